Background: an optimization exercise with open tools, aiming at small area. Do not read the settings as production practice.
RTL that was checked went through simulation tests only; none was proved equivalent to the original.
The runs stand in the order in which they began. Some may have run side by side, so a run need not build on the results above it, and the first need not be the original design.
Some runs may be left out. An edit can pass the tests and still lose a function that they never use.
For runs 2 to 7 and 13 to 25, only the layout was checked, not whether the RTL still works.
The clock cells of runs 9 to 25 come from the design's own scripts or RTL, not from TritonCTS.
The clock port is modelled as an ideal driver, which makes a skipped or thinned clock tree look cheaper than it is; a real chip needs a root buffer or a tree.

==> design/flow/design.v <==
module digital_lock #(
	parameter	width = 4,  
	parameter	tick_cycles = 250  
)(
	input 				clock,
	input 				reset,
	input				[3:0] key,
	output reg		[6:0] HEX0,
	output reg		[6:0] HEX1,
	output reg		[6:0] HEX2,
	output reg		[6:0] HEX3,
	output reg		[6:0] HEX4,
	output reg		[6:0] HEX5,
	output reg 			LOCK_STATE,
	output reg 			UNLOCK_STATE,
	output reg 			ORIGIN_STATE,
	output reg 			SECOND_STATE,
	output reg 			THIRD_STATE
);
reg	[6:0] state;
reg 	 		key0_last;
reg	 		key1_last;
reg	 		key2_last;
reg	 		key3_last;
localparam	UNLOCKED		=	7'b0000000;
localparam	LOCKED		=	7'b0000001;
localparam	ORIGIN		=	7'b0000010;
localparam	SECOND		=	7'b0000100;
localparam	THIRD			= 	7'b0001000;
localparam	LOCKING		=	7'b0010000;
localparam	UNLOCKING	=	7'b0100000;
reg	[2*width-1:0]	password_origin;  
reg	[2*width-1:0]	password_second;  
reg	[2*width-1:0]	password_unlock; 
reg 	[27:0]			counter;                   
wire [1:0] x1 = 2'b00;	 
wire [1:0] x2 = 2'b01;	 
wire [1:0] x3 = 2'b10;	 
wire [1:0] x4 = 2'b11;	 
integer i,s,t;
integer i_e,s_e,t_e; 
reg [3:0] t_h;			 
wire [3:0] timecount = t_h;
always @ (posedge clock) begin 
		if (!reset) begin 
			counter				<= 28'd0;  
			password_origin 	<= 0; 
			password_second	<= 0;
			password_unlock	<=	0;
			t_h			 		<= 4'b0;	
			state					<= 7'b0000000;
			i						 = 0;
			s						 = 0;
			t						 = 0;
			s_e					<= 1'b0;
			t_e					<= 1'b0;
			LOCK_STATE	<= 1'b1;  
			UNLOCK_STATE<= 1'b1;
			ORIGIN_STATE<= 1'b1;
			SECOND_STATE<= 1'b1;
			THIRD_STATE <= 1'b1;
		end
		else begin 
			if (counter < tick_cycles - 1)
				counter			<= counter + 1'b1;
			else begin 
				counter 			<= 28'd0;
				t_h		<= timecount + 4'b0001;  
			end 
			key0_last			<= key[0];
			key1_last			<= key[1];
			key2_last			<= key[2];
			key3_last			<= key[3];
			case (state) 
				UNLOCKED 	: begin 
					LOCK_STATE	<= 1'b0;
					UNLOCK_STATE<= 1'b1;
					ORIGIN_STATE<= 1'b0;
					SECOND_STATE<= 1'b0;
					THIRD_STATE <= 1'b0;
					if (key0_last && ~key[0]) begin  
						HEX5		<= 7'b1111111;
						HEX4		<= 7'b1111111;
						HEX3		<= 7'b1111111;
						HEX2		<= 7'b1111111;
						HEX1		<= 7'b1111111;
						HEX0		<= 7'b1111111;
						s_e		<= 1'b0;
						t_h		<= 4'b0;  
						state		<= ORIGIN;  
					end
					else if (s_e == 1'b1) begin 
						HEX5		<= 7'b0000110;
						HEX4		<= 7'b0101111;
						HEX3		<= 7'b0101111;
						HEX2		<= 7'b0100011;
						HEX1		<= 7'b0101111;
						HEX0		<= 7'b1111111;
					end
					else begin 
						HEX5		<= 7'b1000001;
						HEX4		<= 7'b0101011;
						HEX3		<= 7'b1000111;
						HEX2		<= 7'b0100011;
						HEX1		<= 7'b0100111;
						HEX0		<= 7'b0000101;
						state		<= UNLOCKED;  
					end
				end
				ORIGIN		: begin	 
					LOCK_STATE	<= 1'b0;
					UNLOCK_STATE<= 1'b0;
					ORIGIN_STATE<= 1'b1;
					SECOND_STATE<= 1'b0;
					THIRD_STATE <= 1'b0;							 
					if 		  (i == width && key1_last && ~key[1]) begin  
						HEX5		<= 7'b1111111;
						HEX4		<= 7'b1111111;
						HEX3		<= 7'b1111111;
						HEX2		<= 7'b1111111;
						HEX1		<= 7'b1111111;
						HEX0		<= 7'b1111111;
						t_h		<= 4'b0;	  
						i			 = 0;	  
						state		<= SECOND;	 
					end
					else if 	  (t_h > 4'b0101 ) begin  
						t_h		<= 4'b0;
						state		<= UNLOCKED;  
					end
					else begin 
						if 	  (key0_last && ~key[0]) begin   
							password_origin [2 * i +:2] <= x1;  
							i	= i + 1;  
						end
						else if (key1_last && ~key[1]) begin 
							password_origin [2 * i +:2] <= x2;  
							i	= i + 1;
						end
						else if (key2_last && ~key[2]) begin 
							password_origin [2 * i +:2] <= x3;
							i	= i + 1;
						end
						else if (key3_last && ~key[3]) begin 
							password_origin [2 * i +:2] <= x4;
							i	= i + 1;
						end
						else begin
							if 	  (i	== 1) begin 
								if 	  (password_origin [2 * (i-1) +:2] == x1) begin 
									HEX5		<= 7'b1111001;
								end
								else if (password_origin [2 * (i-1) +:2] == x2) begin 
									HEX5		<= 7'b0100100;
								end
								else if (password_origin [2 * (i-1) +:2] == x3) begin 
									HEX5		<= 7'b0110000;
								end
								else if (password_origin [2 * (i-1) +:2] == x4) begin 
									HEX5		<= 7'b0011001;
								end
								else begin 
									HEX5		<= 7'b1111111;
								end
							end
							else if (i	== 2) begin 
								if 	  (password_origin [2 * (i-1) +:2] == x1) begin 
									HEX4		<= 7'b1111001;
								end
								else if (password_origin [2 * (i-1) +:2] == x2) begin 
									HEX4		<= 7'b0100100;
								end
								else if (password_origin [2 * (i-1) +:2] == x3) begin 
									HEX4		<= 7'b0110000;
								end
								else if (password_origin [2 * (i-1) +:2] == x4) begin 
									HEX4		<= 7'b0011001;
								end
								else begin 
									HEX4		<= 7'b1111111;
								end
							end
							else if (i	== 3) begin 
								if 	  (password_origin [2 * (i-1) +:2] == x1) begin 
									HEX3		<= 7'b1111001;
								end
								else if (password_origin [2 * (i-1) +:2] == x2) begin 
									HEX3		<= 7'b0100100;
								end
								else if (password_origin [2 * (i-1) +:2] == x3) begin 
									HEX3		<= 7'b0110000;
								end
								else if (password_origin [2 * (i-1) +:2] == x4) begin 
									HEX3		<= 7'b0011001;
								end
								else begin 
									HEX3		<= 7'b1111111;
								end
							end
							else if (i	== 4) begin 
								if 	  (password_origin [2 * (i-1) +:2] == x1) begin 
									HEX2		<= 7'b1111001;
								end
								else if (password_origin [2 * (i-1) +:2] == x2) begin 
									HEX2		<= 7'b0100100;
								end
								else if (password_origin [2 * (i-1) +:2] == x3) begin 
									HEX2		<= 7'b0110000;
								end
								else if (password_origin [2 * (i-1) +:2] == x4) begin 
									HEX2		<= 7'b0011001;
								end
								else begin 
									HEX2		<= 7'b1111111;
								end
							end
							else if (i	== 5) begin 
								HEX1		<= 7'b1111111;  
							end
							else if (i	== 6) begin 
								HEX0		<= 7'b1111111;  
							end
							else begin 
								HEX5		<= 7'b1111111;
								HEX4		<= 7'b1111111;
								HEX3		<= 7'b1111111;
								HEX2		<= 7'b1111111;
								HEX1		<= 7'b1111111;
								HEX0		<= 7'b1111111;
							end
						end
					end
				end
				SECOND		: begin   
					LOCK_STATE	<= 1'b0;
					UNLOCK_STATE<= 1'b0;
					ORIGIN_STATE<= 1'b0;
					SECOND_STATE<= 1'b1;
					THIRD_STATE <= 1'b0;						  
					if 		  (s == width && key1_last && ~key[1]) begin  
						HEX5		<= 7'b1111111;
						HEX4		<= 7'b1111111;
						HEX3		<= 7'b1111111;
						HEX2		<= 7'b1111111;
						HEX1		<= 7'b1111111;
						HEX0		<= 7'b1111111;
						t_h		<= 4'b0;
						s			 = 0;  
						state 	<= LOCKING;  
					end
					else if (t_h > 4'b0101 ) begin  
						t_h		<= 4'b0;
						state		<= UNLOCKED;  
					end
					else begin 
						if 	  (key0_last && ~key[0]) begin   
							password_second [2 * s +:2] <= x1;
							s	= s + 1;
						end
						else if (key1_last && ~key[1]) begin 
							password_second [2 * s +:2] <= x2;
							s	= s + 1;
						end
						else if (key2_last && ~key[2]) begin 
							password_second [2 * s +:2] <= x3;
							s	= s + 1;
						end
						else if (key3_last && ~key[3]) begin 
							password_second [2 * s +:2] <= x4;
							s	= s + 1;
						end
						else begin
							if 	  (s	== 1) begin 
								if 	  (password_second [2 * (s-1) +:2] == x1) begin 
									HEX5		<= 7'b1111001;
								end
								else if (password_second [2 * (s-1) +:2] == x2) begin 
									HEX5		<= 7'b0100100;
								end
								else if (password_second [2 * (s-1) +:2] == x3) begin 
									HEX5		<= 7'b0110000;
								end
								else if (password_second [2 * (s-1) +:2] == x4) begin 
									HEX5		<= 7'b0011001;
								end
								else begin 
									HEX5		<= 7'b1111111;
								end
							end
							else if (s	== 2) begin 
								if 	  (password_second [2 * (s-1) +:2] == x1) begin 
									HEX4		<= 7'b1111001;
								end
								else if (password_second [2 * (s-1) +:2] == x2) begin 
									HEX4		<= 7'b0100100;
								end
								else if (password_second [2 * (s-1) +:2] == x3) begin 
									HEX4		<= 7'b0110000;
								end
								else if (password_second [2 * (s-1) +:2] == x4) begin 
									HEX4		<= 7'b0011001;
								end
								else begin 
									HEX4		<= 7'b1111111;
								end
							end
							else if (s	== 3) begin 
								if 	  (password_second [2 * (s-1) +:2] == x1) begin 
									HEX3		<= 7'b1111001;
								end
								else if (password_second [2 * (s-1) +:2] == x2) begin 
									HEX3		<= 7'b0100100;
								end
								else if (password_second [2 * (s-1) +:2] == x3) begin 
									HEX3		<= 7'b0110000;
								end
								else if (password_second [2 * (s-1) +:2] == x4) begin 
									HEX3		<= 7'b0011001;
								end
								else begin 
									HEX3		<= 7'b1111111;
								end
							end
							else if (s	== 4) begin 
								if 	  (password_second [2 * (s-1) +:2] == x1) begin 
									HEX2		<= 7'b1111001;
								end
								else if (password_second [2 * (s-1) +:2] == x2) begin 
									HEX2		<= 7'b0100100;
								end
								else if (password_second [2 * (s-1) +:2] == x3) begin 
									HEX2		<= 7'b0110000;
								end
								else if (password_second [2 * (s-1) +:2] == x4) begin 
									HEX2		<= 7'b0011001;
								end
								else begin 
									HEX2		<= 7'b1111111;
								end
							end
							else if (s	== 5) begin 
								HEX1		<= 7'b1111111;  
							end
							else if (s	== 6) begin 
								HEX0		<= 7'b1111111;  
							end
							else begin 
								HEX5		<= 7'b1111111;
								HEX4		<= 7'b1111111;
								HEX3		<= 7'b1111111;
								HEX2		<= 7'b1111111;
								HEX1		<= 7'b1111111;
								HEX0		<= 7'b1111111;
							end
						end
					end
				end 
				LOCKING		: begin  
					if (password_origin	== password_second) begin 
						state				<= LOCKED; 
					end
					else begin 
						s_e				<= 1'b1;
						state				<= UNLOCKED;  
					end
				end
				LOCKED		: begin 
					LOCK_STATE	<= 1'b1;
					UNLOCK_STATE<= 1'b0;
					ORIGIN_STATE<= 1'b0;
					SECOND_STATE<= 1'b0;
					THIRD_STATE <= 1'b0; 
					if (key3_last && ~key[3]) begin   
						HEX5		<= 7'b1111111;
						HEX4		<= 7'b1111111;
						HEX3		<= 7'b1111111;
						HEX2		<= 7'b1111111;
						HEX1		<= 7'b1111111;
						HEX0		<= 7'b1111111;
						t_h		<= 4'b0; 
						state		<= THIRD; 
					end
					else if (t_e == 1'b1) begin 
						HEX5		<= 7'b0000110;
						HEX4		<= 7'b0101111;
						HEX3		<= 7'b0101111;
						HEX2		<= 7'b0100011;
						HEX1		<= 7'b0101111;
						HEX0		<= 7'b1111111;
					end
					else begin 
						HEX5		<= 7'b1000111;
						HEX4		<= 7'b0100011;
						HEX3		<= 7'b0100111;
						HEX2		<= 7'b0000101;
						HEX1		<= 7'b1111111;
						HEX0		<= 7'b1111111;
						state		<= LOCKED; 
					end
				end
				THIRD			: begin  
					LOCK_STATE	<= 1'b0;
					UNLOCK_STATE<= 1'b0;
					ORIGIN_STATE<= 1'b0;
					SECOND_STATE<= 1'b0;
					THIRD_STATE <= 1'b1;						 
					if (t == width && key1_last && ~key[1]) begin  
						HEX5		<= 7'b1111111;
						HEX4		<= 7'b1111111;
						HEX3		<= 7'b1111111;
						HEX2		<= 7'b1111111;
						HEX1		<= 7'b1111111;
						HEX0		<= 7'b1111111;
						t_h		<= 4'b0;
						t			 = 0; 
						state 	<= UNLOCKING; 
					end
					else if 	  (t_h > 4'b0101 ) begin  
						state		<= LOCKED; 
					end
					else begin
						if 	  (key0_last && ~key[0]) begin  
							password_unlock [2 * t +:2] <= x1;
							t = t + 1;
						end
						else if (key1_last && ~key[1]) begin 
							password_unlock [2 * t +:2] <= x2;
							t = t + 1;
						end
						else if (key2_last && ~key[2]) begin 
							password_unlock [2 * t +:2] <= x3;
							t = t + 1;
						end
						else if (key3_last && ~key[3]) begin 
							password_unlock [2 * t +:2] <= x4;
							t = t + 1;
						end
						else begin
							if 	  (t	== 1) begin 
								if 	  (password_unlock [2 * (t-1) +:2] == x1) begin 
									HEX5		<= 7'b1111001;
								end
								else if (password_unlock [2 * (t-1) +:2] == x2) begin 
									HEX5		<= 7'b0100100;
								end
								else if (password_unlock [2 * (t-1) +:2] == x3) begin 
									HEX5		<= 7'b0110000;
								end
								else if (password_unlock [2 * (t-1) +:2] == x4) begin 
									HEX5		<= 7'b0011001;
								end
								else begin 
									HEX5		<= 7'b1111111;
								end
							end
							else if (t	== 2) begin 
								if 	  (password_unlock [2 * (t-1) +:2] == x1) begin 
									HEX4		<= 7'b1111001;
								end
								else if (password_unlock [2 * (t-1) +:2] == x2) begin 
									HEX4		<= 7'b0100100;
								end
								else if (password_unlock [2 * (t-1) +:2] == x3) begin 
									HEX4		<= 7'b0110000;
								end
								else if (password_unlock [2 * (t-1) +:2] == x4) begin 
									HEX4		<= 7'b0011001;
								end
								else begin 
									HEX4		<= 7'b1111111;
								end
							end
							else if (t	== 3) begin 
								if 	  (password_unlock [2 * (t-1) +:2] == x1) begin 
									HEX3		<= 7'b1111001;
								end
								else if (password_unlock [2 * (t-1) +:2] == x2) begin 
									HEX3		<= 7'b0100100;
								end
								else if (password_unlock [2 * (t-1) +:2] == x3) begin 
									HEX3		<= 7'b0110000;
								end
								else if (password_unlock [2 * (t-1) +:2] == x4) begin 
									HEX3		<= 7'b0011001;
								end
								else begin 
									HEX3		<= 7'b1111111;
								end
							end
							else if (t	== 4) begin 
								if 	  (password_unlock [2 * (t-1) +:2] == x1) begin 
									HEX2		<= 7'b1111001;
								end
								else if (password_unlock [2 * (t-1) +:2] == x2) begin 
									HEX2		<= 7'b0100100;
								end
								else if (password_unlock [2 * (t-1) +:2] == x3) begin 
									HEX2		<= 7'b0110000;
								end
								else if (password_unlock [2 * (t-1) +:2] == x4) begin 
									HEX2		<= 7'b0011001;
								end
								else begin 
									HEX2		<= 7'b1111111;
								end
							end
							else if (t	== 5) begin 
								HEX1		<= 7'b1111111;  
							end
							else if (t	== 6) begin 
								HEX0		<= 7'b1111111;  
							end
							else begin 
								HEX5		<= 7'b1111111;
								HEX4		<= 7'b1111111;
								HEX3		<= 7'b1111111;
								HEX2		<= 7'b1111111;
								HEX1		<= 7'b1111111;
								HEX0		<= 7'b1111111;
							end
						end
					end
				end
				UNLOCKING	: begin  
					if (password_unlock	==	password_origin) begin 
						state 			<= UNLOCKED; 
					end
					else begin 
						t_e				<= 1'b1;
						state				<= LOCKED; 
					end
				end 
				default state			<= UNLOCKED; 
			endcase
		end
end
endmodule
==> design/flow/run.sh <==
#!/bin/bash
# synth_recipe.tcl (not shown) runs the flow's synth.tcl, then flattens the netlist and writes it again
# the make line also repeats each setting of config.mk as NAME=value (left out here)
make -C /OpenROAD-flow-scripts/flow DESIGN_CONFIG=/design/flow/config.mk WORK_HOME=/design/flow/orfs CLKGATE_MAP_FILE= SYNTH_SCRIPT=/design/flow/synth_recipe.tcl finish
==> design/flow/config.mk <==
export PLATFORM = sky130hd
export DESIGN_NAME = digital_lock
export DESIGN_NICKNAME = digital_lock
export VERILOG_FILES = /design/flow/design.v
export SDC_FILE = /design/flow/constraint.sdc
export NUM_CORES = 4
export LEC_CHECK = 0
export CAP_MARGIN = 20
export CORE_MARGIN = 2
export CORE_UTILIZATION = 40
export SLEW_MARGIN = 20
==> design/flow/constraint.sdc <==
create_clock -name core_clock -period 10.0 [get_ports {clock}]
set_input_delay 2.0000 -clock core_clock [delete_from_list [all_inputs] [get_ports {clock}]]
set_output_delay 2.0000 -clock core_clock [all_outputs]
set_load 0.01 [all_outputs]
==> impl_metrics.yaml, run 1 <==
timing:
  relSlewSlack_pct: 23.15
  fin_setup_tns_ps: 0
  hold_ws_ps: 473.6
  final.setup.worst_slack_ps: 4766
  max_freq_mhz: 191.1
  setup_violations: 0
  drv_slew: 0
  fin_crit_sh_pct: 52.34
  rsz0062_at_grt: "no"
  tightest_slew_ps: 1150
  fin_crit_ps: 5234
  hold_viol: 0
  finalClockSkew_ps: 10.72
cts:
  cts_resized: 0
  h-tree-depth: 1
  clock_sinks: 201
  clockBufferDepth: 3
  cts_hold_buf: 0
  cts_setup_buffers: 0
  numCtsBuffers: 24
  root_buffer: "clkbuf_16"
  path_clk_slew_ps: 60
  clk_latency_ps: 540
  cts_tree: "done"
critical_path:
  critPathRequiredTime_ps: 10150
  path_class: "in -> reg"
  crit_fanout: 10
  critPathArrivalTime_ps: 5380
  startpoint_type: "primary input"
  cp-end-kind: "flop"
global_routing:
  track_usage_pct: 23.43
  antenna_found_initial: 0
  grt_max_degree: 49
  grt_pass1_wl_mm: 69.35
  grt_pass1_vias: 12823
  overflow: 0
detailed_routing:
  vias: 13914
  drtIter0Drc: 1299
  post_drt_wl_per_cell_um: 18.95
  antenna_left: 0
  drc: 0
  drt_wl_total_mm: 43.04
  drt-vias-per-instance: 6.127
  drt-pass1-iter-count: 6
cells_and_area:
  nNetsFinal: 1833
  n_fill_cell: 3496
  seqCellArea_mm2: 0.004374
  final_layout_size_suffix_gt1_share_pct: 6.112
  multi_input_comb_area_mm2: 0.008803
  area_growth_pct: 10.54
  antennaDiodeCount: 0
die:
  core_area_mm2: 0.03437
  num_rows: 68
  start_util_pct: 40.46
  ios: 53
  die-area_mm2: 0.03627
  die_w_um: 190.5
  die_y_um: 190.5
place:
  place_ws_ps: 4310
  hpwl_mm: 30.82
  port_buffers: 46
  place.gp.congestion: 0.9121
yosys:
  synth.area.top_cells: "dfxtp_1 24%, edfxtp_1 7.6%, nor2_1 5.3%"
  synth_seq_cells: 201
  synth_edf_count: 35
  postSynthAreaPerCell_um2: 7.541
  synth_sequential_area_ratio_pct: 31.46
  syn_inst: 1844
  syn_area_mm2: 0.01391
  synthDistinctLibCells: 83
  ys.flop_type: "dfxtp_1"
  netlist.area_leader.share_pct: 23.90
  synth_area_leader_cell: "dfxtp_1"
  postSynth.asyncResetShare_pct: 0
  ys_warn_count: 1
job:
  drv_cap: 0
min_path:
  hp-class: "reg -> reg"
run_status:
  status: "timing/DRC/antenna clean"
==> routing by layer <==
metal | wire length [um] | track usage (%) | vias up
met2 | 19840 | 38.34 | 536
met1 | 19000 | 31.47 | 6593
met5 | 0 | 0 | -
met3 | 2928 | 3.220 | 89
li1 | - | - | 6696
met4 | 1272 | 8.497 | 0
==> path summary, 6_finish.rpt <==
path	startpoint	end	slack, ps	cells past startpoint
max reg2reg	s[0]	password_second[7]	5270	10
min reg2reg	SECOND_STATE	SECOND_STATE	470	2
max	key[1]	HEX5[0]	4770	9
min	SECOND_STATE	SECOND_STATE	470	2
==> flip-flops by register name (all words and copies together), names as in the netlist, 2 cells and up <==
register / count
state: 7
password_unlock: 8
HEX2: 7
password_origin: 8
t: 32
HEX1: 2
t_h: 4
counter: 28
HEX3: 7
password_second: 8
i: 32
HEX5: 7
HEX4: 7
s: 32
==> stage by stage <==
stage	std cells	cell area (um2)	utilization [%]
floorplan	1869	14000	-
CTS	2271	15350	44.67
detailed placement	2227	14500	42.18
global placement	2226	14490	42.16
finish	2271	15370	44.72
global route	2271	15370	44.72
==> cell usage after synthesis, drive strengths merged (7+ instances only) <==
master,count
nor2,196
dfxtp,166
nand2,151
a21oi,142
clkbuf,136
o21ai,106
nor3,83
nand3,81
nor4,54
nand4,52
inv,43
or3,37
edfxtp,35
mux2i,34
xnor2,34
and3,31
ha,29
or4,29
buf,27
xor2,27
a211oi,26
a31oi,23
and2,23
nand3b,22
nor2b,19
or2,16
a21o,14
o211ai,13
nand2b,12
a211o,9
a41oi,9
nor3b,9
o21a,9
o22ai,9
o31a,9
nand4b,8
o2111ai,8
and4,7
o31ai,7
o41ai,7
==> layout make-up <==
class	count	share of cell area (%)
Multi-Input combinational cell	1461	57.27
Clock buffer	27	4.184
Inverter	44	1.074
Tap cell	455	3.703
Sequential cell	201	28.46
Timing Repair Buffer	66	3.939
Clock inverter	17	1.376
==> layout by cell type (no fill, tap or decap), types with 12 or more instances in the layout <==
cell	n
or3_1	37
clkbuf_16	25
nand2b_1	12
nor2_1	196
edfxtp_1	35
and3_1	31
ha_1	29
a21o_1	14
mux2i_1	34
inv_1	43
nor4_1	50
a211oi_1	23
a21oi_1	142
nand3_1	81
and2_1	22
buf_4	20
clkdlybuf4s50_1	45
dfxtp_1	166
xor2_1	27
nand4_1	52
o21ai_0	104
or2_2	15
o211ai_1	13
a31oi_1	23
nand2_1	151
nor2b_1	19
nor3_1	82
xnor2_1	34
nand3b_1	22
or4_1	25
conb_1	27
==> logic make-up (layout without fill, tap and decap cells) <==
kind of cell             Yosys count  after routing  share of synthesized area [%]
multiplexers                      39             39                          2.852
AND/OR/NAND/NOR                  847            847                          31.86
buffers and inverters            207            154                          6.037
other                              2             27                        0.05401
AO/OA/AOI/OAI                    458            458                          21.29
flip-flops                       201            201                          31.46
adder cells (fa/ha/maj)           29             29                          2.609
XOR/XNOR                          61             61                          3.842
==> worst max-delay path: stages <==
cell	delay, ps
clkdlybuf4s50_1	440
nor2b_1	580
nand4_1	170
nor4_1	600
nor2_1	250
nor2_1	200
a31o_2	210
o211ai_1	100
a211oi_1	820
Power of run 1 is not shown: the default activity estimate is doubtful for this run.
==> run 2, diff against run 1 <==
==> design/flow/design.v (replaced) <==
module digital_lock #(
	parameter	width = 4,
	parameter	tick_cycles = 250
)(
	input				clock,
	input				reset,
	input		[3:0]	key,
	output	reg	[6:0]	HEX0,
	output	reg	[6:0]	HEX1,
	output	reg	[6:0]	HEX2,
	output	reg	[6:0]	HEX3,
	output	reg	[6:0]	HEX4,
	output	reg	[6:0]	HEX5,
	output	reg			LOCK_STATE,
	output	reg			UNLOCK_STATE,
	output	reg			ORIGIN_STATE,
	output	reg			SECOND_STATE,
	output	reg			THIRD_STATE
);
localparam	UNLOCKED	= 3'd0;
localparam	ORIGIN		= 3'd1;
localparam	SECOND		= 3'd2;
localparam	THIRD		= 3'd3;
localparam	LOCKED		= 3'd4;
localparam	LOCKING		= 3'd6;
localparam	UNLOCKING	= 3'd7;
reg	[2:0]	state;
reg	[3:0]	key_last;
reg	[7:0]	counter;		 
reg	[2:0]	t_h;			 
reg	[2:0]	cnt_o, cnt_s, cnt_u;	 
reg	[7:0]	pw_o, pw_s, pw_u;	 
reg			s_e, t_e;
reg	[3:0]	shown;			 
wire	[3:0]	press = key_last & ~key;
wire			any_press = |press;
wire	[1:0]	digit = press[0] ? 2'd0 : press[1] ? 2'd1 : press[2] ? 2'd2 : 2'd3;
wire			tick = (counter == tick_cycles - 1);
wire			in_o = (state == ORIGIN);
wire			in_s = (state == SECOND);
wire			in_u = (state == THIRD);
wire			in_entry = in_o | in_s | in_u;
wire	[2:0]	cnt = in_o ? cnt_o : in_s ? cnt_s : cnt_u;
wire			confirm = (cnt == 3'd4) & press[1];
wire			timeout = t_h[2] & t_h[1];
wire			enter = ~confirm & ~timeout & any_press;	 
wire			show = ~timeout & ~any_press;				 
wire	[2:0]	cnt_inc = (cnt == 3'd7) ? 3'd7 : cnt + 3'd1;
always @(posedge clock) begin
	key_last	<= key;
	if (!reset) begin
		cnt_o	<= 3'd0;
		cnt_s	<= 3'd0;
		cnt_u	<= 3'd0;
	end
	else if (in_entry) begin
		if (confirm) begin
			if (in_o) cnt_o <= 3'd0;
			if (in_s) cnt_s <= 3'd0;
			if (in_u) cnt_u <= 3'd0;
		end
		else if (enter) begin
			if (in_o) cnt_o <= cnt_inc;
			if (in_s) cnt_s <= cnt_inc;
			if (in_u) cnt_u <= cnt_inc;
		end
	end
	if (in_entry & enter & ~cnt[2]) begin
		if (in_o) pw_o[2*cnt[1:0] +: 2] <= digit;
		if (in_s) pw_s[2*cnt[1:0] +: 2] <= digit;
		if (in_u) pw_u[2*cnt[1:0] +: 2] <= digit;
	end
	if (!in_entry | confirm)
		t_h		<= 3'd0;
	else if (tick)
		t_h		<= t_h + 3'd1;
	if (!reset | tick)
		counter	<= 8'd0;
	else
		counter	<= counter + 8'd1;
	if (!in_entry | confirm)
		shown	<= 4'b0000;
	else if (show) begin
		case (cnt)
			3'd1: shown[0] <= 1'b1;
			3'd2: shown[1] <= 1'b1;
			3'd3: shown[2] <= 1'b1;
			3'd4: shown[3] <= 1'b1;
			3'd7: shown <= 4'b0000;
			default: ;
		endcase
	end
	LOCK_STATE		<= !reset | (state == LOCKED);
	UNLOCK_STATE	<= !reset | (state == UNLOCKED);
	ORIGIN_STATE	<= !reset | in_o;
	SECOND_STATE	<= !reset | in_s | (state == LOCKING);
	THIRD_STATE		<= !reset | in_u | (state == UNLOCKING);
	if (!reset) begin
		state	<= UNLOCKED;
		s_e		<= 1'b0;
		t_e		<= 1'b0;
	end
	else case (state)
		UNLOCKED: if (press[0]) begin
			state	<= ORIGIN;
			s_e		<= 1'b0;
		end
		LOCKED: if (press[3])
			state	<= THIRD;
		ORIGIN: if (confirm)
			state	<= SECOND;
		else if (timeout)
			state	<= UNLOCKED;
		SECOND: if (confirm)
			state	<= LOCKING;
		else if (timeout)
			state	<= UNLOCKED;
		THIRD: if (confirm)
			state	<= UNLOCKING;
		else if (timeout)
			state	<= LOCKED;
		LOCKING: if (pw_o == pw_s)
			state	<= LOCKED;
		else begin
			state	<= UNLOCKED;
			s_e		<= 1'b1;
		end
		UNLOCKING: if (pw_u == pw_o)
			state	<= UNLOCKED;
		else begin
			state	<= LOCKED;
			t_e		<= 1'b1;
		end
		default: state	<= UNLOCKED;
	endcase
end
wire		msg_u = UNLOCK_STATE & (state == UNLOCKED);	 
wire		msg_l = LOCK_STATE & (state == LOCKED);		 
wire	[7:0]	pw_shown = ORIGIN_STATE ? pw_o : SECOND_STATE ? pw_s : pw_u;
function [6:0] seg;
	input [1:0] d;
	case (d)
		2'd0:	seg = 7'b1111001;
		2'd1:	seg = 7'b0100100;
		2'd2:	seg = 7'b0110000;
		default: seg = 7'b0011001;
	endcase
endfunction
always @(*) begin
	if ((msg_u & s_e) | (msg_l & t_e)) begin
		HEX5 = 7'b0000110;
		HEX4 = 7'b0101111;
		HEX3 = 7'b0101111;
		HEX2 = 7'b0100011;
		HEX1 = 7'b0101111;
		HEX0 = 7'b1111111;
	end
	else if (msg_u) begin
		HEX5 = 7'b1000001;
		HEX4 = 7'b0101011;
		HEX3 = 7'b1000111;
		HEX2 = 7'b0100011;
		HEX1 = 7'b0100111;
		HEX0 = 7'b0000101;
	end
	else if (msg_l) begin
		HEX5 = 7'b1000111;
		HEX4 = 7'b0100011;
		HEX3 = 7'b0100111;
		HEX2 = 7'b0000101;
		HEX1 = 7'b1111111;
		HEX0 = 7'b1111111;
	end
	else begin
		HEX5 = shown[0] ? seg(pw_shown[1:0]) : 7'b1111111;
		HEX4 = shown[1] ? seg(pw_shown[3:2]) : 7'b1111111;
		HEX3 = shown[2] ? seg(pw_shown[5:4]) : 7'b1111111;
		HEX2 = shown[3] ? seg(pw_shown[7:6]) : 7'b1111111;
		HEX1 = 7'b1111111;
		HEX0 = 7'b1111111;
	end
end
endmodule
==> impl_metrics.yaml, run 2 <==
run_status:
  status: "timing/DRC/antenna clean"
die:
  ios: 53
  core_area_mm2: 0.009639
  die-area_mm2: 0.01056
  num_rows: 36
  die_y_um: 102.7
  die_w_um: 102.7
  start_util_pct: 40.46
timing:
  fin_crit_sh_pct: 46.93
  drv_slew: 0
  max_freq_mhz: 213.1
  tightest_slew_ps: 1058
  fin_crit_ps: 4693
  rsz0062_at_grt: "no"
  hold_viol: 0
  fin_setup_tns_ps: 0
  setup_violations: 0
  finalClockSkew_ps: 10.73
  relSlewSlack_pct: 28.91
critical_path:
  rrSetupSlack_ps: 6740
  startpoint_type: "flop"
  critical-path-top-delay-family: "flip-flops"
  cp-end-kind: "primary output"
  crit_fanout: 16
  setup.worst_path.start: "state[1]"
  r2r_end: "cnt_u[0]"
  rr_worst_depth: 11
  crit_end: "HEX2[2]"
  crit_buf_inv: 1
  r2r_start: "state[0]"
  path_class: "reg -> out"
  slowest_stage: "dfxtp_1"
  crit_cells: 5
  crit_chain: "nor2_1 > and3_2 > a21oi_1 > o31a_1 > clkdlybuf4s50_1"
  critPathRequiredTime_ps: 8000
  critPathArrivalTime_ps: 2690
  cpPeakStageDelay_ps: 610
global_routing:
  track_usage_pct: 18.16
  grt_max_degree: 22
  grt_pass1_vias: 2984
  grt_pass1_wl_mm: 14.90
  overflow: 0
  antenna_found_initial: 0
detailed_routing:
  post_drt_wl_per_cell_um: 15.11
  vias: 3129
  antenna_left: 0
  drc: 0
  drt-vias-per-instance: 5.189
  drt_wl_total_mm: 9.109
  drtIter0Drc: 177
  drt-pass1-iter-count: 4
cells_and_area:
  nNetsFinal: 497
  n_fill_cell: 969
  final_layout_size_suffix_gt1_share_pct: 7.872
  antennaDiodeCount: 0
  final_common_cell: "nand2_1"
  final_core_util_pct: 47.52
  area_growth_pct: 17.45
  mostFrequentLayoutCells: "47 x nand2_1, 46 x clkdlybuf4s50_1, 38 x dfxtp_1"
yosys:
  netlist.area_leader.share_pct: 19.51
  postSynth.asyncResetShare_pct: 0
  syn_area_mm2: 0.003900
  synthDistinctLibCells: 64
  yosys-top-cells-count: "47 x nand2_1, 38 x dfxtp_1, 33 x inv_1"
  syn_inst: 427
  synth_area_leader_cell: "dfxtp_1"
  synth_most_common_cell: "nand2_1"
  ys.flop_type: "dfxtp_1"
  postSynthAreaPerCell_um2: 9.133
  synth_sequential_area_ratio_pct: 37.99
  synth.area.top_cells: "dfxtp_1 20%, edfxtp_1 18%, ha_1 8.3%"
  synth_seq_cells: 62
  ys_warn_count: 1
  synth_edf_count: 24
job:
  drv_cap: 0
cts:
  path_clk_slew_ps: 70
  root_buffer: "clkbuf_8"
  clockBufferDepth: 2
  numCtsBuffers: 9
  cts_hold_buf: 0
  cts_resized: 0
  cts_setup_buffers: 0
  h-tree-depth: 3
  cts_tree: "done"
  clk_latency_ps: 340
  clock_sinks: 62
place:
  place.gp.congestion: 0.8817
  hpwl_mm: 6.979
  port_buffers: 46
min_path:
  whs_path_depth: 1
  hp-class: "reg -> reg"
-- run 2: changes by cell type in the layout (fill, tap and decap cells not counted), sizes merged, moves of 27 or more --
cell   delta
dfxtp   -128
nor4     -48
o21ai    -81
nor2    -164
nand3    -70
nor3     -75
a21oi   -123
or3      -37
nand2   -104
or4      -29
xnor2    -29
nand4    -46
and3     -27
-- run 2: per-layer routing --
layer	vias to the layer above	part of all wire (%)	global-route usage, %
li1	1546	-	-
met1	1507	50	25.35
met2	61	44	28.05
met3	15	3.5	2.576
met4	0	2.4	8.097
met5	-	0	0
-- run 2: how the worst min path moves through the flow --
| stage | startpoint | to | slack [ps] |
|---|---|---|---|
| after global placement | counter[0] | counter[0] | 450 |
| after detailed placement | counter[0] | counter[0] | 460 |
| final | counter[0] | counter[0] | 470 |
| after global routing | cnt_u[1] | cnt_u[1] | 500 |
| after CTS | counter[0] | counter[0] | 470 |
| after floorplan | counter[0] | counter[0] | 430 |
-- run 2: worst reg2reg max path: stages (launching register included) --
cell and delay, ps:
dfxtp_1 590, and2b_4 290, nand2b_1 240, mux2i_1 240
nor2_1 70, a21oi_1 240, ha_1 380, and3b_1 330
nand4_1 160, o21ai_0 240, nand2_1 150, o32ai_1 240
-- run 2: layout make-up --
class                   instances  area, um2  share of cell area [%]
multi-input cells             312       2162                   47.20
clock inverters                 6      52.55                   1.147
clock buffers                  10      127.6                   2.786
well taps                     133      166.4                   3.633
inverters                      34      130.1                   2.841
flip-flops and latches         62       1481                   32.34
repair buffers                 46      460.4                   10.05
-- run 2: metrics by stage --
| step | instance area, um2 | hold slack [ps] | setup WS (ps) | std cells |
|---|---|---|---|---|
| 6_report | 4581 | 465.6 | 5307 | 603 |
| 5_1_grt | 4581 | 496.6 | 5135 | 603 |
| 4_1_cts | 4571 | 473.6 | 5267 | 603 |
| 3_5_place_dp | 4390 | 459.5 | 5531 | 587 |
| 3_3_place_gp | 4390 | 446.3 | 5627 | 587 |
| 2_1_floorplan | 3919 | 433.4 | 6195 | 432 |
-- run 2: logic make-up (layout without fill, tap and decap cells) --
| family | after synthesis | in the layout | share of synthesized area [%] |
|---|---|---|---|
| AO/OA/AOI/OAI | 97 | 97 | 18.38 |
| multiplexers | 12 | 12 | 3.080 |
| adder cells (fa/ha/maj) | 26 | 26 | 8.341 |
| XOR/XNOR | 24 | 24 | 5.390 |
| buffers and inverters | 58 | 96 | 7.315 |
| other | 1 | 6 | 0.09615 |
| flip-flops | 62 | 62 | 37.99 |
| AND/OR/NAND/NOR | 147 | 147 | 19.41 |
Power of run 2 is not shown: the default activity estimate is doubtful for this run.
==> run 3, diff against run 2 <==
==> design/flow/design.v (replaced) <==
module digital_lock #(
	parameter	width = 4,
	parameter	tick_cycles = 250
)(
	input				clock,
	input				reset,
	input		[3:0]	key,
	output	reg	[6:0]	HEX0,
	output	reg	[6:0]	HEX1,
	output	reg	[6:0]	HEX2,
	output	reg	[6:0]	HEX3,
	output	reg	[6:0]	HEX4,
	output	reg	[6:0]	HEX5,
	output	reg			LOCK_STATE,
	output	reg			UNLOCK_STATE,
	output	reg			ORIGIN_STATE,
	output	reg			SECOND_STATE,
	output	reg			THIRD_STATE
);
localparam	UNLOCKED		= 3'b000;
localparam	UNLOCKED_ERR	= 3'b001;
localparam	LOCKED			= 3'b010;
localparam	LOCKING			= 3'b011;
localparam	ORIGIN			= 3'b100;
localparam	UNLOCKING		= 3'b101;
localparam	SECOND			= 3'b110;
localparam	THIRD			= 3'b111;
localparam	TICK_START	= 8'h08;
localparam	TICK_END	= 8'ha0;
localparam	TH_START	= 3'b001;
localparam	C0 = 3'b110, C1 = 3'b100, C2 = 3'b000, C3 = 3'b001,
			C4 = 3'b010, C5 = 3'b101, C6 = 3'b011, C7 = 3'b111;
reg	[2:0]	state;
reg	[3:0]	key_last;
reg	[7:0]	counter;
reg	[2:0]	t_h;
reg	[2:0]	cnt_o, cnt_b;	 
reg	[7:0]	pw_o, pw_b;		 
reg			t_e;
reg	[3:0]	shown;			 
wire	[3:0]	press = key_last & ~key;
wire			any_press = |press;
wire	[1:0]	digit = {~press[0] & ~press[1], ~press[0] & (press[1] | press[2])};
wire			tick = ({counter[7:6], counter[4:0]} == {TICK_END[7:6], TICK_END[4:0]});
wire			in_o = (state == ORIGIN);
wire			in_b = (state == SECOND) | (state == THIRD);
wire			in_entry = in_o | in_b;
wire	[2:0]	cnt = in_o ? cnt_o : cnt_b;
wire			confirm = (cnt == C4) & press[1];
wire			timeout = ~t_h[1] & ~t_h[0];
wire			enter = ~confirm & ~timeout & any_press;	 
wire			show = ~timeout & ~any_press;				 
wire	[2:0]	cnt_next = {cnt[1:0], cnt[0] ? (cnt[2] | cnt[1]) : ~cnt[2]};
wire	[3:0]	wpos = {cnt == C3, cnt == C2, cnt == C1, cnt == C0};
wire	[3:0]	spos = {cnt == C4, cnt == C3, cnt == C2, cnt == C1};
wire	[7:0]	pw_shown = ORIGIN_STATE ? pw_o : pw_b;
wire			match = (pw_shown == pw_o);
integer k;
always @(posedge clock) begin
	key_last	<= key;
	if (!reset) begin
		cnt_o	<= C0;
		cnt_b	<= C0;
	end
	else if (confirm) begin
		if (in_o) cnt_o <= C0;
		if (in_b) cnt_b <= C0;
	end
	else if (enter) begin
		if (in_o) cnt_o <= cnt_next;
		if (in_b) cnt_b <= cnt_next;
	end
	for (k = 0; k < 4; k = k + 1)
		if (enter & wpos[k]) begin
			if (in_o) pw_o[2*k +: 2] <= digit;
			if (in_b) pw_b[2*k +: 2] <= digit;
		end
	if (!in_entry | confirm)
		t_h		<= TH_START;
	else if (tick)
		t_h		<= {t_h[1:0], t_h[2] ^ t_h[1]};
	if (!reset | tick)
		counter	<= TICK_START;
	else
		counter	<= {counter[6:0], counter[7] ^ counter[5] ^ counter[4] ^ counter[3]};
	if (!in_entry | confirm | (show & (cnt == C7)))
		shown	<= 4'b0000;
	else if (show)
		shown	<= shown | spos;
	LOCK_STATE		<= !reset | (state == LOCKED);
	UNLOCK_STATE	<= !reset | (state == UNLOCKED) | (state == UNLOCKED_ERR);
	ORIGIN_STATE	<= !reset | in_o;
	SECOND_STATE	<= !reset | (state == SECOND) | (state == LOCKING);
	THIRD_STATE		<= !reset | (state == THIRD) | (state == UNLOCKING);
	if (!reset) begin
		state	<= UNLOCKED;
		t_e		<= 1'b0;
	end
	else case (state)
		UNLOCKED, UNLOCKED_ERR: if (press[0])
			state	<= ORIGIN;
		LOCKED: if (press[3])
			state	<= THIRD;
		ORIGIN: if (confirm)
			state	<= SECOND;
		else if (timeout)
			state	<= UNLOCKED;
		SECOND: if (confirm)
			state	<= LOCKING;
		else if (timeout)
			state	<= UNLOCKED;
		THIRD: if (confirm)
			state	<= UNLOCKING;
		else if (timeout)
			state	<= LOCKED;
		LOCKING:
			state	<= match ? LOCKED : UNLOCKED_ERR;
		UNLOCKING: if (match)
			state	<= UNLOCKED;
		else begin
			state	<= LOCKED;
			t_e		<= 1'b1;
		end
	endcase
end
wire		msg_u = UNLOCK_STATE & (state == UNLOCKED);		 
wire		msg_ue = UNLOCK_STATE & (state == UNLOCKED_ERR);	 
wire		msg_l = LOCK_STATE & (state == LOCKED);			 
function [6:0] seg;
	input [1:0] d;
	seg = {~d[1] & ~d[0], ~(d[1] & ~d[0]), ~(~d[1] & d[0]), ~d[0], ~d[1] & d[0], 1'b0, ~d[0]};
endfunction
always @(*) begin
	if (msg_ue | (msg_l & t_e)) begin
		HEX5 = 7'b0000110;
		HEX4 = 7'b0101111;
		HEX3 = 7'b0101111;
		HEX2 = 7'b0100011;
		HEX1 = 7'b0101111;
		HEX0 = 7'b1111111;
	end
	else if (msg_u) begin
		HEX5 = 7'b1000001;
		HEX4 = 7'b0101011;
		HEX3 = 7'b1000111;
		HEX2 = 7'b0100011;
		HEX1 = 7'b0100111;
		HEX0 = 7'b0000101;
	end
	else if (msg_l) begin
		HEX5 = 7'b1000111;
		HEX4 = 7'b0100011;
		HEX3 = 7'b0100111;
		HEX2 = 7'b0000101;
		HEX1 = 7'b1111111;
		HEX0 = 7'b1111111;
	end
	else begin
		HEX5 = shown[0] ? seg(pw_shown[1:0]) : 7'b1111111;
		HEX4 = shown[1] ? seg(pw_shown[3:2]) : 7'b1111111;
		HEX3 = shown[2] ? seg(pw_shown[5:4]) : 7'b1111111;
		HEX2 = shown[3] ? seg(pw_shown[7:6]) : 7'b1111111;
		HEX1 = 7'b1111111;
		HEX0 = 7'b1111111;
	end
end
endmodule
==> impl_metrics.yaml, run 3 <==
run_status:
  status: "timing/DRC/antenna clean"
yosys:
  syn_area_mm2: 0.002743
  synth_xor_area_share_pct: 4.151
  synth_area_leader_cell: "dfxtp_1"
  synth-compound-area-share_pct: 14.01
  postSynthAreaPerCell_um2: 9.173
  syn_inst: 299
  ys.flop_type: "dfxtp_1"
  synth_top_family_by_area: "simple AND/OR/NAND/NOR gates"
  synthMuxAreaShare_pct: 10.17
  netlist.area_leader.share_pct: 24.82
  postSynth.asyncResetShare_pct: 0
  yosys.area_share.simple_pct: 23.45
  synth_edf_count: 16
  ys_warn_count: 1
  synthDistinctLibCells: 47
  synth_seq_cells: 50
  yosys-top-cells-count: "34 x dfxtp_1, 32 x nand2_1, 22 x a21oi_1, 22 x nor2_1, 17 x mux2i_1"
  synth_most_common_cell: "dfxtp_1"
  synth.area.top_cells: "dfxtp_1 25%, edfxtp_1 18%, mux2i_1 6.2%"
  synthAdderAreaFrac_pct: 0
  synth_sequential_area_ratio_pct: 42.34
timing:
  drv_slew: 0
  tightest_slew_ps: 774.1
  fin_crit_ps: 4660
  rsz0062_at_grt: "no"
  finalClockSkew_ps: 10.47
  max_freq_mhz: 214.6
  fin_crit_sh_pct: 46.60
  hold_viol: 0
  relSlewSlack_pct: 48.23
  fin_setup_tns_ps: 0
  hold_ws_ps: 457.8
  setup_violations: 0
die:
  core_area_mm2: 0.006719
  start_util_pct: 40.82
  num_rows: 30
  die-area_mm2: 0.007535
  ios: 53
  die_y_um: 86.81
  die_w_um: 86.81
critical_path:
  crit_fanout: 15
  cpPeakStageDelay_ps: 640
  critPathRequiredTime_ps: 8000
  crit_buf_inv: 1
  startpoint_type: "flop"
  cp-end-kind: "primary output"
  critPathArrivalTime_ps: 2660
  critical-path-top-delay-family: "flip-flops"
  crit_chain: "nor2b_1 > nand2_1 > a21oi_1 > nor2_1 > o21ai_0 > clkdlybuf4s50_1"
  path_class: "reg -> out"
  slowest_stage: "dfxtp_1"
cells_and_area:
  final_layout_size_suffix_gt1_share_pct: 6.866
  final_common_cell: "clkdlybuf4s50_1"
  mostFrequentLayoutCells: "46 x clkdlybuf4s50_1, 34 x dfxtp_1, 32 x nand2_1"
  antennaDiodeCount: 0
  fin_cells: 415
  area_growth_pct: 19.66
  nNetsFinal: 340
detailed_routing:
  post_drt_wl_per_cell_um: 15.15
  drc: 0
  vias: 2250
  antenna_left: 0
  drt-vias-per-instance: 5.422
  drt_wl_total_mm: 6.286
  drtIter0Drc: 186
  drt-pass1-iter-count: 4
cts:
  clockBufferDepth: 2
  clock_sinks: 50
  cts_hold_buf: 0
  path_clk_slew_ps: 90
  cts_resized: 0
  cts_tree: "done"
  h-tree-depth: 2
  cts_setup_buffers: 0
  root_buffer: "clkbuf_8"
  numCtsBuffers: 5
  clk_latency_ps: 300
global_routing:
  grt_pass1_wl_mm: 10.27
  grt_pass1_vias: 2041
  overflow: 0
  grt_max_degree: 26
  track_usage_pct: 17.47
  antenna_found_initial: 0
place:
  dp.cells: 407
  port_buffers: 46
  hpwl_mm: 4.756
  place.gp.congestion: 0.8550
min_path:
  hp-class: "reg -> reg"
job:
  drv_cap: 0
## run 3: layout make-up
cell class              instances  area, um2
clock buffers                   7      76.32
clock inverters                 1      30.03
fillers                       640       3437
inverters                       3      11.26
multi-input cells             228       1443
flip-flops and latches         50       1161
well taps                      80      100.1
repair buffers                 46      460.4
## run 3: per-layer routing
layer / part of all wire [%] / vias to the layer above / global-route usage (%)
met5: 0 / - / 0
met3: 4.8 / 14 / 3.429
li1: - / 1128 / -
met4: 2.2 / 0 / 6.960
met2: 46 / 76 / 28.24
met1: 47 / 1032 / 22.90
## run 3: path summary, 6_finish.rpt
check                                 from  cells after the start  slack, ps    endpoint
worst max-delay path              state[0]                      6       5340     HEX2[5]
worst min-delay path            counter[1]                      1        460  counter[2]
worst min register to register  counter[1]                      1        460  counter[2]
worst max register to register    state[2]                      4       6990     pw_o[6]
## run 3: cell families after synthesis
kind of cell / after synthesis
xor gates and xnor gates: 13
DFF: 50
buffers and inverters: 26
other: 1
muxes: 25
and+or+nand+nor: 123
AOI/OAI and AO/OA: 61
## run 3: worst register-to-register path: cells and delay by family, from the launching register on
family / cells / cell delay [ps]
muxes: 1 / 570
and+or+nand+nor: 3 / 1290
DFF: 1 / 800
## run 3: through the flow
step / util [%] / worst slack (ps) / area, um2
finish: 48.85 / 5340 / 3282
CTS: 48.85 / 5301 / 3282
global route: 48.85 / 5072 / 3282
detailed placement: 47.26 / 5669 / 3176
floorplan: - / 6349 / 2761
global placement: 47.26 / 5658 / 3176
Power of run 3 is not shown: the default activity estimate is doubtful for this run.
==> run 4, diff against run 3 <==
==> design/flow/flow/run.sh (new file) <==
#!/bin/bash
# Standard layout, with the port buffers made of the smallest buffer and a
# clock tree without dummy loads.
cp standard.sh standard_sh_copy.log
export BUFFER_PORTS_ARGS="-buffer_cell sky130_fd_sc_hd__buf_1"
export CTS_ARGS="-sink_clustering_enable -repair_clock_nets -sink_clustering_size 64 -sink_clustering_max_diameter 500 -buf_list sky130_fd_sc_hd__clkbuf_8 -dont_use_dummy_load"
bash standard.sh > standard.log 2>&1
==> design/flow/standard.sh (new file) <==
#!/bin/bash
# synth_recipe.tcl (not shown) runs the flow's synth.tcl, then flattens the netlist and writes it again
# the make line also repeats each setting of config.mk as NAME=value (left out here)
make -C /OpenROAD-flow-scripts/flow DESIGN_CONFIG=/design/flow/config.mk WORK_HOME=/design/flow/orfs CLKGATE_MAP_FILE= SYNTH_SCRIPT=/design/flow/synth_recipe.tcl "${@:-finish}"
removed: design/flow/run.sh
==> impl_metrics.yaml, run 4 <==
run_status:
  status: "timing/DRC/antenna clean"
cts:
  cts_resized: 0
  cts_hold_buf: 0
  h-tree-depth: 2
  clockBufferDepth: 2
  cts_tree: "done"
  clk_latency_ps: 290
  numCtsBuffers: 5
  cts_setup_buffers: 0
  path_clk_slew_ps: 80
  clock_sinks: 50
  root_buffer: "clkbuf_8"
timing:
  rsz0062_at_grt: "no"
  drv_slew: 0
  setup_violations: 0
  fin_crit_ps: 4404
  max_freq_mhz: 227.1
  finalClockSkew_ps: 8.813
  tightest_slew_ps: 1011
  fin_crit_sh_pct: 44.04
  fin_setup_tns_ps: 0
  hold_viol: 0
  relSlewSlack_pct: 32.57
critical_path:
  path_class: "reg -> out"
  rrSetupSlack_ps: 6880
  startpoint_type: "flop"
  r2r_end: "pw_o[5]"
  r2r_start: "state[2]"
  critPathArrivalTime_ps: 2400
  rr_worst_depth: 4
  crit_fanout: 15
  cp-end-kind: "primary output"
  critPathRequiredTime_ps: 8000
detailed_routing:
  drt-vias-per-instance: 5.437
  drtIter0Drc: 196
  drt_wl_total_mm: 6.306
  drt-pass1-iter-count: 5
  drc: 0
  post_drt_wl_per_cell_um: 15.31
  antenna_left: 0
  vias: 2240
yosys:
  ys_warn_count: 1
  yosys-top-cells-count: "34 x dfxtp_1, 32 x nand2_1, 22 x a21oi_1, 22 x nor2_1, 17 x mux2i_1"
  synth_area_leader_cell: "dfxtp_1"
  synthDistinctLibCells: 47
  netlist.area_leader.share_pct: 24.82
  synth_seq_cells: 50
  synthMuxAreaShare_pct: 10.17
  synth-compound-area-share_pct: 14.01
  synth_sequential_area_ratio_pct: 42.34
  ys.flop_type: "dfxtp_1"
  yosys.area_share.simple_pct: 23.45
  synthAdderAreaFrac_pct: 0
  synth_most_common_cell: "dfxtp_1"
  syn_inst: 299
  synth.area.top_cells: "dfxtp_1 25%, edfxtp_1 18%, mux2i_1 6.2%"
  synth_xor_area_share_pct: 4.151
  syn_area_mm2: 0.002743
  synth_top_family_by_area: "simple AND/OR/NAND/NOR gates"
  postSynthAreaPerCell_um2: 9.173
  postSynth.asyncResetShare_pct: 0
  synth_edf_count: 16
die:
  core_area_mm2: 0.006719
  die_y_um: 86.81
  num_rows: 30
  die_w_um: 86.81
  start_util_pct: 40.82
  die-area_mm2: 0.007535
  ios: 53
job:
  drv_cap: 0
global_routing:
  grt_pass1_wl_mm: 10.31
  track_usage_pct: 17.41
  antenna_found_initial: 0
  overflow: 0
  grtUsageMet2_pct: 27.06
  gr-usage-met1_pct: 23.61
  grt_pass1_vias: 2076
  grt_max_degree: 26
  grtUsageMet3_pct: 3.714
  top_usage_layer: "met2"
cells_and_area:
  final_common_cell: "buf_1"
  multi_input_comb_area_mm2: 0.001443
  antennaDiodeCount: 0
  final_layout_size_suffix_gt1_share_pct: 6.627
  area_growth_pct: 7.801
  seqCellArea_mm2: 0.001161
  nNetsFinal: 340
  n_fill_cell: 661
  mostFrequentLayoutCells: "46 x buf_1, 34 x dfxtp_1, 32 x nand2_1"
place:
  place.gp.congestion: 0.8702
  port_buffers: 46
  hpwl_mm: 4.689
min_path:
  whs_path_depth: 1
  hold_end: "counter[3]"
  hold_start: "counter[2]"
  hp-class: "reg -> reg"
[run 4: cell type report]
type                            instances  area share [%]
Inverter                                3          0.3809
Clock buffer                            5           2.328
Sequential cell                        50           39.27
Multi-Input combinational cell        228           48.79
Timing Repair Buffer                   46           5.840
Tap cell                               80           3.386
[run 4: worst max-delay path, cell delays in order, from the launching register on]
cell and delay, ps:
dfxtp_1 690, nor2b_1 380, nand2_1 120, a21oi_1 400
nor2_1 190, o21ai_0 150, buf_1 180
[run 4: metal layers]
metal,part of all wire (%),wire length [um]
met5,0,0
met3,5.3,337
met4,1.8,116
met2,44,2799
met1,48,3051
[run 4: how the worst max path moves through the flow]
stage / slack, ps / to / from
4_1_cts: 5650 / HEX2[2] / state[0]
5_1_grt: 5450 / HEX2[1] / state[0]
3_5_place_dp: 5980 / HEX2[2] / state[0]
3_3_place_gp: 6020 / HEX2[2] / state[0]
6_report: 5600 / HEX2[5] / state[0]
2_1_floorplan: 6350 / HEX3[6] / ORIGIN_STATE
[run 4: through the flow]
| stage | instances | utilization [%] | cell area, um2 | setup slack (ps) | hold slack [ps] |
|---|---|---|---|---|---|
| 2_1_floorplan | 304 | - | 2761 | 6349 | 418.2 |
| 3_3_place_gp | 407 | 42.98 | 2888 | 6022 | 430.3 |
| 3_5_place_dp | 407 | 42.98 | 2888 | 5984 | 444.6 |
| 4_1_cts | 412 | 44.00 | 2957 | 5645 | 459.1 |
| 5_1_grt | 412 | 44.00 | 2957 | 5446 | 495.0 |
| 6_report | 412 | 44.00 | 2957 | 5596 | 463.7 |
[run 4: logic make-up after synthesis]
logic type | Yosys count
compound gates | 61
flops | 50
mux | 25
buf+inv | 26
xor+xnor | 13
other cells | 1
simple gates | 123
Power of run 4 is not shown: the default activity estimate is doubtful for this run.
==> run 5, diff against run 4 <==
==> design/flow/flow/run.sh (replaced) <==
#!/bin/bash
# Standard layout, with the port buffers made of the smallest buffer and a
# clock tree without dummy loads.
cp standard.sh standard_sh_copy.log
export BUFFER_PORTS_ARGS="-buffer_cell sky130_fd_sc_hd__buf_1"
export CTS_ARGS="-sink_clustering_enable -repair_clock_nets -sink_clustering_size 64 -sink_clustering_max_diameter 500 -buf_list sky130_fd_sc_hd__clkbuf_16 -dont_use_dummy_load"
bash standard.sh > standard.log 2>&1
==> impl_metrics.yaml, run 5 <==
run_status:
  status: "timing/DRC/antenna clean"
detailed_routing:
  drtIter0Drc: 228
  drc: 0
  wl_met3_um: 433
  post_drt_wl_per_cell_um: 15.02
  drt-vias-per-instance: 5.505
  route.met2.wl_mm: 2.841
  maxUsedRoutingLayer: "met4"
  drt-pass1-iter-count: 4
  vias: 2268
  antenna_left: 0
  wl_met1_mm: 2.805
  drt_wl_total_mm: 6.189
cts:
  cts_resized: 0
  clk_latency_ps: 280
  root_buffer: "clkbuf_16"
  clock_sinks: 50
  cts_setup_buffers: 0
  path_clk_slew_ps: 60
  cts_tree: "done"
  cts_hold_buf: 0
  h-tree-depth: 2
  clockBufferDepth: 2
  numCtsBuffers: 5
timing:
  tightest_slew_ps: 979.4
  final.setup.worst_slack_ps: 5657
  relSlewSlack_pct: 34.71
  finalClockSkew_ps: 7.071
  fin_setup_tns_ps: 0
  max_freq_mhz: 230.2
  hold_viol: 0
  setup_violations: 0
  rsz0062_at_grt: "no"
  drv_slew: 0
  fin_crit_sh_pct: 43.43
  fin_crit_ps: 4343
cells_and_area:
  final_common_cell: "buf_1"
  multi_input_comb_area_mm2: 0.001443
  area_growth_pct: 9.854
  seqCellArea_mm2: 0.001161
  mostFrequentLayoutCells: "46 x buf_1, 34 x dfxtp_1, 32 x nand2_1"
  nNetsFinal: 340
  final_layout_size_suffix_gt1_share_pct: 6.627
  n_fill_cell: 650
  antennaDiodeCount: 0
yosys:
  postSynthAreaPerCell_um2: 9.173
  synth_edf_count: 16
  postSynth.asyncResetShare_pct: 0
  netlist.area_leader.share_pct: 24.82
  synth_most_common_cell: "dfxtp_1"
  syn_inst: 299
  ys.flop_type: "dfxtp_1"
  syn_area_mm2: 0.002743
  yosys-top-cells-count: "34 x dfxtp_1, 32 x nand2_1, 22 x a21oi_1, 22 x nor2_1, 17 x mux2i_1"
  ys_warn_count: 1
  synth_area_leader_cell: "dfxtp_1"
  synth_sequential_area_ratio_pct: 42.34
  synth_seq_cells: 50
  synthDistinctLibCells: 47
  synth.area.top_cells: "dfxtp_1 25%, edfxtp_1 18%, mux2i_1 6.2%"
die:
  num_rows: 30
  ios: 53
  core_area_mm2: 0.006719
  start_util_pct: 40.82
  die_y_um: 86.81
  die_w_um: 86.81
  die-area_mm2: 0.007535
job:
  drv_cap: 0
critical_path:
  cp-end-kind: "primary output"
  slowest_stage: "dfxtp_1"
  crit_fanout: 15
  critPathArrivalTime_ps: 2340
  critPathRequiredTime_ps: 8000
  cpPeakStageDelay_ps: 650
  crit_buf_inv: 1
  crit_chain: "nor2b_1 > nand2_1 > a21oi_1 > nor2_1 > o21ai_0 > buf_1"
  path_class: "reg -> out"
  startpoint_type: "flop"
  critical-path-top-delay-family: "simple AND/OR/NAND/NOR gates"
global_routing:
  track_usage_pct: 17.33
  grt_max_degree: 26
  grt_pass1_wl_mm: 10.34
  antenna_found_initial: 0
  overflow: 0
  grt_pass1_vias: 2058
min_path:
  hp-class: "reg -> reg"
place:
  hpwl_mm: 4.689
  place_ws_ps: 5984
  place.gp.congestion: 0.8702
  port_buffers: 46
run 5: cell counts after synthesis:
No cell type changed its count.
run 5: cell families after synthesis:
group | share of synthesized area (%)
DFF | 42.34
AOI/OAI and AO/OA | 14.01
other | 0.1367
muxes | 10.17
and+or+nand+nor | 23.45
buffers and inverters | 5.748
xor gates and xnor gates | 4.151
run 5: per-layer routing:
| layer | GRT usage, % | vias up |
|---|---|---|
| li1 | - | 1127 |
| met1 | 24.15 | 1038 |
| met2 | 27.27 | 93 |
| met3 | 2.857 | 10 |
| met4 | 5.824 | 0 |
| met5 | 0 | - |
run 5: worst paths after layout:
check,cells past startpoint,startpoint,end,slack [ps]
worst min register to register,1,counter[0],counter[1],460
worst min-delay path,1,counter[0],counter[1],460
worst max register to register,4,state[2],pw_o[5],6940
worst max-delay path,6,state[0],HEX2[5],5660
run 5: final cells by class:
cell class	count	area share, %
inverters	3	0.3738
well taps	80	3.322
multi-input cells	228	47.88
repair buffers	46	5.731
flip-flops and latches	50	38.54
clock buffers	5	4.153
run 5: through the flow:
step | cell area [um2] | cells | util (%) | hold WS, ps
finish | 3013 | 412 | 44.84 | 457.1
global route | 3013 | 412 | 44.84 | 488.7
CTS | 3013 | 412 | 44.84 | 454.0
detailed placement | 2888 | 407 | 42.98 | 444.6
global placement | 2888 | 407 | 42.98 | 430.3
floorplan | 2761 | 304 | - | 418.2
Power of run 5 is not shown: the default activity estimate is doubtful for this run.
==> run 6, diff against run 5 <==
==> design/flow/flow/run.sh (replaced) <==
#!/bin/bash
# Standard layout, with the port buffers made of the smallest buffer and a
# clock tree without dummy loads.
cp standard.sh standard_sh_copy.log
export BUFFER_PORTS_ARGS="-buffer_cell sky130_fd_sc_hd__buf_1"
export CTS_ARGS="-sink_clustering_enable -repair_clock_nets -sink_clustering_size 64 -sink_clustering_max_diameter 500 -buf_list {sky130_fd_sc_hd__clkbuf_2 sky130_fd_sc_hd__clkbuf_4 sky130_fd_sc_hd__clkbuf_8} -dont_use_dummy_load"
bash standard.sh > standard.log 2>&1
==> impl_metrics.yaml, run 6 <==
yosys:
  postSynth.asyncResetShare_pct: 0
  netlist.area_leader.share_pct: 24.82
  ys_warn_count: 1
  yosys-top-cells-count: "34 x dfxtp_1, 32 x nand2_1, 22 x a21oi_1, 22 x nor2_1, 17 x mux2i_1"
  synth_most_common_cell: "dfxtp_1"
  ys.flop_type: "dfxtp_1"
  synthDistinctLibCells: 47
  synthAdderAreaFrac_pct: 0
  synth-compound-area-share_pct: 14.01
  synth_area_leader_cell: "dfxtp_1"
  syn_area_mm2: 0.002743
  syn_inst: 299
  synth.area.top_cells: "dfxtp_1 25%, edfxtp_1 18%, mux2i_1 6.2%"
  synth_xor_area_share_pct: 4.151
  postSynthAreaPerCell_um2: 9.173
  synthMuxAreaShare_pct: 10.17
  synth_sequential_area_ratio_pct: 42.34
  synth_top_family_by_area: "simple AND/OR/NAND/NOR gates"
  synth_edf_count: 16
  yosys.area_share.simple_pct: 23.45
  synth_seq_cells: 50
cts:
  cts_hold_buf: 0
  clock_sinks: 50
  cts_resized: 0
  h-tree-depth: 2
  numCtsBuffers: 5
  cts_tree: "done"
  cts_setup_buffers: 0
  path_clk_slew_ps: 80
  root_buffer: "clkbuf_8"
  clk_latency_ps: 290
  clockBufferDepth: 2
timing:
  max_freq_mhz: 227.1
  rsz0062_at_grt: "no"
  fin_setup_tns_ps: 0
  finalClockSkew_ps: 8.813
  fin_crit_sh_pct: 44.04
  fin_crit_ps: 4404
  drv_slew: 0
  tightest_slew_ps: 1011
  hold_viol: 0
  setup_violations: 0
  final.setup.worst_slack_ps: 5596
  relSlewSlack_pct: 32.57
global_routing:
  gr-usage-met1_pct: 23.61
  grtUsageMet3_pct: 3.714
  overflow: 0
  top_usage_layer: "met2"
  grt_pass1_vias: 2076
  grt_pass1_wl_mm: 10.31
  antenna_found_initial: 0
  grtUsageMet2_pct: 27.06
  track_usage_pct: 17.41
  grt_max_degree: 26
cells_and_area:
  fin_area_mm2: 0.002957
  fin_cells: 412
  nNetsFinal: 340
  final_layout_size_suffix_gt1_share_pct: 6.627
  mostFrequentLayoutCells: "46 x buf_1, 34 x dfxtp_1, 32 x nand2_1"
  area_growth_pct: 7.801
  antennaDiodeCount: 0
  final_common_cell: "buf_1"
job:
  drv_cap: 0
place:
  hpwl_mm: 4.689
  port_buffers: 46
  dp.cells: 407
  place_ws_ps: 5984
  place.gp.congestion: 0.8702
  dpl-instance-area_mm2: 0.002888
run_status:
  status: "timing/DRC/antenna clean"
critical_path:
  critPathRequiredTime_ps: 8000
  startpoint_type: "flop"
  critPathArrivalTime_ps: 2400
  path_class: "reg -> out"
  cp-end-kind: "primary output"
  crit_fanout: 15
die:
  die-area_mm2: 0.007535
  die_y_um: 86.81
  num_rows: 30
  die_w_um: 86.81
  start_util_pct: 40.82
  core_area_mm2: 0.006719
  ios: 53
detailed_routing:
  drtIter0Drc: 196
  antenna_left: 0
  drt-vias-per-instance: 5.437
  drt_wl_total_mm: 6.306
  drt-pass1-iter-count: 5
  drc: 0
  post_drt_wl_per_cell_um: 15.31
  vias: 2240
min_path:
  hp-class: "reg -> reg"
[run 6: cell families after synthesis]
| family | after synthesis |
|---|---|
| buf+inv | 26 |
| other cells | 1 |
| simple gates | 123 |
| compound gates | 61 |
| xor+xnor | 13 |
| flops | 50 |
| mux | 25 |
[run 6: worst max-delay path, stage by stage, from the launching register on]
cell     delay, ps
dfxtp_1        690
nor2b_1        380
nand2_1        120
a21oi_1        400
nor2_1         190
o21ai_0        150
buf_1          180
[run 6: area by class of cell]
type | instances | area, um2
Tap cell | 80 | 100.1
Clock buffer | 5 | 68.82
Fill cell | 661 | 3762
Multi-Input combinational cell | 228 | 1443
Timing Repair Buffer | 46 | 172.7
Inverter | 3 | 11.26
Sequential cell | 50 | 1161
[run 6: final timing paths]
path                   start          to  slack (ps)  cells after the start
setup / recovery    state[0]     HEX2[5]        5600                      6
hold / removal    counter[2]  counter[3]         460                      1
setup reg to reg    state[2]     pw_o[5]        6880                      4
hold reg to reg   counter[2]  counter[3]         460                      1
[run 6: through the flow]
stage / hold slack [ps] / utilization [%]
after global placement: 430.3 / 42.98
final: 463.7 / 44.00
after floorplan: 418.2 / -
after CTS: 459.1 / 44.00
after detailed placement: 444.6 / 42.98
after global routing: 495.0 / 44.00
[run 6: per-layer routing]
metal,routed length [um],vias up
met5,0,-
met4,116,0
met3,337,9
met2,2799,81
met1,3051,1020
li1,-,1130
Power of run 6 is not shown: the default activity estimate is doubtful for this run.
==> run 7, diff against run 6 <==
--- a/design/flow/design.v
+++ b/design/flow/design.v
@@ -19,12 +19,12 @@
 );
 localparam	UNLOCKED		= 3'b000;
 localparam	UNLOCKED_ERR	= 3'b001;
-localparam	LOCKED			= 3'b010;
+localparam	SECOND			= 3'b010;
 localparam	LOCKING			= 3'b011;
+localparam	THIRD			= 3'b110;
+localparam	UNLOCKING		= 3'b111;
 localparam	ORIGIN			= 3'b100;
-localparam	UNLOCKING		= 3'b101;
-localparam	SECOND			= 3'b110;
-localparam	THIRD			= 3'b111;
+localparam	LOCKED			= 3'b101;
 localparam	TICK_START	= 8'h08;
 localparam	TICK_END	= 8'ha0;
 localparam	TH_START	= 3'b001;
@@ -43,7 +43,7 @@
 wire	[1:0]	digit = {~press[0] & ~press[1], ~press[0] & (press[1] | press[2])};
 wire			tick = ({counter[7:6], counter[4:0]} == {TICK_END[7:6], TICK_END[4:0]});
 wire			in_o = (state == ORIGIN);
-wire			in_b = (state == SECOND) | (state == THIRD);
+wire			in_b = state[1] & ~state[0];
 wire			in_entry = in_o | in_b;
 wire	[2:0]	cnt = in_o ? cnt_o : cnt_b;
 wire			confirm = (cnt == C4) & press[1];
@@ -88,10 +88,10 @@
 	else if (show)
 		shown	<= shown | spos;
 	LOCK_STATE		<= !reset | (state == LOCKED);
-	UNLOCK_STATE	<= !reset | (state == UNLOCKED) | (state == UNLOCKED_ERR);
+	UNLOCK_STATE	<= !reset | (state[2:1] == 2'b00);
 	ORIGIN_STATE	<= !reset | in_o;
-	SECOND_STATE	<= !reset | (state == SECOND) | (state == LOCKING);
-	THIRD_STATE		<= !reset | (state == THIRD) | (state == UNLOCKING);
+	SECOND_STATE	<= !reset | (state[2:1] == 2'b01);
+	THIRD_STATE		<= !reset | (state[2:1] == 2'b11);
 	if (!reset) begin
 		state	<= UNLOCKED;
 		t_e		<= 1'b0;
==> design/flow/flow/run.sh (replaced) <==
#!/bin/bash
# Standard layout, with the port buffers made of the smallest buffer and a
# clock tree without dummy loads.
cp standard.sh standard_sh_copy.log
export BUFFER_PORTS_ARGS="-buffer_cell sky130_fd_sc_hd__buf_1"
export CTS_ARGS="-sink_clustering_enable -repair_clock_nets -sink_clustering_size 64 -sink_clustering_max_diameter 500 -buf_list sky130_fd_sc_hd__clkbuf_8 -dont_use_dummy_load"
bash standard.sh > standard.log 2>&1
==> impl_metrics.yaml, run 7 <==
run_status:
  status: "timing/DRC/antenna clean"
detailed_routing:
  vias: 2110
  drt-pass1-iter-count: 4
  drc: 0
  drt-vias-per-instance: 5.342
  antenna_left: 0
  drtIter0Drc: 151
  drt_wl_total_mm: 5.721
  post_drt_wl_per_cell_um: 14.48
yosys:
  synth_sequential_area_ratio_pct: 42.96
  synth_edf_count: 16
  netlist.area_leader.share_pct: 25.19
  syn_area_mm2: 0.002703
  ys_warn_count: 1
  synth-compound-area-share_pct: 14.86
  syn_inst: 287
  synthAdderAreaFrac_pct: 0
  synth_seq_cells: 50
  synthDistinctLibCells: 59
  yosys-top-cells-count: "34 x dfxtp_1, 30 x nand2_1, 22 x nor2_1"
  synthMuxAreaShare_pct: 7.685
  postSynth.asyncResetShare_pct: 0
  synth_most_common_cell: "dfxtp_1"
  synth_top_family_by_area: "simple AND/OR/NAND/NOR gates"
  synth_xor_area_share_pct: 3.889
  synth_area_leader_cell: "dfxtp_1"
  postSynthAreaPerCell_um2: 9.417
  yosys.area_share.simple_pct: 23.84
  ys.flop_type: "dfxtp_1"
  synth.area.top_cells: "dfxtp_1 25%, edfxtp_1 18%, mux2i_1 4.8%"
timing:
  rsz0062_at_grt: "no"
  fin_crit_sh_pct: 40.88
  drv_slew: 0
  finalClockSkew_ps: 10.62
  max_freq_mhz: 244.6
  tightest_slew_ps: 997.3
  relSlewSlack_pct: 33.52
  hold_viol: 0
  fin_crit_ps: 4088
  fin_setup_tns_ps: 0
  setup_violations: 0
die:
  ios: 53
  die_w_um: 86.20
  num_rows: 29
  die_y_um: 86.20
  die-area_mm2: 0.007430
  start_util_pct: 41.84
  core_area_mm2: 0.006459
critical_path:
  startpoint_type: "flop"
  critPathArrivalTime_ps: 2090
  crit_fanout: 14
  path_class: "reg -> out"
  cp-end-kind: "primary output"
  critPathRequiredTime_ps: 8000
  cpPeakStageDelay_ps: 620
  crit_chain: "nor2b_1 > and3_1 > nor2_2 > nand2_1 > or2_1 > buf_1"
  crit_buf_inv: 1
  slowest_stage: "dfxtp_1"
  critical-path-top-delay-family: "simple AND/OR/NAND/NOR gates"
cells_and_area:
  final_common_cell: "buf_1"
  antennaDiodeCount: 0
  area_growth_pct: 6.991
  nNetsFinal: 326
  final_core_util_pct: 44.77
  final_layout_size_suffix_gt1_share_pct: 7.547
  mostFrequentLayoutCells: "46 x buf_1, 34 x dfxtp_1, 30 x nand2_1"
place:
  place.gp.congestion: 0.8880
  hpwl_mm: 4.433
  port_buffers: 46
cts:
  clk_latency_ps: 290
  clock_sinks: 50
  cts_setup_buffers: 0
  h-tree-depth: 2
  cts_hold_buf: 0
  path_clk_slew_ps: 80
  cts_resized: 0
  cts_tree: "done"
  numCtsBuffers: 5
  root_buffer: "clkbuf_8"
  clockBufferDepth: 2
global_routing:
  track_usage_pct: 15.85
  grtUsageMet3_pct: 3.238
  grt_max_degree: 27
  grt_pass1_wl_mm: 9.377
  grt_pass1_vias: 1925
  top_usage_layer: "met2"
  gr-usage-met1_pct: 21.04
  overflow: 0
  grtUsageMet2_pct: 25.58
  antenna_found_initial: 0
min_path:
  hp-class: "reg -> reg"
job:
  drv_cap: 0
run 7: area by class of cell:
cell class	instances	area, um2
tap	77	96.34
sequential	50	1161
multi-input combinational	214	1381
inverter	3	11.26
timing repair buffer	46	172.7
clock buffer	5	68.82
fill	639	3567
run 7: logic make-up after synthesis:
kind of cell	Yosys count
AO/OA/AOI/OAI	57
XOR/XNOR	12
buffers and inverters	28
flip-flops	50
multiplexers	19
other	1
AND/OR/NAND/NOR	120
run 7: worst register-to-register path: stages, from the launching register on:
cell and delay [ps]:
dfxtp_1 700, nor3b_2 770, mux2i_1 840, nand3_1 200, nor3_1 330
run 7: final timing paths:
check	startpoint	endpoint	slack, ps	cells past startpoint
setup reg to reg	state[2]	pw_b[5]	6850	4
hold / removal	counter[1]	counter[2]	460	1
hold reg to reg	counter[1]	counter[2]	460	1
setup / recovery	state[1]	HEX3[2]	5910	6
run 7: through the flow:
step	std cells	area [um2]	hold WS, ps	worst slack [ps]
after floorplan	292	2721	418.2	6580
after global placement	390	2823	439.1	6048
after detailed placement	390	2823	441.9	5988
after CTS	395	2892	462.9	5903
after global routing	395	2892	474.5	5709
final	395	2892	456.0	5912
run 7: per-layer routing:
layer  vias to the layer above  wire, um
li1                       1082         -
met1                       960      2787
met2                        59      2588
met3                         9       254
met4                         0        90
met5                         -         0
Power of run 7 is not shown: the default activity estimate is doubtful for this run.
==> run 8, diff against run 7 <==
--- a/design/flow/design.v
+++ b/design/flow/design.v
@@ -123,45 +123,25 @@
 		end
 	endcase
 end
-wire		msg_u = UNLOCK_STATE & (state == UNLOCKED);		 
-wire		msg_ue = UNLOCK_STATE & (state == UNLOCKED_ERR);	 
-wire		msg_l = LOCK_STATE & (state == LOCKED);			 
-function [6:0] seg;
-	input [1:0] d;
-	seg = {~d[1] & ~d[0], ~(d[1] & ~d[0]), ~(~d[1] & d[0]), ~d[0], ~d[1] & d[0], 1'b0, ~d[0]};
+wire		m_u = UNLOCK_STATE & ~state[2] & ~state[0];	 
+wire		m_lck = LOCK_STATE & state[0];					 
+wire		m_e = (UNLOCK_STATE & state[0]) | (m_lck & t_e);	 
+wire		m_l = m_lck & ~t_e;								 
+function [6:0] lit;
+	input [1:0] x;
+	lit = {x[1] | x[0], x[1] & ~x[0], ~x[1] & x[0], x[0], x[1] | ~x[0], 1'b1, x[0]};
 endfunction
+wire	[6:0]	l5 = {7{shown[0]}} & lit(pw_shown[1:0]);
+wire	[6:0]	l4 = {7{shown[1]}} & lit(pw_shown[3:2]);
+wire	[6:0]	l3 = {7{shown[2]}} & lit(pw_shown[5:4]);
+wire	[6:0]	l2 = {7{shown[3]}} & lit(pw_shown[7:6]);
+wire			m_any = m_e | m_u | m_l;
 always @(*) begin
-	if (msg_ue | (msg_l & t_e)) begin
-		HEX5 = 7'b0000110;
-		HEX4 = 7'b0101111;
-		HEX3 = 7'b0101111;
-		HEX2 = 7'b0100011;
-		HEX1 = 7'b0101111;
-		HEX0 = 7'b1111111;
-	end
-	else if (msg_u) begin
-		HEX5 = 7'b1000001;
-		HEX4 = 7'b0101011;
-		HEX3 = 7'b1000111;
-		HEX2 = 7'b0100011;
-		HEX1 = 7'b0100111;
-		HEX0 = 7'b0000101;
-	end
-	else if (msg_l) begin
-		HEX5 = 7'b1000111;
-		HEX4 = 7'b0100011;
-		HEX3 = 7'b0100111;
-		HEX2 = 7'b0000101;
-		HEX1 = 7'b1111111;
-		HEX0 = 7'b1111111;
-	end
-	else begin
-		HEX5 = shown[0] ? seg(pw_shown[1:0]) : 7'b1111111;
-		HEX4 = shown[1] ? seg(pw_shown[3:2]) : 7'b1111111;
-		HEX3 = shown[2] ? seg(pw_shown[5:4]) : 7'b1111111;
-		HEX2 = shown[3] ? seg(pw_shown[7:6]) : 7'b1111111;
-		HEX1 = 7'b1111111;
-		HEX0 = 7'b1111111;
-	end
+	HEX5 = ~(l5 | {m_e, m_any, m_any, m_any, m_u, m_u, m_e});
+	HEX4 = ~(l4 | {m_any, 1'b0, m_any, m_l, m_u | m_l, 1'b0, 1'b0});
+	HEX3 = ~(l3 | {m_e | m_l, m_u, m_any, m_u | m_l, 1'b0, 1'b0, 1'b0});
+	HEX2 = ~(l2 | {m_any, m_l, m_any, m_any, m_e | m_u, m_l, 1'b0});
+	HEX1 = ~{m_e | m_u, 1'b0, m_e | m_u, m_u, 3'b000};
+	HEX0 = ~{m_u, m_u, m_u, m_u, 1'b0, m_u, 1'b0};
 end
 endmodule
==> design/flow/flow/run.sh (replaced) <==
#!/bin/bash
# Standard layout (standard.sh on ORFS), with two changes:
#  - the port buffers are the smallest buffer (sky130_fd_sc_hd__buf_1);
#  - clock tree synthesis uses sky130_fd_sc_hd__clkbuf_8 only and inserts
#    no dummy loads.
# The tools' output goes to standard.log; ORFS keeps its per-step logs
# under orfs/logs.
set -uo pipefail
export BUFFER_PORTS_ARGS="-buffer_cell sky130_fd_sc_hd__buf_1"
export CTS_ARGS="-sink_clustering_enable -repair_clock_nets -sink_clustering_size 64 -sink_clustering_max_diameter 500 -buf_list sky130_fd_sc_hd__clkbuf_8 -dont_use_dummy_load"
bash standard.sh > standard.log 2>&1
==> impl_metrics.yaml, run 8 <==
run_status:
  status: "timing/DRC/antenna clean"
place:
  place.gp.congestion: 0.8310
  hpwl_mm: 4.250
  port_buffers: 46
critical_path:
  crit_fanout: 14
  cpPeakStageDelay_ps: 690
  path_class: "reg -> out"
  slowest_stage: "dfxtp_1"
  cp-end-kind: "primary output"
  crit_chain: "mux2i_1 > inv_1 > a21oi_1 > a21boi_0 > buf_1"
  critPathArrivalTime_ps: 1970
  critPathRequiredTime_ps: 8000
  startpoint_type: "flop"
cts:
  cts_resized: 0
  cts_hold_buf: 0
  numCtsBuffers: 5
  clock_sinks: 50
  cts_tree: "done"
  root_buffer: "clkbuf_8"
  h-tree-depth: 2
  path_clk_slew_ps: 90
  clockBufferDepth: 2
  cts_setup_buffers: 0
  clk_latency_ps: 300
detailed_routing:
  vias: 2019
  post_drt_wl_per_cell_um: 13.57
  antenna_left: 0
  drtIter0Drc: 114
  drt-vias-per-instance: 5.098
  drt_wl_total_mm: 5.372
  drt-pass1-iter-count: 4
  drc: 0
timing:
  tightest_slew_ps: 1096
  fin_crit_sh_pct: 39.75
  finalClockSkew_ps: 23.08
  setup_violations: 0
  max_freq_mhz: 251.6
  drv_slew: 0
  fin_setup_tns_ps: 0
  relSlewSlack_pct: 26.95
  rsz0062_at_grt: "no"
  hold_viol: 0
  fin_crit_ps: 3975
yosys:
  synth_seq_cells: 50
  netlist.area_leader.share_pct: 26.00
  ys.flop_type: "dfxtp_1"
  syn_area_mm2: 0.002618
  synth.area.top_cells: "dfxtp_1 26%, edfxtp_1 18%, mux2i_1 6.5%"
  postSynth.asyncResetShare_pct: 0
  synthDistinctLibCells: 50
  syn_inst: 283
  postSynthAreaPerCell_um2: 9.249
  synth_area_leader_cell: "dfxtp_1"
  synth_sequential_area_ratio_pct: 44.36
  synth_edf_count: 16
  yosys-top-cells-count: "40 x nor2_1, 34 x dfxtp_1, 22 x nand2_1"
  ys_warn_count: 1
  synth_most_common_cell: "nor2_1"
job:
  drv_cap: 0
die:
  die-area_mm2: 0.007207
  die_y_um: 84.90
  core_area_mm2: 0.006350
  die_w_um: 84.90
  ios: 53
  num_rows: 29
  start_util_pct: 41.22
cells_and_area:
  mostFrequentLayoutCells: "46 x buf_1, 40 x nor2_1, 34 x dfxtp_1"
  n_fill_cell: 615
  nNetsFinal: 327
  final_layout_size_suffix_gt1_share_pct: 5.643
  final_common_cell: "buf_1"
  antennaDiodeCount: 0
  area_growth_pct: 8.174
global_routing:
  track_usage_pct: 15.77
  antenna_found_initial: 0
  grt_pass1_vias: 1896
  grt_pass1_wl_mm: 9.052
  overflow: 0
  grt_max_degree: 27
min_path:
  hp-class: "reg -> reg"
## run 8: cell families (layout without fill, tap and decap cells)
group,Yosys count,in the layout,share of synthesized area [%]
and+or+nand+nor,115,115,23.04
DFF,50,50,44.36
other,1,6,0.1433
xor gates and xnor gates,12,12,4.015
AOI/OAI and AO/OA,51,51,12.33
muxes,23,23,9.082
buffers and inverters,31,62,7.027
## run 8: cell type report
class	count	area [um2]	share of cell area (%)
Multi-Input combinational cell	207	1291	45.60
Sequential cell	50	1161	41.01
Timing Repair Buffer	46	172.7	6.098
Tap cell	77	96.34	3.403
Clock buffer	5	68.82	2.430
Inverter	11	41.29	1.458
## run 8: stage by stage
stage          area (um2)  utilization, %  worst slack [ps]  hold WS [ps]  cells
3_3_place_gp         2763           43.51              6428         440.4    391
3_5_place_dp         2763           43.51              6365         439.4    391
5_1_grt              2831           44.59              5860         487.7    396
6_report             2831           44.59              6025         461.1    396
2_1_floorplan        2636               -              6469         418.2    288
4_1_cts              2831           44.59              6027         465.0    396
## run 8: path summary, 6_finish.rpt
path,startpoint,end,slack (ps),depth (start not counted)
hold / removal,counter[2],counter[3],460,1
setup reg to reg,state[2],pw_b[7],7300,4
setup / recovery,ORIGIN_STATE,HEX5[6],6030,5
hold reg to reg,counter[2],counter[3],460,1
## run 8: layer usage
layer / part of all wire, % / track usage, % / wire length (um) / vias to the layer above
li1: - / - / - / 1040
met1: 48 / 20.73 / 2577 / 908
met2: 46 / 26.13 / 2449 / 63
met3: 5.0 / 3.210 / 268 / 8
met4: 1.4 / 5.195 / 77 / 0
met5: 0 / 0 / 0 / -
## run 8: worst max-delay path: cells and delay by family, from the launching register on
family	cells	cell delay (ps)
AOI/OAI and AO/OA	2	410
DFF	1	690
buffers and inverters	2	240
muxes	1	330
Power of run 8 is not shown: the default activity estimate is doubtful for this run.
==> run 9, diff against run 8 <==
==> design/flow/flow/run.sh (replaced) <==
#!/bin/bash
# Standard layout (standard.sh on ORFS), with two changes:
#  - the port buffers are the smallest buffer (sky130_fd_sc_hd__buf_1);
#  - the clock tree is a few sky130_fd_sc_hd__clkbuf_8, each at the centre
#    of a cluster of registers it drives, all driven by the clock port
#    (flow/cts_pre.tcl builds it before the CTS step and turns
#    clock_tree_synthesis into a no-op); the rest of the CTS step (timing
#    repair, legalisation) runs as usual.
# The tools' output goes to standard.log; ORFS keeps its per-step logs
# under orfs/logs.
set -uo pipefail
export BUFFER_PORTS_ARGS="-buffer_cell sky130_fd_sc_hd__buf_1"
export PRE_CTS_TCL="$PWD/flow/cts_pre.tcl"
bash standard.sh > standard.log 2>&1
==> design/flow/flow/cts_pre.tcl (new file) <==
# Clock tree: the registers are split into NCLUSTERS groups by position
# (k-means); a clock buffer at the centre of each group drives it, and the
# clock port drives the buffers.
set nclusters 3
set block [ord::get_db_block]
set clk_net [$block findNet clock]
set master [[ord::get_db] findMaster sky130_fd_sc_hd__clkbuf_8]
set sinks {}
foreach iterm [$clk_net getITerms] {
  set inst [$iterm getInst]
  set box [$inst getBBox]
  set x [expr { ([$box xMin] + [$box xMax]) / 2.0 }]
  set y [expr { ([$box yMin] + [$box yMax]) / 2.0 }]
  lappend sinks [list $iterm $x $y]
}
set n [llength $sinks]
# k-means, seeded with sinks spread along the sorted order of x + y
set sorted [lsort -real -index 1 [lmap s $sinks { list $s [expr { [lindex $s 1] + [lindex $s 2] }] }]]
set centres {}
for { set c 0 } { $c < $nclusters } { incr c } {
  set s [lindex [lindex $sorted [expr { int(($c + 0.5) * $n / $nclusters) }]] 0]
  lappend centres [list [lindex $s 1] [lindex $s 2]]
}
for { set iter 0 } { $iter < 50 } { incr iter } {
  set assign {}
  foreach s $sinks {
    set best 0
    set bestd 1e30
    for { set c 0 } { $c < $nclusters } { incr c } {
      lassign [lindex $centres $c] cx cy
      set d [expr { abs([lindex $s 1] - $cx) + abs([lindex $s 2] - $cy) }]
      if { $d < $bestd } { set bestd $d; set best $c }
    }
    lappend assign $best
  }
  set new {}
  for { set c 0 } { $c < $nclusters } { incr c } {
    set sx 0.0; set sy 0.0; set k 0
    foreach s $sinks a $assign {
      if { $a == $c } { set sx [expr { $sx + [lindex $s 1] }]; set sy [expr { $sy + [lindex $s 2] }]; incr k }
    }
    if { $k > 0 } { lappend new [list [expr { $sx / $k }] [expr { $sy / $k }]] } else { lappend new [lindex $centres $c] }
  }
  set centres $new
}
for { set c 0 } { $c < $nclusters } { incr c } {
  set buf [odb::dbInst_create $block $master clkbuf_leaf_$c]
  set net [odb::dbNet_create $block clknet_leaf_$c]
  $net setSigType CLOCK
  set k 0
  foreach s $sinks a $assign {
    if { $a == $c } {
      set iterm [lindex $s 0]
      $iterm disconnect
      $iterm connect $net
      incr k
    }
  }
  [$buf findITerm A] connect $clk_net
  [$buf findITerm X] connect $net
  lassign [lindex $centres $c] cx cy
  $buf setLocation [expr { round($cx) }] [expr { round($cy) }]
  $buf setPlacementStatus PLACED
  puts "cts_pre: clkbuf_leaf_$c drives $k registers from ([expr { round($cx) }], [expr { round($cy) }])"
}
proc clock_tree_synthesis { args } {
  puts "cts_pre: clock_tree_synthesis skipped"
}
==> impl_metrics.yaml, run 9 <==
yosys:
  syn_inst: 283
  synth_seq_cells: 50
  ys_warn_count: 1
  netlist.area_leader.share_pct: 26.00
  postSynth.asyncResetShare_pct: 0
  synth_sequential_area_ratio_pct: 44.36
  synth_most_common_cell: "nor2_1"
  synthDistinctLibCells: 50
  synth_area_leader_cell: "dfxtp_1"
  ys.flop_type: "dfxtp_1"
  postSynthAreaPerCell_um2: 9.249
  syn_area_mm2: 0.002618
  synth_edf_count: 16
  synth.area.top_cells: "dfxtp_1 26%, edfxtp_1 18%, mux2i_1 6.5%"
  yosys-top-cells-count: "40 x nor2_1, 34 x dfxtp_1, 22 x nand2_1"
detailed_routing:
  drtIter0Drc: 101
  antenna_left: 0
  drt_wl_total_mm: 5.310
  drc: 0
  vias: 2002
  drt-pass1-iter-count: 4
  post_drt_wl_per_cell_um: 13.48
  drt-vias-per-instance: 5.081
timing:
  max_freq_mhz: 261.4
  hold_ws_ps: 469.1
  drv_slew: 0
  fin_crit_ps: 3826
  hold_viol: 0
  relSlewSlack_pct: 30.16
  tightest_slew_ps: 1048
  fin_crit_sh_pct: 38.26
  rsz0062_at_grt: "no"
  finalClockSkew_ps: 19.95
  fin_setup_tns_ps: 0
  setup_violations: 0
die:
  die_y_um: 84.90
  die-area_mm2: 0.007207
  die_w_um: 84.90
  ios: 53
  num_rows: 29
  core_area_mm2: 0.006350
  start_util_pct: 41.22
critical_path:
  r2r_start: "state[2]"
  r2r_end: "pw_b[7]"
  path_class: "reg -> out"
  cp-end-kind: "primary output"
  crit_chain: "mux2i_1 > inv_1 > a21oi_1 > a21boi_0 > buf_1"
  cpPeakStageDelay_ps: 690
  rrSetupSlack_ps: 7330
  critPathRequiredTime_ps: 8000
  critical-path-top-delay-family: "flip-flops"
  startpoint_type: "flop"
  rr_worst_depth: 4
  slowest_stage: "dfxtp_1"
  crit_fanout: 14
  critPathArrivalTime_ps: 1830
  crit_buf_inv: 2
cts:
  path_clk_slew_ps: 110
  cts_hold_buf: 0
  cts_setup_buffers: 0
  clk_latency_ps: 160
  cts_resized: 0
cells_and_area:
  mostFrequentLayoutCells: "46 x buf_1, 40 x nor2_1, 34 x dfxtp_1"
  final_common_cell: "buf_1"
  final_layout_size_suffix_gt1_share_pct: 5.047
  nNetsFinal: 325
  area_growth_pct: 7.122
  n_fill_cell: 617
  antennaDiodeCount: 0
min_path:
  hold_start: "counter[0]"
  hp-class: "reg -> reg"
  hold_end: "counter[1]"
  whs_path_depth: 1
global_routing:
  overflow: 0
  grt_max_degree: 27
  antenna_found_initial: 0
  grt_pass1_wl_mm: 9.004
  grt_pass1_vias: 1877
  track_usage_pct: 14.83
place:
  place.gp.congestion: 0.8310
  hpwl_mm: 4.250
  port_buffers: 46
run_status:
  status: "timing/DRC/antenna clean"
job:
  drv_cap: 0
run 9: how the worst max path moves through the flow:
stage	start	endpoint	cells past startpoint	slack, ps
detailed placement	ORIGIN_STATE	HEX5[6]	5	6370
global route	ORIGIN_STATE	HEX5[6]	5	6000
floorplan	ORIGIN_STATE	HEX3[6]	6	6470
global placement	ORIGIN_STATE	HEX5[6]	5	6430
finish	ORIGIN_STATE	HEX5[6]	5	6170
CTS	ORIGIN_STATE	HEX5[6]	5	6370
run 9: cell families (layout without fill, tap and decap cells):
kind of cell,after synthesis,count (layout),synth area share (%)
and+or+nand+nor,115,115,23.04
AOI/OAI and AO/OA,51,51,12.33
DFF,50,50,44.36
buffers and inverters,31,60,7.027
muxes,23,23,9.082
xor gates and xnor gates,12,12,4.015
other,1,6,0.1433
run 9: per-stage QoR:
step                area, um2  setup WS (ps)  instances  util, %
detailed placement       2763           6365        391    43.51
global route             2804           6004        394    44.16
finish                   2804           6174        394    44.16
floorplan                2636           6469        288        -
CTS                      2804           6373        394    44.16
global placement         2763           6428        391    43.51
run 9: layout make-up:
cell class / instances / area, um2 / area share, %
multi-input cells: 207 / 1291 / 46.05
inverters: 11 / 41.29 / 1.473
repair buffers: 46 / 172.7 / 6.158
well taps: 77 / 96.34 / 3.436
flip-flops and latches: 50 / 1161 / 41.41
plain buffers: 3 / 41.29 / 1.473
run 9: layer usage:
metal,wire (um),track usage [%]
met5,0,0
met2,2418,25.91
met4,78,2.309
met1,2577,20.85
met3,235,0.7782
Power of run 9 is not shown: the default activity estimate is doubtful for this run.
==> run 10, diff against run 9 <==
--- a/design/flow/flow/run.sh
+++ b/design/flow/flow/run.sh
@@ -1,5 +1,8 @@
 #!/bin/bash
-# Standard layout (standard.sh on ORFS), with two changes:
+# Standard layout (standard.sh on ORFS), with three changes:
+#  - before global placement every logic cell gets the smallest drive
+#    strength of its kind (flow/downsize.tcl); repair_design in the
+#    placement step sizes up again where needed;
 #  - the port buffers are the smallest buffer (sky130_fd_sc_hd__buf_1);
 #  - the clock tree is a few sky130_fd_sc_hd__clkbuf_8, each at the centre
 #    of a cluster of registers it drives, all driven by the clock port
@@ -10,5 +13,6 @@
 # under orfs/logs.
 set -uo pipefail
 export BUFFER_PORTS_ARGS="-buffer_cell sky130_fd_sc_hd__buf_1"
+export PRE_GLOBAL_PLACE_TCL="$PWD/flow/downsize.tcl"
 export PRE_CTS_TCL="$PWD/flow/cts_pre.tcl"
 bash standard.sh > standard.log 2>&1
==> design/flow/flow/downsize.tcl (new file) <==
# Before global placement: give every logic cell the smallest drive strength
# of its kind (synthesis upsizes some for a timing target this design meets
# with a wide margin); the placement step's repair_design sizes cells up
# again where slew or capacitance needs it.
set db [ord::get_db]
set nswap 0
foreach inst [[ord::get_db_block] getInsts] {
  set m [$inst getMaster]
  set name [$m getName]
  if { ![regexp {^(sky130_fd_sc_hd__[a-z0-9]+)_([0-9]+)$} $name -> base drive] } { continue }
  if { [regexp {__(df|edf|sdf|dl|tap|fill|decap|conb|clk)} $base] } { continue }
  set best $name
  set best_area [expr { [$m getWidth] * [$m getHeight] }]
  foreach d {0 1 2} {
    set cand [$db findMaster ${base}_$d]
    if { $cand eq "NULL" || $cand eq "" } { continue }
    set a [expr { [$cand getWidth] * [$cand getHeight] }]
    if { $a < $best_area } { set best ${base}_$d; set best_area $a }
  }
  if { $best ne $name } {
    replace_cell [$inst getName] $best
    incr nswap
  }
}
puts "downsize: $nswap cells given a smaller drive strength"
==> impl_metrics.yaml, run 10 <==
timing:
  tightest_slew_ps: 606.1
  drv_slew: 0
  relSlewSlack_pct: 58.44
  setup_violations: 0
  finalClockSkew_ps: 29.51
  fin_crit_sh_pct: 38.74
  fin_crit_ps: 3874
  rsz0062_at_grt: "no"
  hold_viol: 0
  fin_setup_tns_ps: 0
  max_freq_mhz: 258.1
detailed_routing:
  drt-pass1-iter-count: 4
  drtIter0Drc: 101
  drc: 0
  vias: 2015
  post_drt_wl_per_cell_um: 13.38
  antenna_left: 0
  drt-vias-per-instance: 5.101
  drt_wl_total_mm: 5.285
die:
  start_util_pct: 41.22
  die_w_um: 84.90
  core_area_mm2: 0.006350
  die_y_um: 84.90
  die-area_mm2: 0.007207
  ios: 53
  num_rows: 29
yosys:
  synth_area_leader_cell: "dfxtp_1"
  synth_sequential_area_ratio_pct: 44.36
  synth_edf_count: 16
  synth.area.top_cells: "dfxtp_1 26%, edfxtp_1 18%, mux2i_1 6.5%"
  postSynthAreaPerCell_um2: 9.249
  netlist.area_leader.share_pct: 26.00
  yosys-top-cells-count: "40 x nor2_1, 34 x dfxtp_1, 22 x nand2_1"
  synth_most_common_cell: "nor2_1"
  postSynth.asyncResetShare_pct: 0
  syn_area_mm2: 0.002618
  synthDistinctLibCells: 50
  syn_inst: 283
  synth_seq_cells: 50
  ys_warn_count: 1
  ys.flop_type: "dfxtp_1"
cts:
  clk_latency_ps: 170
  cts_hold_buf: 0
  path_clk_slew_ps: 110
  cts_setup_buffers: 0
  cts_resized: 0
place:
  place.gp.congestion: 0.8810
  hpwl_mm: 4.161
  port_buffers: 46
global_routing:
  grt_pass1_wl_mm: 8.928
  top_usage_layer: "met2"
  grt_max_degree: 27
  gr-usage-met1_pct: 21.60
  grt_pass1_vias: 1784
  track_usage_pct: 14.69
  antenna_found_initial: 0
  grtUsageMet2_pct: 24.84
  grtUsageMet3_pct: 0.9728
  overflow: 0
critical_path:
  critPathRequiredTime_ps: 8000
  startpoint_type: "flop"
  path_class: "reg -> out"
  critPathArrivalTime_ps: 1870
  crit_fanout: 14
  cp-end-kind: "primary output"
cells_and_area:
  multi_input_comb_area_mm2: 0.001246
  mostFrequentLayoutCells: "45 x buf_1, 40 x nor2_1, 34 x dfxtp_1"
  n_fill_cell: 667
  final_common_cell: "buf_1"
  antennaDiodeCount: 0
  final_layout_size_suffix_gt1_share_pct: 3.774
  seqCellArea_mm2: 0.001161
  nNetsFinal: 326
  area_growth_pct: 5.736
min_path:
  hp-class: "reg -> reg"
run_status:
  status: "timing/DRC/antenna clean"
job:
  drv_cap: 0
==> run 10: cell type report <==
class / instances / share of cell area, %
Multi-Input combinational cell: 207 / 45.03
Sequential cell: 50 / 41.95
Timing Repair Buffer: 47 / 6.555
Tap cell: 77 / 3.481
Buffer: 3 / 1.492
Inverter: 11 / 1.492
==> run 10: logic make-up after synthesis <==
| group | Yosys count | synth area share [%] |
|---|---|---|
| simple gates | 115 | 23.04 |
| mux | 23 | 9.082 |
| compound gates | 51 | 12.33 |
| other cells | 1 | 0.1433 |
| xor+xnor | 12 | 4.015 |
| flops | 50 | 44.36 |
| buf+inv | 31 | 7.027 |
==> run 10: per-stage QoR <==
stage                     std cells  cell area (um2)  util [%]  setup slack (ps)  hold slack, ps
after floorplan                 288             2636         -              6469           418.2
after global placement          392             2725     42.92              6319           436.8
after detailed placement        392             2725     42.92              6211           446.7
after CTS                       395             2766     43.57              6212           446.7
after global routing            395             2768     43.59              5898           479.0
final                           395             2768     43.59              6126           464.9
==> run 10: worst max-delay path, stage by stage, from the launching register on <==
cell	delay, ps
dfxtp_1	700
mux2i_1	350
inv_1	60
a21oi_1	210
a21boi_0	220
buf_1	170
==> run 10: worst paths after layout <==
check                           depth (start not counted)  slack (ps)         end         start
worst min-delay path                                    1         460  counter[1]    counter[0]
worst max register to register                          5        7540     pw_o[7]      state[2]
worst min register to register                          1         460  counter[1]    counter[0]
worst max-delay path                                    5        6130     HEX5[6]  ORIGIN_STATE
==> run 10: routing by layer <==
layer	share of wire [%]	routed length [um]	vias to the layer above
met1	49	2606	924
met4	1.0	53	0
met2	45	2403	52
met3	4.2	221	5
li1	-	-	1034
met5	0	0	-
Power of run 10 is not shown: the default activity estimate is doubtful for this run.
==> run 11, diff against run 10 <==
--- a/design/flow/design.v
+++ b/design/flow/design.v
@@ -25,9 +25,6 @@
 localparam	UNLOCKING		= 3'b111;
 localparam	ORIGIN			= 3'b100;
 localparam	LOCKED			= 3'b101;
-localparam	TICK_START	= 8'h08;
-localparam	TICK_END	= 8'ha0;
-localparam	TH_START	= 3'b001;
 localparam	C0 = 3'b110, C1 = 3'b100, C2 = 3'b000, C3 = 3'b001,
 			C4 = 3'b010, C5 = 3'b101, C6 = 3'b011, C7 = 3'b111;
 reg	[2:0]	state;
@@ -41,13 +38,13 @@
 wire	[3:0]	press = key_last & ~key;
 wire			any_press = |press;
 wire	[1:0]	digit = {~press[0] & ~press[1], ~press[0] & (press[1] | press[2])};
-wire			tick = ({counter[7:6], counter[4:0]} == {TICK_END[7:6], TICK_END[4:0]});
+wire			tick = counter[7] & counter[6] & counter[5] & counter[4] & counter[3] & ~counter[1] & ~counter[0];
 wire			in_o = (state == ORIGIN);
 wire			in_b = state[1] & ~state[0];
 wire			in_entry = in_o | in_b;
 wire	[2:0]	cnt = in_o ? cnt_o : cnt_b;
 wire			confirm = (cnt == C4) & press[1];
-wire			timeout = ~t_h[1] & ~t_h[0];
+wire			timeout = ~t_h[2] & ~t_h[0];
 wire			enter = ~confirm & ~timeout & any_press;	 
 wire			show = ~timeout & ~any_press;				 
 wire	[2:0]	cnt_next = {cnt[1:0], cnt[0] ? (cnt[2] | cnt[1]) : ~cnt[2]};
@@ -76,13 +73,13 @@
 			if (in_b) pw_b[2*k +: 2] <= digit;
 		end
 	if (!in_entry | confirm)
-		t_h		<= TH_START;
+		t_h		<= 3'b100;
 	else if (tick)
-		t_h		<= {t_h[1:0], t_h[2] ^ t_h[1]};
+		t_h		<= {t_h[1:0], ~(t_h[2] & t_h[0])};
 	if (!reset | tick)
-		counter	<= TICK_START;
+		counter	<= 8'd0;
 	else
-		counter	<= {counter[6:0], counter[7] ^ counter[5] ^ counter[4] ^ counter[3]};
+		counter	<= {counter[6:0], counter[7] ^ ~(counter[4] & counter[0])};
 	if (!in_entry | confirm | (show & (cnt == C7)))
 		shown	<= 4'b0000;
 	else if (show)
==> impl_metrics.yaml, run 11 <==
detailed_routing:
  post_drt_wl_per_cell_um: 12.97
  drt-vias-per-instance: 5.046
  drc: 0
  antenna_left: 0
  drt-pass1-iter-count: 4
  vias: 1993
  drtIter0Drc: 139
  drt_wl_total_mm: 5.124
yosys:
  synth_xor_area_share_pct: 3.027
  syn_inst: 286
  postSynthAreaPerCell_um2: 9.104
  synth.area.top_cells: "dfxtp_1 26%, edfxtp_1 18%, mux2i_1 6.5%"
  synth-compound-area-share_pct: 14.42
  synthMuxAreaShare_pct: 9.130
  synth_top_family_by_area: "simple AND/OR/NAND/NOR gates"
  synthDistinctLibCells: 46
  synth_sequential_area_ratio_pct: 44.59
  synth_seq_cells: 50
  synth_most_common_cell: "nor2_1"
  ys_warn_count: 1
  ys.flop_type: "dfxtp_1"
  yosys.area_share.simple_pct: 21.00
  synth_area_leader_cell: "dfxtp_1"
  syn_area_mm2: 0.002604
  postSynth.asyncResetShare_pct: 0
  synthAdderAreaFrac_pct: 0
  yosys-top-cells-count: "43 x nor2_1, 34 x dfxtp_1, 25 x a21oi_1"
  synth_edf_count: 16
  netlist.area_leader.share_pct: 26.14
cells_and_area:
  nNetsFinal: 326
  antennaDiodeCount: 0
  final_common_cell: "buf_1"
  final_layout_size_suffix_gt1_share_pct: 3.459
  mostFrequentLayoutCells: "46 x buf_1, 43 x nor2_1, 34 x dfxtp_1"
  area_growth_pct: 5.094
critical_path:
  startpoint_type: "flop"
  cp-end-kind: "primary output"
  cpPeakStageDelay_ps: 720
  critical-path-top-delay-family: "flip-flops"
  path_class: "reg -> out"
  crit_buf_inv: 2
  crit_chain: "mux2_2 > a21oi_1 > inv_1 > o22ai_1 > buf_1"
  critPathRequiredTime_ps: 8000
  slowest_stage: "dfxtp_1"
  crit_fanout: 15
  critPathArrivalTime_ps: 1910
  r2r_start: "state[2]"
  rr_worst_depth: 4
  r2r_end: "pw_b[6]"
  rrSetupSlack_ps: 7350
place:
  hpwl_mm: 3.957
  port_buffers: 46
  place.gp.congestion: 0.8612
timing:
  hold_ws_ps: 472.0
  finalClockSkew_ps: 28.82
  tightest_slew_ps: 857.1
  rsz0062_at_grt: "no"
  fin_crit_ps: 3914
  setup_violations: 0
  relSlewSlack_pct: 42.74
  hold_viol: 0
  fin_setup_tns_ps: 0
  drv_slew: 0
  fin_crit_sh_pct: 39.14
  max_freq_mhz: 255.5
run_status:
  status: "timing/DRC/antenna clean"
cts:
  cts_hold_buf: 0
  cts_setup_buffers: 0
  clk_latency_ps: 160
  path_clk_slew_ps: 110
  cts_resized: 0
global_routing:
  antenna_found_initial: 0
  track_usage_pct: 14.14
  grt_max_degree: 22
  grt_pass1_wl_mm: 8.638
  overflow: 0
  grt_pass1_vias: 1750
min_path:
  hp-class: "reg -> reg"
  whs_path_depth: 1
  hold_end: "counter[3]"
  hold_start: "counter[2]"
job:
  drv_cap: 0
die:
  die-area_mm2: 0.007171
  ios: 53
  die_y_um: 84.68
  core_area_mm2: 0.006314
  die_w_um: 84.68
  start_util_pct: 41.24
  num_rows: 29
## run 11: worst max-delay path by stage
stage	startpoint	end	cells after the start
after floorplan	ORIGIN_STATE	HEX5[5]	3
after CTS	ORIGIN_STATE	HEX5[4]	5
after global placement	ORIGIN_STATE	HEX5[4]	5
after global routing	ORIGIN_STATE	HEX5[6]	5
after detailed placement	ORIGIN_STATE	HEX5[4]	5
final	ORIGIN_STATE	HEX5[4]	5
## run 11: final cells by class
type | instances | area (um2)
well taps | 77 | 96.34
repair buffers | 46 | 172.7
flip-flops and latches | 50 | 1161
fillers | 643 | 3577
inverters | 14 | 52.55
plain buffers | 3 | 41.29
multi-input cells | 205 | 1212
## run 11: cell families (layout without fill, tap and decap cells)
group                     count (synthesis)  count (layout)
muxes                                    23              23
DFF                                      50              50
buffers and inverters                    36              63
and+or+nand+nor                         111             111
AOI/OAI and AO/OA                        56              56
other                                     1               6
xor gates and xnor gates                  9               9
## run 11: metrics by stage
step	instance area, um2	utilization, %	setup slack (ps)	std cells
floorplan	2623	-	6519	291
finish	2736	43.34	6086	395
global route	2736	43.34	5933	395
detailed placement	2695	42.69	6267	392
global placement	2695	42.69	6364	392
CTS	2736	43.34	6269	395
## run 11: worst register-to-register path, delay by kind of cell, from the launching register on
family / cells / cell delay [ps]
DFF: 1 / 640
and+or+nand+nor: 3 / 1380
muxes: 1 / 350
## run 11: metal layers
layer | track usage [%] | share of wire (%) | routed length [um] | up-vias
li1 | - | - | - | 1038
met1 | 20.83 | 50 | 2576 | 888
met2 | 23.05 | 42 | 2168 | 58
met3 | 0.8850 | 4.9 | 251 | 9
met4 | 2.886 | 2.5 | 128 | 0
met5 | 0 | 0 | 0 | -
Power of run 11 is not shown: the default activity estimate is doubtful for this run.
==> run 12, diff against run 11 <==
--- a/design/flow/design.v
+++ b/design/flow/design.v
@@ -17,16 +17,26 @@
 	output	reg			SECOND_STATE,
 	output	reg			THIRD_STATE
 );
-localparam	UNLOCKED		= 3'b000;
+localparam	UNLOCKED	= 3'b000;
 localparam	UNLOCKED_ERR	= 3'b001;
-localparam	SECOND			= 3'b010;
-localparam	LOCKING			= 3'b011;
-localparam	THIRD			= 3'b110;
-localparam	UNLOCKING		= 3'b111;
-localparam	ORIGIN			= 3'b100;
-localparam	LOCKED			= 3'b101;
-localparam	C0 = 3'b110, C1 = 3'b100, C2 = 3'b000, C3 = 3'b001,
-			C4 = 3'b010, C5 = 3'b101, C6 = 3'b011, C7 = 3'b111;
+localparam	LOCKED	= 3'b101;
+localparam	LOCKING	= 3'b011;
+localparam	ORIGIN	= 3'b100;
+localparam	UNLOCKING	= 3'b111;
+localparam	SECOND	= 3'b010;
+localparam	THIRD	= 3'b110;
+localparam	C0 = 3'b000;
+localparam	C1 = 3'b001;
+localparam	C2 = 3'b100;
+localparam	C3 = 3'b101;
+localparam	C4 = 3'b110;
+localparam	C5 = 3'b011;
+localparam	C6 = 3'b010;
+localparam	C7 = 3'b111;
+localparam	D0 = 2'b00;
+localparam	D1 = 2'b01;
+localparam	D2 = 2'b11;
+localparam	D3 = 2'b10;
 reg	[2:0]	state;
 reg	[3:0]	key_last;
 reg	[7:0]	counter;
@@ -37,17 +47,28 @@
 reg	[3:0]	shown;			 
 wire	[3:0]	press = key_last & ~key;
 wire			any_press = |press;
-wire	[1:0]	digit = {~press[0] & ~press[1], ~press[0] & (press[1] | press[2])};
+wire	[1:0]	digit = press[0] ? D0 : press[1] ? D1 : press[2] ? D2 : D3;
 wire			tick = counter[7] & counter[6] & counter[5] & counter[4] & counter[3] & ~counter[1] & ~counter[0];
-wire			in_o = (state == ORIGIN);
-wire			in_b = state[1] & ~state[0];
-wire			in_entry = in_o | in_b;
-wire	[2:0]	cnt = in_o ? cnt_o : cnt_b;
+wire			in_o = (state[2] & ~state[1] & ~state[0]);
+wire			in_b = (state[1] & ~state[0]);
+wire			in_entry = (state[2] & ~state[0]) | (state[1] & ~state[0]);
+wire			sel_b = (state[1]);
+wire	[2:0]	cnt = sel_b ? cnt_b : cnt_o;
 wire			confirm = (cnt == C4) & press[1];
 wire			timeout = ~t_h[2] & ~t_h[0];
 wire			enter = ~confirm & ~timeout & any_press;	 
 wire			show = ~timeout & ~any_press;				 
-wire	[2:0]	cnt_next = {cnt[1:0], cnt[0] ? (cnt[2] | cnt[1]) : ~cnt[2]};
+reg		[2:0]	cnt_next;
+always @(*)
+	case (cnt)
+		C0:	cnt_next = C1;
+		C1:	cnt_next = C2;
+		C2:	cnt_next = C3;
+		C3:	cnt_next = C4;
+		C4:	cnt_next = C5;
+		C5:	cnt_next = C6;
+		default:	cnt_next = C7;
+	endcase
 wire	[3:0]	wpos = {cnt == C3, cnt == C2, cnt == C1, cnt == C0};
 wire	[3:0]	spos = {cnt == C4, cnt == C3, cnt == C2, cnt == C1};
 wire	[7:0]	pw_shown = ORIGIN_STATE ? pw_o : pw_b;
@@ -84,11 +105,11 @@
 		shown	<= 4'b0000;
 	else if (show)
 		shown	<= shown | spos;
-	LOCK_STATE		<= !reset | (state == LOCKED);
-	UNLOCK_STATE	<= !reset | (state[2:1] == 2'b00);
-	ORIGIN_STATE	<= !reset | in_o;
-	SECOND_STATE	<= !reset | (state[2:1] == 2'b01);
-	THIRD_STATE		<= !reset | (state[2:1] == 2'b11);
+	LOCK_STATE		<= !reset | (state[2] & ~state[1] & state[0]);
+	UNLOCK_STATE	<= !reset | (~state[2] & ~state[1]);
+	ORIGIN_STATE	<= !reset | (state[2] & ~state[1] & ~state[0]);
+	SECOND_STATE	<= !reset | (~state[2] & state[1]);
+	THIRD_STATE		<= !reset | (state[2] & state[1]);
 	if (!reset) begin
 		state	<= UNLOCKED;
 		t_e		<= 1'b0;
@@ -120,13 +141,18 @@
 		end
 	endcase
 end
-wire		m_u = UNLOCK_STATE & ~state[2] & ~state[0];	 
-wire		m_lck = LOCK_STATE & state[0];					 
-wire		m_e = (UNLOCK_STATE & state[0]) | (m_lck & t_e);	 
+wire		m_u = UNLOCK_STATE & ((~state[2] & ~state[0]));	 
+wire		m_lck = LOCK_STATE & ((~state[1]));	 
+wire		m_e = (UNLOCK_STATE & ((state[0]))) | (m_lck & t_e);	 
 wire		m_l = m_lck & ~t_e;								 
 function [6:0] lit;
 	input [1:0] x;
-	lit = {x[1] | x[0], x[1] & ~x[0], ~x[1] & x[0], x[0], x[1] | ~x[0], 1'b1, x[0]};
+	case (x)
+		D0: lit = ~7'b1111001;
+		D1: lit = ~7'b0100100;
+		D2: lit = ~7'b0110000;
+		D3: lit = ~7'b0011001;
+	endcase
 endfunction
 wire	[6:0]	l5 = {7{shown[0]}} & lit(pw_shown[1:0]);
 wire	[6:0]	l4 = {7{shown[1]}} & lit(pw_shown[3:2]);
==> impl_metrics.yaml, run 12 <==
die:
  die-area_mm2: 0.006833
  num_rows: 28
  start_util_pct: 41.55
  die_w_um: 82.66
  die_y_um: 82.66
  ios: 53
  core_area_mm2: 0.005956
cells_and_area:
  fin_cells: 375
  n_fill_cell: 600
  final_common_cell: "buf_1"
  antennaDiodeCount: 0
  nNetsFinal: 308
  mostFrequentLayoutCells: "46 x buf_1, 34 x dfxtp_1, 34 x nor2_1"
  area_growth_pct: 6.471
  final_layout_size_suffix_gt1_share_pct: 2.000
cts:
  cts_setup_buffers: 0
  cts_hold_buf: 0
  path_clk_slew_ps: 100
  clk_latency_ps: 160
  cts_resized: 0
critical_path:
  rr_worst_depth: 5
  critPathArrivalTime_ps: 1920
  rrSetupSlack_ps: 7510
  r2r_start: "state[1]"
  path_class: "reg -> out"
  crit_buf_inv: 1
  slowest_stage: "dfxtp_1"
  crit_fanout: 19
  startpoint_type: "flop"
  cp-end-kind: "primary output"
  critPathRequiredTime_ps: 8000
  critical-path-top-delay-family: "flip-flops"
  crit_chain: "nor2b_1 > or2_2 > a211oi_1 > buf_1"
  cpPeakStageDelay_ps: 750
  r2r_end: "cnt_o[2]"
place:
  dp.cells: 372
  hpwl_mm: 4.079
  place.gp.congestion: 0.8044
  port_buffers: 46
detailed_routing:
  drt_wl_total_mm: 5.278
  vias: 1940
  antenna_left: 0
  drc: 0
  post_drt_wl_per_cell_um: 14.07
  drtIter0Drc: 152
  drt-vias-per-instance: 5.173
  drt-pass1-iter-count: 4
timing:
  max_freq_mhz: 255.0
  fin_crit_ps: 3922
  setup_violations: 0
  fin_crit_sh_pct: 39.22
  tightest_slew_ps: 804.1
  drv_slew: 0
  rsz0062_at_grt: "no"
  relSlewSlack_pct: 46.39
  hold_viol: 0
  fin_setup_tns_ps: 0
  finalClockSkew_ps: 12.53
yosys:
  syn_area_mm2: 0.002475
  ys_warn_count: 1
  ys.flop_type: "dfxtp_1"
  yosys-top-cells-count: "34 x dfxtp_1, 34 x nor2_1, 19 x nand2_1"
  syn_inst: 266
  synth_area_leader_cell: "dfxtp_1"
  synth_seq_cells: 50
  synth_edf_count: 16
  synthDistinctLibCells: 47
  synth.area.top_cells: "dfxtp_1 28%, edfxtp_1 19%, mux2i_1 6.1%"
  netlist.area_leader.share_pct: 27.50
  synth_sequential_area_ratio_pct: 46.92
  postSynth.asyncResetShare_pct: 0
  postSynthAreaPerCell_um2: 9.304
global_routing:
  track_usage_pct: 15.35
  grt_pass1_vias: 1688
  grtUsageMet3_pct: 1.304
  grt_pass1_wl_mm: 8.293
  overflow: 0
  gr-usage-met1_pct: 20.84
  top_usage_layer: "met2"
  grtUsageMet2_pct: 27.58
  antenna_found_initial: 0
  grt_max_degree: 22
min_path:
  hold_end: "counter[3]"
  hp-class: "reg -> reg"
  hold_start: "counter[2]"
  whs_path_depth: 1
job:
  drv_cap: 0
run_status:
  status: "timing/DRC/antenna clean"
-- run 12: changes by cell type in the layout (fill, tap and decap cells not counted), moves of 3 or more --
cell	before	now
nor3_1	1	8
and2_1	3	7
nor3b_1	5	0
a21oi_1	26	17
a211oi_1	0	3
nor2_1	43	34
nand2_1	23	19
mux2_2	6	1
nand3_1	3	8
inv_1	14	10
-- run 12: cell families after synthesis --
| kind of cell | count (synthesis) | synth area share (%) |
|---|---|---|
| other cells | 1 | 0.1515 |
| buf+inv | 30 | 6.724 |
| flops | 50 | 46.92 |
| simple gates | 108 | 21.23 |
| mux | 19 | 8.240 |
| compound gates | 48 | 13.20 |
| xor+xnor | 10 | 3.539 |
-- run 12: worst max path at each step --
stage / start / endpoint / slack [ps] / cells past startpoint
after floorplan: ORIGIN_STATE / HEX3[6] / 6370 / 4
final: state[1] / HEX2[6] / 6080 / 4
after detailed placement: state[1] / HEX2[6] / 6260 / 4
after global routing: state[1] / HEX2[6] / 5830 / 4
after global placement: ORIGIN_STATE / HEX3[6] / 6290 / 4
after CTS: ORIGIN_STATE / HEX4[6] / 6260 / 5
-- run 12: metal layers --
metal,up-vias,share of wire (%)
met5,-,0
met3,4,6.3
met4,0,1.2
met1,876,47
met2,72,46
li1,988,-
-- run 12: metrics by stage --
step	hold slack [ps]	area (um2)	utilization [%]	setup slack [ps]
2_1_floorplan	431.3	2494	-	6372
3_3_place_gp	439.1	2594	43.55	6294
3_5_place_dp	450.9	2594	43.55	6255
4_1_cts	457.5	2635	44.24	6257
5_1_grt	493.6	2635	44.24	5833
6_report	474.5	2635	44.24	6078
-- run 12: layout make-up --
cell class / instances / area, um2 / share of cell area, %
repair buffers: 46 / 172.7 / 6.553
flip-flops and latches: 50 / 1161 / 44.06
multi-input cells: 191 / 1129 / 42.83
well taps: 75 / 93.84 / 3.561
inverters: 10 / 37.54 / 1.424
plain buffers: 3 / 41.29 / 1.567
-- run 12: worst reg2reg max path: cells and delay by family (launching register included) --
family             cells  cell delay, ps
AOI/OAI and AO/OA      2             910
DFF                    1             750
muxes                  2             680
and+or+nand+nor        1              50
Power of run 12 is not shown: the default activity estimate is doubtful for this run.
==> run 13, diff against run 12 <==
--- a/design/flow/design.v
+++ b/design/flow/design.v
@@ -44,7 +44,8 @@
 reg	[2:0]	cnt_o, cnt_b;	 
 reg	[7:0]	pw_o, pw_b;		 
 reg			t_e;
-reg	[3:0]	shown;			 
+reg	[3:0]	shown_n;		 
+wire	[3:0]	shown = ~shown_n;
 wire	[3:0]	press = key_last & ~key;
 wire			any_press = |press;
 wire	[1:0]	digit = press[0] ? D0 : press[1] ? D1 : press[2] ? D2 : D3;
@@ -55,7 +56,7 @@
 wire			sel_b = (state[1]);
 wire	[2:0]	cnt = sel_b ? cnt_b : cnt_o;
 wire			confirm = (cnt == C4) & press[1];
-wire			timeout = ~t_h[2] & ~t_h[0];
+wire			timeout = (~t_h[2] & ~t_h[0]);
 wire			enter = ~confirm & ~timeout & any_press;	 
 wire			show = ~timeout & ~any_press;				 
 reg		[2:0]	cnt_next;
@@ -96,15 +97,15 @@
 	if (!in_entry | confirm)
 		t_h		<= 3'b100;
 	else if (tick)
-		t_h		<= {t_h[1:0], ~(t_h[2] & t_h[0])};
+		t_h		<= {t_h[1:0], ~(t_h[0] & t_h[2])};
 	if (!reset | tick)
 		counter	<= 8'd0;
 	else
-		counter	<= {counter[6:0], counter[7] ^ ~(counter[4] & counter[0])};
+		counter	<= {counter[6:0], counter[7] ^ (~(counter[0] & counter[4]))};
 	if (!in_entry | confirm | (show & (cnt == C7)))
-		shown	<= 4'b0000;
+		shown_n	<= 4'b1111;
 	else if (show)
-		shown	<= shown | spos;
+		shown_n	<= shown_n & ~spos;
 	LOCK_STATE		<= !reset | (state[2] & ~state[1] & state[0]);
 	UNLOCK_STATE	<= !reset | (~state[2] & ~state[1]);
 	ORIGIN_STATE	<= !reset | (state[2] & ~state[1] & ~state[0]);
==> impl_metrics.yaml, run 13 <==
critical_path:
  crit_end: "HEX4[6]"
  critPathArrivalTime_ps: 2080
  crit_fanout: 22
  r2r_start: "state[1]"
  path_class: "reg -> out"
  rr_worst_depth: 5
  startpoint_type: "flop"
  cp-end-kind: "primary output"
  r2r_end: "pw_o[3]"
  critPathRequiredTime_ps: 8000
  rrSetupSlack_ps: 7250
  setup.worst_path.start: "state[1]"
place:
  place.gp.congestion: 0.7785
  port_buffers: 46
  dpl-instance-area_mm2: 0.002596
  dp.cells: 372
  hpwl_mm: 4.002
cells_and_area:
  final_layout_size_suffix_gt1_share_pct: 2.333
  mostFrequentLayoutCells: "46 x buf_1, 34 x dfxtp_1, 27 x nor2_1"
  fin_cells: 375
  nNetsFinal: 308
  n_fill_cell: 601
  final_core_util_pct: 44.29
  antennaDiodeCount: 0
  area_growth_pct: 6.196
  final_common_cell: "buf_1"
  fin_area_mm2: 0.002638
global_routing:
  antenna_found_initial: 0
  grt_max_degree: 29
  grt_pass1_vias: 1648
  grt_pass1_wl_mm: 8.100
  track_usage_pct: 14.77
  overflow: 0
yosys:
  postSynth.asyncResetShare_pct: 0
  syn_area_mm2: 0.002484
  synth_sequential_area_ratio_pct: 46.75
  ys.flop_type: "dfxtp_1"
  synth_most_common_cell: "dfxtp_1"
  syn_inst: 268
  ys_warn_count: 1
  synth_seq_cells: 50
  synthDistinctLibCells: 46
  synth.area.top_cells: "dfxtp_1 27%, edfxtp_1 19%, mux2i_1 7.3%"
  synth_area_leader_cell: "dfxtp_1"
  netlist.area_leader.share_pct: 27.41
  synth_edf_count: 16
  yosys-top-cells-count: "34 x dfxtp_1, 27 x nor2_1, 23 x nand2_1"
  postSynthAreaPerCell_um2: 9.267
timing:
  fin_setup_tns_ps: 0
  fin_crit_ps: 4078
  finalClockSkew_ps: 12.78
  hold_viol: 0
  relSlewSlack_pct: 34.84
  rsz0062_at_grt: "no"
  max_freq_mhz: 245.2
  setup_violations: 0
  fin_crit_sh_pct: 40.78
  drv_slew: 0
  tightest_slew_ps: 977.5
cts:
  path_clk_slew_ps: 100
  cts_hold_buf: 0
  clk_latency_ps: 160
  cts_resized: 0
  cts_setup_buffers: 0
detailed_routing:
  antenna_left: 0
  post_drt_wl_per_cell_um: 13.87
  drt-vias-per-instance: 5.173
  drt_wl_total_mm: 5.203
  drt-pass1-iter-count: 4
  drc: 0
  drtIter0Drc: 118
  vias: 1940
min_path:
  hold_start: "counter[2]"
  hp-class: "reg -> reg"
die:
  ios: 53
  core_area_mm2: 0.005956
  die_y_um: 82.80
  start_util_pct: 41.70
  die_w_um: 82.80
  die-area_mm2: 0.006855
  num_rows: 28
run_status:
  status: "timing/DRC/antenna clean"
job:
  drv_cap: 0
run 13: kinds of logic (layout without fill, tap and decap cells):
group,count (synthesis),in the layout,share of synthesized area [%]
AND/OR/NAND/NOR,112,112,22.42
flip-flops,50,50,46.75
buffers and inverters,30,57,7.002
other,1,6,0.1510
AO/OA/AOI/OAI,44,44,11.39
XOR/XNOR,10,10,3.527
multiplexers,21,21,8.765
run 13: layout make-up:
| class | instances | area, um2 | share of cell area [%] |
|---|---|---|---|
| plain buffers | 3 | 41.29 | 1.565 |
| inverters | 8 | 30.03 | 1.139 |
| multi-input cells | 193 | 1139 | 43.17 |
| flip-flops and latches | 50 | 1161 | 44.02 |
| well taps | 75 | 93.84 | 3.558 |
| repair buffers | 46 | 172.7 | 6.547 |
run 13: how the worst min path moves through the flow:
stage / endpoint / slack, ps / cells past startpoint
6_report: counter[3] / 470 / 1
3_5_place_dp: counter[3] / 450 / 1
5_1_grt: counter[3] / 500 / 1
3_3_place_gp: t_h[2] / 450 / 2
4_1_cts: counter[3] / 450 / 1
2_1_floorplan: counter[2] / 430 / 1
run 13: per-stage QoR:
stage | setup slack (ps) | hold WS (ps)
CTS | 6109 | 451.0
finish | 5922 | 472.2
floorplan | 6366 | 431.3
detailed placement | 6111 | 447.7
global placement | 6127 | 449.8
global route | 5729 | 496.6
run 13: critical path, stage by stage, from the launching register on:
cell     delay, ps
dfxtp_1        830
nor2b_1        170
a22oi_1        410
o21ai_0        180
nor3_1         160
buf_1          170
run 13: metal layers:
metal / part of all wire (%) / vias to the layer above / global-route usage, %
met3: 6.6 / 2 / 1.190
met2: 46 / 73 / 26.29
li1: - / 984 / -
met1: 47 / 881 / 20.45
met4: 0.81 / 0 / 1.148
met5: 0 / - / 0
Power of run 13 is not shown: the default activity estimate is doubtful for this run.
==> run 14, diff against run 13 <==
--- a/design/flow/design.v
+++ b/design/flow/design.v
@@ -49,11 +49,12 @@
 wire	[3:0]	press = key_last & ~key;
 wire			any_press = |press;
 wire	[1:0]	digit = press[0] ? D0 : press[1] ? D1 : press[2] ? D2 : D3;
-wire			tick = counter[7] & counter[6] & counter[5] & counter[4] & counter[3] & ~counter[1] & ~counter[0];
+wire			tick = counter[7] & counter[6] & counter[5] & counter[4] & counter[3] & counter[2] & ~counter[0];
 wire			in_o = (state[2] & ~state[1] & ~state[0]);
 wire			in_b = (state[1] & ~state[0]);
 wire			in_entry = (state[2] & ~state[0]) | (state[1] & ~state[0]);
 wire			sel_b = (state[1]);
+wire			in_s = (~state[2] & state[1] & ~state[0]);
 wire	[2:0]	cnt = sel_b ? cnt_b : cnt_o;
 wire			confirm = (cnt == C4) & press[1];
 wire			timeout = (~t_h[2] & ~t_h[0]);
@@ -99,9 +100,9 @@
 	else if (tick)
 		t_h		<= {t_h[1:0], ~(t_h[0] & t_h[2])};
 	if (!reset | tick)
-		counter	<= 8'd0;
+		counter	<= 8'd128;
 	else
-		counter	<= {counter[6:0], counter[7] ^ (~(counter[0] & counter[4]))};
+		counter	<= {counter[6:0], counter[7] ^ (counter[6] | counter[2])};
 	if (!in_entry | confirm | (show & (cnt == C7)))
 		shown_n	<= 4'b1111;
 	else if (show)
==> impl_metrics.yaml, run 14 <==
die:
  die_w_um: 82.50
  die-area_mm2: 0.006806
  core_area_mm2: 0.005956
  die_y_um: 82.50
  start_util_pct: 41.39
  num_rows: 28
  ios: 53
critical_path:
  path_class: "reg -> out"
  slowest_stage: "dfxtp_1"
  critPathRequiredTime_ps: 8000
  crit_fanout: 19
  cp-end-kind: "primary output"
  startpoint_type: "flop"
  crit_chain: "nor2b_1 > a22oi_1 > o21ai_0 > nor3_1 > buf_1"
  critPathArrivalTime_ps: 1980
  cpPeakStageDelay_ps: 770
job:
  drv_cap: 0
place:
  dpl-instance-area_mm2: 0.002613
  port_buffers: 46
  place.gp.congestion: 0.8577
  hpwl_mm: 4.056
detailed_routing:
  drtIter0Drc: 100
  drc: 0
  vias: 2006
  drt_wl_total_mm: 5.329
  antenna_left: 0
  drt-pass1-iter-count: 4
  drt-vias-per-instance: 5.265
  post_drt_wl_per_cell_um: 13.99
timing:
  rsz0062_at_grt: "no"
  fin_setup_tns_ps: 0
  setup_violations: 0
  max_freq_mhz: 251.0
  drv_slew: 0
  hold_viol: 0
  fin_crit_sh_pct: 39.84
  fin_crit_ps: 3984
  relSlewSlack_pct: 43.83
  finalClockSkew_ps: 22.59
  tightest_slew_ps: 840.7
cells_and_area:
  area_growth_pct: 7.665
  fin_area_mm2: 0.002654
  final_layout_size_suffix_gt1_share_pct: 2.288
  mostFrequentLayoutCells: "46 x buf_1, 39 x nor2_1, 34 x dfxtp_1"
  final_common_cell: "buf_1"
  nNetsFinal: 314
  antennaDiodeCount: 0
yosys:
  postSynth.asyncResetShare_pct: 0
  synth_edf_count: 16
  postSynthAreaPerCell_um2: 9.029
  synth_most_common_cell: "nor2_1"
  syn_area_mm2: 0.002465
  synth_seq_cells: 50
  netlist.area_leader.share_pct: 27.61
  synthDistinctLibCells: 47
  synth_sequential_area_ratio_pct: 47.11
  synth_area_leader_cell: "dfxtp_1"
  ys.flop_type: "dfxtp_1"
  synth.area.top_cells: "dfxtp_1 28%, edfxtp_1 19%, nor2_1 5.8%"
  yosys-top-cells-count: "38 x nor2_1, 34 x dfxtp_1, 25 x nand2_1"
  ys_warn_count: 1
  syn_inst: 273
global_routing:
  antenna_found_initial: 0
  grt_max_degree: 25
  track_usage_pct: 15.37
  overflow: 0
  grt_pass1_vias: 1770
  grt_pass1_wl_mm: 8.404
min_path:
  hp-class: "reg -> reg"
cts:
  cts_resized: 0
  cts_hold_buf: 0
  path_clk_slew_ps: 100
  cts_setup_buffers: 0
  clk_latency_ps: 160
run_status:
  status: "timing/DRC/antenna clean"
-- run 14: changes by cell type in the layout (fill, tap and decap cells not counted), moves of 3 or more --
cell     change
and2_1       -3
mux2i_1      -5
nand3_1      -3
nor2_1      +12
nor2b_1      -5
nor3_1       -3
o21ai_1      -3
-- run 14: path summary, 6_finish.rpt --
| check | startpoint | to | slack (ps) | cells past startpoint |
|---|---|---|---|---|
| worst max-delay path | state[1] | HEX4[6] | 6020 | 5 |
| worst min-delay path | counter[1] | counter[2] | 470 | 1 |
| worst max register to register | state[1] | cnt_b[0] | 7660 | 5 |
| worst min register to register | counter[1] | counter[2] | 470 | 1 |
-- run 14: cells by family after synthesis --
group                     share of synthesized area [%]
AOI/OAI and AO/OA                                 13.45
DFF                                               47.11
other                                            0.1521
xor gates and xnor gates                          3.553
and+or+nand+nor                                   22.23
buffers and inverters                             7.310
muxes                                             6.193
-- run 14: critical path: cells and delay by family, from the launching register on --
| family | cells | cell delay [ps] |
|---|---|---|
| flops | 1 | 770 |
| compound gates | 2 | 530 |
| buf+inv | 1 | 180 |
| simple gates | 2 | 350 |
-- run 14: layout make-up --
cell class | instances | area, um2
inverters | 10 | 37.54
well taps | 75 | 93.84
repair buffers | 47 | 180.2
flip-flops and latches | 50 | 1161
fillers | 591 | 3302
plain buffers | 3 | 41.29
multi-input cells | 196 | 1140
-- run 14: layer usage --
layer / track usage [%] / part of all wire (%) / routed length (um)
met5: 0 / 0 / 0
met1: 22.30 / 49 / 2628
met2: 25.40 / 42 / 2257
met3: 1.304 / 6.6 / 350
met4: 2.623 / 1.7 / 93
-- run 14: metrics by stage --
stage	hold slack, ps	instances	util [%]	setup slack, ps
2_1_floorplan	422.5	278	-	6395
3_3_place_gp	438.9	378	43.87	6237
3_5_place_dp	449.9	378	43.87	6302
4_1_cts	449.9	381	44.56	6303
5_1_grt	503.6	381	44.56	5875
6_report	472.9	381	44.56	6016
Power of run 14 is not shown: the default activity estimate is doubtful for this run.
==> run 15, diff against run 14 <==
--- a/design/flow/design.v
+++ b/design/flow/design.v
@@ -26,16 +26,16 @@
 localparam	SECOND	= 3'b010;
 localparam	THIRD	= 3'b110;
 localparam	C0 = 3'b000;
-localparam	C1 = 3'b001;
-localparam	C2 = 3'b100;
-localparam	C3 = 3'b101;
-localparam	C4 = 3'b110;
-localparam	C5 = 3'b011;
-localparam	C6 = 3'b010;
+localparam	C1 = 3'b110;
+localparam	C2 = 3'b001;
+localparam	C3 = 3'b010;
+localparam	C4 = 3'b101;
+localparam	C5 = 3'b100;
+localparam	C6 = 3'b011;
 localparam	C7 = 3'b111;
 localparam	D0 = 2'b00;
-localparam	D1 = 2'b01;
-localparam	D2 = 2'b11;
+localparam	D1 = 2'b11;
+localparam	D2 = 2'b01;
 localparam	D3 = 2'b10;
 reg	[2:0]	state;
 reg	[3:0]	key_last;
@@ -44,12 +44,11 @@
 reg	[2:0]	cnt_o, cnt_b;	 
 reg	[7:0]	pw_o, pw_b;		 
 reg			t_e;
-reg	[3:0]	shown_n;		 
-wire	[3:0]	shown = ~shown_n;
+reg	[3:0]	shown;			 
 wire	[3:0]	press = key_last & ~key;
 wire			any_press = |press;
 wire	[1:0]	digit = press[0] ? D0 : press[1] ? D1 : press[2] ? D2 : D3;
-wire			tick = counter[7] & counter[6] & counter[5] & counter[4] & counter[3] & counter[2] & ~counter[0];
+wire			tick = counter[7] & counter[6] & counter[5] & counter[4] & counter[3] & ~counter[1] & ~counter[0];
 wire			in_o = (state[2] & ~state[1] & ~state[0]);
 wire			in_b = (state[1] & ~state[0]);
 wire			in_entry = (state[2] & ~state[0]) | (state[1] & ~state[0]);
@@ -100,13 +99,13 @@
 	else if (tick)
 		t_h		<= {t_h[1:0], ~(t_h[0] & t_h[2])};
 	if (!reset | tick)
-		counter	<= 8'd128;
+		counter	<= 8'd0;
 	else
-		counter	<= {counter[6:0], counter[7] ^ (counter[6] | counter[2])};
+		counter	<= {counter[6:0], counter[7] ^ (~(counter[0] & counter[4]))};
 	if (!in_entry | confirm | (show & (cnt == C7)))
-		shown_n	<= 4'b1111;
+		shown	<= 4'b0000;
 	else if (show)
-		shown_n	<= shown_n & ~spos;
+		shown	<= shown | spos;
 	LOCK_STATE		<= !reset | (state[2] & ~state[1] & state[0]);
 	UNLOCK_STATE	<= !reset | (~state[2] & ~state[1]);
 	ORIGIN_STATE	<= !reset | (state[2] & ~state[1] & ~state[0]);
==> impl_metrics.yaml, run 15 <==
run_status:
  status: "timing/DRC/antenna clean"
yosys:
  yosys-top-cells-count: "34 x dfxtp_1, 26 x nor2_1, 22 x nand2_1"
  synth_seq_cells: 50
  synth_xor_area_share_pct: 3.518
  synth_area_leader_cell: "dfxtp_1"
  netlist.area_leader.share_pct: 27.34
  yosys.area_share.simple_pct: 21.31
  synth_edf_count: 16
  synth_top_family_by_area: "simple AND/OR/NAND/NOR gates"
  postSynth.asyncResetShare_pct: 0
  synth-compound-area-share_pct: 13.32
  synth.area.top_cells: "dfxtp_1 27%, edfxtp_1 19%, mux2_2 4.1%"
  synth_most_common_cell: "dfxtp_1"
  synthDistinctLibCells: 46
  syn_inst: 269
  syn_area_mm2: 0.002490
  postSynthAreaPerCell_um2: 9.256
  ys_warn_count: 1
  synthAdderAreaFrac_pct: 0
  ys.flop_type: "dfxtp_1"
  synthMuxAreaShare_pct: 8.241
  synth_sequential_area_ratio_pct: 46.63
global_routing:
  grt_pass1_wl_mm: 8.928
  track_usage_pct: 15.01
  antenna_found_initial: 0
  grt_max_degree: 24
  overflow: 0
  grt_pass1_vias: 1830
detailed_routing:
  drc: 0
  post_drt_wl_per_cell_um: 14.00
  drt_wl_total_mm: 5.277
  drtIter0Drc: 86
  drt-pass1-iter-count: 4
  vias: 1980
  drt-vias-per-instance: 5.252
  antenna_left: 0
cells_and_area:
  final_layout_size_suffix_gt1_share_pct: 3.974
  antennaDiodeCount: 0
  area_growth_pct: 7.437
  nNetsFinal: 310
  final_common_cell: "buf_1"
  mostFrequentLayoutCells: "46 x buf_1, 34 x dfxtp_1, 26 x nor2_1"
die:
  start_util_pct: 41.81
  die-area_mm2: 0.006872
  die_w_um: 82.90
  die_y_um: 82.90
  core_area_mm2: 0.005956
  num_rows: 28
  ios: 53
critical_path:
  crit_fanout: 20
  critPathRequiredTime_ps: 8000
  startpoint_type: "flop"
  path_class: "reg -> out"
  cp-end-kind: "primary output"
  critPathArrivalTime_ps: 1940
timing:
  fin_setup_tns_ps: 0
  fin_crit_sh_pct: 39.40
  hold_viol: 0
  setup_violations: 0
  finalClockSkew_ps: 32.51
  rsz0062_at_grt: "no"
  tightest_slew_ps: 870.4
  max_freq_mhz: 253.8
  relSlewSlack_pct: 41.62
  fin_crit_ps: 3940
  drv_slew: 0
cts:
  path_clk_slew_ps: 80
  cts_hold_buf: 0
  cts_resized: 0
  clk_latency_ps: 170
  cts_setup_buffers: 0
job:
  drv_cap: 0
place:
  hpwl_mm: 4.033
  place.gp.congestion: 0.8001
  port_buffers: 46
min_path:
  hp-class: "reg -> reg"
-- run 15: cell types whose count changed after synthesis, moves of 4 or more --
cell,before,now
a31oi_1,0,4
and2_1,1,5
mux2_2,2,9
mux2i_1,13,9
nor2_1,38,26
nor2b_1,7,3
nor4_1,2,6
o21ai_0,15,11
-- run 15: layout make-up --
type | count | area (um2)
Buffer | 3 | 41.29
Fill cell | 611 | 3281
Inverter | 12 | 45.04
Multi-Input combinational cell | 191 | 1161
Sequential cell | 50 | 1161
Tap cell | 75 | 93.84
Timing Repair Buffer | 46 | 172.7
-- run 15: cell families after synthesis --
group,count (synthesis)
buffers and inverters,33
multiplexers,19
other,1
flip-flops,50
AND/OR/NAND/NOR,105
AO/OA/AOI/OAI,51
XOR/XNOR,10
-- run 15: worst paths after layout --
check | to | from | slack [ps] | depth (start not counted)
worst max-delay path | HEX2[2] | state[1] | 6060 | 4
worst min-delay path | counter[2] | counter[1] | 470 | 1
worst max register to register | pw_b[3] | state[1] | 7350 | 4
worst min register to register | counter[2] | counter[1] | 470 | 1
-- run 15: critical path, cell delays in order (launching register included) --
cell	delay (ps)
dfxtp_1	760
nor2b_1	190
a22oi_1	440
a21boi_0	220
buf_1	170
-- run 15: layer usage --
metal  vias to the layer above  GRT usage (%)  part of all wire (%)
li1                       1008              -                     -
met1                       893          20.53                    47
met2                        77          26.61                    46
met3                         2          1.590                   6.8
met5                         -              0                     0
met4                         0          1.341                  0.55
-- run 15: metrics by stage --
stage | hold WS (ps) | util (%) | std cells | cell area [um2] | setup slack (ps)
global route | 491.4 | 44.92 | 377 | 2675 | 5808
floorplan | 431.3 | - | 274 | 2509 | 6326
detailed placement | 444.6 | 44.22 | 374 | 2634 | 6212
finish | 465.9 | 44.92 | 377 | 2675 | 6060
global placement | 442.0 | 44.22 | 374 | 2634 | 6282
CTS | 451.1 | 44.92 | 377 | 2675 | 6212
Power of run 15 is not shown: the default activity estimate is doubtful for this run.
==> run 16, diff against run 15 <==
--- a/design/flow/design.v
+++ b/design/flow/design.v
@@ -25,18 +25,18 @@
 localparam	UNLOCKING	= 3'b111;
 localparam	SECOND	= 3'b010;
 localparam	THIRD	= 3'b110;
-localparam	C0 = 3'b000;
+localparam	C0 = 3'b111;
 localparam	C1 = 3'b110;
-localparam	C2 = 3'b001;
-localparam	C3 = 3'b010;
-localparam	C4 = 3'b101;
-localparam	C5 = 3'b100;
+localparam	C2 = 3'b100;
+localparam	C3 = 3'b101;
+localparam	C4 = 3'b010;
+localparam	C5 = 3'b001;
 localparam	C6 = 3'b011;
-localparam	C7 = 3'b111;
-localparam	D0 = 2'b00;
-localparam	D1 = 2'b11;
-localparam	D2 = 2'b01;
-localparam	D3 = 2'b10;
+localparam	C7 = 3'b000;
+localparam	D0 = 2'b10;
+localparam	D1 = 2'b01;
+localparam	D2 = 2'b11;
+localparam	D3 = 2'b00;
 reg	[2:0]	state;
 reg	[3:0]	key_last;
 reg	[7:0]	counter;
==> impl_metrics.yaml, run 16 <==
cts:
  clk_latency_ps: 180
  path_clk_slew_ps: 130
  cts_hold_buf: 0
  cts_setup_buffers: 0
  cts_resized: 0
critical_path:
  critPathRequiredTime_ps: 8000
  critical-path-top-delay-family: "flip-flops"
  cp-end-kind: "primary output"
  crit_fanout: 23
  startpoint_type: "flop"
  crit_chain: "inv_1 > nand2_1 > nand2_1 > a211oi_1 > buf_1"
  path_class: "reg -> out"
  path_common_cell: "nand2_1"
  crit_buf_inv: 2
  cpPeakStageDelay_ps: 840
  critPathArrivalTime_ps: 2050
  slowest_stage: "dfxtp_1"
cells_and_area:
  mostFrequentLayoutCells: "46 x buf_1, 34 x dfxtp_1, 33 x nand2_1"
  final_common_cell: "buf_1"
  final_layout_size_suffix_gt1_share_pct: 1.623
  nNetsFinal: 316
  antennaDiodeCount: 0
  area_growth_pct: 7.495
min_path:
  hp-class: "reg -> reg"
die:
  core_area_mm2: 0.005956
  num_rows: 28
  ios: 53
  die_w_um: 82.86
  die-area_mm2: 0.006865
  start_util_pct: 41.76
  die_y_um: 82.86
timing:
  setup_violations: 0
  relSlewSlack_pct: 36.04
  hold_viol: 0
  max_freq_mhz: 246.7
  fin_setup_tns_ps: 0
  drv_slew: 0
  finalClockSkew_ps: 43.50
  rsz0062_at_grt: "no"
  tightest_slew_ps: 949.3
  fin_crit_ps: 4053
  fin_crit_sh_pct: 40.53
yosys:
  syn_inst: 274
  ys.flop_type: "dfxtp_1"
  postSynthAreaPerCell_um2: 9.078
  ys_warn_count: 1
  synth_seq_cells: 50
  synth_sequential_area_ratio_pct: 46.68
  netlist.area_leader.share_pct: 27.36
  syn_area_mm2: 0.002487
  synth_most_common_cell: "dfxtp_1"
  synth_edf_count: 16
  yosys-top-cells-count: "34 x dfxtp_1, 33 x nand2_1, 22 x nor2_1"
  postSynth.asyncResetShare_pct: 0
  synth.area.top_cells: "dfxtp_1 27%, edfxtp_1 19%, nand2_1 5.0%"
  synthDistinctLibCells: 46
  synth_area_leader_cell: "dfxtp_1"
place:
  hpwl_mm: 4.104
  port_buffers: 46
  place.gp.congestion: 0.8780
detailed_routing:
  antenna_left: 0
  drc: 0
  vias: 1993
  drt_wl_total_mm: 5.302
  drt-vias-per-instance: 5.204
  post_drt_wl_per_cell_um: 13.84
  drtIter0Drc: 125
  drt-pass1-iter-count: 5
global_routing:
  overflow: 0
  antenna_found_initial: 0
  grt_max_degree: 25
  grt_pass1_wl_mm: 9.101
  grt_pass1_vias: 1862
  track_usage_pct: 15.22
job:
  drv_cap: 0
run_status:
  status: "timing/DRC/antenna clean"
==> run 16: worst paths after layout <==
kind	start	end	slack, ps	cells after the start
worst max-delay path	state[1]	HEX2[6]	5950	5
worst min-delay path	counter[2]	counter[3]	480	1
worst max register to register	state[1]	cnt_b[0]	7200	5
worst min register to register	counter[2]	counter[3]	480	1
==> run 16: cells by family (layout without fill, tap and decap cells) <==
group,after synthesis,count (layout),share of synthesized area [%]
AO/OA/AOI/OAI,62,62,16.75
XOR/XNOR,9,9,3.169
buffers and inverters,30,59,6.389
flip-flops,50,50,46.68
multiplexers,13,13,5.332
other,1,6,0.1508
AND/OR/NAND/NOR,109,109,21.53
==> run 16: cell type report <==
class | instances | area (um2)
timing repair buffer | 46 | 172.7
multi-input combinational | 199 | 1167
fill | 592 | 3282
sequential | 50 | 1161
tap | 75 | 93.84
inverter | 10 | 37.54
buffer | 3 | 41.29
==> run 16: per-stage QoR <==
stage	cell area [um2]	util, %	setup slack, ps	instances	hold WS [ps]
floorplan	2506	-	6320	279	431.3
global placement	2633	44.20	6214	380	443.0
detailed placement	2633	44.20	6172	380	456.1
CTS	2674	44.90	6176	383	450.0
global route	2674	44.90	5675	383	499.7
finish	2674	44.90	5947	383	475.2
==> run 16: metal layers <==
metal | routed length (um) | share of wire, % | GRT usage (%)
met3 | 322 | 6.1 | 1.889
met1 | 2568 | 48 | 22.55
met4 | 46 | 0.87 | 1.490
met5 | 0 | 0 | 0
met2 | 2364 | 45 | 24.71
Power of run 16 is not shown: the default activity estimate is doubtful for this run.
==> run 17, diff against run 16 <==
--- a/design/flow/design.v
+++ b/design/flow/design.v
@@ -26,17 +26,17 @@
 localparam	SECOND	= 3'b010;
 localparam	THIRD	= 3'b110;
 localparam	C0 = 3'b111;
-localparam	C1 = 3'b110;
-localparam	C2 = 3'b100;
-localparam	C3 = 3'b101;
-localparam	C4 = 3'b010;
-localparam	C5 = 3'b001;
-localparam	C6 = 3'b011;
-localparam	C7 = 3'b000;
-localparam	D0 = 2'b10;
+localparam	C1 = 3'b001;
+localparam	C2 = 3'b011;
+localparam	C3 = 3'b010;
+localparam	C4 = 3'b101;
+localparam	C5 = 3'b110;
+localparam	C6 = 3'b000;
+localparam	C7 = 3'b100;
+localparam	D0 = 2'b00;
 localparam	D1 = 2'b01;
 localparam	D2 = 2'b11;
-localparam	D3 = 2'b00;
+localparam	D3 = 2'b10;
 reg	[2:0]	state;
 reg	[3:0]	key_last;
 reg	[7:0]	counter;
==> impl_metrics.yaml, run 17 <==
cells_and_area:
  area_growth_pct: 7.230
  nNetsFinal: 317
  final_common_cell: "buf_1"
  mostFrequentLayoutCells: "46 x buf_1, 37 x nor2_1, 35 x nand2_1"
  antennaDiodeCount: 0
  final_layout_size_suffix_gt1_share_pct: 1.942
timing:
  fin_crit_ps: 4001
  finalClockSkew_ps: 43.50
  rsz0062_at_grt: "no"
  tightest_slew_ps: 858.3
  drv_slew: 0
  setup_violations: 0
  fin_setup_tns_ps: 0
  max_freq_mhz: 249.9
  hold_viol: 0
  relSlewSlack_pct: 42.78
  fin_crit_sh_pct: 40.01
detailed_routing:
  drt_wl_total_mm: 5.360
  antenna_left: 0
  drt-pass1-iter-count: 4
  post_drt_wl_per_cell_um: 13.96
  drc: 0
  drt-vias-per-instance: 5.146
  drtIter0Drc: 116
  vias: 1976
global_routing:
  grt_max_degree: 25
  overflow: 0
  grt_pass1_vias: 1724
  grt_pass1_wl_mm: 8.562
  track_usage_pct: 15.65
  antenna_found_initial: 0
yosys:
  yosys-top-cells-count: "37 x nor2_1, 35 x nand2_1, 34 x dfxtp_1"
  synth-compound-area-share_pct: 14.21
  postSynth.asyncResetShare_pct: 0
  synthAdderAreaFrac_pct: 0
  synthDistinctLibCells: 47
  synth_seq_cells: 50
  synth_top_family_by_area: "simple AND/OR/NAND/NOR gates"
  ys_warn_count: 1
  synthMuxAreaShare_pct: 6.926
  postSynthAreaPerCell_um2: 9.032
  ys.flop_type: "dfxtp_1"
  netlist.area_leader.share_pct: 27.50
  synth_most_common_cell: "nor2_1"
  synth_edf_count: 16
  syn_area_mm2: 0.002475
  synth_sequential_area_ratio_pct: 46.92
  syn_inst: 274
  synth.area.top_cells: "dfxtp_1 28%, edfxtp_1 19%, mux2i_1 6.5%"
  synth_xor_area_share_pct: 3.185
  yosys.area_share.simple_pct: 21.59
  synth_area_leader_cell: "dfxtp_1"
cts:
  cts_resized: 0
  clk_latency_ps: 170
  cts_hold_buf: 0
  cts_setup_buffers: 0
  path_clk_slew_ps: 120
place:
  hpwl_mm: 4.191
  port_buffers: 46
  place.gp.congestion: 0.8429
critical_path:
  rrSetupSlack_ps: 7490
  critPathArrivalTime_ps: 2000
  cp-end-kind: "primary output"
  critPathRequiredTime_ps: 8000
  path_class: "reg -> out"
  startpoint_type: "flop"
  crit_fanout: 14
min_path:
  hp-class: "reg -> reg"
die:
  die-area_mm2: 0.006833
  die_w_um: 82.66
  die_y_um: 82.66
  core_area_mm2: 0.005956
  num_rows: 28
  start_util_pct: 41.55
  ios: 53
run_status:
  status: "timing/DRC/antenna clean"
job:
  drv_cap: 0
-- run 17: routing by layer --
metal	global-route usage, %	vias to the layer above	wire length, um
li1	-	1008	-
met1	23.01	888	2512
met2	26.21	75	2408
met3	1.196	5	392
met4	1.311	0	47
met5	0	-	0
-- run 17: final timing paths --
check,from,to,depth (start not counted)
hold / removal,counter[2],counter[3],1
hold reg to reg,counter[2],counter[3],1
setup / recovery,ORIGIN_STATE,HEX5[6],5
setup reg to reg,state[1],cnt_b[2],5
-- run 17: logic make-up after synthesis --
family                    count (synthesis)
muxes                                    17
AOI/OAI and AO/OA                        51
DFF                                      50
buffers and inverters                    32
other                                     1
xor gates and xnor gates                  9
and+or+nand+nor                         114
-- run 17: layout make-up --
cell class	instances	area, um2
Buffer	3	41.29
Fill cell	611	3302
Inverter	13	48.80
Multi-Input combinational cell	197	1136
Sequential cell	50	1161
Tap cell	75	93.84
Timing Repair Buffer	46	172.7
-- run 17: stage by stage --
| step | util (%) | instances | hold WS (ps) | area (um2) | worst slack (ps) |
|---|---|---|---|---|---|
| after CTS | 44.56 | 384 | 450.4 | 2654 | 6224 |
| after global placement | 43.87 | 381 | 439.3 | 2613 | 6215 |
| after floorplan | - | 279 | 431.3 | 2494 | 6353 |
| after global routing | 44.56 | 384 | 504.1 | 2654 | 5816 |
| after detailed placement | 43.87 | 381 | 450.4 | 2613 | 6229 |
| final | 44.56 | 384 | 474.7 | 2654 | 5999 |
-- run 17: critical path, stage by stage, from the launching register on --
cell and delay (ps):
dfxtp_1 700, mux2i_1 260, nor2b_1 100, a221oi_1 370, a21boi_0 230, buf_1 170
Power of run 17 is not shown: the default activity estimate is doubtful for this run.
==> run 18, diff against run 17 <==
--- a/design/flow/design.v
+++ b/design/flow/design.v
@@ -25,14 +25,14 @@
 localparam	UNLOCKING	= 3'b111;
 localparam	SECOND	= 3'b010;
 localparam	THIRD	= 3'b110;
-localparam	C0 = 3'b111;
+localparam	C0 = 3'b000;
 localparam	C1 = 3'b001;
-localparam	C2 = 3'b011;
-localparam	C3 = 3'b010;
-localparam	C4 = 3'b101;
-localparam	C5 = 3'b110;
-localparam	C6 = 3'b000;
-localparam	C7 = 3'b100;
+localparam	C2 = 3'b100;
+localparam	C3 = 3'b101;
+localparam	C4 = 3'b110;
+localparam	C5 = 3'b011;
+localparam	C6 = 3'b010;
+localparam	C7 = 3'b111;
 localparam	D0 = 2'b00;
 localparam	D1 = 2'b01;
 localparam	D2 = 2'b11;
==> impl_metrics.yaml, run 18 <==
cells_and_area:
  antennaDiodeCount: 0
  n_fill_cell: 619
  area_growth_pct: 7.010
  nNetsFinal: 317
  mostFrequentLayoutCells: "46 x buf_1, 34 x dfxtp_1, 30 x nor2_1"
  fin_area_mm2: 0.002674
  final_layout_size_suffix_gt1_share_pct: 2.265
  final_common_cell: "buf_1"
yosys:
  netlist.area_leader.share_pct: 27.24
  ys.flop_type: "dfxtp_1"
  synth_area_leader_cell: "dfxtp_1"
  syn_inst: 276
  synth_most_common_cell: "dfxtp_1"
  postSynth.asyncResetShare_pct: 0
  synth.area.top_cells: "dfxtp_1 27%, edfxtp_1 19%, mux2i_1 6.0%"
  postSynthAreaPerCell_um2: 9.053
  ys_warn_count: 1
  synth_edf_count: 16
  yosys-top-cells-count: "34 x dfxtp_1, 30 x nor2_1, 27 x nand2_1"
  syn_area_mm2: 0.002499
  synth_seq_cells: 50
  synth_sequential_area_ratio_pct: 46.47
  synthDistinctLibCells: 45
timing:
  drv_slew: 0
  max_freq_mhz: 251.7
  fin_crit_ps: 3973
  fin_crit_sh_pct: 39.73
  tightest_slew_ps: 930.6
  fin_setup_tns_ps: 0
  setup_violations: 0
  rsz0062_at_grt: "no"
  hold_viol: 0
  relSlewSlack_pct: 37.96
  finalClockSkew_ps: 22.12
place:
  dpl-instance-area_mm2: 0.002633
  place.gp.congestion: 0.8507
  hpwl_mm: 3.804
  port_buffers: 46
die:
  num_rows: 28
  die-area_mm2: 0.006895
  die_w_um: 83.04
  start_util_pct: 41.71
  die_y_um: 83.04
  ios: 53
  core_area_mm2: 0.005991
cts:
  path_clk_slew_ps: 110
  cts_hold_buf: 0
  cts_setup_buffers: 0
  cts_resized: 0
  clk_latency_ps: 160
critical_path:
  slowest_stage: "dfxtp_1"
  path_class: "reg -> out"
  crit_chain: "mux2i_1 > nor2b_1 > a221oi_1 > a21boi_0 > buf_1"
  startpoint_type: "flop"
  cp-end-kind: "primary output"
  critical-path-top-delay-family: "flip-flops"
  cpPeakStageDelay_ps: 800
  crit_buf_inv: 1
  crit_fanout: 20
  critPathArrivalTime_ps: 1970
  critPathRequiredTime_ps: 8000
run_status:
  status: "timing/DRC/antenna clean"
detailed_routing:
  post_drt_wl_per_cell_um: 12.69
  antenna_left: 0
  vias: 1952
  drt_wl_total_mm: 4.873
  drt-pass1-iter-count: 4
  drtIter0Drc: 128
  drt-vias-per-instance: 5.083
  drc: 0
global_routing:
  grtUsageMet3_pct: 0.8946
  grt_max_degree: 27
  overflow: 0
  grt_pass1_vias: 1783
  track_usage_pct: 13.84
  gr-usage-met1_pct: 18.48
  grtUsageMet2_pct: 24.93
  grt_pass1_wl_mm: 8.349
  antenna_found_initial: 0
  top_usage_layer: "met2"
job:
  drv_cap: 0
min_path:
  hp-class: "reg -> reg"
run 18: worst reg2reg max path, delay by kind of cell (launching register included):
family	cells	cell delay (ps)
mux	1	460
compound gates	3	1230
simple gates	1	360
flops	1	760
run 18: logic make-up (layout without fill, tap and decap cells):
family	count (synthesis)	after routing	synth area share (%)
and+or+nand+nor	112	112	21.93
AOI/OAI and AO/OA	55	55	14.42
DFF	50	50	46.47
buffers and inverters	32	60	6.911
muxes	16	16	6.610
xor gates and xnor gates	10	10	3.505
other	1	6	0.1501
run 18: final cells by class:
| class | instances | area [um2] | area share (%) |
|---|---|---|---|
| Multi-Input combinational cell | 199 | 1164 | 43.52 |
| Sequential cell | 50 | 1161 | 43.43 |
| Timing Repair Buffer | 46 | 172.7 | 6.458 |
| Tap cell | 75 | 93.84 | 3.510 |
| Buffer | 3 | 41.29 | 1.544 |
| Inverter | 11 | 41.29 | 1.544 |
run 18: path summary, 6_finish.rpt:
path,from,endpoint,slack [ps],cells past startpoint
max,ORIGIN_STATE,HEX5[6],6030,5
min,counter[2],counter[3],470,1
max reg2reg,state[1],cnt_o[2],7130,5
min reg2reg,counter[2],counter[3],470,1
run 18: stage by stage:
stage	instances	util [%]	setup slack, ps	hold slack, ps
final	384	44.63	6027	466.1
after global routing	384	44.63	5811	482.0
after CTS	384	44.63	6029	451.1
after detailed placement	381	43.94	6043	447.7
after global placement	381	43.94	6160	442.2
after floorplan	281	-	6234	431.3
run 18: routing by layer:
| layer | share of wire, % | wire length [um] |
|---|---|---|
| met4 | 2.3 | 110 |
| met5 | 0 | 0 |
| met1 | 46 | 2230 |
| met3 | 4.7 | 231 |
| met2 | 47 | 2301 |
Power of run 18 is not shown: the default activity estimate is doubtful for this run.
==> run 19, diff against run 18 <==
--- a/design/flow/design.v
+++ b/design/flow/design.v
@@ -48,7 +48,7 @@
 wire	[3:0]	press = key_last & ~key;
 wire			any_press = |press;
 wire	[1:0]	digit = press[0] ? D0 : press[1] ? D1 : press[2] ? D2 : D3;
-wire			tick = counter[7] & counter[6] & counter[5] & counter[4] & counter[3] & ~counter[1] & ~counter[0];
+wire			tick = ~counter[7] & counter[6] & counter[5] & ~counter[4] & counter[3] & counter[2] & counter[0];
 wire			in_o = (state[2] & ~state[1] & ~state[0]);
 wire			in_b = (state[1] & ~state[0]);
 wire			in_entry = (state[2] & ~state[0]) | (state[1] & ~state[0]);
@@ -56,7 +56,7 @@
 wire			in_s = (~state[2] & state[1] & ~state[0]);
 wire	[2:0]	cnt = sel_b ? cnt_b : cnt_o;
 wire			confirm = (cnt == C4) & press[1];
-wire			timeout = (~t_h[2] & ~t_h[0]);
+wire			timeout = (t_h[2] & ~t_h[1] & t_h[0]);
 wire			enter = ~confirm & ~timeout & any_press;	 
 wire			show = ~timeout & ~any_press;				 
 reg		[2:0]	cnt_next;
@@ -95,13 +95,13 @@
 			if (in_b) pw_b[2*k +: 2] <= digit;
 		end
 	if (!in_entry | confirm)
-		t_h		<= 3'b100;
+		t_h		<= 3'b111;
 	else if (tick)
-		t_h		<= {t_h[1:0], ~(t_h[0] & t_h[2])};
+		t_h		<= {t_h[1:0], ~(t_h[0] | t_h[2])};
 	if (!reset | tick)
-		counter	<= 8'd0;
+		counter	<= 8'd127;
 	else
-		counter	<= {counter[6:0], counter[7] ^ (~(counter[0] & counter[4]))};
+		counter	<= {counter[6:0], ~(counter[7] ^ (counter[0] & counter[4]))};
 	if (!in_entry | confirm | (show & (cnt == C7)))
 		shown	<= 4'b0000;
 	else if (show)
==> impl_metrics.yaml, run 19 <==
run_status:
  status: "timing/DRC/antenna clean"
cells_and_area:
  antennaDiodeCount: 0
  multi_input_comb_area_mm2: 0.001353
  final_common_cell: "buf_1"
  nNetsFinal: 340
  area_growth_pct: 3.363
  fin_cells: 428
  n_fill_cell: 703
  seqCellArea_mm2: 0.001161
  mostFrequentLayoutCells: "46 x buf_1, 34 x dfxtp_1, 22 x a21oi_1, 22 x nand2_1, 20 x nor2_1"
  final_layout_size_suffix_gt1_share_pct: 2.711
timing:
  final.setup.worst_slack_ps: 6104
  relSlewSlack_pct: 41.19
  fin_crit_ps: 3896
  tightest_slew_ps: 859.9
  fin_setup_tns_ps: 0
  hold_ws_ps: 442.1
  finalClockSkew_ps: 7.223
  rsz0062_at_grt: "no"
  drv_slew: 0
  max_freq_mhz: 256.7
  setup_violations: 0
  fin_crit_sh_pct: 38.96
  hold_viol: 0
detailed_routing:
  wl_met1_mm: 3.003
  route.met2.wl_mm: 2.750
  drt_wl_total_mm: 6.064
  wl_met3_um: 284
  maxUsedRoutingLayer: "met4"
  drtIter0Drc: 191
  drt-vias-per-instance: 5.280
  drt-pass1-iter-count: 4
  post_drt_wl_per_cell_um: 14.17
  antenna_left: 0
  drc: 0
  vias: 2260
yosys:
  syn_area_mm2: 0.002828
  syn_inst: 302
  synthDistinctLibCells: 63
  synth.area.top_cells: "dfxtp_1 24%, edfxtp_1 17%, a21oi_1 3.7%"
  synth_area_leader_cell: "dfxtp_1"
  ys.flop_type: "dfxtp_1"
  ys_warn_count: 1
  postSynth.asyncResetShare_pct: 0
  synth_most_common_cell: "dfxtp_1"
  synth_edf_count: 16
  postSynthAreaPerCell_um2: 9.363
  netlist.area_leader.share_pct: 24.07
  synth_sequential_area_ratio_pct: 41.06
  yosys-top-cells-count: "34 x dfxtp_1, 22 x nand2_1, 21 x a21oi_1"
  synth_seq_cells: 50
place:
  hpwl_mm: 4.584
  place_ws_ps: 6299
  dp.cells: 425
  place.gp.congestion: 0.8611
  port_buffers: 46
die:
  start_util_pct: 41.39
  die_w_um: 88.08
  ios: 53
  die-area_mm2: 0.007758
  die_y_um: 88.08
  core_area_mm2: 0.006832
  num_rows: 30
critical_path:
  critPathArrivalTime_ps: 1900
  critPathRequiredTime_ps: 8000
  crit_chain: "nor2b_1 > nor2b_1 > nand2b_1 > a21oi_1 > buf_1"
  critical-path-top-delay-family: "flip-flops"
  rrSetupSlack_ps: 7410
  cp-end-kind: "primary output"
  crit_buf_inv: 1
  path_common_cell: "nor2b_1"
  slowest_stage: "dfxtp_1"
  cpPeakStageDelay_ps: 810
  crit_fanout: 20
  startpoint_type: "flop"
  path_class: "reg -> out"
global_routing:
  antenna_found_initial: 0
  grt_max_degree: 28
  grt_pass1_vias: 1998
  overflow: 0
  track_usage_pct: 15.54
  grt_pass1_wl_mm: 9.929
job:
  drv_cap: 0
cts:
  cts_hold_buf: 0
  path_clk_slew_ps: 100
  cts_resized: 0
  clk_latency_ps: 160
  cts_setup_buffers: 0
min_path:
  hp-class: "reg -> reg"
==> run 19: stage by stage <==
step | util, % | instance area [um2]
finish | 42.78 | 2923
global route | 42.78 | 2923
CTS | 42.78 | 2923
detailed placement | 42.18 | 2882
global placement | 42.18 | 2882
floorplan | - | 2846
==> run 19: final timing paths <==
check | depth (start not counted) | to | startpoint
min reg2reg | 1 | counter[2] | counter[1]
max reg2reg | 4 | cnt_b[1] | state[1]
min | 1 | counter[2] | counter[1]
max | 5 | HEX4[2] | state[1]
==> run 19: worst reg2reg max path, delay by kind of cell (launching register included) <==
| kind | cells | cell delay, ps |
|---|---|---|
| AO/OA/AOI/OAI | 3 | 1150 |
| flip-flops | 1 | 810 |
| multiplexers | 1 | 550 |
==> run 19: cell type report <==
type / count / share of cell area, %
plain buffers: 3 / 1.413
well taps: 96 / 4.110
inverters: 18 / 2.312
repair buffers: 47 / 6.164
multi-input cells: 214 / 46.28
flip-flops and latches: 50 / 39.73
==> run 19: routing by layer <==
metal	vias up	GRT usage, %
met4	0	1.515
met3	4	1.037
met1	1049	23.14
met5	-	0
li1	1143	-
met2	64	25.83
==> run 19: cells by family after synthesis <==
family | Yosys count | synth area share (%)
multiplexers | 12 | 5.221
AO/OA/AOI/OAI | 75 | 20.05
other | 1 | 0.1326
buffers and inverters | 43 | 7.920
XOR/XNOR | 11 | 3.407
flip-flops | 50 | 41.06
AND/OR/NAND/NOR | 110 | 22.21
Power of run 19 is not shown: the default activity estimate is doubtful for this run.
==> run 20, diff against run 19 <==
--- a/design/flow/design.v
+++ b/design/flow/design.v
@@ -48,7 +48,7 @@
 wire	[3:0]	press = key_last & ~key;
 wire			any_press = |press;
 wire	[1:0]	digit = press[0] ? D0 : press[1] ? D1 : press[2] ? D2 : D3;
-wire			tick = ~counter[7] & counter[6] & counter[5] & ~counter[4] & counter[3] & counter[2] & counter[0];
+wire			tick = ~counter[7] & counter[6] & counter[5] & ~counter[4] & ~counter[2] & counter[1] & counter[0];
 wire			in_o = (state[2] & ~state[1] & ~state[0]);
 wire			in_b = (state[1] & ~state[0]);
 wire			in_entry = (state[2] & ~state[0]) | (state[1] & ~state[0]);
@@ -56,7 +56,7 @@
 wire			in_s = (~state[2] & state[1] & ~state[0]);
 wire	[2:0]	cnt = sel_b ? cnt_b : cnt_o;
 wire			confirm = (cnt == C4) & press[1];
-wire			timeout = (t_h[2] & ~t_h[1] & t_h[0]);
+wire			timeout = (t_h[2] & t_h[0]);
 wire			enter = ~confirm & ~timeout & any_press;	 
 wire			show = ~timeout & ~any_press;				 
 reg		[2:0]	cnt_next;
@@ -95,13 +95,13 @@
 			if (in_b) pw_b[2*k +: 2] <= digit;
 		end
 	if (!in_entry | confirm)
-		t_h		<= 3'b111;
+		t_h		<= 3'b011;
 	else if (tick)
 		t_h		<= {t_h[1:0], ~(t_h[0] | t_h[2])};
 	if (!reset | tick)
-		counter	<= 8'd127;
+		counter	<= 8'd215;
 	else
-		counter	<= {counter[6:0], ~(counter[7] ^ (counter[0] & counter[4]))};
+		counter	<= {counter[6:0], counter[7] ^ (counter[4] | counter[3])};
 	if (!in_entry | confirm | (show & (cnt == C7)))
 		shown	<= 4'b0000;
 	else if (show)
==> impl_metrics.yaml, run 20 <==
yosys:
  netlist.area_leader.share_pct: 27.05
  yosys.area_share.simple_pct: 22.97
  postSynthAreaPerCell_um2: 9.019
  synth-compound-area-share_pct: 14.22
  synth_xor_area_share_pct: 3.481
  syn_inst: 279
  synth.area.top_cells: "dfxtp_1 27%, edfxtp_1 19%, mux2i_1 5.6%"
  postSynth.asyncResetShare_pct: 0
  synth_sequential_area_ratio_pct: 46.15
  syn_area_mm2: 0.002516
  synthMuxAreaShare_pct: 6.464
  ys.flop_type: "dfxtp_1"
  synth_seq_cells: 50
  ys_warn_count: 1
  synth_edf_count: 16
  yosys-top-cells-count: "34 x dfxtp_1, 34 x nor2_1, 31 x nand2_1"
  synth_top_family_by_area: "simple AND/OR/NAND/NOR gates"
  synthDistinctLibCells: 43
  synth_area_leader_cell: "dfxtp_1"
  synthAdderAreaFrac_pct: 0
critical_path:
  path_class: "reg -> out"
  critPathRequiredTime_ps: 8000
  startpoint_type: "flop"
  critical-path-top-delay-family: "flip-flops"
  slowest_stage: "dfxtp_1"
  crit_buf_inv: 1
  crit_chain: "mux2i_1 > nor2_1 > a2111oi_0 > buf_1"
  cp-end-kind: "primary output"
  cpPeakStageDelay_ps: 810
  crit_fanout: 20
  critPathArrivalTime_ps: 2110
global_routing:
  track_usage_pct: 14.47
  grt_pass1_vias: 1839
  grt_pass1_wl_mm: 8.687
  grt_max_degree: 27
  antenna_found_initial: 0
  overflow: 0
detailed_routing:
  drt-pass1-iter-count: 4
  drc: 0
  drtIter0Drc: 100
  antenna_left: 0
  vias: 1958
  drt-vias-per-instance: 5.046
  post_drt_wl_per_cell_um: 13.24
  drt_wl_total_mm: 5.139
timing:
  rsz0062_at_grt: "no"
  tightest_slew_ps: 915.1
  fin_setup_tns_ps: 0
  finalClockSkew_ps: 9.909
  fin_crit_ps: 4114
  max_freq_mhz: 243.1
  drv_slew: 0
  hold_viol: 0
  relSlewSlack_pct: 38.99
  fin_crit_sh_pct: 41.14
  setup_violations: 0
die:
  num_rows: 28
  core_area_mm2: 0.005991
  die_y_um: 83.31
  ios: 53
  die_w_um: 83.31
  start_util_pct: 42.00
  die-area_mm2: 0.006941
cts:
  cts_hold_buf: 0
  path_clk_slew_ps: 90
  cts_setup_buffers: 0
  cts_resized: 0
  clk_latency_ps: 160
place:
  hpwl_mm: 4.031
  place.gp.congestion: 0.8970
  dp.cells: 385
  port_buffers: 46
cells_and_area:
  area_growth_pct: 7.061
  n_fill_cell: 594
  nNetsFinal: 321
  antennaDiodeCount: 0
  mostFrequentLayoutCells: "46 x buf_1, 34 x dfxtp_1, 34 x nor2_1"
  fin_cells: 388
  final_layout_size_suffix_gt1_share_pct: 2.236
  final_common_cell: "buf_1"
run_status:
  status: "timing/DRC/antenna clean"
job:
  drv_cap: 0
min_path:
  hp-class: "reg -> reg"
[run 20: path summary, 6_finish.rpt]
check,slack (ps),cells after the start,start,to
max reg2reg,7260,5,state[1],cnt_o[2]
max,5890,4,ORIGIN_STATE,HEX3[6]
min,450,1,counter[5],counter[6]
min reg2reg,450,1,counter[5],counter[6]
[run 20: final cells by class]
cell class              instances  area [um2]  area share [%]
flip-flops and latches         50        1161           43.10
multi-input cells             203        1184           43.94
plain buffers                   3       41.29           1.533
well taps                      75       93.84           3.484
repair buffers                 46       172.7           6.410
inverters                      11       41.29           1.533
[run 20: worst reg2reg max path: stages, from the launching register on]
cell and delay (ps):
dfxtp_1 770, mux2_2 480, a211oi_1 710, o21ai_1 310, or2_1 290, a21boi_1 110
[run 20: cells by family after synthesis]
group,after synthesis
buf+inv,31
other cells,1
mux,16
simple gates,117
xor+xnor,10
flops,50
compound gates,54
[run 20: metrics by stage]
step | instance area, um2 | worst slack, ps | utilization [%] | hold slack (ps)
after global routing | 2694 | 5751 | 44.97 | 472.7
after floorplan | 2535 | 6234 | - | 410.7
after global placement | 2653 | 6154 | 44.28 | 413.7
after detailed placement | 2653 | 6121 | 44.28 | 421.8
after CTS | 2694 | 6112 | 44.97 | 423.2
final | 2694 | 5886 | 44.97 | 445.6
[run 20: routing by layer]
layer,GRT usage (%),vias to the layer above,share of wire [%]
met5,0,-,0
met4,4.024,0,2.3
met3,1.392,10,5.1
met2,24.27,57,45
met1,19.89,871,47
li1,-,1020,-
Power of run 20 is not shown: the default activity estimate is doubtful for this run.
==> run 21, diff against run 20 <==
--- a/design/flow/design.v
+++ b/design/flow/design.v
@@ -48,7 +48,7 @@
 wire	[3:0]	press = key_last & ~key;
 wire			any_press = |press;
 wire	[1:0]	digit = press[0] ? D0 : press[1] ? D1 : press[2] ? D2 : D3;
-wire			tick = ~counter[7] & counter[6] & counter[5] & ~counter[4] & ~counter[2] & counter[1] & counter[0];
+wire			tick = ~counter[7] & ~counter[6] & ~counter[5] & ~counter[4] & ~counter[3] & ~counter[2] & counter[0];
 wire			in_o = (state[2] & ~state[1] & ~state[0]);
 wire			in_b = (state[1] & ~state[0]);
 wire			in_entry = (state[2] & ~state[0]) | (state[1] & ~state[0]);
@@ -56,7 +56,7 @@
 wire			in_s = (~state[2] & state[1] & ~state[0]);
 wire	[2:0]	cnt = sel_b ? cnt_b : cnt_o;
 wire			confirm = (cnt == C4) & press[1];
-wire			timeout = (t_h[2] & t_h[0]);
+wire			timeout = (t_h[2] & t_h[1]);
 wire			enter = ~confirm & ~timeout & any_press;	 
 wire			show = ~timeout & ~any_press;				 
 reg		[2:0]	cnt_next;
@@ -95,13 +95,13 @@
 			if (in_b) pw_b[2*k +: 2] <= digit;
 		end
 	if (!in_entry | confirm)
-		t_h		<= 3'b011;
+		t_h		<= 3'b101;
 	else if (tick)
-		t_h		<= {t_h[1:0], ~(t_h[0] | t_h[2])};
+		t_h		<= {t_h[1:0], ~(t_h[1] | t_h[2])};
 	if (!reset | tick)
-		counter	<= 8'd215;
+		counter	<= 8'd127;
 	else
-		counter	<= {counter[6:0], counter[7] ^ (counter[4] | counter[3])};
+		counter	<= {counter[6:0], counter[7] ^ (~(counter[2] & counter[6]))};
 	if (!in_entry | confirm | (show & (cnt == C7)))
 		shown	<= 4'b0000;
 	else if (show)
==> impl_metrics.yaml, run 21 <==
yosys:
  netlist.area_leader.share_pct: 25.77
  synth.area.top_cells: "dfxtp_1 26%, edfxtp_1 18%, nor2_1 4.7%"
  postSynthAreaPerCell_um2: 8.834
  synth_seq_cells: 50
  synth_area_leader_cell: "dfxtp_1"
  ys_warn_count: 1
  ys.flop_type: "dfxtp_1"
  postSynth.asyncResetShare_pct: 0
  synth_sequential_area_ratio_pct: 43.96
  synth_most_common_cell: "dfxtp_1"
  synthDistinctLibCells: 56
  synth_edf_count: 16
  syn_inst: 299
  syn_area_mm2: 0.002641
  yosys-top-cells-count: "34 x dfxtp_1, 33 x nor2_1, 29 x nand2_1"
place:
  place.gp.congestion: 0.8575
  dpl-instance-area_mm2: 0.002774
  hpwl_mm: 4.444
  port_buffers: 46
die:
  die_y_um: 85.26
  core_area_mm2: 0.006386
  ios: 53
  num_rows: 29
  die-area_mm2: 0.007269
  die_w_um: 85.26
  start_util_pct: 41.36
global_routing:
  overflow: 0
  grt_max_degree: 28
  grt_pass1_wl_mm: 9.956
  track_usage_pct: 15.97
  antenna_found_initial: 0
  grt_pass1_vias: 2048
min_path:
  hp-class: "reg -> reg"
cells_and_area:
  nNetsFinal: 338
  antennaDiodeCount: 0
  n_fill_cell: 629
  final_core_util_pct: 44.08
  mostFrequentLayoutCells: "46 x buf_1, 34 x dfxtp_1, 33 x nor2_1"
  area_growth_pct: 6.585
  final_layout_size_suffix_gt1_share_pct: 3.636
  final_common_cell: "buf_1"
  multi_input_comb_area_mm2: 0.001276
  seqCellArea_mm2: 0.001161
  fin_area_mm2: 0.002815
critical_path:
  slowest_stage: "dfxtp_1"
  crit_chain: "nor2b_1 > a21o_1 > nor2_1 > o21a_1 > buf_1"
  critPathRequiredTime_ps: 8000
  crit_fanout: 18
  critical-path-top-delay-family: "flip-flops"
  cp-end-kind: "primary output"
  path_class: "reg -> out"
  crit_buf_inv: 1
  startpoint_type: "flop"
  critPathArrivalTime_ps: 1800
  cpPeakStageDelay_ps: 740
timing:
  hold_viol: 0
  fin_crit_sh_pct: 38.04
  finalClockSkew_ps: 39.57
  fin_setup_tns_ps: 0
  rsz0062_at_grt: "no"
  relSlewSlack_pct: 40.39
  max_freq_mhz: 262.9
  fin_crit_ps: 3804
  drv_slew: 0
  hold_ws_ps: 425.3
  setup_violations: 0
  tightest_slew_ps: 871.5
cts:
  cts_hold_buf: 0
  clk_latency_ps: 170
  cts_setup_buffers: 0
  path_clk_slew_ps: 120
  cts_resized: 0
run_status:
  status: "timing/DRC/antenna clean"
detailed_routing:
  post_drt_wl_per_cell_um: 14.30
  drtIter0Drc: 143
  antenna_left: 0
  drt-pass1-iter-count: 4
  vias: 2218
  drc: 0
  drt_wl_total_mm: 5.820
  drt-vias-per-instance: 5.450
job:
  drv_cap: 0
run 21: final timing paths:
| check | from | end | slack [ps] | depth (start not counted) |
|---|---|---|---|---|
| setup / recovery | state[1] | HEX2[6] | 6200 | 5 |
| hold / removal | counter[1] | counter[2] | 430 | 1 |
| setup reg to reg | state[1] | cnt_b[1] | 7550 | 4 |
| hold reg to reg | counter[1] | counter[2] | 430 | 1 |
run 21: kinds of logic after synthesis:
| family | after synthesis | synth area share (%) |
|---|---|---|
| AND/OR/NAND/NOR | 115 | 22.12 |
| XOR/XNOR | 9 | 2.985 |
| AO/OA/AOI/OAI | 72 | 18.62 |
| flip-flops | 50 | 43.96 |
| other | 1 | 0.1420 |
| multiplexers | 11 | 4.263 |
| buffers and inverters | 41 | 7.911 |
run 21: layout make-up:
| type | count | area share, % |
|---|---|---|
| plain buffers | 3 | 1.467 |
| well taps | 77 | 3.422 |
| flip-flops and latches | 50 | 41.24 |
| inverters | 18 | 2.400 |
| repair buffers | 46 | 6.133 |
| multi-input cells | 213 | 45.33 |
run 21: metrics by stage:
stage / setup WS, ps / cells
detailed placement: 6314 / 404
floorplan: 6570 / 304
CTS: 6309 / 407
finish: 6196 / 407
global placement: 6360 / 404
global route: 5979 / 407
run 21: routing by layer:
layer / vias up / track usage, % / share of wire [%]
met5: - / 0 / 0
met4: 0 / 1.587 / 0.76
met3: 3 / 1.362 / 5.8
met2: 75 / 26.42 / 44
met1: 1022 / 23.62 / 49
li1: 1118 / - / -
Power of run 21 is not shown: the default activity estimate is doubtful for this run.
==> run 22, diff against run 21 <==
--- a/design/flow/design.v
+++ b/design/flow/design.v
@@ -48,7 +48,7 @@
 wire	[3:0]	press = key_last & ~key;
 wire			any_press = |press;
 wire	[1:0]	digit = press[0] ? D0 : press[1] ? D1 : press[2] ? D2 : D3;
-wire			tick = ~counter[7] & ~counter[6] & ~counter[5] & ~counter[4] & ~counter[3] & ~counter[2] & counter[0];
+wire			tick = counter[7] & counter[6] & counter[5] & counter[4] & counter[3] & counter[1] & counter[0];
 wire			in_o = (state[2] & ~state[1] & ~state[0]);
 wire			in_b = (state[1] & ~state[0]);
 wire			in_entry = (state[2] & ~state[0]) | (state[1] & ~state[0]);
@@ -56,7 +56,7 @@
 wire			in_s = (~state[2] & state[1] & ~state[0]);
 wire	[2:0]	cnt = sel_b ? cnt_b : cnt_o;
 wire			confirm = (cnt == C4) & press[1];
-wire			timeout = (t_h[2] & t_h[1]);
+wire			timeout = (~t_h[2] & ~t_h[1] & ~t_h[0]);
 wire			enter = ~confirm & ~timeout & any_press;	 
 wire			show = ~timeout & ~any_press;				 
 reg		[2:0]	cnt_next;
@@ -95,13 +95,13 @@
 			if (in_b) pw_b[2*k +: 2] <= digit;
 		end
 	if (!in_entry | confirm)
-		t_h		<= 3'b101;
+		t_h		<= 3'b001;
 	else if (tick)
-		t_h		<= {t_h[1:0], ~(t_h[1] | t_h[2])};
+		t_h		<= {t_h[1:0], ~(t_h[2] ^ t_h[1])};
 	if (!reset | tick)
-		counter	<= 8'd127;
+		counter	<= 8'd231;
 	else
-		counter	<= {counter[6:0], counter[7] ^ (~(counter[2] & counter[6]))};
+		counter	<= {counter[6:0], ~(counter[7] ^ (counter[4] & counter[3]))};
 	if (!in_entry | confirm | (show & (cnt == C7)))
 		shown	<= 4'b0000;
 	else if (show)
==> impl_metrics.yaml, run 22 <==
run_status:
  status: "timing/DRC/antenna clean"
detailed_routing:
  drt-pass1-iter-count: 4
  antenna_left: 0
  post_drt_wl_per_cell_um: 12.82
  drt_wl_total_mm: 5.053
  drtIter0Drc: 108
  drc: 0
  drt-vias-per-instance: 5.201
  vias: 2049
yosys:
  ys_warn_count: 1
  synth_most_common_cell: "dfxtp_1"
  syn_area_mm2: 0.002608
  synthDistinctLibCells: 48
  synthMuxAreaShare_pct: 6.334
  syn_inst: 285
  synth-compound-area-share_pct: 13.63
  synth_seq_cells: 50
  synth.area.top_cells: "dfxtp_1 26%, edfxtp_1 18%, mux2i_1 5.8%"
  synth_area_leader_cell: "dfxtp_1"
  ys.flop_type: "dfxtp_1"
  yosys-top-cells-count: "34 x dfxtp_1, 33 x nor2_1, 22 x nand2_1"
  synth_sequential_area_ratio_pct: 44.53
  synthAdderAreaFrac_pct: 0.4798
  synth_edf_count: 16
  netlist.area_leader.share_pct: 26.10
  postSynth.asyncResetShare_pct: 0
  postSynthAreaPerCell_um2: 9.149
  synth_xor_area_share_pct: 3.359
  synth_top_family_by_area: "simple AND/OR/NAND/NOR gates"
  yosys.area_share.simple_pct: 23.03
critical_path:
  setup.worst_path.start: "ORIGIN_STATE"
  path_class: "reg -> out"
  rr_worst_depth: 5
  critPathArrivalTime_ps: 2060
  r2r_start: "state[1]"
  critPathRequiredTime_ps: 8000
  rrSetupSlack_ps: 7210
  cp-end-kind: "primary output"
  crit_end: "HEX5[6]"
  crit_fanout: 25
  r2r_end: "cnt_b[2]"
  startpoint_type: "flop"
timing:
  fin_crit_ps: 4059
  drv_slew: 0
  rsz0062_at_grt: "no"
  fin_setup_tns_ps: 0
  max_freq_mhz: 246.3
  hold_viol: 0
  tightest_slew_ps: 985.3
  setup_violations: 0
  finalClockSkew_ps: 21.70
  relSlewSlack_pct: 34.31
  fin_crit_sh_pct: 40.59
place:
  hpwl_mm: 3.948
  port_buffers: 46
  place.gp.congestion: 0.8073
die:
  num_rows: 29
  core_area_mm2: 0.006314
  ios: 53
  die_y_um: 84.74
  die_w_um: 84.74
  start_util_pct: 41.30
  die-area_mm2: 0.007181
cells_and_area:
  final_common_cell: "buf_1"
  antennaDiodeCount: 0
  seqCellArea_mm2: 0.001161
  nNetsFinal: 326
  mostFrequentLayoutCells: "46 x buf_1, 34 x dfxtp_1, 33 x nor2_1"
  n_fill_cell: 635
  final_layout_size_suffix_gt1_share_pct: 2.524
  multi_input_comb_area_mm2: 0.001211
  area_growth_pct: 5.039
cts:
  cts_setup_buffers: 0
  clk_latency_ps: 160
  cts_hold_buf: 0
  path_clk_slew_ps: 110
  cts_resized: 0
min_path:
  hp-class: "reg -> reg"
job:
  drv_cap: 0
global_routing:
  overflow: 0
  grt_pass1_vias: 1840
  track_usage_pct: 13.64
  grt_max_degree: 27
  antenna_found_initial: 0
  grt_pass1_wl_mm: 8.431
run 22: changes by cell type in the layout (fill, tap and decap cells not counted), moves of 4 or more:
cell and delta:
a21oi_1 -6, o21ai_0 +7, xnor2_1 +9, a211oi_1 -6
nand2_1 -7, nand3_1 +4, xor2_1 -8, mux2i_1 +6
run 22: critical path, cell delays in order (launching register included):
cell and delay (ps):
dfxtp_1 920, mux2i_1 270, nor2_1 90, a221oi_1 290, o21a_1 180, buf_1 150
run 22: how the worst min path moves through the flow:
| stage | startpoint | end | slack, ps | cells after the start |
|---|---|---|---|---|
| final | counter[4] | counter[5] | 420 | 1 |
| after global routing | counter[4] | counter[5] | 430 | 1 |
| after CTS | counter[4] | counter[5] | 430 | 1 |
| after detailed placement | counter[0] | counter[1] | 430 | 1 |
| after global placement | counter[4] | counter[5] | 420 | 1 |
| after floorplan | counter[4] | counter[5] | 410 | 1 |
run 22: layout make-up:
| class | count | share of cell area (%) |
|---|---|---|
| plain buffers | 3 | 1.508 |
| repair buffers | 46 | 6.304 |
| inverters | 15 | 2.056 |
| flip-flops and latches | 50 | 42.39 |
| multi-input cells | 203 | 44.22 |
| well taps | 77 | 3.518 |
run 22: routing by layer:
metal  up-vias  wire [um]  GRT usage [%]  share of wire (%)
met4         0        125          3.752                2.5
li1       1033          -              -                  -
met1       951       2317          18.14                 46
met3         9        300          1.082                5.9
met2        56       2310          23.84                 46
met5         -          0              0                  0
run 22: cells by family (layout without fill, tap and decap cells):
logic type | after synthesis | in the layout
AO/OA/AOI/OAI | 53 | 53
XOR/XNOR | 10 | 10
adder cells (fa/ha/maj) | 1 | 1
buffers and inverters | 37 | 64
flip-flops | 50 | 50
multiplexers | 16 | 16
other | 1 | 6
AND/OR/NAND/NOR | 117 | 117
run 22: stage by stage:
stage                     instance area (um2)  utilization [%]  hold slack, ps  setup WS [ps]  cells
after CTS                                2739            43.38           429.4           6002    394
after detailed placement                 2698            42.73           425.9           6010    391
after global placement                   2698            42.73           418.0           6125    391
after floorplan                          2626                -           410.7           6442    290
final                                    2739            43.38           420.5           5941    394
after global routing                     2739            43.38           427.4           5778    394
Power of run 22 is not shown: the default activity estimate is doubtful for this run.
==> run 23, diff against run 22 <==
--- a/design/flow/design.v
+++ b/design/flow/design.v
@@ -48,7 +48,7 @@
 wire	[3:0]	press = key_last & ~key;
 wire			any_press = |press;
 wire	[1:0]	digit = press[0] ? D0 : press[1] ? D1 : press[2] ? D2 : D3;
-wire			tick = counter[7] & counter[6] & counter[5] & counter[4] & counter[3] & counter[1] & counter[0];
+wire			tick = counter[7] & ~counter[6] & counter[5] & counter[4] & counter[2] & ~counter[1] & counter[0];
 wire			in_o = (state[2] & ~state[1] & ~state[0]);
 wire			in_b = (state[1] & ~state[0]);
 wire			in_entry = (state[2] & ~state[0]) | (state[1] & ~state[0]);
@@ -56,7 +56,7 @@
 wire			in_s = (~state[2] & state[1] & ~state[0]);
 wire	[2:0]	cnt = sel_b ? cnt_b : cnt_o;
 wire			confirm = (cnt == C4) & press[1];
-wire			timeout = (~t_h[2] & ~t_h[1] & ~t_h[0]);
+wire			timeout = (t_h[2] & ~t_h[1] & t_h[0]);
 wire			enter = ~confirm & ~timeout & any_press;	 
 wire			show = ~timeout & ~any_press;				 
 reg		[2:0]	cnt_next;
@@ -95,13 +95,13 @@
 			if (in_b) pw_b[2*k +: 2] <= digit;
 		end
 	if (!in_entry | confirm)
-		t_h		<= 3'b001;
+		t_h		<= 3'b111;
 	else if (tick)
-		t_h		<= {t_h[1:0], ~(t_h[2] ^ t_h[1])};
+		t_h		<= {t_h[1:0], ~(t_h[2] | t_h[0])};
 	if (!reset | tick)
-		counter	<= 8'd231;
+		counter	<= 8'd123;
 	else
-		counter	<= {counter[6:0], ~(counter[7] ^ (counter[4] & counter[3]))};
+		counter	<= {counter[6:0], counter[7] ^ (~(counter[4] & counter[0]))};
 	if (!in_entry | confirm | (show & (cnt == C7)))
 		shown	<= 4'b0000;
 	else if (show)
==> impl_metrics.yaml, run 23 <==
run_status:
  status: "timing/DRC/antenna clean"
critical_path:
  slowest_stage: "dfxtp_1"
  critPathArrivalTime_ps: 2110
  startpoint_type: "flop"
  path_class: "reg -> out"
  critPathRequiredTime_ps: 8000
  cp-end-kind: "primary output"
  cpPeakStageDelay_ps: 900
  crit_fanout: 25
  crit_chain: "mux2i_1 > nor2b_1 > a221oi_1 > a21boi_0 > buf_1"
yosys:
  ys.flop_type: "dfxtp_1"
  synth_sequential_area_ratio_pct: 43.94
  netlist.area_leader.share_pct: 25.76
  synth_area_leader_cell: "dfxtp_1"
  synth_seq_cells: 50
  ys_warn_count: 1
  synth_edf_count: 16
  synth.area.top_cells: "dfxtp_1 26%, edfxtp_1 18%, mux2i_1 5.3%"
  syn_area_mm2: 0.002643
  yosys-top-cells-count: "34 x dfxtp_1, 23 x nand2_1, 22 x nor2_1"
  postSynth.asyncResetShare_pct: 0
  syn_inst: 288
  synthDistinctLibCells: 54
  postSynthAreaPerCell_um2: 9.175
  synth_most_common_cell: "dfxtp_1"
place:
  port_buffers: 46
  place.gp.congestion: 0.8599
  hpwl_mm: 4.476
timing:
  fin_setup_tns_ps: 0
  finalClockSkew_ps: 51.84
  tightest_slew_ps: 887.1
  hold_viol: 0
  max_freq_mhz: 243.3
  fin_crit_sh_pct: 41.11
  relSlewSlack_pct: 40.86
  setup_violations: 0
  fin_crit_ps: 4111
  rsz0062_at_grt: "no"
  drv_slew: 0
detailed_routing:
  drtIter0Drc: 93
  drt-pass1-iter-count: 4
  post_drt_wl_per_cell_um: 14.91
  vias: 2152
  antenna_left: 0
  drc: 0
  drt-vias-per-instance: 5.462
  drt_wl_total_mm: 5.875
cells_and_area:
  n_fill_cell: 659
  area_growth_pct: 6.061
  final_layout_size_suffix_gt1_share_pct: 2.524
  mostFrequentLayoutCells: "46 x buf_1, 34 x dfxtp_1, 23 x nand2_1"
  final_common_cell: "buf_1"
  nNetsFinal: 325
  antennaDiodeCount: 0
global_routing:
  track_usage_pct: 15.35
  overflow: 0
  grt_max_degree: 26
  antenna_found_initial: 0
  grt_pass1_wl_mm: 9.390
  grt_pass1_vias: 1923
die:
  start_util_pct: 41.38
  die-area_mm2: 0.007273
  ios: 53
  core_area_mm2: 0.006386
  die_y_um: 85.28
  die_w_um: 85.28
  num_rows: 29
cts:
  cts_hold_buf: 0
  cts_resized: 0
  clk_latency_ps: 180
  cts_setup_buffers: 0
  path_clk_slew_ps: 130
job:
  drv_cap: 0
min_path:
  hp-class: "reg -> reg"
run 23: final timing paths:
path | from | end | slack, ps | cells after the start
worst max-delay path | ORIGIN_STATE | HEX5[6] | 5890 | 5
worst min-delay path | counter[3] | counter[4] | 430 | 1
worst max register to register | state[1] | pw_o[0] | 7490 | 3
worst min register to register | counter[3] | counter[4] | 430 | 1
run 23: final cells by class:
cell class	count	area (um2)	share of cell area [%]
Inverter	13	48.80	1.741
Buffer	3	41.29	1.473
Multi-Input combinational cell	205	1282	45.76
Timing Repair Buffer	46	172.7	6.161
Tap cell	77	96.34	3.437
Sequential cell	50	1161	41.43
run 23: critical path: cells and delay by family, from the launching register on:
kind / cells / cell delay, ps
flip-flops: 1 / 900
AO/OA/AOI/OAI: 2 / 500
multiplexers: 1 / 260
buffers and inverters: 1 / 170
AND/OR/NAND/NOR: 1 / 90
run 23: cells by family (layout without fill, tap and decap cells):
kind of cell / count (synthesis) / count (layout) / synth area share, %
and+or+nand+nor: 105 / 105 / 20.55
AOI/OAI and AO/OA: 66 / 66 / 17.28
DFF: 50 / 50 / 43.94
buffers and inverters: 38 / 62 / 7.528
muxes: 18 / 18 / 7.244
xor gates and xnor gates: 10 / 10 / 3.315
other: 1 / 6 / 0.1419
run 23: through the flow:
stage / hold WS [ps] / instance area, um2 / instances / utilization, % / setup slack, ps
finish: 432.9 / 2803 / 394 / 43.89 / 5889
global route: 448.3 / 2803 / 394 / 43.89 / 5727
CTS: 403.5 / 2803 / 394 / 43.89 / 6137
detailed placement: 400.5 / 2761 / 391 / 43.24 / 6137
global placement: 396.2 / 2761 / 391 / 43.24 / 6220
floorplan: 390.6 / 2661 / 293 / - / 6369
run 23: routing by layer:
metal,GRT usage [%],up-vias,routed length [um],part of all wire (%)
li1,-,1075,-,-
met3,1.751,9,407,6.9
met5,0,-,0,0
met2,23.30,79,2479,42
met4,4.040,0,106,1.8
met1,23.16,989,2882,49
Power of run 23 is not shown: the default activity estimate is doubtful for this run.
==> run 24, diff against run 23 <==
--- a/design/flow/design.v
+++ b/design/flow/design.v
@@ -25,14 +25,14 @@
 localparam	UNLOCKING	= 3'b111;
 localparam	SECOND	= 3'b010;
 localparam	THIRD	= 3'b110;
-localparam	C0 = 3'b000;
-localparam	C1 = 3'b001;
-localparam	C2 = 3'b100;
+localparam	C0 = 3'b010;
+localparam	C1 = 3'b000;
+localparam	C2 = 3'b011;
 localparam	C3 = 3'b101;
-localparam	C4 = 3'b110;
-localparam	C5 = 3'b011;
-localparam	C6 = 3'b010;
-localparam	C7 = 3'b111;
+localparam	C4 = 3'b100;
+localparam	C5 = 3'b110;
+localparam	C6 = 3'b111;
+localparam	C7 = 3'b001;
 localparam	D0 = 2'b00;
 localparam	D1 = 2'b01;
 localparam	D2 = 2'b11;
@@ -48,7 +48,7 @@
 wire	[3:0]	press = key_last & ~key;
 wire			any_press = |press;
 wire	[1:0]	digit = press[0] ? D0 : press[1] ? D1 : press[2] ? D2 : D3;
-wire			tick = counter[7] & ~counter[6] & counter[5] & counter[4] & counter[2] & ~counter[1] & counter[0];
+wire			tick = counter[7] & counter[6] & counter[5] & counter[4] & counter[3] & ~counter[1] & ~counter[0];
 wire			in_o = (state[2] & ~state[1] & ~state[0]);
 wire			in_b = (state[1] & ~state[0]);
 wire			in_entry = (state[2] & ~state[0]) | (state[1] & ~state[0]);
@@ -56,7 +56,7 @@
 wire			in_s = (~state[2] & state[1] & ~state[0]);
 wire	[2:0]	cnt = sel_b ? cnt_b : cnt_o;
 wire			confirm = (cnt == C4) & press[1];
-wire			timeout = (t_h[2] & ~t_h[1] & t_h[0]);
+wire			timeout = (~t_h[2] & ~t_h[0]);
 wire			enter = ~confirm & ~timeout & any_press;	 
 wire			show = ~timeout & ~any_press;				 
 reg		[2:0]	cnt_next;
@@ -95,13 +95,13 @@
 			if (in_b) pw_b[2*k +: 2] <= digit;
 		end
 	if (!in_entry | confirm)
-		t_h		<= 3'b111;
+		t_h		<= 3'b100;
 	else if (tick)
-		t_h		<= {t_h[1:0], ~(t_h[2] | t_h[0])};
+		t_h		<= {t_h[1:0], ~(t_h[0] & t_h[2])};
 	if (!reset | tick)
-		counter	<= 8'd123;
+		counter	<= 8'd0;
 	else
-		counter	<= {counter[6:0], counter[7] ^ (~(counter[4] & counter[0]))};
+		counter	<= {counter[6:0], counter[7] ^ (~(counter[0] & counter[4]))};
 	if (!in_entry | confirm | (show & (cnt == C7)))
 		shown	<= 4'b0000;
 	else if (show)
==> impl_metrics.yaml, run 24 <==
run_status:
  status: "timing/DRC/antenna clean"
timing:
  fin_crit_sh_pct: 40.34
  fin_setup_tns_ps: 0
  relSlewSlack_pct: 39.88
  hold_viol: 0
  setup_violations: 0
  rsz0062_at_grt: "no"
  fin_crit_ps: 4034
  drv_slew: 0
  finalClockSkew_ps: 28.61
  max_freq_mhz: 247.9
  tightest_slew_ps: 892.4
die:
  ios: 53
  num_rows: 29
  die-area_mm2: 0.007155
  start_util_pct: 41.14
  core_area_mm2: 0.006314
  die_w_um: 84.59
  die_y_um: 84.59
cts:
  cts_resized: 0
  path_clk_slew_ps: 100
  cts_setup_buffers: 0
  cts_hold_buf: 0
  clk_latency_ps: 170
yosys:
  synth_area_leader_cell: "dfxtp_1"
  netlist.area_leader.share_pct: 26.20
  synth_edf_count: 16
  postSynth.asyncResetShare_pct: 0
  ys_warn_count: 1
  ys.flop_type: "dfxtp_1"
  synth_seq_cells: 50
  synthDistinctLibCells: 59
  syn_inst: 276
  yosys-top-cells-count: "34 x dfxtp_1, 34 x nor2_1, 19 x nand2_1"
  syn_area_mm2: 0.002597
  synth.area.top_cells: "dfxtp_1 26%, edfxtp_1 18%, mux2i_1 5.0%"
  synth_sequential_area_ratio_pct: 44.70
  postSynthAreaPerCell_um2: 9.411
cells_and_area:
  nNetsFinal: 318
  area_growth_pct: 4.432
  n_fill_cell: 642
  final_layout_size_suffix_gt1_share_pct: 2.903
  fin_cells: 387
  antennaDiodeCount: 0
  final_common_cell: "buf_1"
  mostFrequentLayoutCells: "46 x buf_1, 35 x nor2_1, 34 x dfxtp_1"
global_routing:
  track_usage_pct: 14.20
  antenna_found_initial: 0
  grt_max_degree: 26
  overflow: 0
  grt_pass1_vias: 1725
  grt_pass1_wl_mm: 8.638
place:
  dp.cells: 384
  hpwl_mm: 4.020
  place.gp.congestion: 0.8720
  port_buffers: 46
detailed_routing:
  antenna_left: 0
  drt_wl_total_mm: 5.253
  drtIter0Drc: 149
  vias: 2004
  drt-pass1-iter-count: 5
  drc: 0
  drt-vias-per-instance: 5.178
  post_drt_wl_per_cell_um: 13.57
critical_path:
  crit_fanout: 23
  critPathRequiredTime_ps: 8000
  critPathArrivalTime_ps: 2030
  startpoint_type: "flop"
  cp-end-kind: "primary output"
  path_class: "reg -> out"
min_path:
  hp-class: "reg -> reg"
job:
  drv_cap: 0
[run 24: cell types whose count changed after synthesis, moves of 3 or more]
cell      change
a21oi_1       -3
a31oi_1       -5
and3_1        +6
nand2_1       -4
nand2b_1      -8
nor2_1       +12
nor2b_1       +4
nor3_1        -5
o21ai_0       -4
or4_1         -4
[run 24: routing by layer]
layer	wire length [um]	up-vias	global-route usage, %
met1	2521	920	20.35
met3	297	3	1.278
li1	-	1020	-
met4	49	0	1.154
met5	0	-	0
met2	2385	61	24.41
[run 24: cell type report]
| class | count | area [um2] | area share [%] |
|---|---|---|---|
| plain buffers | 3 | 41.29 | 1.522 |
| inverters | 14 | 52.55 | 1.937 |
| multi-input cells | 196 | 1181 | 43.54 |
| flip-flops and latches | 50 | 1161 | 42.80 |
| well taps | 77 | 96.34 | 3.552 |
| repair buffers | 47 | 180.2 | 6.642 |
[run 24: kinds of logic after synthesis]
family | Yosys count | share of synthesized area, %
mux | 15 | 6.117
buf+inv | 35 | 7.129
simple gates | 108 | 21.34
other cells | 1 | 0.1444
compound gates | 57 | 17.20
flops | 50 | 44.70
xor+xnor | 10 | 3.372
[run 24: worst paths after layout]
| path | cells after the start | from | slack (ps) | endpoint |
|---|---|---|---|---|
| worst max-delay path | 5 | state[1] | 5970 | HEX5[6] |
| worst min-delay path | 1 | counter[2] | 480 | counter[3] |
| worst max register to register | 5 | state[1] | 7520 | shown[2] |
| worst min register to register | 1 | counter[2] | 480 | counter[3] |
[run 24: worst max-delay path, cell delays in order, from the launching register on]
cell and delay, ps:
dfxtp_1 820, nor2b_1 190, a22o_1 250, or2_2 320, a21oi_1 150, buf_1 170
[run 24: through the flow]
stage	utilization [%]	setup WS (ps)	area, um2	hold WS, ps
2_1_floorplan	-	6377	2616	431.3
3_3_place_gp	42.31	6231	2671	442.5
3_5_place_dp	42.31	6170	2671	450.4
4_1_cts	42.96	6169	2713	461.8
5_1_grt	42.96	5869	2713	506.7
6_report	42.96	5966	2713	482.7
Power of run 24 is not shown: the default activity estimate is doubtful for this run.
==> run 25, diff against run 24 <==
--- a/design/flow/design.v
+++ b/design/flow/design.v
@@ -25,14 +25,14 @@
 localparam	UNLOCKING	= 3'b111;
 localparam	SECOND	= 3'b010;
 localparam	THIRD	= 3'b110;
-localparam	C0 = 3'b010;
+localparam	C0 = 3'b111;
 localparam	C1 = 3'b000;
-localparam	C2 = 3'b011;
-localparam	C3 = 3'b101;
-localparam	C4 = 3'b100;
-localparam	C5 = 3'b110;
-localparam	C6 = 3'b111;
-localparam	C7 = 3'b001;
+localparam	C2 = 3'b010;
+localparam	C3 = 3'b110;
+localparam	C4 = 3'b011;
+localparam	C5 = 3'b100;
+localparam	C6 = 3'b001;
+localparam	C7 = 3'b101;
 localparam	D0 = 2'b00;
 localparam	D1 = 2'b01;
 localparam	D2 = 2'b11;
==> impl_metrics.yaml, run 25 <==
run_status:
  status: "timing/DRC/antenna clean"
die:
  die_w_um: 83.35
  die_y_um: 83.35
  core_area_mm2: 0.005991
  die-area_mm2: 0.006947
  start_util_pct: 42.04
  num_rows: 28
  ios: 53
global_routing:
  grt_max_degree: 26
  antenna_found_initial: 0
  overflow: 0
  grt_pass1_vias: 1821
  grt_pass1_wl_mm: 8.914
  track_usage_pct: 14.99
timing:
  relSlewSlack_pct: 36.07
  max_freq_mhz: 242.6
  finalClockSkew_ps: 26.78
  fin_setup_tns_ps: 0
  rsz0062_at_grt: "no"
  drv_slew: 0
  fin_crit_ps: 4121
  fin_crit_sh_pct: 41.21
  tightest_slew_ps: 953.2
  hold_viol: 0
  hold_ws_ps: 471.6
  setup_violations: 0
yosys:
  synth-compound-area-share_pct: 15.35
  syn_inst: 274
  synthAdderAreaFrac_pct: 0
  synth_most_common_cell: "dfxtp_1"
  synth.area.top_cells: "dfxtp_1 27%, edfxtp_1 19%, mux2i_1 6.4%"
  synth_area_leader_cell: "dfxtp_1"
  postSynthAreaPerCell_um2: 9.192
  synth_top_family_by_area: "simple AND/OR/NAND/NOR gates"
  netlist.area_leader.share_pct: 27.02
  ys_warn_count: 1
  synthMuxAreaShare_pct: 8.296
  postSynth.asyncResetShare_pct: 0
  synth_seq_cells: 50
  ys.flop_type: "dfxtp_1"
  synth_sequential_area_ratio_pct: 46.10
  synth_edf_count: 16
  yosys.area_share.simple_pct: 19.77
  yosys-top-cells-count: "34 x dfxtp_1, 28 x nand2_1, 27 x nor2_1"
  synthDistinctLibCells: 51
  syn_area_mm2: 0.002519
  synth_xor_area_share_pct: 3.130
cts:
  path_clk_slew_ps: 110
  cts_setup_buffers: 0
  cts_resized: 0
  cts_hold_buf: 0
  clk_latency_ps: 160
place:
  port_buffers: 46
  dp.cells: 379
  dpl-instance-area_mm2: 0.002655
  place.gp.congestion: 0.9160
  hpwl_mm: 4.131
detailed_routing:
  drc: 0
  antenna_left: 0
  drt-pass1-iter-count: 7
  drtIter0Drc: 130
  post_drt_wl_per_cell_um: 14.07
  drt-vias-per-instance: 5.332
  vias: 2037
  drt_wl_total_mm: 5.375
critical_path:
  cp-end-kind: "primary output"
  crit_fanout: 25
  path_class: "reg -> out"
  startpoint_type: "flop"
  critPathRequiredTime_ps: 8000
  critPathArrivalTime_ps: 2120
cells_and_area:
  final_common_cell: "buf_1"
  antennaDiodeCount: 0
  fin_area_mm2: 0.002696
  nNetsFinal: 315
  multi_input_comb_area_mm2: 0.001179
  seqCellArea_mm2: 0.001161
  mostFrequentLayoutCells: "46 x buf_1, 34 x dfxtp_1, 28 x nand2_1"
  n_fill_cell: 600
  fin_cells: 382
  area_growth_pct: 7.054
  final_layout_size_suffix_gt1_share_pct: 2.280
min_path:
  hp-class: "reg -> reg"
job:
  drv_cap: 0
[run 25: layout make-up]
cell class	instances	share of cell area, %
multi-input cells	195	43.71
plain buffers	3	1.531
inverters	13	1.810
flip-flops and latches	50	43.06
well taps	75	3.480
repair buffers	46	6.404
[run 25: worst max-delay path, stage by stage (launching register included)]
cell and delay (ps):
dfxtp_1 860, inv_1 280, nand2_1 190, nand2_1 200
a211oi_1 270, buf_1 180
[run 25: cell families (layout without fill, tap and decap cells)]
logic type	count (synthesis)	count (layout)
compound gates	58	58
xor+xnor	9	9
buf+inv	34	62
flops	50	50
mux	20	20
other cells	1	6
simple gates	102	102
[run 25: final timing paths]
| path | startpoint | end | slack [ps] | cells past startpoint |
|---|---|---|---|---|
| hold reg to reg | counter[2] | counter[3] | 470 | 1 |
| hold / removal | counter[2] | counter[3] | 470 | 1 |
| setup reg to reg | state[1] | cnt_b[0] | 7060 | 5 |
| setup / recovery | state[1] | HEX2[6] | 5880 | 5 |
[run 25: routing by layer]
layer / share of wire, % / GRT usage, % / vias to the layer above
li1: - / - / 1028
met1: 48 / 22.36 / 893
met2: 41 / 23.53 / 107
met3: 8.7 / 1.590 / 9
met4: 2.1 / 2.981 / 0
met5: 0 / 0 / -
[run 25: metrics by stage]
stage               worst slack [ps]  util [%]
floorplan                       6357         -
global placement                6053     44.32
detailed placement              6059     44.32
CTS                             6059     45.01
global route                    5657     45.01
finish                          5879     45.01
Power of run 25 is not shown: the default activity estimate is doubtful for this run.

-- what the ideal ports hide --
In the flow no input, the clock included, has a driving cell. The finished layouts below were timed again as built, in two steps.
Step 1: set_driving_cell puts a clkbuf_16 on clock and a buf_2 on each other input, an assumption about the parent block.
Step 2 also shifts input and output timing later by t, the mid clock arrival at the registers, as if the neighbouring blocks saw the same clock.
Three values: ideal, step 1, step 2; two values: the first two.
run | shift t [ns] | setup slack, ns | clock arrival spread, ns
run 1 | 0.583 | 4.766 / 4.795 / 4.212 | 0.011 / 0.010
run 2 | 0.368 | 5.307 / 5.277 / 5.592 | 0.011 / 0.011
run 3 | 0.328 | 5.340 / 5.311 / 5.638 | 0.011 / 0.011
run 4 | 0.320 | 5.596 / 5.567 / 5.887 | 0.009 / 0.009
run 5 | 0.311 | 5.657 / 5.624 / 5.935 | 0.007 / 0.008
run 6 | 0.320 | 5.596 / 5.567 / 5.887 | 0.009 / 0.009
run 7 | 0.315 | 5.912 / 5.883 / 5.994 | 0.011 / 0.011
run 8 | 0.321 | 6.025 / 5.998 / 6.318 | 0.023 / 0.023
run 9 | 0.204 | 6.174 / 6.123 / 6.327 | 0.020 / 0.020
run 10 | 0.199 | 6.126 / 6.077 / 6.226 | 0.029 / 0.030
run 11 | 0.203 | 6.086 / 6.032 / 6.235 | 0.029 / 0.029
run 12 | 0.205 | 6.078 / 6.026 / 6.230 | 0.013 / 0.013
run 13 | 0.206 | 5.922 / 5.873 / 6.079 | 0.012 / 0.013
run 14 | 0.203 | 6.016 / 5.964 / 6.167 | 0.023 / 0.022
run 15 | 0.207 | 6.060 / 6.011 / 6.183 | 0.033 / 0.033
run 16 | 0.206 | 5.947 / 5.896 / 6.101 | 0.044 / 0.043
run 17 | 0.197 | 5.999 / 5.949 / 6.146 | 0.043 / 0.044
run 18 | 0.203 | 6.027 / 5.975 / 6.008 | 0.022 / 0.022
run 19 | 0.204 | 6.104 / 6.055 / 6.259 | 0.008 / 0.008
run 20 | 0.203 | 5.886 / 5.835 / 6.038 | 0.011 / 0.010
run 21 | 0.199 | 6.196 / 6.145 / 6.316 | 0.039 / 0.040
run 22 | 0.201 | 5.941 / 5.891 / 6.011 | 0.021 / 0.022
run 23 | 0.201 | 5.889 / 5.840 / 6.041 | 0.052 / 0.052
run 24 | 0.208 | 5.966 / 5.915 / 6.123 | 0.029 / 0.029
run 25 | 0.204 | 5.879 / 5.826 / 6.029 | 0.028 / 0.027
After both steps setup and hold are still met in every run listed. The setup slack of run 1, which loses most, moves by +0.029 ns with the drivers and by -0.554 ns with both steps.
